Background: an optimization exercise with open tools, aiming at small area, a short achievable clock period and few clock cycles. Do not read the settings as production practice.
Where RTL was checked, it was by simulation tests only, not by an equivalence proof against the original.
The runs stand in the order in which they began. Some may have run side by side, so a run need not build on the results above it, and the first need not be the original design.
Some runs may be left out. An edit can pass the tests and still lose a function that they never use.
Function not checked in runs 2 to 4: the RTL went through the layout flow alone.

**flow/run.sh**
```bash
#!/bin/bash
# synth_recipe.tcl (not shown) runs the flow's synth.tcl, then flattens the netlist and writes it again
# the make line also repeats each setting of config.mk as NAME=value (left out here)
make -C /OpenROAD-flow-scripts/flow DESIGN_CONFIG=/design/flow/config.mk WORK_HOME=/design/flow/orfs CLKGATE_MAP_FILE= SYNTH_SCRIPT=/design/flow/synth_recipe.tcl finish
```
**flow/config.mk**
```make
export PLATFORM = sky130hd
export DESIGN_NAME = CPU
export DESIGN_NICKNAME = CPU
export VERILOG_FILES = /design/flow/design.v
export SDC_FILE = /design/flow/constraint.sdc
export NUM_CORES = 8
export LEC_CHECK = 0
export CAP_MARGIN = 20
export CORE_MARGIN = 2
export CORE_UTILIZATION = 40
export SETUP_SLACK_MARGIN = 0.4
export SLEW_MARGIN = 20
```
**flow/constraint.sdc**
```tcl
create_clock -name core_clock -period 12.0 [get_ports {clk}]
set_input_delay 2.4000 -clock core_clock [delete_from_list [all_inputs] [get_ports {clk}]]
set_output_delay 2.4000 -clock core_clock [all_outputs]
set_load 0.01 [all_outputs]
```
**flow/design.v**
```verilog
module CPU(clk,
            rst_n,
            wen_D,
            addr_D,
            wdata_D,
            rdata_D,
            addr_I,
            rdata_I);
    input         clk, rst_n ;
    output        wen_D  ;
    output [31:0] addr_D ;
    output [31:0] wdata_D;
    input  [31:0] rdata_D;
    output [31:0] addr_I ;
    input  [31:0] rdata_I;
    reg    [31:0] PC          ;              
    wire   [31:0] PC_nxt      ;              
    wire          regWrite    ;              
    wire   [ 4:0] rs1, rs2, rd;              
    wire   [31:0] rs1_data    ;              
    wire   [31:0] rs2_data    ;              
    wire   [31:0] rd_data     ;              
    wire [31:0] instr = rdata_I;
    wire [6:0]  opcode = instr[6:0];
    wire [4:0]  reg_rd = instr[11:7];
    wire [2:0]  funct3 = instr[14:12];
    wire [4:0]  reg_rs1 = instr[19:15];
    wire [4:0]  reg_rs2 = instr[24:20];
    wire [6:0]  funct7 = instr[31:25];
    wire        Branch, MemRead, MemtoReg, MemWrite, ALUSrc, ALUregWrite, Jump, Jalr;
    wire [3:0]  ALU_control;
    wire        mulDiv_valid, mulDiv_ready;
    wire [1:0]  mulDiv_control;
    assign regWrite = ALUregWrite || mulDiv_ready;
    wire [31:0] imm;
    wire [31:0] ALU_in1;
    wire [31:0] ALU_in2;
    wire [31:0] ALU_result;
    wire        ALU_zero;
    wire [31:0] MulDiv_result;
    wire [31:0] PC_plus4 = PC + 32'd4;
    wire [31:0] branch_jal_target;
    wire [31:0] jalr_target;
    wire [31:0] mem_data_out = rdata_D;
    wire [31:0] wb_data = MemtoReg     ? mem_data_out : 
                          ALUregWrite  ? ALU_result :
                          mulDiv_ready ? MulDiv_result :
                          32'b0;
    assign rd_data = (Jump || Jalr) ? PC_plus4 : wb_data;
    assign rs1 = reg_rs1;
    assign rs2 = reg_rs2;
    assign rd  = reg_rd;
    reg_file reg0(                           
        .clk(clk),                           
        .rst_n(rst_n),                       
        .wen(regWrite),                      
        .a1(rs1),                            
        .a2(rs2),                            
        .aw(rd),                             
        .d(rd_data),                         
        .q1(rs1_data),                       
        .q2(rs2_data));                      
    ImmediateGenerator immGen(
        .instr(instr),
        .imm(imm)
    );
    assign ALU_in1 = ALU_control == 4'b0111 ? PC : rs1_data;
    assign ALU_in2 = ALUSrc ? imm : rs2_data;
    ALU alu0(
        .in1(ALU_in1),
        .in2(ALU_in2),
        .control(ALU_control),
        .result(ALU_result),
        .zero(ALU_zero)
    );
    assign branch_jal_target = PC + imm;             
    assign jalr_target = (rs1_data + imm) & ~32'h1;  
    wire stall = mulDiv_valid;
    wire signed_lt = ($signed(rs1_data) < $signed(rs2_data));
    wire branch_taken = Branch & (
       (funct3 == 3'b000 & ALU_zero)  |  
       (funct3 == 3'b001 & ~ALU_zero) |  
       (funct3 == 3'b100 & signed_lt) |  
       (funct3 == 3'b101 & ~signed_lt)   
    );
    assign PC_nxt = (stall)        ? PC : 
                    (Jump)         ? branch_jal_target :
                    (Jalr)         ? jalr_target :
                    (branch_taken) ? branch_jal_target :
                    PC_plus4;
    assign wen_D = MemWrite;
    assign addr_D  = ALU_result;
    assign wdata_D = rs2_data;
    assign addr_I = PC;
    ControlUnit ctrl(
        .opcode(opcode),
        .funct3(funct3),
        .funct7(funct7),
        .mulDiv_ready(mulDiv_ready),
        .ALUregWrite(ALUregWrite),
        .ALUSrc(ALUSrc),
        .MemRead(MemRead),
        .MemWrite(MemWrite),
        .MemtoReg(MemtoReg),
        .Branch(Branch),
        .Jump(Jump),
        .Jalr(Jalr),
        .ALUOp(ALU_control),
        .mulDiv_valid(mulDiv_valid),
        .mulDivOp(mulDiv_control)
    );
    MulDiv mulDiv0(
        .clk(clk),
        .rst_n(rst_n),
        .valid(mulDiv_valid),
        .ready(mulDiv_ready),
        .control(mulDiv_control),
        .in_A(rs1_data),
        .in_B(rs2_data),
        .out(MulDiv_result)
    );
    always @(posedge clk or negedge rst_n) begin
        if (!rst_n) begin
            PC <= 32'h00010000;  
        end
        else begin
            PC <= PC_nxt;
        end
    end
endmodule
module reg_file(clk, rst_n, wen, a1, a2, aw, d, q1, q2);
    parameter BITS = 32;
    parameter word_depth = 32;
    parameter addr_width = 5;  
    input clk, rst_n, wen;  
    input [BITS-1:0] d;
    input [addr_width-1:0] a1, a2, aw;
    output [BITS-1:0] q1, q2;
    reg [BITS-1:0] mem [0:word_depth-1];
    reg [BITS-1:0] mem_nxt [0:word_depth-1];
    integer i;
    assign q1 = mem[a1];
    assign q2 = mem[a2];
    always @(*) begin
        for (i=0; i<word_depth; i=i+1)
            mem_nxt[i] = (wen && (aw == i)) ? d : mem[i];
    end
    always @(posedge clk or negedge rst_n) begin
        if (!rst_n) begin
            mem[0] <= 0;
            for (i=1; i<word_depth; i=i+1) begin
                case(i)
                    32'd2: mem[i] <= 32'hbffffff0;
                    32'd3: mem[i] <= 32'h10008000;
                    default: mem[i] <= 32'h0;
                endcase
            end
        end
        else begin
            mem[0] <= 0;
            for (i=1; i<word_depth; i=i+1)
                mem[i] <= mem_nxt[i];
        end
    end
endmodule
module ControlUnit(
    input [6:0] opcode,
    input [2:0] funct3,
    input [6:0] funct7,
    input mulDiv_ready,
    output reg ALUregWrite,
    output reg ALUSrc,
    output reg MemRead,
    output reg MemWrite,
    output reg MemtoReg,
    output reg Branch,
    output reg Jump,
    output reg Jalr,
    output reg [3:0] ALUOp,
    output reg mulDiv_valid,
    output reg [1:0] mulDivOp);
    wire isMul  = (opcode == 7'b0110011 && funct7 == 7'b0000001 && funct3 == 3'b000);
    wire isDivu = (opcode == 7'b0110011 && funct7 == 7'b0000001 && funct3 == 3'b101);
    wire isRemu = (opcode == 7'b0110011 && funct7 == 7'b0000001 && funct3 == 3'b111);
    always @(*) begin
        ALUregWrite     = 0;
        ALUSrc          = 0;
        MemRead         = 0;
        MemWrite        = 0;
        MemtoReg        = 0;
        Branch          = 0;
        Jump            = 0;
        Jalr            = 0;
        ALUOp           = 4'b0000;
        mulDiv_valid    = 0;
        mulDivOp     = 2'b00;
        case(opcode)
            7'b0110011: begin  
                if (funct7 == 7'b0000000) begin
                    ALUregWrite = 1;
                    ALUSrc   = 0;
                    case(funct3)
                        3'b000: ALUOp = 4'b0001;  
                        default: ALUOp = 4'b0000;
                    endcase
                end else if (funct7 == 7'b0100000) begin
                    ALUregWrite = 1;
                    ALUSrc   = 0;
                    case(funct3)
                        3'b000: ALUOp = 4'b0010;  
                        default: ALUOp = 4'b0000;
                    endcase
                end else if (funct7 == 7'b0000001) begin
                    ALUregWrite = 0;
                    mulDiv_valid = ~mulDiv_ready;
                    if(isMul)  mulDivOp = 2'b00;  
                    else if(isDivu) mulDivOp = 2'b01;  
                    else if(isRemu) mulDivOp = 2'b10;  
                end
            end
            7'b0010011: begin  
                ALUregWrite = 1;
                ALUSrc   = 1;
                case(funct3)
                    3'b000: ALUOp = 4'b0001;  
                    3'b001: ALUOp = 4'b0011;  
                    3'b101: ALUOp = (funct7[5]) ? 4'b0101 : 4'b0100;  
                    3'b010: ALUOp = 4'b0110;  
                    default: ALUOp = 4'b0000;
                endcase
            end
            7'b0000011: begin  
                ALUregWrite = 1;
                ALUSrc   = 1;
                MemRead  = 1;
                MemtoReg = 1;
                ALUOp    = 4'b0001;  
            end
            7'b0100011: begin  
                ALUSrc   = 1;
                MemWrite = 1;
                ALUOp    = 4'b0001;  
            end
            7'b1100011: begin  
                Branch = 1;
                ALUOp  = 4'b0010;  
            end
            7'b1101111: begin  
                ALUregWrite = 1;
                Jump     = 1;
                ALUOp    = 4'b0001;  
            end
            7'b1100111: begin  
                ALUregWrite = 1;
                Jalr     = 1;
                ALUSrc   = 1;
                ALUOp    = 4'b0001;  
            end
            7'b0110111: begin  
                ALUregWrite = 1;
                ALUSrc   = 1;
                ALUOp    = 4'b1000; 
            end
            7'b0010111: begin  
                ALUregWrite = 1;
                ALUSrc   = 1;
                ALUOp    = 4'b0111;
            end
            default: begin
            end
        endcase
    end
endmodule
module ImmediateGenerator(
    input [31:0] instr,
    output reg [31:0] imm);
    wire [6:0] opcode = instr[6:0];
    wire [2:0] funct3 = instr[14:12];
    always @(*) begin
        case(opcode)
            7'b0000011,  
            7'b0010011,  
            7'b1100111:  
                imm = {{20{instr[31]}}, instr[31:20]};
            7'b0100011:  
                imm = {{20{instr[31]}}, instr[31:25], instr[11:7]};
            7'b1100011:  
                imm = {{19{instr[31]}}, instr[31], instr[7], instr[30:25], instr[11:8], 1'b0};
            7'b0010111,  
            7'b0110111:  
                imm = {instr[31:12], 12'b0};
            7'b1101111:  
                imm = {{11{instr[31]}}, instr[31], instr[19:12], instr[20], instr[30:21], 1'b0};
            default: imm = 32'b0;
        endcase
    end
endmodule
module ALU(
    input  [31:0] in1,
    input  [31:0] in2,
    input  [3:0]  control,
    output reg [31:0] result,
    output zero);
    always @(*) begin
        case(control)
            4'b0001: result = in1 + in2;                                     
            4'b0010: result = in1 - in2;                                     
            4'b0011: result = in1 << in2[4:0];                               
            4'b0100: result = in1 >> in2[4:0];                               
            4'b0101: result = $signed(in1) >>> in2[4:0];                     
            4'b0110: result = $signed(in1) < $signed(in2) ? 32'b1 : 32'b0;   
            4'b0111: result = in1 + in2;                                     
            4'b1000: result = in2;                                           
            default: result = 32'b0;
        endcase
    end
    assign zero = (result == 32'b0);
endmodule
module MulDiv(
    input clk,
    input rst_n,
    input valid,
    output reg ready,
    input  [1:0] control,
    input  [31:0] in_A,
    input  [31:0] in_B,
    output [31:0] out);
    localparam IDLE = 2'b00;
    localparam MUL  = 2'b01;
    localparam DIV  = 2'b10;
    reg [1:0] state, next_state;
    reg [5:0] calc_counter;
    reg [31:0] multiplicand;
    reg [64:0] product;
    reg [63:0] divisor;
    reg [64:0] remainder;
    always @(*) begin
        next_state = state;
        case(state)
            IDLE: begin
                if(valid) begin
                    case(control)
                        2'b00: next_state = MUL;  
                        2'b01,
                        2'b10: next_state = DIV;  
                        default: next_state = IDLE;
                    endcase
                end else begin
                    next_state = IDLE;
                end
            end
            MUL: begin
                if(calc_counter == 6'd31)
                    next_state = IDLE;
                else
                    next_state = MUL;
            end
            DIV: begin
                if(calc_counter == 6'd31)
                    next_state = IDLE;
                else
                    next_state = DIV;
            end
            default: next_state = IDLE;
        endcase
    end
    always @(posedge clk or negedge rst_n) begin
        if(!rst_n)
            state <= IDLE;
        else
            state <= next_state;
    end
    always @(posedge clk or negedge rst_n) begin
        if(!rst_n) begin
            calc_counter <= 6'd0;
        end else begin
            if((state == MUL || state == DIV) && next_state != IDLE)
                calc_counter <= calc_counter + 1;
            else
                calc_counter <= 6'd0;
        end
    end
    always @(*) begin
        ready = 1'b0;
        if((state == MUL || state == DIV) && calc_counter == 6'd31)
            ready = 1'b1;
    end
    assign out = ( (state == MUL) && (calc_counter == 6'd31) ) ? product[31:0] :
             ( (state == DIV) && (calc_counter == 6'd31) && (control == 2'b01) ) ? remainder[31:0] :
             ( (state == DIV) && (calc_counter == 6'd31) && (control == 2'b10) ) ? remainder[64:33] :
             32'b0;
    always @(posedge clk or negedge rst_n) begin
        if(!rst_n) begin
            multiplicand <= 32'b0;
            product <= 65'b0;
            divisor <= 64'b0;
            remainder <= 65'b0;
        end else begin
            case(state)
                IDLE: begin
                    if(valid) begin
                        case(control)
                            2'b00: begin  
                                multiplicand <= in_B;
                                if (in_A[0] == 1) begin
                                    product <= ({33'b0, in_A} + {1'b0, in_B, 32'b0}) >> 1;
                                end else begin
                                    product <= {33'b0, in_A} >> 1;
                                end
                            end
                            2'b01, 2'b10: begin  
                                divisor <= {in_B, 32'b0};
                                if ({32'b0, in_A, 1'b0} >= {1'b0, in_B, 32'b0}) begin
                                    remainder <= ((({33'b0, in_A} << 1) - {in_B, 32'b0}) << 1) + 1;
                                end else begin
                                    remainder <= {33'b0, in_A} << 2;
                                end
                            end
                        endcase
                    end
                end
                MUL: begin
                    if (product[0] == 1)
                        product <= (product + {1'b0, multiplicand, 32'b0}) >> 1;
                    else
                        product <= product >> 1;
                end
                DIV: begin
                    if (remainder >= divisor)
                        remainder <= ((remainder - divisor) << 1) + 1;
                    else
                        remainder <= remainder << 1;
                end
            endcase
        end
    end
endmodule
```
==> report_table.html, run 1 <==
<table>
<tr><th>Metric</th><th>Value</th></tr>
<tr><th colspan="2">Status</th></tr>
<tr><td>Outcome</td><td>no timing/DRC/antenna violations</td></tr>
<tr><th colspan="2">CTS</th></tr>
<tr><td>Maximum number of buffers from clock root to sink</td><td>3</td></tr>
<tr><td>Cell at the root of the clock tree</td><td>sky130_fd_sc_hd__clkbuf_16</td></tr>
<tr><td>H-tree Lvls</td><td>4</td></tr>
<tr><td>Clock buffers created by TritonCTS</td><td>144</td></tr>
<tr><td>Clock sink count</td><td>1225</td></tr>
<tr><td># hold bufs at CTS</td><td>0</td></tr>
<tr><td>Clock slew at reported path FFs</td><td>0.06 ns</td></tr>
<tr><td>Worst-Skew Late Latency</td><td>0.85 ns</td></tr>
<tr><td>Clock tree from TritonCTS</td><td>built</td></tr>
<tr><th colspan="2">Synthesis</th></tr>
<tr><td>Dominant register cell in the synthesized netlist</td><td>sky130_fd_sc_hd__dfrtp_1</td></tr>
<tr><td>Synth Register Bits</td><td>1225</td></tr>
<tr><td>Fraction of the yosys area taken by sequential cells</td><td>39.16%</td></tr>
<tr><td>Most numerous cell in the Yosys netlist</td><td>sky130_fd_sc_hd__dfrtp_1</td></tr>
<tr><td>Biggest area contributors in the synthesized netlist</td><td>sky130_fd_sc_hd__dfrtp_1 38%, sky130_fd_sc_hd__o21ai_0 5.6%, sky130_fd_sc_hd__nand2_1 5.4%</td></tr>
<tr><td>Share of synthesized area spent on multiplexers</td><td>2.733%</td></tr>
<tr><td>Share of flip-flops with an asynchronous set or reset after synthesis</td><td>100.0%</td></tr>
<tr><td>Simple-gate share of the synthesized area</td><td>21.51%</td></tr>
<tr><td>Yosys warnings</td><td>8</td></tr>
<tr><td>Dominant combinational cell family by area after synthesis</td><td>compound AO/OA/AOI/OAI gates</td></tr>
<tr><td>Ranking of synthesized cells by instance count</td><td>1195 x sky130_fd_sc_hd__dfrtp_1, 1128 x sky130_fd_sc_hd__nand2_1, 977 x sky130_fd_sc_hd__nor2_1, 880 x sky130_fd_sc_hd__o21ai_0, 732 x sky130_fd_sc_hd__a21oi_1</td></tr>
<tr><td>Post-synth top area cell</td><td>sky130_fd_sc_hd__dfrtp_1</td></tr>
<tr><td>Synthesized netlist net count</td><td>9781</td></tr>
<tr><td>Area of the mapped netlist</td><td>78370 um^2</td></tr>
<tr><td>Cell count after synthesis</td><td>9477</td></tr>
<tr><td>Post-synthesis adder-cell area fraction</td><td>3.857%</td></tr>
<tr><td>Post-synthesis cell type count</td><td>117</td></tr>
<tr><td>XOR/XNOR Fraction of Synth Area</td><td>1.565%</td></tr>
<tr><td>Number of enable flip-flop cells after synthesis</td><td>0</td></tr>
<tr><td>Fraction of post-synthesis cell area in the top cell type by area</td><td>38.16%</td></tr>
<tr><td>Average cell area after synthesis</td><td>8.270 um^2</td></tr>
<tr><td>Complex-gate fraction of the synthesized area</td><td>25.96%</td></tr>
<tr><th colspan="2">Timing</th></tr>
<tr><td>Highest clock rate</td><td>0.08609 GHz</td></tr>
<tr><td>Actual transition at the worst max-transition pin</td><td>1.238 ns</td></tr>
<tr><td>TNS Setup</td><td>0 ns</td></tr>
<tr><td>Period utilisation layout</td><td>96.80%</td></tr>
<tr><td>Final number of setup-violating endpoints</td><td>0</td></tr>
<tr><td>Hold violation total from the final report</td><td>0</td></tr>
<tr><td>Worst slew margin relative to its limit</td><td>17.21%</td></tr>
<tr><td>Final Slew Violations</td><td>0</td></tr>
<tr><td>Hold slack final</td><td>0.4605 ns</td></tr>
<tr><td>Clock Skews</td><td>0.03739 ns</td></tr>
<tr><td>Clock period minus worst slack</td><td>11.62 ns</td></tr>
<tr><td>Setup repair after global routing missed its margin</td><td>yes</td></tr>
<tr><th colspan="2">Cells and area</th></tr>
<tr><td>Layout Nets</td><td>9901</td></tr>
<tr><td>Fillcell total</td><td>19000</td></tr>
<tr><td>Area growth, synth to finish</td><td>17.02%</td></tr>
<tr><td>Ratio of cells with drive above 1 in the final layout</td><td>12.80%</td></tr>
<tr><td>Area occupied by multi-input gates</td><td>44790 um^2</td></tr>
<tr><td>FF/Latch Area</td><td>30690 um^2</td></tr>
<tr><th colspan="2">Detailed routing</th></tr>
<tr><td>Per-cell routed wire length</td><td>40.19 um</td></tr>
<tr><td>Antenna-violating nets left</td><td>0</td></tr>
<tr><td>Via/cell ratio</td><td>6.927</td></tr>
<tr><td>Routed wire length</td><td>496900 um</td></tr>
<tr><td>Vias</td><td>85640</td></tr>
<tr><td>Detailed Route Iter0 Violations</td><td>12890</td></tr>
<tr><td>DRC errors left</td><td>0</td></tr>
<tr><td>First drt pass iteration count</td><td>12</td></tr>
<tr><th colspan="2">Global route</th></tr>
<tr><td>Global-route wire length before repair</td><td>672500 um</td></tr>
<tr><td>Maximum number of pins on one net before global-route repair</td><td>159</td></tr>
<tr><td>Number of antenna violations at the first check in global routing</td><td>40</td></tr>
<tr><td>Sum of overflow across all layers after global routing</td><td>0</td></tr>
<tr><td>Number of global-route vias before repair</td><td>80040</td></tr>
<tr><td>Total Routing Usage GR</td><td>48.54%</td></tr>
<tr><th colspan="2">Floorplanning</th></tr>
<tr><td>Placeable core area</td><td>194800 um^2</td></tr>
<tr><td>Row Count</td><td>162</td></tr>
<tr><td>Starting density of the core</td><td>40.24%</td></tr>
<tr><td>Number of I/O pins</td><td>163</td></tr>
<tr><td>Chip height</td><td>446.6 um</td></tr>
<tr><td>Die area</td><td>199500 um^2</td></tr>
<tr><td>Die boundary width</td><td>446.6 um</td></tr>
<tr><th colspan="2">Critical path</th></tr>
<tr><td>Crit-path most repeated cell</td><td>sky130_fd_sc_hd__buf_4</td></tr>
<tr><td>Data required time of the critical path</td><td>9.60 ns</td></tr>
<tr><td>Critical path arrival</td><td>9.22 ns</td></tr>
<tr><td>Startpoint Class</td><td>input port</td></tr>
<tr><td>Slowest stage delay, CP</td><td>0.74 ns</td></tr>
<tr><td>Crit-path slowest cell</td><td>sky130_fd_sc_hd__a31oi_1</td></tr>
<tr><td>Crit end category</td><td>primary output</td></tr>
<tr><td>Slack of the worst reg-to-reg path</td><td>3.59 ns</td></tr>
<tr><td>Cell class contributing the biggest share of worst-path delay</td><td>compound AO/OA/AOI/OAI gates</td></tr>
<tr><td>Critical-path maximum fanout</td><td>17</td></tr>
<tr><td>Cell chain of the critical path</td><td>buf_2 &gt; buf_4 &gt; nand3b_1 &gt; nor2_2 &gt; buf_4 &gt; a2111oi_0 &gt; and4_1 &gt; a31oi_1 &gt; ha_1 &gt; nor2b_1 &gt; o21ai_0 &gt; a21oi_1 &gt; o21ai_0 &gt; a21boi_0 &gt; nor4_1 &gt; buf_4 &gt; xnor2_1 &gt; o221ai_2 &gt; buf_4 &gt; a311oi_1 &gt; o21ai_0 &gt; buf_4 &gt; clkdlybuf4s50_1</td></tr>
<tr><td>Classification of the worst setup path</td><td>in -&gt; out</td></tr>
<tr><td>Count of buffering cells on the critical path with inverters included</td><td>7</td></tr>
<tr><th colspan="2">Placed design</th></tr>
<tr><td>DPL Wire Length</td><td>348600 um</td></tr>
<tr><td>RD Place Congestion</td><td>1.072</td></tr>
<tr><td>Buffers on Ports</td><td>162</td></tr>
<tr><th colspan="2">Hold path</th></tr>
<tr><td>Worst min-delay path class</td><td>reg -&gt; reg</td></tr>
<tr><th colspan="2">Flow run</th></tr>
<tr><td># Max-Cap Violations</td><td>0</td></tr>
</table>
==> worst paths after layout <==
kind / startpoint / end / depth (start not counted)
min reg2reg: mulDiv0.calc_counter[0] / mulDiv0.calc_counter[0] / 1
min: mulDiv0.calc_counter[0] / mulDiv0.calc_counter[0] / 1
min in group asynchronous: rst_n / mulDiv0.remainder[52] / 1
max in group asynchronous: rst_n / reg0.mem[13][6] / 3
max reg2reg: reg0.mem[8][0] / PC[21] / 31
max: rdata_I[17] / addr_D[18] / 23
==> through the flow <==
stage	util [%]	worst slack [ns]	instance area (um^2)	cells
detailed placement	44.23	-0.08704	86150	12060
floorplan	-	1.292	78370	9477
global route	47.06	0.2785	91660	12340
CTS	46.83	0.4058	91220	12330
global placement	44.22	-0.1314	86130	12060
finish	47.08	0.3845	91710	12360
==> metal layers <==
metal  up-vias  track usage, %  wire (um)
met5         -         0.04884        217
met4        34           41.10      52780
met3      2144           15.82      56970
met2      6470           71.25     208500
met1     41920           57.34     178400
li1      35070               -          -
==> layout make-up <==
cell class / count / share of cell area (%)
multi-input cells: 7229 / 48.84
flip-flops and latches: 1225 / 33.47
repair buffers: 770 / 7.677
clock buffers: 210 / 4.572
well taps: 2624 / 3.580
inverters: 227 / 0.9291
clock inverters: 56 / 0.8813
diodes: 22 / 0.06003
==> kinds of logic after synthesis <==
kind of cell | Yosys count
multiplexers | 192
AO/OA/AOI/OAI | 3119
flip-flops | 1225
buffers and inverters | 1023
XOR/XNOR | 140
AND/OR/NAND/NOR | 3540
adder cells (fa/ha/maj) | 238
==> timing repair <==
| action | 4_1_cts | 5_1_grt |
|---|---|---|
| resized for setup | 13 | 74 |
| buffers inserted | 2 | 9 |
| gates cloned | 0 | 1 |
| pin swaps | 1 | 10 |
| setup endpoints to repair | 12 | 15 |
==> registers in the layout (all words and copies together) (netlist names) <==
register	cells
mulDiv0.product	64
PC	32
reg0.mem	992
mulDiv0.state	2
mulDiv0.remainder	65
mulDiv0.multiplicand	32
mulDiv0.calc_counter	6
mulDiv0.divisor	32
==> cells in the final DEF, fill, tap and decap left out, types with 37 or more instances in the layout <==
master	Yosys	layout
sky130_fd_sc_hd__dfrtp_1	1195	1195
sky130_fd_sc_hd__nand2_1	1128	1113
sky130_fd_sc_hd__nor2_1	977	909
sky130_fd_sc_hd__o21ai_0	880	850
sky130_fd_sc_hd__a21oi_1	732	726
sky130_fd_sc_hd__buf_4	19	531
sky130_fd_sc_hd__a22oi_1	487	485
sky130_fd_sc_hd__and3_1	436	434
sky130_fd_sc_hd__nand3_1	296	286
sky130_fd_sc_hd__ha_1	232	228
sky130_fd_sc_hd__inv_1	217	217
sky130_fd_sc_hd__clkdlybuf4s50_1	0	154
sky130_fd_sc_hd__clkbuf_16	0	146
sky130_fd_sc_hd__nor3_1	146	138
sky130_fd_sc_hd__mux2i_1	128	123
sky130_fd_sc_hd__a221oi_1	113	113
sky130_fd_sc_hd__nand4_1	101	101
sky130_fd_sc_hd__xnor2_1	88	88
sky130_fd_sc_hd__a2111oi_0	88	81
sky130_fd_sc_hd__a21o_1	67	66
sky130_fd_sc_hd__a22o_1	64	64
sky130_fd_sc_hd__buf_12	0	63
sky130_fd_sc_hd__nand2b_1	64	61
sky130_fd_sc_hd__nor4_1	61	60
sky130_fd_sc_hd__xor2_1	52	52
sky130_fd_sc_hd__nor2_4	0	51
sky130_fd_sc_hd__mux2_2	50	50
sky130_fd_sc_hd__o211ai_1	49	49
sky130_fd_sc_hd__o31ai_1	48	47
sky130_fd_sc_hd__a211oi_1	49	46
sky130_fd_sc_hd__or3_1	47	45
sky130_fd_sc_hd__o22ai_1	45	45
sky130_fd_sc_hd__a31oi_1	48	44
sky130_fd_sc_hd__nor2b_1	41	39
sky130_fd_sc_hd__a222oi_1	37	37
sky130_fd_sc_hd__and4_1	38	37
Testbench counts, summed over its fixed seeds: cycles 166,359.
Power of run 1 is not shown: the default activity estimate is doubtful for this run.
==> run 2, diff against run 1 <==
==> flow/design.v (replaced) <==
module CPU(clk,
            rst_n,
            wen_D,
            addr_D,
            wdata_D,
            rdata_D,
            addr_I,
            rdata_I);
    input         clk, rst_n ;
    output        wen_D  ;
    output [31:0] addr_D ;
    output [31:0] wdata_D;
    input  [31:0] rdata_D;
    output [31:0] addr_I ;
    input  [31:0] rdata_I;
    reg  [31:0] PC;           
    reg  [31:0] IR;           
    reg         ex_v;         
    reg         m_wr;         
    reg         m_ld;         
    reg         m_st;         
    reg  [4:0]  m_rd;
    reg  [31:0] m_val;        
    reg  [31:0] m_sd;         
    wire        rf_we = m_wr;
    wire [31:0] rf_wd = m_ld ? rdata_D : m_val;
    wire [31:0] rf_q [0:31];
    reg  [31:1] rf_vld;
    assign rf_q[0] = 32'b0;
    genvar gi;
    generate
        for (gi = 1; gi < 32; gi = gi + 1) begin : RF
            reg [31:0] r;
            if (gi == 2 || gi == 3) begin : RST
                always @(posedge clk or negedge rst_n) begin
                    if (!rst_n)
                        r <= (gi == 2) ? 32'hbffffff0 : 32'h10008000;
                    else if (rf_we && m_rd == gi)
                        r <= rf_wd;
                end
            end else begin : NRST
                always @(posedge clk) begin
                    if (rf_we && m_rd == gi)
                        r <= rf_wd;
                end
            end
            assign rf_q[gi] = r;
        end
    endgenerate
    always @(posedge clk or negedge rst_n) begin
        if (!rst_n)
            rf_vld <= 31'b110;             
        else if (rf_we)
            rf_vld[m_rd] <= 1'b1;
    end
    wire [31:0] vld = {rf_vld, 1'b0};
    wire [4:0] rs1 = IR[19:15];
    wire [4:0] rs2 = IR[24:20];
    wire [4:0] rd  = IR[11:7];
    wire [2:0] f3  = IR[14:12];
    wire i_br    =  IR[6] & ~IR[2];
    wire i_jalr  =  IR[6] &  IR[2] & ~IR[3];
    wire i_jal   =  IR[6] &  IR[3];
    wire i_U     = ~IR[6] &  IR[2];
    wire i_lui   =  i_U &  IR[5];
    wire i_auipc =  i_U & ~IR[5];
    wire i_ld    = ~IR[6] & ~IR[5] & ~IR[4];
    wire i_st    = ~IR[6] &  IR[5] & ~IR[4];
    wire i_opimm = ~IR[6] & ~IR[5] &  IR[4] & ~IR[2];
    wire i_op    = ~IR[6] &  IR[5] &  IR[4] & ~IR[2];
    wire i_md    =  i_op & IR[25];
    wire use1 = ~i_U & ~i_jal;
    wire use2 =  i_op | i_st | i_br;
    wire wr   = ~i_st & ~i_br & (rd != 5'd0);
    wire [31:0] imm_i = {{20{IR[31]}}, IR[31:20]};
    wire [31:0] imm_s = {{20{IR[31]}}, IR[31:25], IR[11:7]};
    wire [31:0] imm_b = {{19{IR[31]}}, IR[31], IR[7], IR[30:25], IR[11:8], 1'b0};
    wire [31:0] imm_u = {IR[31:12], 12'b0};
    wire [31:0] imm_j = {{11{IR[31]}}, IR[31], IR[19:12], IR[20], IR[30:21], 1'b0};
    wire [31:0] r1 = rf_q[rs1] & {32{vld[rs1]}};
    wire [31:0] r2 = rf_q[rs2] & {32{vld[rs2]}};
    wire fw1 = m_wr & ~m_ld & (m_rd == rs1);
    wire fw2 = m_wr & ~m_ld & (m_rd == rs2);
    wire [31:0] a = fw1 ? m_val : r1;
    wire [31:0] b = fw2 ? m_val : r2;
    wire lu_stall = m_ld & m_wr & ((use1 & (m_rd == rs1)) | (use2 & (m_rd == rs2)));
    wire sel_shift = i_opimm & f3[0];
    wire sel_slt   = i_opimm & f3[1];
    wire sub       = (i_op & IR[30]) | i_br | sel_slt;
    wire [31:0] bi = (i_op | i_br) ? b : (i_st ? imm_s : imm_i);
    wire [31:0] bx = sub ? ~bi : bi;
    wire [31:0] sum = a + bx + {31'b0, sub};
    wire lt = (a[31] ^ bi[31]) ? a[31] : sum[31];
    wire eq = (a == b);
    wire        sh_left = ~f3[2];
    wire [31:0] sh_in;
    wire [31:0] sh_rev;
    genvar gs;
    generate
        for (gs = 0; gs < 32; gs = gs + 1) begin : SHR
            assign sh_in[gs] = sh_left ? a[31-gs] : a[gs];
        end
    endgenerate
    wire [32:0] sh_ext = {IR[30] & a[31] & ~sh_left, sh_in};
    wire [32:0] sh_out = $signed(sh_ext) >>> IR[24:20];
    generate
        for (gs = 0; gs < 32; gs = gs + 1) begin : SHL
            assign sh_rev[gs] = sh_left ? sh_out[31-gs] : sh_out[gs];
        end
    endgenerate
    wire [31:0] imm_pc = i_br ? imm_b : (i_jal ? imm_j : imm_u);
    wire [31:0] tgt    = PC + imm_pc - 32'd4;
    wire taken = f3[2] ? (lt ^ f3[0]) : (eq ^ f3[0]);
    reg         md_busy;
    reg         md_first;
    reg  [4:0]  md_cnt;
    reg  [31:0] md_acc;       
    reg  [31:0] md_bb;        
    reg  [31:0] md_xq;        
    function [5:0] clz32(input [31:0] x);
        reg [4:0] n;
        reg [31:0] v;
        begin
            v = x;
            n[4] = (v[31:16] == 16'b0); if (n[4]) v = {v[15:0], 16'b0};
            n[3] = (v[31:24] ==  8'b0); if (n[3]) v = {v[23:0],  8'b0};
            n[2] = (v[31:28] ==  4'b0); if (n[2]) v = {v[27:0],  4'b0};
            n[1] = (v[31:30] ==  2'b0); if (n[1]) v = {v[29:0],  2'b0};
            n[0] = ~v[31];
            clz32 = (x == 32'b0) ? 6'd32 : {1'b0, n};
        end
    endfunction
    wire        is_mul = ~f3[2];
    wire        is_rem =  f3[1];
    wire [5:0]  clza = clz32(a);
    wire [5:0]  clzb = clz32(b);
    wire [6:0]  sdiff = {1'b0, clzb} - {1'b0, clza};    
    wire        a_short = sdiff[6];                     
    wire        bz = clzb[5];
    wire        zq = bz | a_short;
    wire [31:0] pp0  = md_xq[0] ? md_bb : 32'b0;
    wire [31:0] pp1  = md_xq[1] ? {md_bb[30:0], 1'b0} : 32'b0;
    wire [31:0] prod = md_acc + pp0 + pp1;
    wire [31:0] d_eff = md_first ? (md_bb << md_cnt) : md_bb;
    wire [32:0] diff = {1'b0, md_acc} - {1'b0, d_eff};
    wire        ge = ~diff[32];
    wire [31:0] rem_n = ge ? diff[31:0] : md_acc;
    wire [31:0] quo_n = {md_xq[30:0], ge};
    wire        md_last = is_mul ? (md_xq[31:2] == 30'b0) : (md_cnt == 5'd0);
    wire [31:0] md_res = is_mul ? prod : (is_rem ? rem_n : quo_n);
    wire md_wait  = i_md & ~(md_busy & md_last);
    wire stall    = ex_v & (lu_stall | md_wait);
    wire ex_go    = ex_v & ~stall;
    wire redirect = ex_go & (i_jal | i_jalr | (i_br & taken));
    wire [31:0] rtgt = i_jalr ? {sum[31:1], 1'b0} : tgt;
    always @(posedge clk or negedge rst_n) begin
        if (!rst_n)
            md_busy <= 1'b0;
        else if (ex_v & i_md & ~lu_stall)
            md_busy <= ~(md_busy & md_last);
    end
    always @(posedge clk) begin
        if (~md_busy) begin
            md_first <= 1'b1;
            if (is_mul) begin
                md_acc <= 32'b0;
                md_bb  <= a_short ? b : a;
                md_xq  <= a_short ? a : b;
            end else begin
                md_acc <= a;
                md_bb  <= b;
                md_xq  <= {32{bz}};
                md_cnt <= zq ? 5'd0 : sdiff[4:0];
            end
        end else begin
            md_first <= 1'b0;
            if (is_mul) begin
                md_acc <= prod;
                md_bb  <= {md_bb[29:0], 2'b0};
                md_xq  <= {2'b0, md_xq[31:2]};
            end else begin
                md_acc <= rem_n;
                md_bb  <= {1'b0, d_eff[31:1]};
                md_xq  <= quo_n;
                md_cnt <= md_cnt - 5'd1;
            end
        end
    end
    wire [31:0] ex_res = i_md             ? md_res :
                         (i_jal | i_jalr) ? PC :
                         i_lui            ? imm_u :
                         i_auipc          ? tgt :
                         sel_shift        ? sh_rev[31:0] :
                         sel_slt          ? {31'b0, lt} :
                                            sum;
    always @(posedge clk or negedge rst_n) begin
        if (!rst_n) begin
            m_wr <= 1'b0;
            m_ld <= 1'b0;
            m_st <= 1'b0;
            ex_v <= 1'b0;
            PC   <= 32'h00010000;
        end else begin
            m_wr <= ex_go & wr;
            m_ld <= ex_go & i_ld;
            m_st <= ex_go & i_st;
            if (~stall) begin
                ex_v <= ~redirect;
                PC   <= redirect ? rtgt : PC + 32'd4;
            end
        end
    end
    always @(posedge clk) begin
        m_rd  <= rd;
        m_val <= ex_res;
        m_sd  <= b;
        if (~stall)
            IR <= rdata_I;
    end
    assign addr_I  = PC;
    assign wen_D   = m_st;
    assign addr_D  = m_val;
    assign wdata_D = m_sd;
endmodule
==> run 2 against run 1 <==
Area after synthesis fell by 6.3%. Highest routed layer unchanged. Flip-flop and latch count up 35. Register-to-register slack worse by 1.8 ns. Worst setup slack better by 1.4 ns. Critical path depth grew 6. Count of clock-buffer cells in the layout decreased by 28. Wire length shrank 20%. Largest cell class is now registers. Worst hold slack gained 0.026 ns.
==> report_table.html, run 2 <==
<table>
<tr><th>Metric</th><th>Value</th></tr>
<tr><th colspan="2">Status</th></tr>
<tr><td>Outcome</td><td>no timing/DRC/antenna violations (unchanged)</td></tr>
<tr><th colspan="2">Timing</th></tr>
<tr><td>Period utilisation layout</td><td>85.42% (was 96.80%)</td></tr>
<tr><td>Worst slew margin relative to its limit</td><td>8.917% (was 17.21%)</td></tr>
<tr><td>Final Slew Violations</td><td>0 (unchanged)</td></tr>
<tr><td>Clock period minus worst slack</td><td>10.25 ns (was 11.62 ns)</td></tr>
<tr><td>Highest clock rate</td><td>0.09755 GHz (was 0.08609 GHz)</td></tr>
<tr><td>Hold violation total from the final report</td><td>0 (unchanged)</td></tr>
<tr><td>Setup repair after global routing missed its margin</td><td>no (was yes)</td></tr>
<tr><td>TNS Setup</td><td>0 ns (unchanged)</td></tr>
<tr><td>Clock Skews</td><td>0.09282 ns (was 0.03739 ns)</td></tr>
<tr><td>Final number of setup-violating endpoints</td><td>0 (unchanged)</td></tr>
<tr><td>Actual transition at the worst max-transition pin</td><td>1.356 ns (was 1.238 ns)</td></tr>
<tr><th colspan="2">Cells and area</th></tr>
<tr><td>Final cell utilization of the core</td><td>45.84% (was 47.08%)</td></tr>
<tr><td>Most common cell after layout, fill and taps aside</td><td>sky130_fd_sc_hd__edfxtp_1 (was sky130_fd_sc_hd__dfrtp_1)</td></tr>
<tr><td>Max reg flops</td><td>992 (unchanged)</td></tr>
<tr><td>Ratio of cells with drive above 1 in the final layout</td><td>11.80% (was 12.80%)</td></tr>
<tr><td>Most used cells in the layout excluding fill and tap cells</td><td>963 x sky130_fd_sc_hd__edfxtp_1, 547 x sky130_fd_sc_hd__a22oi_1, 484 x sky130_fd_sc_hd__nand2_1 (was 1195 x sky130_fd_sc_hd__dfrtp_1, 1113 x sky130_fd_sc_hd__nand2_1, 909 x sky130_fd_sc_hd__nor2_1)</td></tr>
<tr><td>Area growth, synth to finish</td><td>14.05% (was 17.02%)</td></tr>
<tr><td>Layout Nets</td><td>7453 (was 9901)</td></tr>
<tr><td>Finished Cell Area</td><td>83740 um^2 (was 91710 um^2)</td></tr>
<tr><td>Register name with the most flops</td><td>RF.r (was reg0.mem)</td></tr>
<tr><th colspan="2">Detailed routing</th></tr>
<tr><td>Antenna-violating nets left</td><td>0 (unchanged)</td></tr>
<tr><td>Routed wire length</td><td>398600 um (was 496900 um)</td></tr>
<tr><td>Per-cell routed wire length</td><td>40.98 um (was 40.19 um)</td></tr>
<tr><td>DRC errors left</td><td>0 (unchanged)</td></tr>
<tr><td>First drt pass iteration count</td><td>12 (unchanged)</td></tr>
<tr><td>Via/cell ratio</td><td>7.445 (was 6.927)</td></tr>
<tr><td>Vias</td><td>72420 (was 85640)</td></tr>
<tr><td>Detailed Route Iter0 Violations</td><td>15500 (was 12890)</td></tr>
<tr><th colspan="2">Synthesis</th></tr>
<tr><td>Post-synth top area cell</td><td>sky130_fd_sc_hd__edfxtp_1 (was sky130_fd_sc_hd__dfrtp_1)</td></tr>
<tr><td>Yosys warnings</td><td>1 (was 8)</td></tr>
<tr><td>Ranking of synthesized cells by instance count</td><td>963 x sky130_fd_sc_hd__edfxtp_1, 547 x sky130_fd_sc_hd__a22oi_1, 485 x sky130_fd_sc_hd__nand2_1, 435 x sky130_fd_sc_hd__clkbuf_1, 421 x sky130_fd_sc_hd__nand3_1 (was 1195 x sky130_fd_sc_hd__dfrtp_1, 1128 x sky130_fd_sc_hd__nand2_1, 977 x sky130_fd_sc_hd__nor2_1, 880 x sky130_fd_sc_hd__o21ai_0, 732 x sky130_fd_sc_hd__a21oi_1)</td></tr>
<tr><td>Cell count after synthesis</td><td>7138 (was 9477)</td></tr>
<tr><td>Dominant register cell in the synthesized netlist</td><td>sky130_fd_sc_hd__edfxtp_1 (was sky130_fd_sc_hd__dfrtp_1)</td></tr>
<tr><td>Area of the mapped netlist</td><td>73430 um^2 (was 78370 um^2)</td></tr>
<tr><td>Synth Register Bits</td><td>1260 (was 1225)</td></tr>
<tr><td>Fraction of the yosys area taken by sequential cells</td><td>48.43% (was 39.16%)</td></tr>
<tr><td>Most numerous cell in the Yosys netlist</td><td>sky130_fd_sc_hd__edfxtp_1 (was sky130_fd_sc_hd__dfrtp_1)</td></tr>
<tr><td>Synthesized netlist net count</td><td>7411 (was 9781)</td></tr>
<tr><td>Biggest area contributors in the synthesized netlist</td><td>sky130_fd_sc_hd__edfxtp_1 39%, sky130_fd_sc_hd__a22oi_1 5.6%, sky130_fd_sc_hd__dfxtp_1 4.5% (was sky130_fd_sc_hd__dfrtp_1 38%, sky130_fd_sc_hd__o21ai_0 5.6%, sky130_fd_sc_hd__nand2_1 5.4%)</td></tr>
<tr><td>Fraction of post-synthesis cell area in the top cell type by area</td><td>39.38% (was 38.16%)</td></tr>
<tr><td>Share of flip-flops with an asynchronous set or reset after synthesis</td><td>10.40% (was 100.0%)</td></tr>
<tr><td>Average cell area after synthesis</td><td>10.29 um^2 (was 8.270 um^2)</td></tr>
<tr><td>Number of enable flip-flop cells after synthesis</td><td>963 (was 0)</td></tr>
<tr><td>Post-synthesis cell type count</td><td>100 (was 117)</td></tr>
<tr><th colspan="2">Floorplanning</th></tr>
<tr><td>Starting density of the core</td><td>40.19% (was 40.24%)</td></tr>
<tr><td>Die boundary width</td><td>432.4 um (was 446.6 um)</td></tr>
<tr><td>Placeable core area</td><td>182700 um^2 (was 194800 um^2)</td></tr>
<tr><td>Chip height</td><td>432.4 um (was 446.6 um)</td></tr>
<tr><td>Die area</td><td>187000 um^2 (was 199500 um^2)</td></tr>
<tr><td>Number of I/O pins</td><td>163 (unchanged)</td></tr>
<tr><td>Row Count</td><td>157 (was 162)</td></tr>
<tr><th colspan="2">Hold path</th></tr>
<tr><td>Launch point of the worst hold path</td><td>rf_vld[8] (was mulDiv0.calc_counter[0])</td></tr>
<tr><td>Hold Crit Endpoint</td><td>rf_vld[8] (was mulDiv0.calc_counter[0])</td></tr>
<tr><td>Worst min-delay path class</td><td>reg -&gt; reg (unchanged)</td></tr>
<tr><td>Number of instances on the worst hold path</td><td>1 (unchanged)</td></tr>
<tr><th colspan="2">Global route</th></tr>
<tr><td>Met3 usage in global routing</td><td>18.81% (was 15.82%)</td></tr>
<tr><td>Maximum number of pins on one net before global-route repair</td><td>188 (was 159)</td></tr>
<tr><td>Met2 Resource Use GR</td><td>57.51% (was 71.25%)</td></tr>
<tr><td>Number of global-route vias before repair</td><td>66030 (was 80040)</td></tr>
<tr><td>Most utilized layer in the global route result</td><td>met2 (unchanged)</td></tr>
<tr><td>Global routing usage on met1</td><td>48.40% (was 57.34%)</td></tr>
<tr><td>Total Routing Usage GR</td><td>41.22% (was 48.54%)</td></tr>
<tr><td>Sum of overflow across all layers after global routing</td><td>0 (unchanged)</td></tr>
<tr><td>Number of antenna violations at the first check in global routing</td><td>35 (was 40)</td></tr>
<tr><td>Global-route wire length before repair</td><td>537300 um (was 672500 um)</td></tr>
<tr><th colspan="2">Critical path</th></tr>
<tr><td>Crit end category</td><td>flip-flop (was primary output)</td></tr>
<tr><td>Data required time of the critical path</td><td>12.68 ns (was 9.60 ns)</td></tr>
<tr><td>Critical path arrival</td><td>10.93 ns (was 9.22 ns)</td></tr>
<tr><td>Crit-path slowest cell</td><td>sky130_fd_sc_hd__edfxtp_1 (was sky130_fd_sc_hd__a31oi_1)</td></tr>
<tr><td>Slack of the worst reg-to-reg path</td><td>1.75 ns (was 3.59 ns)</td></tr>
<tr><td>Classification of the worst setup path</td><td>reg -&gt; reg (was in -&gt; out)</td></tr>
<tr><td>End of the worst register-to-register path</td><td>md_bb[6] (was PC[21])</td></tr>
<tr><td>Count of cells along the worst register-to-register path</td><td>29 (was 31)</td></tr>
<tr><td>R2R Path Start</td><td>IR[15] (was reg0.mem[8][0])</td></tr>
<tr><td>Critical-path maximum fanout</td><td>29 (was 17)</td></tr>
<tr><td>Slowest stage delay, CP</td><td>0.95 ns (was 0.74 ns)</td></tr>
<tr><td>Startpoint Class</td><td>flip-flop (was input port)</td></tr>
<tr><th colspan="2">CTS</th></tr>
<tr><td>H-tree Lvls</td><td>4 (unchanged)</td></tr>
<tr><td># hold bufs at CTS</td><td>0 (unchanged)</td></tr>
<tr><td>Clock buffers created by TritonCTS</td><td>142 (was 144)</td></tr>
<tr><td>Clock tree from TritonCTS</td><td>built (unchanged)</td></tr>
<tr><td>Maximum number of buffers from clock root to sink</td><td>3 (unchanged)</td></tr>
<tr><td>Clock slew at reported path FFs</td><td>0.06 ns (about the same)</td></tr>
<tr><td>Setup Buffers After CTS</td><td>0 (was 2)</td></tr>
<tr><td>Cell at the root of the clock tree</td><td>sky130_fd_sc_hd__clkbuf_16 (unchanged)</td></tr>
<tr><td>Number of resized instances in the post-cts repair step</td><td>0 (was 13)</td></tr>
<tr><td>Worst-Skew Late Latency</td><td>0.89 ns (was 0.85 ns)</td></tr>
<tr><td>Clock sink count</td><td>1260 (was 1225)</td></tr>
<tr><th colspan="2">Placed design</th></tr>
<tr><td>DPL Wire Length</td><td>250700 um (was 348600 um)</td></tr>
<tr><td>Cell area after placement</td><td>78570 um^2 (was 86150 um^2)</td></tr>
<tr><td>RD Place Congestion</td><td>1.032 (was 1.072)</td></tr>
<tr><td>Buffers on Ports</td><td>159 (was 162)</td></tr>
<tr><th colspan="2">Flow run</th></tr>
<tr><td># Max-Cap Violations</td><td>0 (unchanged)</td></tr>
</table>
[run 2: cell types whose count changed after synthesis, sizes merged, moves of 74 or more]
cell	change
a21oi	-325
edfxtp	+963
dfrtp	-1096
o21ai	-569
and2	+92
clkbuf	-223
nand3	+125
a221oi	-76
nor2	-575
dfxtp	+166
nand2	-643
and3	-195
a22o	+74
[run 2: area by class of cell]
class | count | area, um^2
multi-input cells | 5076 | 35230
repair buffers | 464 | 3930
inverters | 236 | 889.6
flip-flops and latches | 1260 | 35560
clock buffers | 182 | 3889
well taps | 2385 | 2984
clock inverters | 80 | 1145
fillers | 16930 | 98940
diodes | 44 | 110.1
[run 2: routing by layer]
| layer | share of wire (%) | routed length, um |
|---|---|---|
| met4 | 11 | 42060 |
| met5 | 0.11 | 434 |
| met1 | 33 | 131400 |
| met3 | 17 | 66170 |
| met2 | 40 | 158500 |
[run 2: metrics by stage]
step,instances,hold slack (ns),setup WS [ns]
2_1_floorplan,7138,0.3835,5.130
3_3_place_gp,9420,0.4703,1.972
3_5_place_dp,9420,0.4727,2.043
4_1_cts,9682,0.4887,2.050
5_1_grt,9686,0.5070,1.438
6_report,9727,0.4869,1.749
[run 2: kinds of logic after synthesis]
logic type | synth area share, %
AO/OA/AOI/OAI | 20.36
multiplexers | 4.882
other | 0.005107
AND/OR/NAND/NOR | 15.71
flip-flops | 48.43
adder cells (fa/ha/maj) | 3.899
buffers and inverters | 4.366
XOR/XNOR | 2.350
[run 2: critical path: cells and delay by family (launching register included)]
| kind | cells | cell delay (ns) |
|---|---|---|
| simple gates | 11 | 3.88 |
| buf+inv | 5 | 1.86 |
| flops | 1 | 0.95 |
| fa+ha+maj | 2 | 0.76 |
| compound gates | 11 | 2.56 |
[run 2: worst max path at each step]
stage	endpoint	slack, ns	from	depth (start not counted)
floorplan	md_xq[29]	5.13	IR[20]	30
global placement	md_bb[19]	1.97	IR[15]	30
detailed placement	md_bb[6]	2.04	IR[15]	28
CTS	md_bb[19]	2.05	IR[15]	30
global route	md_bb[19]	1.44	IR[15]	31
finish	md_bb[6]	1.75	IR[15]	29
Power of run 2 is not shown: the default activity estimate is doubtful for this run.
==> run 3, diff against run 2 <==
--- a/flow/design.v
+++ b/flow/design.v
@@ -15,6 +15,8 @@
     input  [31:0] rdata_I;
     reg  [31:0] PC;           
     reg  [31:0] IR;           
+    reg  [31:0] pc_ex;        
+    reg         ex_pt;        
     reg         ex_v;         
     reg         m_wr;         
     reg         m_ld;         
@@ -54,6 +56,13 @@
             rf_vld[m_rd] <= 1'b1;
     end
     wire [31:0] vld = {rf_vld, 1'b0};
+    wire [31:0] fi     = rdata_I;
+    wire        f_jal  = fi[6] & fi[3];
+    wire        f_br   = fi[6] & ~fi[2];
+    wire        f_pt   = f_jal | (f_br & fi[31]);
+    wire [31:0] f_imm  = fi[3] ? {{11{fi[31]}}, fi[31], fi[19:12], fi[20], fi[30:21], 1'b0}
+                               : {{19{fi[31]}}, fi[31], fi[7], fi[30:25], fi[11:8], 1'b0};
+    wire [31:0] f_tgt  = PC + f_imm;
     wire [4:0] rs1 = IR[19:15];
     wire [4:0] rs2 = IR[24:20];
     wire [4:0] rd  = IR[11:7];
@@ -108,8 +117,8 @@
             assign sh_rev[gs] = sh_left ? sh_out[31-gs] : sh_out[gs];
         end
     endgenerate
-    wire [31:0] imm_pc = i_br ? imm_b : (i_jal ? imm_j : imm_u);
-    wire [31:0] tgt    = PC + imm_pc - 32'd4;
+    wire [31:0] tgt    = pc_ex + (i_br ? imm_b : imm_u);
+    wire [31:0] pc4    = pc_ex + 32'd4;
     wire taken = f3[2] ? (lt ^ f3[0]) : (eq ^ f3[0]);
     reg         md_busy;
     reg         md_first;
@@ -151,8 +160,8 @@
     wire md_wait  = i_md & ~(md_busy & md_last);
     wire stall    = ex_v & (lu_stall | md_wait);
     wire ex_go    = ex_v & ~stall;
-    wire redirect = ex_go & (i_jal | i_jalr | (i_br & taken));
-    wire [31:0] rtgt = i_jalr ? {sum[31:1], 1'b0} : tgt;
+    wire redirect = ex_go & (i_jalr | (i_br & (taken ^ ex_pt)));
+    wire [31:0] rtgt = i_jalr ? {sum[31:1], 1'b0} : (ex_pt ? pc4 : tgt);
     always @(posedge clk or negedge rst_n) begin
         if (!rst_n)
             md_busy <= 1'b0;
@@ -187,7 +196,7 @@
         end
     end
     wire [31:0] ex_res = i_md             ? md_res :
-                         (i_jal | i_jalr) ? PC :
+                         (i_jal | i_jalr) ? pc4 :
                          i_lui            ? imm_u :
                          i_auipc          ? tgt :
                          sel_shift        ? sh_rev[31:0] :
@@ -206,7 +215,7 @@
             m_st <= ex_go & i_st;
             if (~stall) begin
                 ex_v <= ~redirect;
-                PC   <= redirect ? rtgt : PC + 32'd4;
+                PC   <= redirect ? rtgt : (f_pt ? f_tgt : PC + 32'd4);
             end
         end
     end
@@ -214,8 +223,11 @@
         m_rd  <= rd;
         m_val <= ex_res;
         m_sd  <= b;
-        if (~stall)
-            IR <= rdata_I;
+        if (~stall) begin
+            IR    <= rdata_I;
+            pc_ex <= PC;
+            ex_pt <= f_pt;
+        end
     end
     assign addr_I  = PC;
     assign wen_D   = m_st;
--- a/flow/config.mk
+++ b/flow/config.mk
@@ -8,5 +8,5 @@
 export CAP_MARGIN = 20
 export CORE_MARGIN = 2
 export CORE_UTILIZATION = 40
-export SETUP_SLACK_MARGIN = 0.4
+export SETUP_SLACK_MARGIN = 5
 export SLEW_MARGIN = 20
==> run 3 against run 2 <==
Still clean. Worst setup slack better by 2.9 ns. Count of clock-buffer cells in the layout is 7 higher. Worst hold slack worse by 0.0056 ns.
==> report_table.html, run 3 <==
<table>
<tr><th>Metric</th><th>Value</th></tr>
<tr><th colspan="2">Synthesis</th></tr>
<tr><td>Synth Register Bits</td><td>1294 (was 1260)</td></tr>
<tr><td>Area of the mapped netlist</td><td>76320 um^2 (was 73430 um^2)</td></tr>
<tr><td>Average cell area after synthesis</td><td>10.55 um^2 (was 10.29 um^2)</td></tr>
<tr><td>Share of flip-flops with an asynchronous set or reset after synthesis</td><td>10.20% (was 10.40%)</td></tr>
<tr><td>Dominant register cell in the synthesized netlist</td><td>sky130_fd_sc_hd__edfxtp_1 (unchanged)</td></tr>
<tr><td>Post-synthesis cell type count</td><td>126 (was 100)</td></tr>
<tr><td>Post-synth top area cell</td><td>sky130_fd_sc_hd__edfxtp_1 (unchanged)</td></tr>
<tr><td>Ranking of synthesized cells by instance count</td><td>996 x sky130_fd_sc_hd__edfxtp_1, 608 x sky130_fd_sc_hd__a22oi_1, 519 x sky130_fd_sc_hd__nand2_1, 404 x sky130_fd_sc_hd__nand3_1, 376 x sky130_fd_sc_hd__nor2_1 (was 963 x sky130_fd_sc_hd__edfxtp_1, 547 x sky130_fd_sc_hd__a22oi_1, 485 x sky130_fd_sc_hd__nand2_1, 435 x sky130_fd_sc_hd__clkbuf_1, 421 x sky130_fd_sc_hd__nand3_1)</td></tr>
<tr><td>Most numerous cell in the Yosys netlist</td><td>sky130_fd_sc_hd__edfxtp_1 (unchanged)</td></tr>
<tr><td>Synthesized netlist net count</td><td>7513 (was 7411)</td></tr>
<tr><td>Number of enable flip-flop cells after synthesis</td><td>996 (was 963)</td></tr>
<tr><td>Biggest area contributors in the synthesized netlist</td><td>sky130_fd_sc_hd__edfxtp_1 39%, sky130_fd_sc_hd__a22oi_1 6.0%, sky130_fd_sc_hd__dfxtp_1 4.4% (was sky130_fd_sc_hd__edfxtp_1 39%, sky130_fd_sc_hd__a22oi_1 5.6%, sky130_fd_sc_hd__dfxtp_1 4.5%)</td></tr>
<tr><td>Fraction of the yosys area taken by sequential cells</td><td>47.92% (was 48.43%)</td></tr>
<tr><td>Cell count after synthesis</td><td>7236 (was 7138)</td></tr>
<tr><td>Fraction of post-synthesis cell area in the top cell type by area</td><td>39.19% (was 39.38%)</td></tr>
<tr><td>Yosys warnings</td><td>1 (unchanged)</td></tr>
<tr><th colspan="2">Cells and area</th></tr>
<tr><td>Most common cell after layout, fill and taps aside</td><td>sky130_fd_sc_hd__edfxtp_1 (unchanged)</td></tr>
<tr><td>Register name with the most flops</td><td>RF.r (unchanged)</td></tr>
<tr><td>Layout Nets</td><td>8003 (was 7453)</td></tr>
<tr><td>Area growth, synth to finish</td><td>22.93% (was 14.05%)</td></tr>
<tr><td>Ratio of cells with drive above 1 in the final layout</td><td>20.13% (was 11.80%)</td></tr>
<tr><td>Most used cells in the layout excluding fill and tap cells</td><td>996 x sky130_fd_sc_hd__edfxtp_1, 583 x sky130_fd_sc_hd__a22oi_1, 500 x sky130_fd_sc_hd__nand2_1 (was 963 x sky130_fd_sc_hd__edfxtp_1, 547 x sky130_fd_sc_hd__a22oi_1, 484 x sky130_fd_sc_hd__nand2_1)</td></tr>
<tr><td>Fillcell total</td><td>17070 (was 16930)</td></tr>
<tr><td>Number of standard cells in the final layout excluding fillers</td><td>10420 (was 9727)</td></tr>
<tr><td>Max reg flops</td><td>992 (unchanged)</td></tr>
<tr><td>Final cell utilization of the core</td><td>49.44% (was 45.84%)</td></tr>
<tr><th colspan="2">Global route</th></tr>
<tr><td>Number of global-route vias before repair</td><td>70360 (was 66030)</td></tr>
<tr><td>Sum of overflow across all layers after global routing</td><td>0 (unchanged)</td></tr>
<tr><td>Maximum number of pins on one net before global-route repair</td><td>91 (was 188)</td></tr>
<tr><td>Number of antenna violations at the first check in global routing</td><td>54 (was 35)</td></tr>
<tr><td>Global-route wire length before repair</td><td>579900 um (was 537300 um)</td></tr>
<tr><td>Total Routing Usage GR</td><td>43.20% (was 41.22%)</td></tr>
<tr><th colspan="2">Floorplanning</th></tr>
<tr><td>Chip height</td><td>440.8 um (was 432.4 um)</td></tr>
<tr><td>Placeable core area</td><td>189800 um^2 (was 182700 um^2)</td></tr>
<tr><td>Die area</td><td>194300 um^2 (was 187000 um^2)</td></tr>
<tr><td>Row Count</td><td>160 (was 157)</td></tr>
<tr><td>Number of I/O pins</td><td>163 (unchanged)</td></tr>
<tr><td>Die boundary width</td><td>440.8 um (was 432.4 um)</td></tr>
<tr><td>Starting density of the core</td><td>40.21% (was 40.19%)</td></tr>
<tr><th colspan="2">Hold path</th></tr>
<tr><td>Launch point of the worst hold path</td><td>rf_vld[26] (was rf_vld[8])</td></tr>
<tr><td>Hold Crit Endpoint</td><td>rf_vld[26] (was rf_vld[8])</td></tr>
<tr><td>Worst min-delay path class</td><td>reg -&gt; reg (unchanged)</td></tr>
<tr><td>Number of instances on the worst hold path</td><td>1 (unchanged)</td></tr>
<tr><th colspan="2">Critical path</th></tr>
<tr><td>Slowest stage delay, CP</td><td>0.75 ns (was 0.95 ns)</td></tr>
<tr><td>Count of cells along the worst register-to-register path</td><td>31 (was 29)</td></tr>
<tr><td>Critical-path maximum fanout</td><td>26 (was 29)</td></tr>
<tr><td>Critical path arrival</td><td>8.03 ns (was 10.93 ns)</td></tr>
<tr><td>R2R Path Start</td><td>IR[22] (was IR[15])</td></tr>
<tr><td>Crit-path slowest cell</td><td>sky130_fd_sc_hd__a31oi_1 (was sky130_fd_sc_hd__edfxtp_1)</td></tr>
<tr><td>Startpoint Class</td><td>flip-flop (unchanged)</td></tr>
<tr><td>Classification of the worst setup path</td><td>reg -&gt; reg (unchanged)</td></tr>
<tr><td>Slack of the worst reg-to-reg path</td><td>4.65 ns (was 1.75 ns)</td></tr>
<tr><td>Crit end category</td><td>flip-flop (unchanged)</td></tr>
<tr><td>Data required time of the critical path</td><td>12.68 ns (about the same)</td></tr>
<tr><td>End of the worst register-to-register path</td><td>md_xq[1] (was md_bb[6])</td></tr>
<tr><th colspan="2">Timing</th></tr>
<tr><td>Hold violation total from the final report</td><td>0 (unchanged)</td></tr>
<tr><td>Clock Skews</td><td>0.08761 ns (was 0.09282 ns)</td></tr>
<tr><td>Clock period minus worst slack</td><td>7.355 ns (was 10.25 ns)</td></tr>
<tr><td>Final number of setup-violating endpoints</td><td>0 (unchanged)</td></tr>
<tr><td>TNS Setup</td><td>0 ns (unchanged)</td></tr>
<tr><td>Smallest setup slack after layout</td><td>4.645 ns (was 1.749 ns)</td></tr>
<tr><td>Actual transition at the worst max-transition pin</td><td>1.274 ns (was 1.356 ns)</td></tr>
<tr><td>Final Slew Violations</td><td>0 (unchanged)</td></tr>
<tr><td>Highest clock rate</td><td>0.1360 GHz (was 0.09755 GHz)</td></tr>
<tr><td>Period utilisation layout</td><td>61.29% (was 85.42%)</td></tr>
<tr><td>Setup repair after global routing missed its margin</td><td>yes (was no)</td></tr>
<tr><td>Worst slew margin relative to its limit</td><td>12.67% (was 8.917%)</td></tr>
<tr><th colspan="2">CTS</th></tr>
<tr><td>Clock tree from TritonCTS</td><td>built (unchanged)</td></tr>
<tr><td>Maximum number of buffers from clock root to sink</td><td>3 (unchanged)</td></tr>
<tr><td>H-tree Lvls</td><td>4 (unchanged)</td></tr>
<tr><td>Clock buffers created by TritonCTS</td><td>147 (was 142)</td></tr>
<tr><td>Clock sink count</td><td>1294 (was 1260)</td></tr>
<tr><td>Clock slew at reported path FFs</td><td>0.06 ns (about the same)</td></tr>
<tr><td>Worst-Skew Late Latency</td><td>0.86 ns (was 0.89 ns)</td></tr>
<tr><td>Cell at the root of the clock tree</td><td>sky130_fd_sc_hd__clkbuf_16 (unchanged)</td></tr>
<tr><th colspan="2">Detailed routing</th></tr>
<tr><td>Detailed Route Iter0 Violations</td><td>15950 (was 15500)</td></tr>
<tr><td>Antenna-violating nets left</td><td>0 (unchanged)</td></tr>
<tr><td>Vias</td><td>77940 (was 72420)</td></tr>
<tr><td>Per-cell routed wire length</td><td>42.55 um (was 40.98 um)</td></tr>
<tr><td>Routed wire length</td><td>443400 um (was 398600 um)</td></tr>
<tr><td>First drt pass iteration count</td><td>11 (was 12)</td></tr>
<tr><td>DRC errors left</td><td>0 (unchanged)</td></tr>
<tr><td>Via/cell ratio</td><td>7.480 (was 7.445)</td></tr>
<tr><th colspan="2">Placed design</th></tr>
<tr><td>Place WS</td><td>2.581 ns (was 2.043 ns)</td></tr>
<tr><td>DPL Wire Length</td><td>266300 um (was 250700 um)</td></tr>
<tr><td>RD Place Congestion</td><td>1.042 (was 1.032)</td></tr>
<tr><td># placed instances</td><td>9694 (was 9420)</td></tr>
<tr><td>Buffers on Ports</td><td>160 (was 159)</td></tr>
<tr><th colspan="2">Flow run</th></tr>
<tr><td># Max-Cap Violations</td><td>0 (unchanged)</td></tr>
<tr><th colspan="2">Status</th></tr>
<tr><td>Outcome</td><td>no timing/DRC/antenna violations (unchanged)</td></tr>
</table>
==> run 3: cell count changes in the layout (fill, tap and decap cells not counted), sizes merged, moves of 67 or more <==
cell,change
a21oi,-108
buf,+371
a22oi,+74
xor2,+85
a22o,-81
inv,-67
==> run 3: metal layers <==
| metal | vias to the layer above | wire length [um] | track usage (%) |
|---|---|---|---|
| met3 | 2895 | 73500 | 20.84 |
| met2 | 8279 | 174600 | 60.37 |
| met5 | - | 937 | 1.290 |
| met1 | 37420 | 143800 | 50.00 |
| met4 | 38 | 50580 | 34.65 |
| li1 | 29320 | - | - |
==> run 3: area by class of cell <==
type | count | area [um^2] | area share (%)
Antenna cell | 60 | 150.1 | 0.1600
Clock buffer | 189 | 4033 | 4.298
Clock inverter | 83 | 1018 | 1.086
Inverter | 175 | 679.4 | 0.7242
Multi-Input combinational cell | 5248 | 39190 | 41.77
Sequential cell | 1294 | 36580 | 38.99
Tap cell | 2511 | 3142 | 3.349
Timing Repair Buffer | 859 | 9022 | 9.617
Timing Repair inverter | 1 | 5.005 | 0.005334
==> run 3: timing repair <==
item	in CTS	in global routing
buffers inserted	186	167
endpoints found under the setup margin	155	126
pin swaps	77	141
gates resized for setup	399	321
gates cloned	22	17
hold buffers	0	0
==> run 3: worst max-delay path by stage <==
stage | from | depth (start not counted) | slack (ns) | endpoint
2_1_floorplan | IR[20] | 30 | 5.17 | md_bb[28]
3_3_place_gp | IR[17] | 26 | 2.56 | md_bb[10]
6_report | IR[22] | 31 | 4.65 | md_xq[1]
5_1_grt | IR[20] | 33 | 4.69 | md_xq[21]
4_1_cts | IR[15] | 31 | 5.01 | md_xq[1]
3_5_place_dp | IR[17] | 26 | 2.58 | md_bb[10]
==> run 3: worst max-delay path: cells and delay by family, from the launching register on <==
kind / cells / cell delay (ns)
compound gates: 13 / 2.86
simple gates: 7 / 1.47
buf+inv: 8 / 1.45
flops: 1 / 0.52
mux: 1 / 0.46
fa+ha+maj: 2 / 0.42
==> run 3: cells by family (layout without fill, tap and decap cells) <==
logic type,after synthesis,after routing,synth area share (%)
other cells,0,60,0
compound gates,2111,2111,19.56
fa+ha+maj,211,211,3.813
simple gates,2324,2329,15.75
xor+xnor,273,273,3.133
buf+inv,699,1307,4.028
flops,1294,1294,47.92
mux,324,324,5.792
==> run 3: through the flow <==
step | hold slack, ns | cell area (um^2)
5_1_grt | 0.5046 | 93710
6_report | 0.4813 | 93820
4_1_cts | 0.4825 | 90500
2_1_floorplan | 0.3844 | 76320
3_5_place_dp | 0.4672 | 81630
3_3_place_gp | 0.4588 | 81620
Power of run 3 is not shown: the default activity estimate is doubtful for this run.
==> run 4, diff against run 3 <==
==> flow/design.v (replaced) <==
module CPU(clk,
            rst_n,
            wen_D,
            addr_D,
            wdata_D,
            rdata_D,
            addr_I,
            rdata_I);
    input         clk, rst_n ;
    output        wen_D  ;
    output [31:0] addr_D ;
    output [31:0] wdata_D;
    input  [31:0] rdata_D;
    output [31:0] addr_I ;
    input  [31:0] rdata_I;
    integer k;
    reg  [31:0] PC;           
    reg         ex_v;         
    reg  [31:0] IR;           
    reg  [31:0] ex_a;         
    reg  [31:0] ex_b;         
    reg  [31:0] ex_alt;       
    reg         ex_pt;        
    reg         ex_fw1;       
    reg         ex_fw2;       
    reg         ex_lu;        
    reg         m_wr;         
    reg         m_ld;         
    reg         m_st;         
    reg  [4:0]  m_rd;
    reg  [31:0] m_val;        
    reg  [31:0] m_sd;         
    wire [31:0] rf_wd = m_ld ? rdata_D : m_val;
    wire [31:0] rf_q [1:31];
    reg  [31:1] rf_vld;
    genvar gi;
    generate
        for (gi = 1; gi < 32; gi = gi + 1) begin : RF
            reg [31:0] r;
            if (gi == 2 || gi == 3) begin : RST
                always @(posedge clk or negedge rst_n) begin
                    if (!rst_n)
                        r <= (gi == 2) ? 32'hbffffff0 : 32'h10008000;
                    else if (m_wr && m_rd == gi)
                        r <= rf_wd;
                end
            end else begin : NRST
                always @(posedge clk) begin
                    if (m_wr && m_rd == gi)
                        r <= rf_wd;
                end
            end
            assign rf_q[gi] = r;
        end
    endgenerate
    always @(posedge clk or negedge rst_n) begin
        if (!rst_n)
            rf_vld <= 31'b110;             
        else if (m_wr)
            rf_vld[m_rd] <= 1'b1;
    end
    wire [4:0] rd  = IR[11:7];
    wire [2:0] f3  = IR[14:12];
    wire i_br    =  IR[6] & ~IR[2];
    wire i_jalr  =  IR[6] &  IR[2] & ~IR[3];
    wire i_jal   =  IR[6] &  IR[3];
    wire i_U     = ~IR[6] &  IR[2];
    wire i_lui   =  i_U &  IR[5];
    wire i_auipc =  i_U & ~IR[5];
    wire i_ld    = ~IR[6] & ~IR[5] & ~IR[4];
    wire i_st    = ~IR[6] &  IR[5] & ~IR[4];
    wire i_opimm = ~IR[6] & ~IR[5] &  IR[4] & ~IR[2];
    wire i_op    = ~IR[6] &  IR[5] &  IR[4] & ~IR[2];
    wire i_md    =  i_op & IR[25];
    wire wr      = ~i_st & ~i_br & (rd != 5'd0);
    wire [31:0] imm_i = {{20{IR[31]}}, IR[31:20]};
    wire [31:0] imm_s = {{20{IR[31]}}, IR[31:25], IR[11:7]};
    wire [31:0] imm_u = {IR[31:12], 12'b0};
    wire [31:0] a  = ex_fw1 ? m_val : ex_a;
    wire [31:0] b  = ex_fw2 ? m_val : ex_b;
    wire [31:0] bi = (i_op | i_br) ? b : (i_st ? imm_s : imm_i);
    wire        i_sub = i_op & IR[30];
    wire [31:0] sum   = a + (i_sub ? ~bi : bi) + {31'b0, i_sub};
    wire        lt    = $signed(a) < $signed(bi);
    wire        eq    = (a == b);
    wire        sh_left = ~f3[2];
    wire [31:0] sh_in, sh_res;
    genvar gs;
    generate
        for (gs = 0; gs < 32; gs = gs + 1) begin : SHR
            assign sh_in[gs] = sh_left ? a[31-gs] : a[gs];
        end
    endgenerate
    wire [32:0] sh_out = $signed({IR[30] & a[31] & ~sh_left, sh_in}) >>> IR[24:20];
    generate
        for (gs = 0; gs < 32; gs = gs + 1) begin : SHL
            assign sh_res[gs] = sh_left ? sh_out[31-gs] : sh_out[gs];
        end
    endgenerate
    wire taken = f3[2] ? (lt ^ f3[0]) : (eq ^ f3[0]);
    reg         md_busy;
    reg         md_al;        
    reg  [4:0]  md_cnt;       
    reg  [31:0] md_acc;       
    reg  [31:0] md_bb;        
    reg  [31:0] md_xq;        
    function [5:0] clz32(input [31:0] x);
        reg [4:0] n;
        reg [31:0] v;
        begin
            v = x;
            n[4] = (v[31:16] == 16'b0); if (n[4]) v = {v[15:0], 16'b0};
            n[3] = (v[31:24] ==  8'b0); if (n[3]) v = {v[23:0],  8'b0};
            n[2] = (v[31:28] ==  4'b0); if (n[2]) v = {v[27:0],  4'b0};
            n[1] = (v[31:30] ==  2'b0); if (n[1]) v = {v[29:0],  2'b0};
            n[0] = ~v[31];
            clz32 = (x == 32'b0) ? 6'd32 : {1'b0, n};
        end
    endfunction
    function [7:0] nib_therm(input [31:0] x);
        integer j;
        reg any;
        begin
            any = 1'b0;
            for (j = 7; j >= 0; j = j - 1) begin
                any = any | (x[4*j +: 4] != 4'b0);
                nib_therm[j] = any;
            end
        end
    endfunction
    wire        is_mul = ~f3[2];
    wire        is_rem =  f3[1];
    wire        a_fewer = |(nib_therm(b) & ~nib_therm(a));
    wire [5:0]  clza  = clz32(a);
    wire [5:0]  clzb  = clz32(b);
    wire [6:0]  sdiff = {1'b0, clzb} - {1'b0, clza};
    wire        bz    = (b == 32'b0);
    wire        one   = bz | sdiff[6] | (sdiff[4:0] == 5'd0);
    wire [4:0]  sh    = one ? 5'd0 : sdiff[4:0];
    wire [31:0] pp0  = md_xq[0] ? md_bb : 32'b0;
    wire [31:0] pp1  = md_xq[1] ? {md_bb[30:0], 1'b0} : 32'b0;
    wire [31:0] cs_s = md_acc ^ pp0 ^ pp1;
    wire [31:0] cs_c = {(md_acc[30:0] & pp0[30:0]) | (md_acc[30:0] & pp1[30:0]) | (pp0[30:0] & pp1[30:0]), 1'b0};
    wire [32:0] ad_x = is_mul ? {1'b0, cs_s} : {1'b0, md_acc};
    wire [32:0] ad_y = is_mul ? {1'b0, cs_c} : {1'b1, ~md_bb};
    wire [32:0] ad_s = ad_x + ad_y + {32'b0, ~is_mul};
    wire        ge    = ~ad_s[32];
    wire [31:0] rem_n = ge ? ad_s[31:0] : md_acc;
    wire [31:0] quo_n = {md_xq[30:0], ge};
    wire        md_last = is_mul ? (md_xq[31:2] == 30'b0) : (~md_al & (md_cnt == 5'd0));
    wire [31:0] md_res  = is_mul ? ad_s[31:0] : (is_rem ? rem_n : quo_n);
    wire md_wait  = i_md & ~(md_busy & md_last);
    wire stall    = ex_v & (ex_lu | md_wait);
    wire ex_go    = ex_v & ~stall;
    wire redirect = ex_go & (i_jalr | (i_br & (taken ^ ex_pt)));
    wire [31:0] rtgt = i_jalr ? {sum[31:1], 1'b0} : ex_alt;
    always @(posedge clk or negedge rst_n) begin
        if (!rst_n)
            md_busy <= 1'b0;
        else if (ex_v & i_md & ~ex_lu)
            md_busy <= ~(md_busy & md_last);
    end
    always @(posedge clk) begin
        if (~md_busy) begin
            if (is_mul) begin
                md_acc <= 32'b0;
                md_bb  <= a_fewer ? b : a;
                md_xq  <= a_fewer ? a : b;
            end else begin
                md_acc <= a;
                md_bb  <= b;
                md_xq  <= {32{bz}};
                md_cnt <= sh;
                md_al  <= ~one;
            end
        end else begin
            if (is_mul) begin
                md_acc <= ad_s[31:0];
                md_bb  <= {md_bb[29:0], 2'b0};
                md_xq  <= {2'b0, md_xq[31:2]};
            end else if (md_al) begin
                md_bb  <= md_bb << md_cnt;
                md_al  <= 1'b0;
            end else begin
                md_acc <= rem_n;
                md_bb  <= {1'b0, md_bb[31:1]};
                md_xq  <= quo_n;
                md_cnt <= md_cnt - 5'd1;
            end
        end
    end
    wire [31:0] ex_res = i_md              ? md_res :
                         i_jal             ? ex_alt :
                         i_jalr            ? PC :
                         i_lui             ? imm_u :
                         i_auipc           ? ex_alt :
                         (i_opimm & f3[0]) ? sh_res :
                         (i_opimm & f3[1]) ? {31'b0, lt} :
                                             sum;
    wire [31:0] fi     = rdata_I;
    wire [4:0]  f_rs1  = fi[19:15];
    wire [4:0]  f_rs2  = fi[24:20];
    wire        f_jal  =  fi[6] & fi[3];
    wire        f_br   =  fi[6] & ~fi[2];
    wire        f_U    = ~fi[6] & fi[2];
    wire        f_use1 = ~f_U & ~f_jal;
    wire        f_use2 = fi[5] & ~fi[2] & (~fi[4] | ~fi[6]);    
    wire        f_pt   = f_jal | (f_br & fi[31]);
    wire [31:0] f_imm  = f_U   ? {fi[31:12], 12'b0} :
                         fi[3] ? {{11{fi[31]}}, fi[31], fi[19:12], fi[20], fi[30:21], 1'b0} :
                                 {{19{fi[31]}}, fi[31], fi[7], fi[30:25], fi[11:8], 1'b0};
    wire [31:0] f_tgt  = PC + f_imm;
    wire [31:0] f_pc4  = PC + 32'd4;
    reg  [31:0] f_r1, f_r2;
    always @(*) begin
        f_r1 = 32'b0;
        f_r2 = 32'b0;
        for (k = 1; k < 32; k = k + 1) begin
            f_r1 = f_r1 | (rf_q[k] & {32{rf_vld[k] & (f_rs1 == k)}});
            f_r2 = f_r2 | (rf_q[k] & {32{rf_vld[k] & (f_rs2 == k)}});
        end
    end
    wire        f_byp1 = m_wr & (m_rd == f_rs1);
    wire        f_byp2 = m_wr & (m_rd == f_rs2);
    wire        h_byp1 = m_wr & (m_rd == IR[19:15]);
    wire        h_byp2 = m_wr & (m_rd == IR[24:20]);
    wire        n_wr   = ex_go & wr;
    wire        n_fw1  = n_wr & ~i_ld & (rd == f_rs1);
    wire        n_fw2  = n_wr & ~i_ld & (rd == f_rs2);
    wire        n_lu   = n_wr &  i_ld & ((f_use1 & (rd == f_rs1)) | (f_use2 & (rd == f_rs2)));
    always @(posedge clk or negedge rst_n) begin
        if (!rst_n) begin
            m_wr   <= 1'b0;
            m_ld   <= 1'b0;
            m_st   <= 1'b0;
            ex_v   <= 1'b0;
            ex_fw1 <= 1'b0;
            ex_fw2 <= 1'b0;
            ex_lu  <= 1'b0;
            PC     <= 32'h00010000;
        end else begin
            m_wr   <= n_wr;
            m_ld   <= ex_go & i_ld;
            m_st   <= ex_go & i_st;
            ex_fw1 <= n_fw1;
            ex_fw2 <= n_fw2;
            ex_lu  <= n_lu;
            if (~stall) begin
                ex_v <= ~redirect;
                PC   <= redirect ? rtgt : (f_pt ? f_tgt : f_pc4);
            end
        end
    end
    always @(posedge clk) begin
        m_rd  <= rd;
        m_val <= ex_res;
        m_sd  <= b;
        if (~stall) begin
            IR     <= fi;
            ex_alt <= f_pt ? f_pc4 : f_tgt;
            ex_pt  <= f_pt;
            ex_a   <= f_byp1 ? rf_wd : f_r1;
            ex_b   <= f_byp2 ? rf_wd : f_r2;
        end else begin
            if (h_byp1) ex_a <= rf_wd;
            if (h_byp2) ex_b <= rf_wd;
        end
    end
    assign addr_I  = PC;
    assign wen_D   = m_st;
    assign addr_D  = m_val;
    assign wdata_D = m_sd;
endmodule
==> flow/flow/run.sh (new file) <==
#!/bin/bash
set -uo pipefail
bash standard.sh SETUP_SLACK_MARGIN=7 finish > standard_flow.log 2>&1
==> flow/standard.sh (new file) <==
#!/bin/bash
# synth_recipe.tcl (not shown) runs the flow's synth.tcl, then flattens the netlist and writes it again
# the make line also repeats each setting of config.mk as NAME=value (left out here)
make -C /OpenROAD-flow-scripts/flow DESIGN_CONFIG=/design/flow/config.mk WORK_HOME=/design/flow/orfs CLKGATE_MAP_FILE= SYNTH_SCRIPT=/design/flow/synth_recipe.tcl "${@:-finish}"
--- a/flow/config.mk
+++ b/flow/config.mk
@@ -8,5 +8,5 @@
 export CAP_MARGIN = 20
 export CORE_MARGIN = 2
 export CORE_UTILIZATION = 40
-export SETUP_SLACK_MARGIN = 5
+export SETUP_SLACK_MARGIN = 0.4
 export SLEW_MARGIN = 20
removed: flow/run.sh
==> run 4 against run 3 <==
Still clean on timing, DRC and antenna. Core utilization down 2.7 points. Clock skew fell by 0.030 ns. Cell area is 5.6% lower. Register-to-register slack improved by 2.3 ns. Area after synthesis shrank 0.39%. Largest cell class is now registers.
==> report_table.html, run 4 <==
<table>
<tr><th>Metric</th><th>Value</th></tr>
<tr><th colspan="2">Status</th></tr>
<tr><td>Outcome</td><td>no timing/DRC/antenna violations (unchanged)</td></tr>
<tr><th colspan="2">Synthesis</th></tr>
<tr><td>Area of the mapped netlist</td><td>76020 um^2 (was 76320 um^2)</td></tr>
<tr><td>Average cell area after synthesis</td><td>11.13 um^2 (was 10.55 um^2)</td></tr>
<tr><td>Share of flip-flops with an asynchronous set or reset after synthesis</td><td>9.919% (was 10.20%)</td></tr>
<tr><td>Biggest area contributors in the synthesized netlist</td><td>sky130_fd_sc_hd__edfxtp_1 45%, sky130_fd_sc_hd__a22oi_1 3.7%, sky130_fd_sc_hd__a221oi_1 3.7% (was sky130_fd_sc_hd__edfxtp_1 39%, sky130_fd_sc_hd__a22oi_1 6.0%, sky130_fd_sc_hd__dfxtp_1 4.4%)</td></tr>
<tr><td>Post-synth top area cell</td><td>sky130_fd_sc_hd__edfxtp_1 (unchanged)</td></tr>
<tr><td>Fraction of the yosys area taken by sequential cells</td><td>51.62% (was 47.92%)</td></tr>
<tr><td>Most numerous cell in the Yosys netlist</td><td>sky130_fd_sc_hd__edfxtp_1 (unchanged)</td></tr>
<tr><td>Post-synthesis cell type count</td><td>107 (was 126)</td></tr>
<tr><td>Number of enable flip-flop cells after synthesis</td><td>1127 (was 996)</td></tr>
<tr><td>Cell count after synthesis</td><td>6833 (was 7236)</td></tr>
<tr><td>Yosys warnings</td><td>1 (unchanged)</td></tr>
<tr><td>Dominant register cell in the synthesized netlist</td><td>sky130_fd_sc_hd__edfxtp_1 (unchanged)</td></tr>
<tr><td>Synth Register Bits</td><td>1361 (was 1294)</td></tr>
<tr><td>Synthesized netlist net count</td><td>7082 (was 7513)</td></tr>
<tr><td>Fraction of post-synthesis cell area in the top cell type by area</td><td>44.52% (was 39.19%)</td></tr>
<tr><td>Ranking of synthesized cells by instance count</td><td>1127 x sky130_fd_sc_hd__edfxtp_1, 449 x sky130_fd_sc_hd__clkbuf_1, 446 x sky130_fd_sc_hd__nand2_1, 440 x sky130_fd_sc_hd__nor2_1, 392 x sky130_fd_sc_hd__a21oi_1 (was 996 x sky130_fd_sc_hd__edfxtp_1, 608 x sky130_fd_sc_hd__a22oi_1, 519 x sky130_fd_sc_hd__nand2_1, 404 x sky130_fd_sc_hd__nand3_1, 376 x sky130_fd_sc_hd__nor2_1)</td></tr>
<tr><th colspan="2">Critical path</th></tr>
<tr><td>Classification of the worst setup path</td><td>in -&gt; reg (was reg -&gt; reg)</td></tr>
<tr><td>Slowest stage delay, CP</td><td>0.64 ns (was 0.75 ns)</td></tr>
<tr><td>Startpoint Class</td><td>input port (was flip-flop)</td></tr>
<tr><td>Critical-path maximum fanout</td><td>19 (was 26)</td></tr>
<tr><td>Cell chain of the critical path</td><td>clkdlybuf4s15_2 &gt; nor3b_1 &gt; and3_4 &gt; buf_4 &gt; a22o_1 &gt; a221oi_1 &gt; nand4_1 &gt; nor3_1 &gt; a21oi_1</td></tr>
<tr><td>Crit end category</td><td>flip-flop (unchanged)</td></tr>
<tr><td>Critical path arrival</td><td>5.67 ns (was 8.03 ns)</td></tr>
<tr><td>Crit-path slowest cell</td><td>sky130_fd_sc_hd__and3_4 (was sky130_fd_sc_hd__a31oi_1)</td></tr>
<tr><td>Data required time of the critical path</td><td>12.53 ns (was 12.68 ns)</td></tr>
<tr><th colspan="2">Placed design</th></tr>
<tr><td>Buffers on Ports</td><td>160 (unchanged)</td></tr>
<tr><td>RD Place Congestion</td><td>1.044 (was 1.042)</td></tr>
<tr><td>DPL Wire Length</td><td>227400 um (was 266300 um)</td></tr>
<tr><th colspan="2">Floorplanning</th></tr>
<tr><td>Placeable core area</td><td>189600 um^2 (was 189800 um^2)</td></tr>
<tr><td>Die area</td><td>193600 um^2 (was 194300 um^2)</td></tr>
<tr><td>Row Count</td><td>160 (unchanged)</td></tr>
<tr><td>Chip height</td><td>439.9 um (was 440.8 um)</td></tr>
<tr><td>Starting density of the core</td><td>40.10% (was 40.21%)</td></tr>
<tr><td>Number of I/O pins</td><td>163 (unchanged)</td></tr>
<tr><td>Die boundary width</td><td>439.9 um (was 440.8 um)</td></tr>
<tr><th colspan="2">CTS</th></tr>
<tr><td>H-tree Lvls</td><td>4 (unchanged)</td></tr>
<tr><td>Clock buffers created by TritonCTS</td><td>148 (was 147)</td></tr>
<tr><td>Clock slew at reported path FFs</td><td>0.07 ns (was 0.06 ns)</td></tr>
<tr><td># hold bufs at CTS</td><td>0 (unchanged)</td></tr>
<tr><td>Clock tree from TritonCTS</td><td>built (unchanged)</td></tr>
<tr><td>Cell at the root of the clock tree</td><td>sky130_fd_sc_hd__clkbuf_16 (unchanged)</td></tr>
<tr><td>Maximum number of buffers from clock root to sink</td><td>3 (unchanged)</td></tr>
<tr><td>Worst-Skew Late Latency</td><td>0.84 ns (was 0.86 ns)</td></tr>
<tr><td>Clock sink count</td><td>1361 (was 1294)</td></tr>
<tr><th colspan="2">Detailed routing</th></tr>
<tr><td>Per-cell routed wire length</td><td>40.11 um (was 42.55 um)</td></tr>
<tr><td>Via/cell ratio</td><td>7.316 (was 7.480)</td></tr>
<tr><td>Antenna-violating nets left</td><td>0 (unchanged)</td></tr>
<tr><td>First drt pass iteration count</td><td>11 (unchanged)</td></tr>
<tr><td>Routed wire length</td><td>384300 um (was 443400 um)</td></tr>
<tr><td>Vias</td><td>70100 (was 77940)</td></tr>
<tr><td>DRC errors left</td><td>0 (unchanged)</td></tr>
<tr><td>Detailed Route Iter0 Violations</td><td>14190 (was 15950)</td></tr>
<tr><th colspan="2">Global route</th></tr>
<tr><td>Total Routing Usage GR</td><td>38.40% (was 43.20%)</td></tr>
<tr><td>Global-route wire length before repair</td><td>520600 um (was 579900 um)</td></tr>
<tr><td>Sum of overflow across all layers after global routing</td><td>0 (unchanged)</td></tr>
<tr><td>Maximum number of pins on one net before global-route repair</td><td>90 (was 91)</td></tr>
<tr><td>Number of antenna violations at the first check in global routing</td><td>13 (was 54)</td></tr>
<tr><td>Number of global-route vias before repair</td><td>64740 (was 70360)</td></tr>
<tr><th colspan="2">Cells and area</th></tr>
<tr><td>Area occupied by multi-input gates</td><td>35610 um^2 (was 39190 um^2)</td></tr>
<tr><td>Area growth, synth to finish</td><td>16.47% (was 22.93%)</td></tr>
<tr><td>Max reg flops</td><td>992 (unchanged)</td></tr>
<tr><td>Fillcell total</td><td>17130 (was 17070)</td></tr>
<tr><td>Most common cell after layout, fill and taps aside</td><td>sky130_fd_sc_hd__edfxtp_1 (unchanged)</td></tr>
<tr><td>Register name with the most flops</td><td>RF.r (unchanged)</td></tr>
<tr><td>FF/Latch Area</td><td>39260 um^2 (was 36580 um^2)</td></tr>
<tr><td>Most used cells in the layout excluding fill and tap cells</td><td>1127 x sky130_fd_sc_hd__edfxtp_1, 439 x sky130_fd_sc_hd__nand2_1, 407 x sky130_fd_sc_hd__nor2_1 (was 996 x sky130_fd_sc_hd__edfxtp_1, 583 x sky130_fd_sc_hd__a22oi_1, 500 x sky130_fd_sc_hd__nand2_1)</td></tr>
<tr><td>Ratio of cells with drive above 1 in the final layout</td><td>16.59% (was 20.13%)</td></tr>
<tr><td>Layout Nets</td><td>7183 (was 8003)</td></tr>
<tr><th colspan="2">Timing</th></tr>
<tr><td>Worst slew margin relative to its limit</td><td>20.58% (was 12.67%)</td></tr>
<tr><td>Clock period minus worst slack</td><td>5.140 ns (was 7.355 ns)</td></tr>
<tr><td>Clock Skews</td><td>0.05718 ns (was 0.08761 ns)</td></tr>
<tr><td>Final Slew Violations</td><td>0 (unchanged)</td></tr>
<tr><td>Setup repair after global routing missed its margin</td><td>yes (unchanged)</td></tr>
<tr><td>Highest clock rate</td><td>0.1946 GHz (was 0.1360 GHz)</td></tr>
<tr><td>TNS Setup</td><td>0 ns (unchanged)</td></tr>
<tr><td>Period utilisation layout</td><td>42.83% (was 61.29%)</td></tr>
<tr><td>Actual transition at the worst max-transition pin</td><td>1.158 ns (was 1.274 ns)</td></tr>
<tr><td>Hold violation total from the final report</td><td>0 (unchanged)</td></tr>
<tr><td>Final number of setup-violating endpoints</td><td>0 (unchanged)</td></tr>
<tr><th colspan="2">Hold path</th></tr>
<tr><td>Worst min-delay path class</td><td>reg -&gt; reg (unchanged)</td></tr>
<tr><th colspan="2">Flow run</th></tr>
<tr><td># Max-Cap Violations</td><td>0 (unchanged)</td></tr>
</table>
==> run 4: cell types whose count changed after synthesis, moves of 64 or more <==
cell	previous run	this run
sky130_fd_sc_hd__edfxtp_1	996	1127
sky130_fd_sc_hd__dfxtp_1	166	99
sky130_fd_sc_hd__a21oi_1	297	392
sky130_fd_sc_hd__clkbuf_1	335	449
sky130_fd_sc_hd__a221oi_1	27	321
sky130_fd_sc_hd__nand2_1	519	446
sky130_fd_sc_hd__a2111oi_0	93	8
sky130_fd_sc_hd__nand3_1	404	190
sky130_fd_sc_hd__a22o_1	57	280
sky130_fd_sc_hd__and3_1	297	94
sky130_fd_sc_hd__a22oi_1	608	375
sky130_fd_sc_hd__nor2_1	376	440
==> run 4: path summary, 6_finish.rpt <==
path	depth (start not counted)	endpoint	slack, ns	startpoint
max	9	ex_b[1]	6.86	rdata_I[24]
min	1	rf_vld[19]	0.49	rf_vld[19]
max reg2reg	23	md_cnt[3]	6.96	ex_fw1
min reg2reg	1	rf_vld[19]	0.49	rf_vld[19]
max in group asynchronous	3	RF[3].r[7]	8.20	rst_n
min in group asynchronous	1	PC[11]	1.46	rst_n
==> run 4: cells by family (layout without fill, tap and decap cells) <==
family,Yosys count,count (layout),share of synthesized area [%]
buffers and inverters,746,968,3.909
AOI/OAI and AO/OA,2319,2319,21.74
adders and majority gates,183,183,3.358
muxes,340,340,6.287
and+or+nand+nor,1638,1642,10.25
DFF,1361,1361,51.62
xor gates and xnor gates,246,246,2.834
other,0,12,0
==> run 4: worst max-delay path, delay by kind of cell <==
kind | cells | cell delay (ns)
buffers and inverters | 2 | 1.01
AND/OR/NAND/NOR | 4 | 1.48
AO/OA/AOI/OAI | 3 | 0.77
==> run 4: what timing repair did <==
action | CTS | global route
cloned | 8 | 3
pin swaps | 55 | 71
gates resized for setup | 286 | 143
endpoints found under the setup margin | 246 | 125
setup buffers | 74 | 79
==> run 4: through the flow <==
step	setup WS, ns	hold slack, ns	area, um^2	std cells	utilization [%]
after global routing	6.840	0.5068	88510	9571	46.69
after CTS	6.910	0.4895	87310	9488	46.05
final	6.860	0.4907	88540	9582	46.70
after global placement	4.691	0.4697	80410	9131	42.42
after detailed placement	4.631	0.4671	80410	9131	42.42
after floorplan	6.778	0.4332	76150	6833	-
==> run 4: metal layers <==
layer / vias up / wire length, um / global-route usage, %
li1: 27190 / - / -
met1: 33980 / 129000 / 46.28
met2: 6879 / 157900 / 55.23
met3: 2045 / 61010 / 15.75
met4: 8 / 36320 / 27.63
met5: - / 86 / 0.4218
==> run 4: area by class of cell <==
| class | count | area share (%) |
|---|---|---|
| tap | 2511 | 3.548 |
| sequential | 1361 | 44.34 |
| inverter | 180 | 0.8140 |
| multi-input combinational | 4730 | 40.22 |
| clock inverter | 84 | 1.091 |
| antenna | 12 | 0.03392 |
| timing repair buffer | 513 | 5.411 |
| clock buffer | 191 | 4.539 |
Power of run 4 is not shown: the default activity estimate is doubtful for this run.
==> run 5, diff against run 4 <==
--- a/flow/design.v
+++ b/flow/design.v
@@ -21,6 +21,8 @@
     reg  [31:0] ex_b;         
     reg  [31:0] ex_alt;       
     reg         ex_pt;        
+    reg         d_br, d_jalr, d_md, d_ld, d_st, d_wr, d_useb, d_sub, d_lui;
+    reg         d_rs_sum, d_rs_sh, d_rs_slt, d_rs_alt;    
     reg         ex_fw1;       
     reg         ex_fw2;       
     reg         ex_lu;        
@@ -61,29 +63,20 @@
     end
     wire [4:0] rd  = IR[11:7];
     wire [2:0] f3  = IR[14:12];
-    wire i_br    =  IR[6] & ~IR[2];
-    wire i_jalr  =  IR[6] &  IR[2] & ~IR[3];
-    wire i_jal   =  IR[6] &  IR[3];
-    wire i_U     = ~IR[6] &  IR[2];
-    wire i_lui   =  i_U &  IR[5];
-    wire i_auipc =  i_U & ~IR[5];
-    wire i_ld    = ~IR[6] & ~IR[5] & ~IR[4];
-    wire i_st    = ~IR[6] &  IR[5] & ~IR[4];
-    wire i_opimm = ~IR[6] & ~IR[5] &  IR[4] & ~IR[2];
-    wire i_op    = ~IR[6] &  IR[5] &  IR[4] & ~IR[2];
-    wire i_md    =  i_op & IR[25];
-    wire wr      = ~i_st & ~i_br & (rd != 5'd0);
+    wire i_md    = d_md;
+    wire i_ld    = d_ld;
+    wire i_st    = d_st;
     wire [31:0] imm_i = {{20{IR[31]}}, IR[31:20]};
     wire [31:0] imm_s = {{20{IR[31]}}, IR[31:25], IR[11:7]};
     wire [31:0] imm_u = {IR[31:12], 12'b0};
     wire [31:0] a  = ex_fw1 ? m_val : ex_a;
     wire [31:0] b  = ex_fw2 ? m_val : ex_b;
-    wire [31:0] bi = (i_op | i_br) ? b : (i_st ? imm_s : imm_i);
-    wire        i_sub = i_op & IR[30];
-    wire [31:0] sum   = a + (i_sub ? ~bi : bi) + {31'b0, i_sub};
+    wire [31:0] bi = d_useb ? b : (i_st ? imm_s : imm_i);
+    wire [31:0] sum   = a + (d_sub ? ~bi : bi) + {31'b0, d_sub};
     wire        lt    = $signed(a) < $signed(bi);
     wire        eq    = (a == b);
-    wire        sh_left = ~f3[2];
+    wire        sh_left = ~f3[2] | d_md;
+    wire [4:0]  sh_amt  = d_md ? sdiff : IR[24:20];
     wire [31:0] sh_in, sh_res;
     genvar gs;
     generate
@@ -91,7 +84,7 @@
             assign sh_in[gs] = sh_left ? a[31-gs] : a[gs];
         end
     endgenerate
-    wire [32:0] sh_out = $signed({IR[30] & a[31] & ~sh_left, sh_in}) >>> IR[24:20];
+    wire [32:0] sh_out = $signed({IR[30] & a[31] & ~sh_left, sh_in}) >>> sh_amt;
     generate
         for (gs = 0; gs < 32; gs = gs + 1) begin : SHL
             assign sh_res[gs] = sh_left ? sh_out[31-gs] : sh_out[gs];
@@ -99,10 +92,10 @@
     endgenerate
     wire taken = f3[2] ? (lt ^ f3[0]) : (eq ^ f3[0]);
     reg         md_busy;
-    reg         md_al;        
+    reg         md_ph;        
+    reg  [5:0]  md_ca;        
+    reg  [5:0]  md_cb;        
     reg  [4:0]  md_cnt;       
-    reg  [31:0] md_acc;       
-    reg  [31:0] md_bb;        
     reg  [31:0] md_xq;        
     function [5:0] clz32(input [31:0] x);
         reg [4:0] n;
@@ -130,30 +123,36 @@
     endfunction
     wire        is_mul = ~f3[2];
     wire        is_rem =  f3[1];
+    wire        md_start = ex_v & i_md & ~md_busy & ~ex_lu;
     wire        a_fewer = |(nib_therm(b) & ~nib_therm(a));
-    wire [5:0]  clza  = clz32(a);
-    wire [5:0]  clzb  = clz32(b);
-    wire [6:0]  sdiff = {1'b0, clzb} - {1'b0, clza};
     wire        bz    = (b == 32'b0);
-    wire        one   = bz | sdiff[6] | (sdiff[4:0] == 5'd0);
-    wire [4:0]  sh    = one ? 5'd0 : sdiff[4:0];
-    wire [31:0] pp0  = md_xq[0] ? md_bb : 32'b0;
-    wire [31:0] pp1  = md_xq[1] ? {md_bb[30:0], 1'b0} : 32'b0;
-    wire [31:0] cs_s = md_acc ^ pp0 ^ pp1;
-    wire [31:0] cs_c = {(md_acc[30:0] & pp0[30:0]) | (md_acc[30:0] & pp1[30:0]) | (pp0[30:0] & pp1[30:0]), 1'b0};
-    wire [32:0] ad_x = is_mul ? {1'b0, cs_s} : {1'b0, md_acc};
-    wire [32:0] ad_y = is_mul ? {1'b0, cs_c} : {1'b1, ~md_bb};
+    wire [4:0]  sdiff = md_cb[4:0] - md_ca[4:0];
+    wire        one   = md_cb[5] | (md_ca >= md_cb);
+    wire        md_al = md_ph & ~one;                
+    wire [31:0] pp0  = md_xq[0] ? ex_a : 32'b0;
+    wire [31:0] pp1  = md_xq[1] ? {ex_a[30:0], 1'b0} : 32'b0;
+    wire [31:0] cs_s = ex_b ^ pp0 ^ pp1;
+    wire [31:0] cs_c = {(ex_b[30:0] & pp0[30:0]) | (ex_b[30:0] & pp1[30:0]) | (pp0[30:0] & pp1[30:0]), 1'b0};
+    wire [32:0] ad_x = is_mul ? {1'b0, cs_s} : {1'b0, ex_b};
+    wire [32:0] ad_y = is_mul ? {1'b0, cs_c} : {1'b1, ~ex_a};
     wire [32:0] ad_s = ad_x + ad_y + {32'b0, ~is_mul};
     wire        ge    = ~ad_s[32];
-    wire [31:0] rem_n = ge ? ad_s[31:0] : md_acc;
+    wire [31:0] rem_n = ge ? ad_s[31:0] : ex_b;
     wire [31:0] quo_n = {md_xq[30:0], ge};
-    wire        md_last = is_mul ? (md_xq[31:2] == 30'b0) : (~md_al & (md_cnt == 5'd0));
+    wire        md_last = is_mul ? (md_xq[31:2] == 30'b0) : (md_ph ? one : (md_cnt == 5'd0));
     wire [31:0] md_res  = is_mul ? ad_s[31:0] : (is_rem ? rem_n : quo_n);
+    wire [31:0] md_a = md_start ? (is_mul ? (a_fewer ? b : a) : b) :
+                       is_mul   ? {ex_a[29:0], 2'b0} :
+                       md_al    ? sh_res :
+                                  {1'b0, ex_a[31:1]};
+    wire [31:0] md_b = md_start ? (is_mul ? 32'b0 : a) :
+                       (is_mul | ~md_al) ? (is_mul ? ad_s[31:0] : rem_n) :
+                                  ex_b;
     wire md_wait  = i_md & ~(md_busy & md_last);
     wire stall    = ex_v & (ex_lu | md_wait);
     wire ex_go    = ex_v & ~stall;
-    wire redirect = ex_go & (i_jalr | (i_br & (taken ^ ex_pt)));
-    wire [31:0] rtgt = i_jalr ? {sum[31:1], 1'b0} : ex_alt;
+    wire redirect = ex_go & (d_jalr | (d_br & (taken ^ ex_pt)));
+    wire [31:0] rtgt = d_jalr ? {sum[31:1], 1'b0} : ex_alt;
     always @(posedge clk or negedge rst_n) begin
         if (!rst_n)
             md_busy <= 1'b0;
@@ -161,48 +160,44 @@
             md_busy <= ~(md_busy & md_last);
     end
     always @(posedge clk) begin
-        if (~md_busy) begin
+        if (md_start) begin
             if (is_mul) begin
-                md_acc <= 32'b0;
-                md_bb  <= a_fewer ? b : a;
                 md_xq  <= a_fewer ? a : b;
             end else begin
-                md_acc <= a;
-                md_bb  <= b;
                 md_xq  <= {32{bz}};
-                md_cnt <= sh;
-                md_al  <= ~one;
-            end
-        end else begin
+                md_ca  <= clz32(a);
+                md_cb  <= clz32(b);
+                md_ph  <= 1'b1;
+            end
+        end else if (md_busy) begin
+            md_ph <= 1'b0;
             if (is_mul) begin
-                md_acc <= ad_s[31:0];
-                md_bb  <= {md_bb[29:0], 2'b0};
                 md_xq  <= {2'b0, md_xq[31:2]};
             end else if (md_al) begin
-                md_bb  <= md_bb << md_cnt;
-                md_al  <= 1'b0;
+                md_cnt <= sdiff;
             end else begin
-                md_acc <= rem_n;
-                md_bb  <= {1'b0, md_bb[31:1]};
                 md_xq  <= quo_n;
                 md_cnt <= md_cnt - 5'd1;
             end
         end
     end
-    wire [31:0] ex_res = i_md              ? md_res :
-                         i_jal             ? ex_alt :
-                         i_jalr            ? PC :
-                         i_lui             ? imm_u :
-                         i_auipc           ? ex_alt :
-                         (i_opimm & f3[0]) ? sh_res :
-                         (i_opimm & f3[1]) ? {31'b0, lt} :
-                                             sum;
+    wire [31:0] ex_alt_res = d_lui ? imm_u : ex_alt;
+    wire [31:0] ex_res = ({32{d_md}}     & md_res) |
+                         ({32{d_rs_sum}} & sum) |
+                         ({32{d_rs_sh}}  & sh_res) |
+                         ({32{d_rs_slt}} & {31'b0, lt}) |
+                         ({32{d_rs_alt}} & ex_alt_res);
     wire [31:0] fi     = rdata_I;
     wire [4:0]  f_rs1  = fi[19:15];
     wire [4:0]  f_rs2  = fi[24:20];
     wire        f_jal  =  fi[6] & fi[3];
     wire        f_br   =  fi[6] & ~fi[2];
     wire        f_U    = ~fi[6] & fi[2];
+    wire        f_jalr =  fi[6] & fi[2] & ~fi[3];
+    wire        f_ld   = ~fi[6] & ~fi[5] & ~fi[4];
+    wire        f_st   = ~fi[6] &  fi[5] & ~fi[4];
+    wire        f_opimm= ~fi[6] & ~fi[5] &  fi[4] & ~fi[2];
+    wire        f_op   = ~fi[6] &  fi[5] &  fi[4] & ~fi[2];
     wire        f_use1 = ~f_U & ~f_jal;
     wire        f_use2 = fi[5] & ~fi[2] & (~fi[4] | ~fi[6]);    
     wire        f_pt   = f_jal | (f_br & fi[31]);
@@ -224,7 +219,7 @@
     wire        f_byp2 = m_wr & (m_rd == f_rs2);
     wire        h_byp1 = m_wr & (m_rd == IR[19:15]);
     wire        h_byp2 = m_wr & (m_rd == IR[24:20]);
-    wire        n_wr   = ex_go & wr;
+    wire        n_wr   = ex_go & d_wr;
     wire        n_fw1  = n_wr & ~i_ld & (rd == f_rs1);
     wire        n_fw2  = n_wr & ~i_ld & (rd == f_rs2);
     wire        n_lu   = n_wr &  i_ld & ((f_use1 & (rd == f_rs1)) | (f_use2 & (rd == f_rs2)));
@@ -257,10 +252,26 @@
         m_sd  <= b;
         if (~stall) begin
             IR     <= fi;
-            ex_alt <= f_pt ? f_pc4 : f_tgt;
+            ex_alt <= (f_pt | f_jalr) ? f_pc4 : f_tgt;
+            d_br     <= f_br;
+            d_jalr   <= f_jalr;
+            d_md     <= f_op & fi[25];
+            d_ld     <= f_ld;
+            d_st     <= f_st;
+            d_wr     <= ~f_st & ~f_br & (fi[11:7] != 5'd0);
+            d_useb   <= f_op | f_br;
+            d_sub    <= f_op & fi[30] & ~fi[25];
+            d_lui    <= f_U & fi[5];
+            d_rs_sum <= (f_op & ~fi[25]) | f_ld | f_st | (f_opimm & (fi[14:12] == 3'b000));
+            d_rs_sh  <= f_opimm & fi[12];
+            d_rs_slt <= f_opimm & fi[13];
+            d_rs_alt <= f_jal | f_jalr | f_U;
             ex_pt  <= f_pt;
             ex_a   <= f_byp1 ? rf_wd : f_r1;
             ex_b   <= f_byp2 ? rf_wd : f_r2;
+        end else if (md_start | md_busy) begin
+            ex_a   <= md_a;
+            ex_b   <= md_b;
         end else begin
             if (h_byp1) ex_a <= rf_wd;
             if (h_byp2) ex_b <= rf_wd;
==> flow/flow/run.sh (replaced) <==
#!/bin/bash
set -uo pipefail
bash standard.sh SETUP_SLACK_MARGIN=7.5 TNS_END_PERCENT=5 \
  "BUFFER_PORTS_ARGS=-buffer_cell sky130_fd_sc_hd__buf_4" finish > standard_flow.log 2>&1
==> run 5 against run 4 <==
Still clean. Worst hold slack gained 0.0022 ns. Wire length grew 5.4%. Flip-flop and latch count shrank 44. Worst setup slack gained 0.097 ns. Die area shrank 2.5%. Register-to-register slack is essentially flat. Critical path depth grew 2. Largest cell class unchanged.
==> report_table.html, run 5 <==
<table>
<tr><th>Metric</th><th>Value</th></tr>
<tr><th colspan="2">Timing</th></tr>
<tr><td>Highest clock rate</td><td>0.1983 GHz (was 0.1946 GHz)</td></tr>
<tr><td>Setup repair after global routing missed its margin</td><td>yes (unchanged)</td></tr>
<tr><td>Clock Skews</td><td>0.05189 ns (was 0.05718 ns)</td></tr>
<tr><td>Final number of setup-violating endpoints</td><td>0 (unchanged)</td></tr>
<tr><td>TNS Setup</td><td>0 ns (unchanged)</td></tr>
<tr><td>Period utilisation layout</td><td>42.02% (was 42.83%)</td></tr>
<tr><td>Clock period minus worst slack</td><td>5.043 ns (was 5.140 ns)</td></tr>
<tr><td>Worst slew margin relative to its limit</td><td>11.69% (was 20.58%)</td></tr>
<tr><td>Actual transition at the worst max-transition pin</td><td>1.311 ns (was 1.158 ns)</td></tr>
<tr><td>Final Slew Violations</td><td>0 (unchanged)</td></tr>
<tr><td>Smallest setup slack after layout</td><td>6.957 ns (was 6.860 ns)</td></tr>
<tr><td>Hold violation total from the final report</td><td>0 (unchanged)</td></tr>
<tr><th colspan="2">Detailed routing</th></tr>
<tr><td>Via/cell ratio</td><td>7.464 (was 7.316)</td></tr>
<tr><td>Detailed Route Iter0 Violations</td><td>13870 (was 14190)</td></tr>
<tr><td>First drt pass iteration count</td><td>12 (was 11)</td></tr>
<tr><td>Vias</td><td>70250 (was 70100)</td></tr>
<tr><td>Routed wire length</td><td>405000 um (was 384300 um)</td></tr>
<tr><td>Per-cell routed wire length</td><td>43.03 um (was 40.11 um)</td></tr>
<tr><td>Antenna-violating nets left</td><td>0 (unchanged)</td></tr>
<tr><td>DRC errors left</td><td>0 (unchanged)</td></tr>
<tr><th colspan="2">Global route</th></tr>
<tr><td>Met3 usage in global routing</td><td>18.44% (was 15.75%)</td></tr>
<tr><td>Most utilized layer in the global route result</td><td>met2 (unchanged)</td></tr>
<tr><td>Global-route wire length before repair</td><td>543100 um (was 520600 um)</td></tr>
<tr><td>Maximum number of pins on one net before global-route repair</td><td>90 (unchanged)</td></tr>
<tr><td>Global routing usage on met1</td><td>48.90% (was 46.28%)</td></tr>
<tr><td>Total Routing Usage GR</td><td>41.77% (was 38.40%)</td></tr>
<tr><td>Number of global-route vias before repair</td><td>65250 (was 64740)</td></tr>
<tr><td>Number of antenna violations at the first check in global routing</td><td>37 (was 13)</td></tr>
<tr><td>Met2 Resource Use GR</td><td>58.79% (was 55.23%)</td></tr>
<tr><td>Sum of overflow across all layers after global routing</td><td>0 (unchanged)</td></tr>
<tr><th colspan="2">Synthesis</th></tr>
<tr><td>Fraction of the yosys area taken by sequential cells</td><td>51.59% (was 51.62%)</td></tr>
<tr><td>Most numerous cell in the Yosys netlist</td><td>sky130_fd_sc_hd__edfxtp_1 (unchanged)</td></tr>
<tr><td>Post-synthesis cell type count</td><td>103 (was 107)</td></tr>
<tr><td>Synthesized netlist net count</td><td>6897 (was 7082)</td></tr>
<tr><td>Area of the mapped netlist</td><td>74090 um^2 (was 76020 um^2)</td></tr>
<tr><td>Ranking of synthesized cells by instance count</td><td>1113 x sky130_fd_sc_hd__edfxtp_1, 506 x sky130_fd_sc_hd__nor2_1, 452 x sky130_fd_sc_hd__clkbuf_1, 370 x sky130_fd_sc_hd__a21oi_1, 323 x sky130_fd_sc_hd__a22oi_1 (was 1127 x sky130_fd_sc_hd__edfxtp_1, 449 x sky130_fd_sc_hd__clkbuf_1, 446 x sky130_fd_sc_hd__nand2_1, 440 x sky130_fd_sc_hd__nor2_1, 392 x sky130_fd_sc_hd__a21oi_1)</td></tr>
<tr><td>Cell count after synthesis</td><td>6647 (was 6833)</td></tr>
<tr><td>Synth Register Bits</td><td>1317 (was 1361)</td></tr>
<tr><td>Number of enable flip-flop cells after synthesis</td><td>1113 (was 1127)</td></tr>
<tr><td>Share of flip-flops with an asynchronous set or reset after synthesis</td><td>10.25% (was 9.919%)</td></tr>
<tr><td>Fraction of post-synthesis cell area in the top cell type by area</td><td>45.11% (was 44.52%)</td></tr>
<tr><td>Average cell area after synthesis</td><td>11.15 um^2 (was 11.13 um^2)</td></tr>
<tr><td>Biggest area contributors in the synthesized netlist</td><td>sky130_fd_sc_hd__edfxtp_1 45%, sky130_fd_sc_hd__a221oi_1 3.6%, sky130_fd_sc_hd__a22o_1 3.5% (was sky130_fd_sc_hd__edfxtp_1 45%, sky130_fd_sc_hd__a22oi_1 3.7%, sky130_fd_sc_hd__a221oi_1 3.7%)</td></tr>
<tr><td>Yosys warnings</td><td>1 (unchanged)</td></tr>
<tr><td>Post-synth top area cell</td><td>sky130_fd_sc_hd__edfxtp_1 (unchanged)</td></tr>
<tr><td>Dominant register cell in the synthesized netlist</td><td>sky130_fd_sc_hd__edfxtp_1 (unchanged)</td></tr>
<tr><th colspan="2">Status</th></tr>
<tr><td>Outcome</td><td>no timing/DRC/antenna violations (unchanged)</td></tr>
<tr><th colspan="2">Critical path</th></tr>
<tr><td>Startpoint Class</td><td>input port (unchanged)</td></tr>
<tr><td>Timing startpoint of the critical path</td><td>rdata_I[22] (was rdata_I[24])</td></tr>
<tr><td>Crit-path slowest cell</td><td>sky130_fd_sc_hd__buf_4 (was sky130_fd_sc_hd__and3_4)</td></tr>
<tr><td>Slack of the worst reg-to-reg path</td><td>6.96 ns (about the same)</td></tr>
<tr><td>Critical path arrival</td><td>5.71 ns (was 5.67 ns)</td></tr>
<tr><td>Count of cells along the worst register-to-register path</td><td>11 (was 23)</td></tr>
<tr><td>Data required time of the critical path</td><td>12.67 ns (was 12.53 ns)</td></tr>
<tr><td>Cell chain of the critical path</td><td>buf_4 &gt; nor2b_2 &gt; and3_2 &gt; buf_4 &gt; buf_4 &gt; a22oi_1 &gt; nand3_1 &gt; nor4_1 &gt; a21oi_1 &gt; o21ai_0 &gt; o21ai_0 (was clkdlybuf4s15_2 &gt; nor3b_1 &gt; and3_4 &gt; buf_4 &gt; a22o_1 &gt; a221oi_1 &gt; nand4_1 &gt; nor3_1 &gt; a21oi_1)</td></tr>
<tr><td>End of the worst register-to-register path</td><td>ex_a[24] (was md_cnt[3])</td></tr>
<tr><td>Crit. path cell count</td><td>11 (was 9)</td></tr>
<tr><td>Critical-path maximum fanout</td><td>17 (was 19)</td></tr>
<tr><td>Endpoint of the worst setup timing path</td><td>ex_b[30] (was ex_b[1])</td></tr>
<tr><td>Crit end category</td><td>flip-flop (unchanged)</td></tr>
<tr><td>Slowest stage delay, CP</td><td>0.62 ns (was 0.64 ns)</td></tr>
<tr><td>Cell class contributing the biggest share of worst-path delay</td><td>buffers and inverters (was simple AND/OR/NAND/NOR gates)</td></tr>
<tr><td>Classification of the worst setup path</td><td>in -&gt; reg (unchanged)</td></tr>
<tr><td>R2R Path Start</td><td>d_md (was ex_fw1)</td></tr>
<tr><td>Count of buffering cells on the critical path with inverters included</td><td>3 (was 2)</td></tr>
<tr><td>Crit-path most repeated cell</td><td>sky130_fd_sc_hd__buf_4</td></tr>
<tr><th colspan="2">CTS</th></tr>
<tr><td>Maximum number of buffers from clock root to sink</td><td>3 (unchanged)</td></tr>
<tr><td>Worst-Skew Late Latency</td><td>0.85 ns (was 0.84 ns)</td></tr>
<tr><td>Clock buffers created by TritonCTS</td><td>148 (unchanged)</td></tr>
<tr><td>Clock slew at reported path FFs</td><td>0.06 ns (was 0.07 ns)</td></tr>
<tr><td>H-tree Lvls</td><td>4 (unchanged)</td></tr>
<tr><td>Clock sink count</td><td>1317 (was 1361)</td></tr>
<tr><td>Cell at the root of the clock tree</td><td>sky130_fd_sc_hd__clkbuf_16 (unchanged)</td></tr>
<tr><td># hold bufs at CTS</td><td>0 (unchanged)</td></tr>
<tr><td>Clock tree from TritonCTS</td><td>built (unchanged)</td></tr>
<tr><th colspan="2">Hold path</th></tr>
<tr><td>Number of instances on the worst hold path</td><td>1 (unchanged)</td></tr>
<tr><td>Worst min-delay path class</td><td>reg -&gt; reg (unchanged)</td></tr>
<tr><th colspan="2">Cells and area</th></tr>
<tr><td>Area growth, synth to finish</td><td>18.07% (was 16.47%)</td></tr>
<tr><td>Fillcell total</td><td>16620 (was 17130)</td></tr>
<tr><td>Most used cells in the layout excluding fill and tap cells</td><td>1113 x sky130_fd_sc_hd__edfxtp_1, 463 x sky130_fd_sc_hd__nor2_1, 453 x sky130_fd_sc_hd__buf_4 (was 1127 x sky130_fd_sc_hd__edfxtp_1, 439 x sky130_fd_sc_hd__nand2_1, 407 x sky130_fd_sc_hd__nor2_1)</td></tr>
<tr><td>Max reg flops</td><td>992 (unchanged)</td></tr>
<tr><td>Most common cell after layout, fill and taps aside</td><td>sky130_fd_sc_hd__edfxtp_1 (unchanged)</td></tr>
<tr><td>Layout Nets</td><td>7055 (was 7183)</td></tr>
<tr><td>Ratio of cells with drive above 1 in the final layout</td><td>19.59% (was 16.59%)</td></tr>
<tr><td>Register name with the most flops</td><td>RF.r (unchanged)</td></tr>
<tr><th colspan="2">Placed design</th></tr>
<tr><td>DPL Wire Length</td><td>247900 um (was 227400 um)</td></tr>
<tr><td>RD Place Congestion</td><td>1.037 (was 1.044)</td></tr>
<tr><td>Place WS</td><td>5.585 ns (was 4.631 ns)</td></tr>
<tr><td>Buffers on Ports</td><td>160 (unchanged)</td></tr>
<tr><th colspan="2">Floorplanning</th></tr>
<tr><td>Die boundary width</td><td>434.4 um (was 439.9 um)</td></tr>
<tr><td>Chip height</td><td>434.4 um (was 439.9 um)</td></tr>
<tr><td>Number of I/O pins</td><td>163 (unchanged)</td></tr>
<tr><td>Die area</td><td>188700 um^2 (was 193600 um^2)</td></tr>
<tr><td>Placeable core area</td><td>183500 um^2 (was 189600 um^2)</td></tr>
<tr><td>Row Count</td><td>157 (was 160)</td></tr>
<tr><td>Starting density of the core</td><td>40.38% (was 40.10%)</td></tr>
<tr><th colspan="2">Flow run</th></tr>
<tr><td># Max-Cap Violations</td><td>0 (unchanged)</td></tr>
</table>
## run 5: cells by family after synthesis
group	Yosys count	share of synthesized area (%)
compound gates	2206	22.03
xor+xnor	250	2.955
fa+ha+maj	184	3.462
buf+inv	708	3.766
flops	1317	51.59
mux	389	5.688
simple gates	1593	10.51
## run 5: what timing repair did
item,in CTS,in global routing
pin swaps,48,23
resized for setup,296,137
setup endpoints to repair,224,149
buffers inserted,88,30
gates cloned,15,1
## run 5: layout make-up
type	count	area, um^2	area share, %
multi-input cells	4623	34970	39.97
inverters	148	594.3	0.6794
clock buffers	189	4094	4.680
diodes	15	37.54	0.04291
well taps	2464	3083	3.524
repair buffers	567	5236	5.986
flip-flops and latches	1317	38240	43.71
clock inverters	89	1231	1.407
## run 5: layer usage
metal	part of all wire, %	routed length, um	up-vias
met2	40	161700	7257
li1	-	-	26710
met3	16	66130	2462
met1	33	132500	33800
met4	11	44310	28
met5	0.11	448	-
## run 5: worst min path at each step
stage                           from          to  slack, ns
final                     rf_vld[10]  rf_vld[10]       0.49
after global routing       rf_vld[6]   rf_vld[6]       0.51
after CTS                 rf_vld[10]  rf_vld[10]       0.50
after detailed placement   rf_vld[6]   rf_vld[6]       0.47
after global placement    rf_vld[10]  rf_vld[10]       0.48
after floorplan               IR[11]     m_rd[4]       0.43
## run 5: metrics by stage
step / util, % / hold slack, ns / cell area (um^2) / instances
after CTS: 47.19 / 0.4964 / 86580 / 9363
after detailed placement: 42.92 / 0.4717 / 78740 / 8982
after global placement: 42.91 / 0.4769 / 78720 / 8979
after global routing: 47.66 / 0.5143 / 87450 / 9401
after floorplan: - / 0.4270 / 74240 / 6647
final: 47.68 / 0.4929 / 87480 / 9412
Testbench counts for the RTL of run 5, summed over its fixed seeds: cycles 70,407.
Power of run 5 is not shown: the default activity estimate is doubtful for this run.
==> run 6, diff against run 5 <==
--- a/flow/design.v
+++ b/flow/design.v
@@ -96,7 +96,7 @@
     reg  [5:0]  md_ca;        
     reg  [5:0]  md_cb;        
     reg  [4:0]  md_cnt;       
-    reg  [31:0] md_xq;        
+    wire [31:0] md_xq = m_sd;   
     function [5:0] clz32(input [31:0] x);
         reg [4:0] n;
         reg [31:0] v;
@@ -159,26 +159,21 @@
         else if (ex_v & i_md & ~ex_lu)
             md_busy <= ~(md_busy & md_last);
     end
+    wire [31:0] md_xq_n = md_start ? (is_mul ? (a_fewer ? a : b) : {32{bz}}) :
+                          is_mul   ? {2'b0, md_xq[31:2]} :
+                          md_al    ? md_xq :
+                                     quo_n;
     always @(posedge clk) begin
         if (md_start) begin
-            if (is_mul) begin
-                md_xq  <= a_fewer ? a : b;
-            end else begin
-                md_xq  <= {32{bz}};
-                md_ca  <= clz32(a);
-                md_cb  <= clz32(b);
-                md_ph  <= 1'b1;
-            end
+            md_ph  <= ~is_mul;
+            md_ca  <= clz32(a);
+            md_cb  <= clz32(b);
         end else if (md_busy) begin
             md_ph <= 1'b0;
-            if (is_mul) begin
-                md_xq  <= {2'b0, md_xq[31:2]};
-            end else if (md_al) begin
+            if (md_al)
                 md_cnt <= sdiff;
-            end else begin
-                md_xq  <= quo_n;
+            else
                 md_cnt <= md_cnt - 5'd1;
-            end
         end
     end
     wire [31:0] ex_alt_res = d_lui ? imm_u : ex_alt;
@@ -206,19 +201,28 @@
                                  {{19{fi[31]}}, fi[31], fi[7], fi[30:25], fi[11:8], 1'b0};
     wire [31:0] f_tgt  = PC + f_imm;
     wire [31:0] f_pc4  = PC + 32'd4;
+    wire        f_byp1 = m_wr & (m_rd == f_rs1);
+    wire        f_byp2 = m_wr & (m_rd == f_rs2);
+    wire        h_byp1 = m_wr & (m_rd == IR[19:15]);
+    wire        h_byp2 = m_wr & (m_rd == IR[24:20]);
     reg  [31:0] f_r1, f_r2;
     always @(*) begin
         f_r1 = 32'b0;
         f_r2 = 32'b0;
         for (k = 1; k < 32; k = k + 1) begin
-            f_r1 = f_r1 | (rf_q[k] & {32{rf_vld[k] & (f_rs1 == k)}});
-            f_r2 = f_r2 | (rf_q[k] & {32{rf_vld[k] & (f_rs2 == k)}});
-        end
-    end
-    wire        f_byp1 = m_wr & (m_rd == f_rs1);
-    wire        f_byp2 = m_wr & (m_rd == f_rs2);
-    wire        h_byp1 = m_wr & (m_rd == IR[19:15]);
-    wire        h_byp2 = m_wr & (m_rd == IR[24:20]);
+            f_r1 = f_r1 | (rf_q[k] & {32{rf_vld[k] & (f_rs1 == k) & ~f_byp1 & ~stall}});
+            f_r2 = f_r2 | (rf_q[k] & {32{rf_vld[k] & (f_rs2 == k) & ~f_byp2 & ~stall}});
+        end
+    end
+    wire        md_on  = md_start | md_busy;
+    wire [31:0] o_a = ({32{~stall & f_byp1}} & rf_wd) |
+                      ({32{stall & md_on}} & md_a) |
+                      ({32{stall & ~md_on & h_byp1}} & rf_wd) |
+                      ({32{stall & ~md_on & ~h_byp1}} & ex_a);
+    wire [31:0] o_b = ({32{~stall & f_byp2}} & rf_wd) |
+                      ({32{stall & md_on}} & md_b) |
+                      ({32{stall & ~md_on & h_byp2}} & rf_wd) |
+                      ({32{stall & ~md_on & ~h_byp2}} & ex_b);
     wire        n_wr   = ex_go & d_wr;
     wire        n_fw1  = n_wr & ~i_ld & (rd == f_rs1);
     wire        n_fw2  = n_wr & ~i_ld & (rd == f_rs2);
@@ -249,7 +253,7 @@
     always @(posedge clk) begin
         m_rd  <= rd;
         m_val <= ex_res;
-        m_sd  <= b;
+        m_sd  <= (md_start | md_busy) ? md_xq_n : b;
         if (~stall) begin
             IR     <= fi;
             ex_alt <= (f_pt | f_jalr) ? f_pc4 : f_tgt;
@@ -267,15 +271,9 @@
             d_rs_slt <= f_opimm & fi[13];
             d_rs_alt <= f_jal | f_jalr | f_U;
             ex_pt  <= f_pt;
-            ex_a   <= f_byp1 ? rf_wd : f_r1;
-            ex_b   <= f_byp2 ? rf_wd : f_r2;
-        end else if (md_start | md_busy) begin
-            ex_a   <= md_a;
-            ex_b   <= md_b;
-        end else begin
-            if (h_byp1) ex_a <= rf_wd;
-            if (h_byp2) ex_b <= rf_wd;
-        end
+        end
+        ex_a <= f_r1 | o_a;
+        ex_b <= f_r2 | o_b;
     end
     assign addr_I  = PC;
     assign wen_D   = m_st;
==> flow/flow/run.sh (replaced) <==
#!/bin/bash
# Standard ORFS layout with these changes to how it is made:
#  - ports are buffered with buf_4 instead of the default delay-cell buffer;
#  - clock tree: larger sink clusters driven by clkbuf_8.
set -uo pipefail
bash standard.sh SETUP_SLACK_MARGIN=7.5 TNS_END_PERCENT=5 \
  "BUFFER_PORTS_ARGS=-buffer_cell sky130_fd_sc_hd__buf_4" \
  CTS_CLUSTER_SIZE=14 CTS_CLUSTER_DIAMETER=50 CTS_BUF_LIST=sky130_fd_sc_hd__clkbuf_8 \
  finish > standard_flow.log 2>&1
==> run 6 against run 5 <==
Worst setup slack lost 0.13 ns. Core utilization grew 0.43 points. Flip-flop and latch count shrank 32. Critical path type unchanged. Highest routed layer unchanged.
==> report_table.html, run 6 <==
<table>
<tr><th>Metric</th><th>Value</th></tr>
<tr><th colspan="2">Synthesis</th></tr>
<tr><td>Dominant register cell in the synthesized netlist</td><td>sky130_fd_sc_hd__edfxtp_1 (unchanged)</td></tr>
<tr><td>Post-synthesis cell type count</td><td>102 (was 103)</td></tr>
<tr><td>Number of enable flip-flop cells after synthesis</td><td>1049 (was 1113)</td></tr>
<tr><td>Fraction of the yosys area taken by sequential cells</td><td>50.40% (was 51.59%)</td></tr>
<tr><td>Synth Register Bits</td><td>1285 (was 1317)</td></tr>
<tr><td>Biggest area contributors in the synthesized netlist</td><td>sky130_fd_sc_hd__edfxtp_1 43%, sky130_fd_sc_hd__a22oi_1 5.5%, sky130_fd_sc_hd__dfrtp_1 3.5% (was sky130_fd_sc_hd__edfxtp_1 45%, sky130_fd_sc_hd__a221oi_1 3.6%, sky130_fd_sc_hd__a22o_1 3.5%)</td></tr>
<tr><td>Yosys warnings</td><td>1 (unchanged)</td></tr>
<tr><td>Most numerous cell in the Yosys netlist</td><td>sky130_fd_sc_hd__edfxtp_1 (unchanged)</td></tr>
<tr><td>Ranking of synthesized cells by instance count</td><td>1049 x sky130_fd_sc_hd__edfxtp_1, 538 x sky130_fd_sc_hd__a22oi_1, 442 x sky130_fd_sc_hd__nor2_1, 410 x sky130_fd_sc_hd__a21oi_1, 410 x sky130_fd_sc_hd__nand2_1 (was 1113 x sky130_fd_sc_hd__edfxtp_1, 506 x sky130_fd_sc_hd__nor2_1, 452 x sky130_fd_sc_hd__clkbuf_1, 370 x sky130_fd_sc_hd__a21oi_1, 323 x sky130_fd_sc_hd__a22oi_1)</td></tr>
<tr><td>Fraction of post-synthesis cell area in the top cell type by area</td><td>42.98% (was 45.11%)</td></tr>
<tr><td>Average cell area after synthesis</td><td>10.90 um^2 (was 11.15 um^2)</td></tr>
<tr><td>Synthesized netlist net count</td><td>6976 (was 6897)</td></tr>
<tr><td>Area of the mapped netlist</td><td>73290 um^2 (was 74090 um^2)</td></tr>
<tr><td>Share of flip-flops with an asynchronous set or reset after synthesis</td><td>10.51% (was 10.25%)</td></tr>
<tr><td>Cell count after synthesis</td><td>6726 (was 6647)</td></tr>
<tr><td>Post-synth top area cell</td><td>sky130_fd_sc_hd__edfxtp_1 (unchanged)</td></tr>
<tr><th colspan="2">Critical path</th></tr>
<tr><td>Crit. path cell count</td><td>9 (was 11)</td></tr>
<tr><td>Classification of the worst setup path</td><td>in -&gt; reg (unchanged)</td></tr>
<tr><td>R2R Path Start</td><td>ex_fw1 (was d_md)</td></tr>
<tr><td>Slowest stage delay, CP</td><td>0.81 ns (was 0.62 ns)</td></tr>
<tr><td>Count of cells along the worst register-to-register path</td><td>13 (was 11)</td></tr>
<tr><td>Critical path arrival</td><td>6.09 ns (was 5.71 ns)</td></tr>
<tr><td>Timing startpoint of the critical path</td><td>rdata_I[22] (unchanged)</td></tr>
<tr><td>Critical-path maximum fanout</td><td>18 (was 17)</td></tr>
<tr><td>Cell class contributing the biggest share of worst-path delay</td><td>simple AND/OR/NAND/NOR gates (was buffers and inverters)</td></tr>
<tr><td>Startpoint Class</td><td>input port (unchanged)</td></tr>
<tr><td>Crit-path slowest cell</td><td>sky130_fd_sc_hd__and3_1 (was sky130_fd_sc_hd__buf_4)</td></tr>
<tr><td>Count of buffering cells on the critical path with inverters included</td><td>2 (was 3)</td></tr>
<tr><td>Cell chain of the critical path</td><td>buf_4 &gt; nor2_2 &gt; and3_1 &gt; nor2b_4 &gt; buf_12 &gt; a22o_1 &gt; nor3_2 &gt; nand4_1 &gt; a221o_1 (was buf_4 &gt; nor2b_2 &gt; and3_2 &gt; buf_4 &gt; buf_4 &gt; a22oi_1 &gt; nand3_1 &gt; nor4_1 &gt; a21oi_1 &gt; o21ai_0 &gt; o21ai_0)</td></tr>
<tr><td>Data required time of the critical path</td><td>12.91 ns (was 12.67 ns)</td></tr>
<tr><td>Crit end category</td><td>flip-flop (unchanged)</td></tr>
<tr><th colspan="2">Floorplanning</th></tr>
<tr><td>Die area</td><td>186700 um^2 (was 188700 um^2)</td></tr>
<tr><td>Die boundary width</td><td>432.0 um (was 434.4 um)</td></tr>
<tr><td>Number of I/O pins</td><td>163 (unchanged)</td></tr>
<tr><td>Row Count</td><td>157 (unchanged)</td></tr>
<tr><td>Starting density of the core</td><td>40.16% (was 40.38%)</td></tr>
<tr><td>Placeable core area</td><td>182500 um^2 (was 183500 um^2)</td></tr>
<tr><td>Chip height</td><td>432.0 um (was 434.4 um)</td></tr>
<tr><th colspan="2">Cells and area</th></tr>
<tr><td>FF/Latch Area</td><td>36980 um^2 (was 38240 um^2)</td></tr>
<tr><td>Ratio of cells with drive above 1 in the final layout</td><td>22.11% (was 19.59%)</td></tr>
<tr><td>Most used cells in the layout excluding fill and tap cells</td><td>1049 x sky130_fd_sc_hd__edfxtp_1, 628 x sky130_fd_sc_hd__buf_4, 522 x sky130_fd_sc_hd__a22oi_1 (was 1113 x sky130_fd_sc_hd__edfxtp_1, 463 x sky130_fd_sc_hd__nor2_1, 453 x sky130_fd_sc_hd__buf_4)</td></tr>
<tr><td>Layout Nets</td><td>7403 (was 7055)</td></tr>
<tr><td>Area growth, synth to finish</td><td>19.80% (was 18.07%)</td></tr>
<tr><td>Most common cell after layout, fill and taps aside</td><td>sky130_fd_sc_hd__edfxtp_1 (unchanged)</td></tr>
<tr><td>Final cell utilization of the core</td><td>48.11% (was 47.68%)</td></tr>
<tr><td>Max reg flops</td><td>992 (unchanged)</td></tr>
<tr><td>Fillcell total</td><td>16710 (was 16620)</td></tr>
<tr><td>Area occupied by multi-input gates</td><td>36350 um^2 (was 34970 um^2)</td></tr>
<tr><td>Register name with the most flops</td><td>RF.r (unchanged)</td></tr>
<tr><th colspan="2">Global route</th></tr>
<tr><td>Global-route wire length before repair</td><td>641000 um (was 543100 um)</td></tr>
<tr><td>Number of antenna violations at the first check in global routing</td><td>72 (was 37)</td></tr>
<tr><td>Total Routing Usage GR</td><td>51.50% (was 41.77%)</td></tr>
<tr><td>Number of global-route vias before repair</td><td>68190 (was 65250)</td></tr>
<tr><td>Sum of overflow across all layers after global routing</td><td>0 (unchanged)</td></tr>
<tr><td>Maximum number of pins on one net before global-route repair</td><td>69 (was 90)</td></tr>
<tr><th colspan="2">Detailed routing</th></tr>
<tr><td>DRC errors left</td><td>0 (unchanged)</td></tr>
<tr><td>Routed wire length</td><td>496200 um (was 405000 um)</td></tr>
<tr><td>Antenna-violating nets left</td><td>0 (unchanged)</td></tr>
<tr><td>Vias</td><td>78090 (was 70250)</td></tr>
<tr><td>Via/cell ratio</td><td>8.020 (was 7.464)</td></tr>
<tr><td>First drt pass iteration count</td><td>17 (was 12)</td></tr>
<tr><td>Per-cell routed wire length</td><td>50.96 um (was 43.03 um)</td></tr>
<tr><td>Detailed Route Iter0 Violations</td><td>18960 (was 13870)</td></tr>
<tr><th colspan="2">Timing</th></tr>
<tr><td>Hold violation total from the final report</td><td>0 (unchanged)</td></tr>
<tr><td>Clock Skews</td><td>0.08232 ns (was 0.05189 ns)</td></tr>
<tr><td>Clock period minus worst slack</td><td>5.171 ns (was 5.043 ns)</td></tr>
<tr><td>Final number of setup-violating endpoints</td><td>0 (unchanged)</td></tr>
<tr><td>TNS Setup</td><td>0 ns (unchanged)</td></tr>
<tr><td>Highest clock rate</td><td>0.1934 GHz (was 0.1983 GHz)</td></tr>
<tr><td>Worst slew margin relative to its limit</td><td>5.374% (was 11.69%)</td></tr>
<tr><td>Period utilisation layout</td><td>43.09% (was 42.02%)</td></tr>
<tr><td>Final Slew Violations</td><td>0 (unchanged)</td></tr>
<tr><td>Setup repair after global routing missed its margin</td><td>yes (unchanged)</td></tr>
<tr><td>Actual transition at the worst max-transition pin</td><td>1.411 ns (was 1.311 ns)</td></tr>
<tr><th colspan="2">Placed design</th></tr>
<tr><td>RD Place Congestion</td><td>1.088 (was 1.037)</td></tr>
<tr><td>DPL Wire Length</td><td>312600 um (was 247900 um)</td></tr>
<tr><td>Buffers on Ports</td><td>160 (unchanged)</td></tr>
<tr><th colspan="2">Flow run</th></tr>
<tr><td># Max-Cap Violations</td><td>0 (unchanged)</td></tr>
<tr><th colspan="2">CTS</th></tr>
<tr><td>Clock tree from TritonCTS</td><td>built (unchanged)</td></tr>
<tr><td>H-tree Lvls</td><td>4 (unchanged)</td></tr>
<tr><td>Clock slew at reported path FFs</td><td>0.08 ns (was 0.06 ns)</td></tr>
<tr><td>Maximum number of buffers from clock root to sink</td><td>3 (unchanged)</td></tr>
<tr><td>Cell at the root of the clock tree</td><td>sky130_fd_sc_hd__clkbuf_8 (was sky130_fd_sc_hd__clkbuf_16)</td></tr>
<tr><td>Clock buffers created by TritonCTS</td><td>149 (was 148)</td></tr>
<tr><td>Clock sink count</td><td>1285 (was 1317)</td></tr>
<tr><td>Worst-Skew Late Latency</td><td>1.03 ns (was 0.85 ns)</td></tr>
<tr><th colspan="2">Hold path</th></tr>
<tr><td>Worst min-delay path class</td><td>reg -&gt; reg (unchanged)</td></tr>
<tr><td>Launch point of the worst hold path</td><td>PC[0] (was rf_vld[10])</td></tr>
<tr><td>Number of instances on the worst hold path</td><td>0 (was 1)</td></tr>
<tr><th colspan="2">Status</th></tr>
<tr><td>Outcome</td><td>no timing/DRC/antenna violations (unchanged)</td></tr>
</table>
run 6: what timing repair did:
action	4_1_cts	5_1_grt
hold buffers	0	0
resized for setup	396	169
gates cloned	24	3
pin swaps	66	69
setup endpoints to repair	226	179
buffers inserted	144	51
run 6: layout make-up:
class                      instances  share of cell area [%]
tap                             2385                   3.399
clock buffer                     158                   2.477
inverter                         161                  0.7339
clock inverter                   118                   1.391
multi-input combinational       4786                   41.41
timing repair inverter             1                0.005700
sequential                      1285                   42.12
antenna                           74                  0.2109
timing repair buffer             769                   8.259
run 6: routing by layer:
| metal | track usage [%] | part of all wire, % | vias up |
|---|---|---|---|
| met5 | 11.71 | 0.45 | - |
| met4 | 45.60 | 12 | 60 |
| met3 | 31.28 | 18 | 3373 |
| met2 | 66.63 | 37 | 9250 |
| met1 | 57.45 | 32 | 37730 |
| li1 | - | - | 27670 |
run 6: path summary, 6_finish.rpt:
kind                            slack, ns          end
min in group asynchronous            1.37       PC[31]
worst max register to register       6.85     ex_a[12]
worst max-delay path                 6.83     ex_b[29]
worst min register to register       0.49    ex_alt[0]
max in group asynchronous            9.20  RF[3].r[10]
worst min-delay path                 0.49    ex_alt[0]
run 6: cell families (layout without fill, tap and decap cells):
family | count (synthesis) | in the layout | share of synthesized area, %
AOI/OAI and AO/OA | 2288 | 2289 | 22.59
muxes | 344 | 344 | 5.414
adders and majority gates | 184 | 184 | 3.500
buffers and inverters | 656 | 1207 | 3.529
other | 0 | 74 | 0
xor gates and xnor gates | 234 | 234 | 2.796
DFF | 1285 | 1285 | 50.40
and+or+nand+nor | 1735 | 1735 | 11.77
run 6: worst register-to-register path, delay by kind of cell, from the launching register on:
family,cells,cell delay (ns)
AND/OR/NAND/NOR,2,0.29
buffers and inverters,4,0.99
flip-flops,1,0.54
multiplexers,3,0.98
AO/OA/AOI/OAI,4,2.33
run 6: metrics by stage:
step                cells  hold WS [ns]  setup WS, ns  cell area (um^2)
global placement     9158        0.4734         4.600             79210
global route         9685        0.5178         7.141             87670
CTS                  9604        0.4951         7.240             86240
detailed placement   9160        0.4790         4.593             79220
finish               9737        0.4899         6.829             87800
floorplan            6726        0.4234         6.646             73540
Testbench counts for the RTL of run 6, summed over its fixed seeds: cycles 70,407.
Power of run 6 is not shown: the default activity estimate is doubtful for this run.
==> run 7, diff against run 6 <==
--- a/flow/design.v
+++ b/flow/design.v
@@ -26,6 +26,7 @@
     reg         ex_fw1;       
     reg         ex_fw2;       
     reg         ex_lu;        
+    reg         ex_fwl2;      
     reg         m_wr;         
     reg         m_ld;         
     reg         m_st;         
@@ -131,11 +132,12 @@
     wire        md_al = md_ph & ~one;                
     wire [31:0] pp0  = md_xq[0] ? ex_a : 32'b0;
     wire [31:0] pp1  = md_xq[1] ? {ex_a[30:0], 1'b0} : 32'b0;
-    wire [31:0] cs_s = ex_b ^ pp0 ^ pp1;
-    wire [31:0] cs_c = {(ex_b[30:0] & pp0[30:0]) | (ex_b[30:0] & pp1[30:0]) | (pp0[30:0] & pp1[30:0]), 1'b0};
-    wire [32:0] ad_x = is_mul ? {1'b0, cs_s} : {1'b0, ex_b};
-    wire [32:0] ad_y = is_mul ? {1'b0, cs_c} : {1'b1, ~ex_a};
-    wire [32:0] ad_s = ad_x + ad_y + {32'b0, ~is_mul};
+    wire [32:0] cs_x = {1'b0, ex_b};
+    wire [32:0] cs_y = is_mul ? {1'b0, pp0} : {1'b1, ~ex_a};
+    wire [32:0] cs_z = is_mul ? {1'b0, pp1} : 33'b0;
+    wire [32:0] cs_s = cs_x ^ cs_y ^ cs_z;
+    wire [32:0] cs_c = (cs_x & cs_y) | (cs_x & cs_z) | (cs_y & cs_z);
+    wire [32:0] ad_s = cs_s + {cs_c[31:0], 1'b0} + {32'b0, ~is_mul};
     wire        ge    = ~ad_s[32];
     wire [31:0] rem_n = ge ? ad_s[31:0] : ex_b;
     wire [31:0] quo_n = {md_xq[30:0], ge};
@@ -205,13 +207,20 @@
     wire        f_byp2 = m_wr & (m_rd == f_rs2);
     wire        h_byp1 = m_wr & (m_rd == IR[19:15]);
     wire        h_byp2 = m_wr & (m_rd == IR[24:20]);
+    wire [31:1] rf_rd_ok;
+    genvar gk;
+    generate
+        for (gk = 1; gk < 32; gk = gk + 1) begin : RDOK
+            assign rf_rd_ok[gk] = rf_vld[gk] & ~(m_wr & (m_rd == gk)) & ~stall;
+        end
+    endgenerate
     reg  [31:0] f_r1, f_r2;
     always @(*) begin
         f_r1 = 32'b0;
         f_r2 = 32'b0;
         for (k = 1; k < 32; k = k + 1) begin
-            f_r1 = f_r1 | (rf_q[k] & {32{rf_vld[k] & (f_rs1 == k) & ~f_byp1 & ~stall}});
-            f_r2 = f_r2 | (rf_q[k] & {32{rf_vld[k] & (f_rs2 == k) & ~f_byp2 & ~stall}});
+            f_r1 = f_r1 | (rf_q[k] & {32{rf_rd_ok[k] & (f_rs1 == k)}});
+            f_r2 = f_r2 | (rf_q[k] & {32{rf_rd_ok[k] & (f_rs2 == k)}});
         end
     end
     wire        md_on  = md_start | md_busy;
@@ -226,7 +235,8 @@
     wire        n_wr   = ex_go & d_wr;
     wire        n_fw1  = n_wr & ~i_ld & (rd == f_rs1);
     wire        n_fw2  = n_wr & ~i_ld & (rd == f_rs2);
-    wire        n_lu   = n_wr &  i_ld & ((f_use1 & (rd == f_rs1)) | (f_use2 & (rd == f_rs2)));
+    wire        n_lu   = n_wr &  i_ld & ((f_use1 & (rd == f_rs1)) | (f_use2 & ~f_st & (rd == f_rs2)));
+    wire        n_fwl2 = n_wr &  i_ld & f_st & (rd == f_rs2);    
     always @(posedge clk or negedge rst_n) begin
         if (!rst_n) begin
             m_wr   <= 1'b0;
@@ -236,6 +246,7 @@
             ex_fw1 <= 1'b0;
             ex_fw2 <= 1'b0;
             ex_lu  <= 1'b0;
+            ex_fwl2 <= 1'b0;
             PC     <= 32'h00010000;
         end else begin
             m_wr   <= n_wr;
@@ -244,6 +255,7 @@
             ex_fw1 <= n_fw1;
             ex_fw2 <= n_fw2;
             ex_lu  <= n_lu;
+            ex_fwl2 <= n_fwl2;
             if (~stall) begin
                 ex_v <= ~redirect;
                 PC   <= redirect ? rtgt : (f_pt ? f_tgt : f_pc4);
@@ -253,10 +265,9 @@
     always @(posedge clk) begin
         m_rd  <= rd;
         m_val <= ex_res;
-        m_sd  <= (md_start | md_busy) ? md_xq_n : b;
+        m_sd  <= (md_start | md_busy) ? md_xq_n : (ex_fwl2 ? rdata_D : b);
         if (~stall) begin
             IR     <= fi;
-            ex_alt <= (f_pt | f_jalr) ? f_pc4 : f_tgt;
             d_br     <= f_br;
             d_jalr   <= f_jalr;
             d_md     <= f_op & fi[25];
@@ -273,6 +284,7 @@
             ex_pt  <= f_pt;
         end
         ex_a <= f_r1 | o_a;
+        ex_alt <= ({32{~stall}} & ((f_pt | f_jalr) ? f_pc4 : f_tgt)) | ({32{stall}} & ex_alt);
         ex_b <= f_r2 | o_b;
     end
     assign addr_I  = PC;
==> flow/flow/run.sh (replaced) <==
#!/bin/bash
set -uo pipefail
bash standard.sh SETUP_SLACK_MARGIN=7.2 \
  "BUFFER_PORTS_ARGS=-buffer_cell sky130_fd_sc_hd__buf_4" \
  finish > standard_flow.log 2>&1
--- a/flow/config.mk
+++ b/flow/config.mk
@@ -8,5 +8,8 @@
 export CAP_MARGIN = 20
 export CORE_MARGIN = 2
 export CORE_UTILIZATION = 40
-export SETUP_SLACK_MARGIN = 0.4
+export CTS_CLUSTER_DIAMETER = 60
+export CTS_CLUSTER_SIZE = 20
+export PLACE_DENSITY = 0.6
 export SLEW_MARGIN = 20
+export TNS_END_PERCENT = 100
==> run 7 against run 6 <==
Worst hold slack worse by 0.016 ns. Wire length is 9.0% lower. First-iteration DRC count is 7.6% lower. Maximum frequency is 1.4% higher. Clock skew is 0.012 ns higher. Critical endpoint is now m_val[30]. Register-to-register slack better by 0.05 ns. Non-clock buffer count is 32 lower. Flip-flop and latch count is 1 higher. Highest routed layer unchanged. Global-route usage is 4.7 points lower. Die area is 1.7% lower. Via count is 5.2% lower. Cell area is 0.77% lower.
==> report_table.html, run 7 <==
<table>
<tr><th>Metric</th><th>Value</th></tr>
<tr><th colspan="2">Status</th></tr>
<tr><td>Outcome</td><td>no timing/DRC/antenna violations (unchanged)</td></tr>
<tr><th colspan="2">Synthesis</th></tr>
<tr><td>Yosys warnings</td><td>1 (unchanged)</td></tr>
<tr><td>Dominant register cell in the synthesized netlist</td><td>sky130_fd_sc_hd__edfxtp_1 (unchanged)</td></tr>
<tr><td>Ranking of synthesized cells by instance count</td><td>1049 x sky130_fd_sc_hd__edfxtp_1, 468 x sky130_fd_sc_hd__a22oi_1, 466 x sky130_fd_sc_hd__nor2_1, 395 x sky130_fd_sc_hd__clkbuf_1, 353 x sky130_fd_sc_hd__a21oi_1 (was 1049 x sky130_fd_sc_hd__edfxtp_1, 538 x sky130_fd_sc_hd__a22oi_1, 442 x sky130_fd_sc_hd__nor2_1, 410 x sky130_fd_sc_hd__a21oi_1, 410 x sky130_fd_sc_hd__nand2_1)</td></tr>
<tr><td>Synth Register Bits</td><td>1286 (was 1285)</td></tr>
<tr><td>Post-synth top area cell</td><td>sky130_fd_sc_hd__edfxtp_1 (unchanged)</td></tr>
<tr><td>Cell count after synthesis</td><td>6531 (was 6726)</td></tr>
<tr><td>Average cell area after synthesis</td><td>11.03 um^2 (was 10.90 um^2)</td></tr>
<tr><td>Fraction of post-synthesis cell area in the top cell type by area</td><td>43.74% (was 42.98%)</td></tr>
<tr><td>Fraction of the yosys area taken by sequential cells</td><td>51.33% (was 50.40%)</td></tr>
<tr><td>Biggest area contributors in the synthesized netlist</td><td>sky130_fd_sc_hd__edfxtp_1 44%, sky130_fd_sc_hd__a22oi_1 4.9%, sky130_fd_sc_hd__dfrtp_1 3.6% (was sky130_fd_sc_hd__edfxtp_1 43%, sky130_fd_sc_hd__a22oi_1 5.5%, sky130_fd_sc_hd__dfrtp_1 3.5%)</td></tr>
<tr><td>Post-synthesis cell type count</td><td>98 (was 102)</td></tr>
<tr><td>Share of flip-flops with an asynchronous set or reset after synthesis</td><td>10.58% (was 10.51%)</td></tr>
<tr><td>Area of the mapped netlist</td><td>72010 um^2 (was 73290 um^2)</td></tr>
<tr><td>Number of enable flip-flop cells after synthesis</td><td>1049 (unchanged)</td></tr>
<tr><td>Most numerous cell in the Yosys netlist</td><td>sky130_fd_sc_hd__edfxtp_1 (unchanged)</td></tr>
<tr><td>Synthesized netlist net count</td><td>6782 (was 6976)</td></tr>
<tr><th colspan="2">Critical path</th></tr>
<tr><td>Slack of the worst reg-to-reg path</td><td>6.90 ns (was 6.85 ns)</td></tr>
<tr><td>End of the worst register-to-register path</td><td>m_val[30] (was ex_a[12])</td></tr>
<tr><td>Count of cells along the worst register-to-register path</td><td>18 (was 13)</td></tr>
<tr><td>Startpoint Class</td><td>flip-flop (was input port)</td></tr>
<tr><td>Timing startpoint of the critical path</td><td>ex_fw2 (was rdata_I[22])</td></tr>
<tr><td>Count of buffering cells on the critical path with inverters included</td><td>3 (was 2)</td></tr>
<tr><td>Crit end category</td><td>flip-flop (unchanged)</td></tr>
<tr><td>Crit-path slowest cell</td><td>sky130_fd_sc_hd__a22oi_2 (was sky130_fd_sc_hd__and3_1)</td></tr>
<tr><td>Data required time of the critical path</td><td>12.58 ns (was 12.91 ns)</td></tr>
<tr><td>Crit. path cell count</td><td>18 (was 9)</td></tr>
<tr><td>Critical path arrival</td><td>5.68 ns (was 6.09 ns)</td></tr>
<tr><td>R2R Path Start</td><td>ex_fw2 (was ex_fw1)</td></tr>
<tr><td>Cell class contributing the biggest share of worst-path delay</td><td>compound AO/OA/AOI/OAI gates (was simple AND/OR/NAND/NOR gates)</td></tr>
<tr><td>Crit-path most repeated cell</td><td>sky130_fd_sc_hd__mux2i_4</td></tr>
<tr><td>Cell chain of the critical path</td><td>buf_12 &gt; clkbuf_16 &gt; mux2i_4 &gt; buf_6 &gt; mux2i_4 &gt; mux2_4 &gt; fa_2 &gt; a21oi_2 &gt; nor2_2 &gt; o31a_1 &gt; o31ai_4 &gt; o311ai_2 &gt; o2111ai_2 &gt; nand2b_1 &gt; a311oi_2 &gt; xnor2_2 &gt; a22oi_2 &gt; o211ai_1 (was buf_4 &gt; nor2_2 &gt; and3_1 &gt; nor2b_4 &gt; buf_12 &gt; a22o_1 &gt; nor3_2 &gt; nand4_1 &gt; a221o_1)</td></tr>
<tr><td>Slowest stage delay, CP</td><td>0.57 ns (was 0.81 ns)</td></tr>
<tr><td>Classification of the worst setup path</td><td>reg -&gt; reg (was in -&gt; reg)</td></tr>
<tr><td>Critical-path maximum fanout</td><td>5 (was 18)</td></tr>
<tr><th colspan="2">Placed design</th></tr>
<tr><td>Cell area after placement</td><td>77850 um^2 (was 79220 um^2)</td></tr>
<tr><td>Buffers on Ports</td><td>160 (unchanged)</td></tr>
<tr><td># placed instances</td><td>8907 (was 9160)</td></tr>
<tr><td>DPL Wire Length</td><td>281200 um (was 312600 um)</td></tr>
<tr><td>RD Place Congestion</td><td>1.110 (was 1.088)</td></tr>
<tr><th colspan="2">Hold path</th></tr>
<tr><td>Hold Crit Endpoint</td><td>rf_vld[1] (was ex_alt[0])</td></tr>
<tr><td>Worst min-delay path class</td><td>reg -&gt; reg (unchanged)</td></tr>
<tr><td>Launch point of the worst hold path</td><td>rf_vld[1] (was PC[0])</td></tr>
<tr><td>Number of instances on the worst hold path</td><td>1 (was 0)</td></tr>
<tr><th colspan="2">Floorplanning</th></tr>
<tr><td>Placeable core area</td><td>178600 um^2 (was 182500 um^2)</td></tr>
<tr><td>Die boundary width</td><td>428.3 um (was 432.0 um)</td></tr>
<tr><td>Row Count</td><td>155 (was 157)</td></tr>
<tr><td>Starting density of the core</td><td>40.32% (was 40.16%)</td></tr>
<tr><td>Number of I/O pins</td><td>163 (unchanged)</td></tr>
<tr><td>Chip height</td><td>428.3 um (was 432.0 um)</td></tr>
<tr><td>Die area</td><td>183400 um^2 (was 186700 um^2)</td></tr>
<tr><th colspan="2">Cells and area</th></tr>
<tr><td>Number of standard cells in the final layout excluding fillers</td><td>9398 (was 9737)</td></tr>
<tr><td>Layout Nets</td><td>7139 (was 7403)</td></tr>
<tr><td>Max reg flops</td><td>992 (unchanged)</td></tr>
<tr><td>Finished Cell Area</td><td>87130 um^2 (was 87800 um^2)</td></tr>
<tr><td>Most common cell after layout, fill and taps aside</td><td>sky130_fd_sc_hd__edfxtp_1 (unchanged)</td></tr>
<tr><td>Most used cells in the layout excluding fill and tap cells</td><td>1049 x sky130_fd_sc_hd__edfxtp_1, 630 x sky130_fd_sc_hd__buf_4, 465 x sky130_fd_sc_hd__a22oi_1 (was 1049 x sky130_fd_sc_hd__edfxtp_1, 628 x sky130_fd_sc_hd__buf_4, 522 x sky130_fd_sc_hd__a22oi_1)</td></tr>
<tr><td>Ratio of cells with drive above 1 in the final layout</td><td>22.87% (was 22.11%)</td></tr>
<tr><td>Register name with the most flops</td><td>RF.r (unchanged)</td></tr>
<tr><td>Fillcell total</td><td>15890 (was 16710)</td></tr>
<tr><td>Area growth, synth to finish</td><td>20.99% (was 19.80%)</td></tr>
<tr><th colspan="2">Global route</th></tr>
<tr><td>Number of antenna violations at the first check in global routing</td><td>57 (was 72)</td></tr>
<tr><td>Global-route wire length before repair</td><td>584400 um (was 641000 um)</td></tr>
<tr><td>Total Routing Usage GR</td><td>46.78% (was 51.50%)</td></tr>
<tr><td>Maximum number of pins on one net before global-route repair</td><td>65 (was 69)</td></tr>
<tr><td>Sum of overflow across all layers after global routing</td><td>0 (unchanged)</td></tr>
<tr><td>Number of global-route vias before repair</td><td>65180 (was 68190)</td></tr>
<tr><th colspan="2">Timing</th></tr>
<tr><td>Highest clock rate</td><td>0.1961 GHz (was 0.1934 GHz)</td></tr>
<tr><td>Setup repair after global routing missed its margin</td><td>yes (unchanged)</td></tr>
<tr><td>Final Slew Violations</td><td>0 (unchanged)</td></tr>
<tr><td>Clock period minus worst slack</td><td>5.099 ns (was 5.171 ns)</td></tr>
<tr><td>Hold slack final</td><td>0.4738 ns (was 0.4899 ns)</td></tr>
<tr><td>Worst slew margin relative to its limit</td><td>9.235% (was 5.374%)</td></tr>
<tr><td>TNS Setup</td><td>0 ns (unchanged)</td></tr>
<tr><td>Hold violation total from the final report</td><td>0 (unchanged)</td></tr>
<tr><td>Clock Skews</td><td>0.09409 ns (was 0.08232 ns)</td></tr>
<tr><td>Period utilisation layout</td><td>42.49% (was 43.09%)</td></tr>
<tr><td>Final number of setup-violating endpoints</td><td>0 (unchanged)</td></tr>
<tr><td>Actual transition at the worst max-transition pin</td><td>1.352 ns (was 1.411 ns)</td></tr>
<tr><th colspan="2">CTS</th></tr>
<tr><td>H-tree Lvls</td><td>3 (was 4)</td></tr>
<tr><td>Clock tree from TritonCTS</td><td>built (unchanged)</td></tr>
<tr><td>Maximum number of buffers from clock root to sink</td><td>3 (unchanged)</td></tr>
<tr><td>Clock slew at reported path FFs</td><td>0.08 ns (about the same)</td></tr>
<tr><td>Clock buffers created by TritonCTS</td><td>108 (was 149)</td></tr>
<tr><td>Clock sink count</td><td>1286 (was 1285)</td></tr>
<tr><td>Cell at the root of the clock tree</td><td>sky130_fd_sc_hd__clkbuf_16 (was sky130_fd_sc_hd__clkbuf_8)</td></tr>
<tr><td>Worst-Skew Late Latency</td><td>0.85 ns (was 1.03 ns)</td></tr>
<tr><th colspan="2">Detailed routing</th></tr>
<tr><td>First drt pass iteration count</td><td>12 (was 17)</td></tr>
<tr><td>Via/cell ratio</td><td>7.876 (was 8.020)</td></tr>
<tr><td>DRC errors left</td><td>0 (unchanged)</td></tr>
<tr><td>Per-cell routed wire length</td><td>48.06 um (was 50.96 um)</td></tr>
<tr><td>Vias</td><td>74020 (was 78090)</td></tr>
<tr><td>Detailed Route Iter0 Violations</td><td>17510 (was 18960)</td></tr>
<tr><td>Routed wire length</td><td>451600 um (was 496200 um)</td></tr>
<tr><td>Antenna-violating nets left</td><td>0 (unchanged)</td></tr>
<tr><th colspan="2">Flow run</th></tr>
<tr><td># Max-Cap Violations</td><td>0 (unchanged)</td></tr>
</table>
## run 7: worst max-delay path by stage
stage | slack (ns) | endpoint
global route | 6.92 | m_val[30]
finish | 6.90 | m_val[30]
global placement | 5.38 | m_val[30]
CTS | 6.99 | m_val[30]
floorplan | 6.74 | flip-flop
detailed placement | 5.43 | m_val[30]
## run 7: cells by family (layout without fill, tap and decap cells)
family | after synthesis | in the layout | share of synthesized area (%)
mux | 362 | 362 | 5.308
fa+ha+maj | 185 | 185 | 3.579
buf+inv | 621 | 1073 | 3.404
compound gates | 2254 | 2254 | 22.90
simple gates | 1586 | 1586 | 10.60
other cells | 0 | 60 | 0
flops | 1286 | 1286 | 51.33
xor+xnor | 237 | 237 | 2.883
## run 7: area by class of cell
cell class              count  area [um^2]  share of cell area [%]
flip-flops and latches   1286        36990                   42.46
multi-input cells        4624        35850                   41.15
repair buffers            737         6683                   7.670
well taps                2355         2947                   3.382
clock buffers             131         2903                   3.332
clock inverters            74         1055                   1.211
inverters                 131        549.3                  0.6304
diodes                     60        150.1                  0.1723
## run 7: layer usage
layer / routed length, um / up-vias / share of wire, % / track usage, %
met5: 1122 / - / 0.25 / 5.074
met4: 50680 / 35 / 11 / 39.00
li1: - / 26860 / - / -
met3: 83020 / 2955 / 18 / 28.39
met2: 171600 / 8500 / 38 / 62.11
met1: 145200 / 35670 / 32 / 52.34
## run 7: worst register-to-register path, delay by kind of cell, from the launching register on
kind	cells	cell delay, ns
mux	3	0.77
buf+inv	3	0.50
compound gates	8	2.47
xor+xnor	1	0.14
fa+ha+maj	1	0.38
simple gates	2	0.19
flops	1	0.45
## run 7: stage by stage
| step | setup slack (ns) | util (%) |
|---|---|---|
| final | 6.901 | 48.78 |
| after global routing | 6.920 | 48.72 |
| after CTS | 6.991 | 47.26 |
| after detailed placement | 5.430 | 43.58 |
| after global placement | 5.380 | 43.57 |
| after floorplan | 6.740 | - |
## run 7: what timing repair did
action	in CTS	in global routing
pin swaps	61	148
hold buffers	0	0
resized for setup	308	334
setup buffers	87	115
setup endpoints to repair	186	138
cloned	14	6
Testbench counts for the RTL of run 7, summed over its fixed seeds: cycles 70,086.
Power of run 7 is not shown: the default activity estimate is doubtful for this run.
==> run 8, diff against run 7 <==
==> flow/flow/run.sh (replaced) <==
#!/bin/bash
set -uo pipefail
bash standard.sh SETUP_SLACK_MARGIN=7.5 \
  "BUFFER_PORTS_ARGS=-buffer_cell sky130_fd_sc_hd__buf_4" \
  finish > standard_flow.log 2>&1
--- a/flow/config.mk
+++ b/flow/config.mk
@@ -10,6 +10,5 @@
 export CORE_UTILIZATION = 40
 export CTS_CLUSTER_DIAMETER = 60
 export CTS_CLUSTER_SIZE = 20
-export PLACE_DENSITY = 0.6
 export SLEW_MARGIN = 20
-export TNS_END_PERCENT = 100
+export TNS_END_PERCENT = 5
==> run 8 against run 7 <==
Critical endpoint is now ex_b[10]. Clock skew increased by 0.025 ns. Global-route usage increased by 0.18 points. Non-clock buffer count decreased by 27. Wire length decreased by 0.28%. Cell area decreased by 0.80%.
==> report_table.html, run 8 <==
<table>
<tr><th>Metric</th><th>Value</th></tr>
<tr><th colspan="2">Status</th></tr>
<tr><td>Outcome</td><td>no timing/DRC/antenna violations (unchanged)</td></tr>
<tr><th colspan="2">Global route</th></tr>
<tr><td>Sum of overflow across all layers after global routing</td><td>0 (unchanged)</td></tr>
<tr><td>Global-route wire length before repair</td><td>588000 um (was 584400 um)</td></tr>
<tr><td>Number of global-route vias before repair</td><td>66160 (was 65180)</td></tr>
<tr><td>Maximum number of pins on one net before global-route repair</td><td>65 (unchanged)</td></tr>
<tr><td>Number of antenna violations at the first check in global routing</td><td>51 (was 57)</td></tr>
<tr><td>Total Routing Usage GR</td><td>46.97% (was 46.78%)</td></tr>
<tr><th colspan="2">Timing</th></tr>
<tr><td>Hold violation total from the final report</td><td>0 (unchanged)</td></tr>
<tr><td>TNS Setup</td><td>0 ns (unchanged)</td></tr>
<tr><td>Final number of setup-violating endpoints</td><td>0 (unchanged)</td></tr>
<tr><td>Setup repair after global routing missed its margin</td><td>yes (unchanged)</td></tr>
<tr><td>Actual transition at the worst max-transition pin</td><td>1.354 ns (was 1.352 ns)</td></tr>
<tr><td>Clock period minus worst slack</td><td>5.275 ns (was 5.099 ns)</td></tr>
<tr><td>Period utilisation layout</td><td>43.96% (was 42.49%)</td></tr>
<tr><td>Final Slew Violations</td><td>0 (unchanged)</td></tr>
<tr><td>Clock Skews</td><td>0.1191 ns (was 0.09409 ns)</td></tr>
<tr><td>Highest clock rate</td><td>0.1896 GHz (was 0.1961 GHz)</td></tr>
<tr><td>Worst slew margin relative to its limit</td><td>9.744% (was 9.235%)</td></tr>
<tr><th colspan="2">Critical path</th></tr>
<tr><td>Crit end category</td><td>flip-flop (unchanged)</td></tr>
<tr><td>Crit-path slowest cell</td><td>sky130_fd_sc_hd__mux2i_2 (was sky130_fd_sc_hd__a22oi_2)</td></tr>
<tr><td>Critical-path maximum fanout</td><td>31 (was 5)</td></tr>
<tr><td>Data required time of the critical path</td><td>12.64 ns (was 12.58 ns)</td></tr>
<tr><td>Startpoint Class</td><td>input port (was flip-flop)</td></tr>
<tr><td>Classification of the worst setup path</td><td>in -&gt; reg (was reg -&gt; reg)</td></tr>
<tr><td>Cell class contributing the biggest share of worst-path delay</td><td>simple AND/OR/NAND/NOR gates (was compound AO/OA/AOI/OAI gates)</td></tr>
<tr><td>Critical path arrival</td><td>5.91 ns (was 5.68 ns)</td></tr>
<tr><td>Count of buffering cells on the critical path with inverters included</td><td>2 (was 3)</td></tr>
<tr><td>Count of cells along the worst register-to-register path</td><td>11 (was 18)</td></tr>
<tr><td>Slack of the worst reg-to-reg path</td><td>6.73 ns (was 6.90 ns)</td></tr>
<tr><td>End of the worst register-to-register path</td><td>ex_b[10] (was m_val[30])</td></tr>
<tr><td>R2R Path Start</td><td>md_busy (was ex_fw2)</td></tr>
<tr><td>Slowest stage delay, CP</td><td>0.97 ns (was 0.57 ns)</td></tr>
<tr><td>Cell chain of the critical path</td><td>buf_4 &gt; mux2i_2 &gt; inv_1 &gt; a22oi_1 &gt; nand4_1 &gt; nor4_4 &gt; o21ai_0 (was buf_12 &gt; clkbuf_16 &gt; mux2i_4 &gt; buf_6 &gt; mux2i_4 &gt; mux2_4 &gt; fa_2 &gt; a21oi_2 &gt; nor2_2 &gt; o31a_1 &gt; o31ai_4 &gt; o311ai_2 &gt; o2111ai_2 &gt; nand2b_1 &gt; a311oi_2 &gt; xnor2_2 &gt; a22oi_2 &gt; o211ai_1)</td></tr>
<tr><th colspan="2">Detailed routing</th></tr>
<tr><td>Routed wire length</td><td>450400 um (was 451600 um)</td></tr>
<tr><td>Detailed Route Iter0 Violations</td><td>16050 (was 17510)</td></tr>
<tr><td>Per-cell routed wire length</td><td>48.14 um (was 48.06 um)</td></tr>
<tr><td>First drt pass iteration count</td><td>13 (was 12)</td></tr>
<tr><td>Vias</td><td>73000 (was 74020)</td></tr>
<tr><td>Antenna-violating nets left</td><td>0 (unchanged)</td></tr>
<tr><td>Via/cell ratio</td><td>7.802 (was 7.876)</td></tr>
<tr><td>DRC errors left</td><td>0 (unchanged)</td></tr>
<tr><th colspan="2">Cells and area</th></tr>
<tr><td>Area growth, synth to finish</td><td>20.03% (was 20.99%)</td></tr>
<tr><td>Most common cell after layout, fill and taps aside</td><td>sky130_fd_sc_hd__edfxtp_1 (unchanged)</td></tr>
<tr><td>Register name with the most flops</td><td>RF.r (unchanged)</td></tr>
<tr><td>Most used cells in the layout excluding fill and tap cells</td><td>1049 x sky130_fd_sc_hd__edfxtp_1, 592 x sky130_fd_sc_hd__buf_4, 462 x sky130_fd_sc_hd__a22oi_1 (was 1049 x sky130_fd_sc_hd__edfxtp_1, 630 x sky130_fd_sc_hd__buf_4, 465 x sky130_fd_sc_hd__a22oi_1)</td></tr>
<tr><td>Layout Nets</td><td>7111 (was 7139)</td></tr>
<tr><td>Max reg flops</td><td>992 (unchanged)</td></tr>
<tr><td>Ratio of cells with drive above 1 in the final layout</td><td>21.53% (was 22.87%)</td></tr>
<tr><th colspan="2">Synthesis</th></tr>
<tr><td>Post-synth top area cell</td><td>sky130_fd_sc_hd__edfxtp_1 (unchanged)</td></tr>
<tr><td>Fraction of the yosys area taken by sequential cells</td><td>51.33% (unchanged)</td></tr>
<tr><td>Synth Register Bits</td><td>1286 (unchanged)</td></tr>
<tr><td>Biggest area contributors in the synthesized netlist</td><td>sky130_fd_sc_hd__edfxtp_1 44%, sky130_fd_sc_hd__a22oi_1 4.9%, sky130_fd_sc_hd__dfrtp_1 3.6% (unchanged)</td></tr>
<tr><td>Cell count after synthesis</td><td>6531 (unchanged)</td></tr>
<tr><td>Dominant register cell in the synthesized netlist</td><td>sky130_fd_sc_hd__edfxtp_1 (unchanged)</td></tr>
<tr><td>Area of the mapped netlist</td><td>72010 um^2 (unchanged)</td></tr>
<tr><td>Ranking of synthesized cells by instance count</td><td>1049 x sky130_fd_sc_hd__edfxtp_1, 468 x sky130_fd_sc_hd__a22oi_1, 466 x sky130_fd_sc_hd__nor2_1, 395 x sky130_fd_sc_hd__clkbuf_1, 353 x sky130_fd_sc_hd__a21oi_1 (unchanged)</td></tr>
<tr><td>Fraction of post-synthesis cell area in the top cell type by area</td><td>43.74% (unchanged)</td></tr>
<tr><td>Share of flip-flops with an asynchronous set or reset after synthesis</td><td>10.58% (unchanged)</td></tr>
<tr><td>Yosys warnings</td><td>1 (unchanged)</td></tr>
<tr><td>Most numerous cell in the Yosys netlist</td><td>sky130_fd_sc_hd__edfxtp_1 (unchanged)</td></tr>
<tr><td>Post-synthesis cell type count</td><td>98 (unchanged)</td></tr>
<tr><td>Number of enable flip-flop cells after synthesis</td><td>1049 (unchanged)</td></tr>
<tr><td>Synthesized netlist net count</td><td>6782 (unchanged)</td></tr>
<tr><td>Average cell area after synthesis</td><td>11.03 um^2 (unchanged)</td></tr>
<tr><th colspan="2">Hold path</th></tr>
<tr><td>Hold Crit Endpoint</td><td>rf_vld[1] (unchanged)</td></tr>
<tr><td>Worst min-delay path class</td><td>reg -&gt; reg (unchanged)</td></tr>
<tr><td>Launch point of the worst hold path</td><td>rf_vld[1] (unchanged)</td></tr>
<tr><td>Number of instances on the worst hold path</td><td>1 (unchanged)</td></tr>
<tr><th colspan="2">CTS</th></tr>
<tr><td>Cell at the root of the clock tree</td><td>sky130_fd_sc_hd__clkbuf_16 (unchanged)</td></tr>
<tr><td>Worst-Skew Late Latency</td><td>0.89 ns (was 0.85 ns)</td></tr>
<tr><td>Maximum number of buffers from clock root to sink</td><td>3 (unchanged)</td></tr>
<tr><td>Clock sink count</td><td>1286 (unchanged)</td></tr>
<tr><td>Clock tree from TritonCTS</td><td>built (unchanged)</td></tr>
<tr><td>Clock buffers created by TritonCTS</td><td>104 (was 108)</td></tr>
<tr><td>Clock slew at reported path FFs</td><td>0.08 ns (about the same)</td></tr>
<tr><td>H-tree Lvls</td><td>3 (unchanged)</td></tr>
<tr><th colspan="2">Placed design</th></tr>
<tr><td>Buffers on Ports</td><td>160 (unchanged)</td></tr>
<tr><td>DPL Wire Length</td><td>284800 um (was 281200 um)</td></tr>
<tr><td>RD Place Congestion</td><td>1.081 (was 1.110)</td></tr>
<tr><th colspan="2">Floorplanning</th></tr>
<tr><td>Number of I/O pins</td><td>163 (unchanged)</td></tr>
<tr><td>Chip height</td><td>428.3 um (unchanged)</td></tr>
<tr><td>Placeable core area</td><td>178600 um^2 (unchanged)</td></tr>
<tr><td>Row Count</td><td>155 (unchanged)</td></tr>
<tr><td>Die area</td><td>183400 um^2 (unchanged)</td></tr>
<tr><td>Starting density of the core</td><td>40.32% (unchanged)</td></tr>
<tr><td>Die boundary width</td><td>428.3 um (unchanged)</td></tr>
<tr><th colspan="2">Flow run</th></tr>
<tr><td># Max-Cap Violations</td><td>0 (unchanged)</td></tr>
</table>
run 8: what timing repair did:
action	CTS	global route
setup buffers	87	97
hold buffers	0	0
gates resized for setup	349	203
pin swaps	73	65
hold endpoints to repair	0	0
gates cloned	17	5
endpoints found under the setup margin	188	154
run 8: layer usage:
metal | track usage [%] | up-vias | routed length, um
li1 | - | 26770 | -
met4 | 40.78 | 50 | 51510
met1 | 52.33 | 35290 | 145000
met3 | 27.37 | 2855 | 80580
met2 | 63.05 | 8038 | 172500
met5 | 1.717 | - | 796
run 8: worst max-delay path by stage:
stage,start,to,slack (ns),cells past startpoint
2_1_floorplan,rdata_I[2],flip-flop,6.74,19
3_3_place_gp,ex_fw2,PC[13],5.30,13
3_5_place_dp,ex_fw2,PC[13],5.38,13
4_1_cts,IR[14],m_val[10],7.16,19
5_1_grt,ex_fw1,m_val[16],6.88,13
6_report,rdata_D[10],ex_b[10],6.73,7
run 8: cells by family (layout without fill, tap and decap cells):
group / count (synthesis) / in the layout / share of synthesized area [%]
xor+xnor: 237 / 238 / 2.883
flops: 1286 / 1286 / 51.33
fa+ha+maj: 185 / 185 / 3.579
simple gates: 1586 / 1587 / 10.60
mux: 362 / 362 / 5.308
buf+inv: 621 / 1040 / 3.404
compound gates: 2254 / 2254 / 22.90
other cells: 0 / 49 / 0
run 8: through the flow:
| stage | cell area (um^2) | setup WS, ns | hold slack, ns | util [%] | cells |
|---|---|---|---|---|---|
| finish | 86440 | 6.725 | 0.4712 | 48.39 | 9356 |
| CTS | 84380 | 7.156 | 0.4762 | 47.24 | 9202 |
| detailed placement | 77770 | 5.385 | 0.4552 | 43.54 | 8900 |
| global placement | 77740 | 5.297 | 0.4558 | 43.52 | 8897 |
| floorplan | 72230 | 6.740 | 0.4216 | - | 6531 |
| global route | 86340 | 6.877 | 0.4877 | 48.34 | 9318 |
run 8: layout make-up:
class	instances	area, um^2
Timing Repair Buffer	710	6638
Multi-Input combinational cell	4626	35490
Inverter	131	550.5
Sequential cell	1286	36990
Clock inverter	69	918.4
Clock buffer	129	2769
Antenna cell	49	122.6
Tap cell	2355	2947
Fill cell	16080	92180
Timing Repair inverter	1	11.26
Power of run 8 is not shown: the default activity estimate is doubtful for this run.
==> run 9, diff against run 8 <==
--- a/flow/design.v
+++ b/flow/design.v
@@ -25,7 +25,6 @@
     reg         d_rs_sum, d_rs_sh, d_rs_slt, d_rs_alt;    
     reg         ex_fw1;       
     reg         ex_fw2;       
-    reg         ex_lu;        
     reg         ex_fwl2;      
     reg         m_wr;         
     reg         m_ld;         
@@ -33,6 +32,11 @@
     reg  [4:0]  m_rd;
     reg  [31:0] m_val;        
     reg  [31:0] m_sd;         
+    reg         md_busy;
+    reg         md_ph;        
+    reg         md_one;       
+    reg  [4:0]  md_sd;        
+    reg  [4:0]  md_cnt;       
     wire [31:0] rf_wd = m_ld ? rdata_D : m_val;
     wire [31:0] rf_q [1:31];
     reg  [31:1] rf_vld;
@@ -73,11 +77,14 @@
     wire [31:0] a  = ex_fw1 ? m_val : ex_a;
     wire [31:0] b  = ex_fw2 ? m_val : ex_b;
     wire [31:0] bi = d_useb ? b : (i_st ? imm_s : imm_i);
-    wire [31:0] sum   = a + (d_sub ? ~bi : bi) + {31'b0, d_sub};
+    wire [31:0] bx_fw  = m_val ^ {32{d_sub}};
+    wire [31:0] bx_rf  = ex_b  ^ {32{d_sub}};
+    wire [31:0] bx     = d_useb ? (ex_fw2 ? bx_fw : bx_rf) : (i_st ? imm_s : imm_i);
+    wire [31:0] sum    = a + bx + {31'b0, d_sub};
     wire        lt    = $signed(a) < $signed(bi);
     wire        eq    = (a == b);
     wire        sh_left = ~f3[2] | d_md;
-    wire [4:0]  sh_amt  = d_md ? sdiff : IR[24:20];
+    wire [4:0]  sh_amt  = d_md ? md_sd : IR[24:20];
     wire [31:0] sh_in, sh_res;
     genvar gs;
     generate
@@ -92,11 +99,6 @@
         end
     endgenerate
     wire taken = f3[2] ? (lt ^ f3[0]) : (eq ^ f3[0]);
-    reg         md_busy;
-    reg         md_ph;        
-    reg  [5:0]  md_ca;        
-    reg  [5:0]  md_cb;        
-    reg  [4:0]  md_cnt;       
     wire [31:0] md_xq = m_sd;   
     function [5:0] clz32(input [31:0] x);
         reg [4:0] n;
@@ -124,12 +126,12 @@
     endfunction
     wire        is_mul = ~f3[2];
     wire        is_rem =  f3[1];
-    wire        md_start = ex_v & i_md & ~md_busy & ~ex_lu;
+    wire        md_start = ex_v & i_md & ~md_busy;
     wire        a_fewer = |(nib_therm(b) & ~nib_therm(a));
     wire        bz    = (b == 32'b0);
-    wire [4:0]  sdiff = md_cb[4:0] - md_ca[4:0];
-    wire        one   = md_cb[5] | (md_ca >= md_cb);
-    wire        md_al = md_ph & ~one;                
+    wire [5:0]  clza  = clz32(a);
+    wire [5:0]  clzb  = clz32(b);
+    wire        md_al = md_ph & ~md_one;             
     wire [31:0] pp0  = md_xq[0] ? ex_a : 32'b0;
     wire [31:0] pp1  = md_xq[1] ? {ex_a[30:0], 1'b0} : 32'b0;
     wire [32:0] cs_x = {1'b0, ex_b};
@@ -141,7 +143,7 @@
     wire        ge    = ~ad_s[32];
     wire [31:0] rem_n = ge ? ad_s[31:0] : ex_b;
     wire [31:0] quo_n = {md_xq[30:0], ge};
-    wire        md_last = is_mul ? (md_xq[31:2] == 30'b0) : (md_ph ? one : (md_cnt == 5'd0));
+    wire        md_last = is_mul ? (md_xq[31:2] == 30'b0) : (md_ph ? md_one : (md_cnt == 5'd0));
     wire [31:0] md_res  = is_mul ? ad_s[31:0] : (is_rem ? rem_n : quo_n);
     wire [31:0] md_a = md_start ? (is_mul ? (a_fewer ? b : a) : b) :
                        is_mul   ? {ex_a[29:0], 2'b0} :
@@ -151,14 +153,14 @@
                        (is_mul | ~md_al) ? (is_mul ? ad_s[31:0] : rem_n) :
                                   ex_b;
     wire md_wait  = i_md & ~(md_busy & md_last);
-    wire stall    = ex_v & (ex_lu | md_wait);
+    wire stall    = ex_v & md_wait;              
     wire ex_go    = ex_v & ~stall;
     wire redirect = ex_go & (d_jalr | (d_br & (taken ^ ex_pt)));
     wire [31:0] rtgt = d_jalr ? {sum[31:1], 1'b0} : ex_alt;
     always @(posedge clk or negedge rst_n) begin
         if (!rst_n)
             md_busy <= 1'b0;
-        else if (ex_v & i_md & ~ex_lu)
+        else if (ex_v & i_md)
             md_busy <= ~(md_busy & md_last);
     end
     wire [31:0] md_xq_n = md_start ? (is_mul ? (a_fewer ? a : b) : {32{bz}}) :
@@ -168,22 +170,22 @@
     always @(posedge clk) begin
         if (md_start) begin
             md_ph  <= ~is_mul;
-            md_ca  <= clz32(a);
-            md_cb  <= clz32(b);
+            md_one <= clzb[5] | (clza >= clzb);
+            md_sd  <= clzb[4:0] - clza[4:0];
         end else if (md_busy) begin
             md_ph <= 1'b0;
             if (md_al)
-                md_cnt <= sdiff;
+                md_cnt <= md_sd;
             else
                 md_cnt <= md_cnt - 5'd1;
         end
     end
     wire [31:0] ex_alt_res = d_lui ? imm_u : ex_alt;
-    wire [31:0] ex_res = ({32{d_md}}     & md_res) |
-                         ({32{d_rs_sum}} & sum) |
+    wire [31:0] ex_oth = ({32{d_md}}     & md_res) |
                          ({32{d_rs_sh}}  & sh_res) |
                          ({32{d_rs_slt}} & {31'b0, lt}) |
                          ({32{d_rs_alt}} & ex_alt_res);
+    wire [31:0] ex_res = d_rs_sum ? sum : ex_oth;
     wire [31:0] fi     = rdata_I;
     wire [4:0]  f_rs1  = fi[19:15];
     wire [4:0]  f_rs2  = fi[24:20];
@@ -205,8 +207,6 @@
     wire [31:0] f_pc4  = PC + 32'd4;
     wire        f_byp1 = m_wr & (m_rd == f_rs1);
     wire        f_byp2 = m_wr & (m_rd == f_rs2);
-    wire        h_byp1 = m_wr & (m_rd == IR[19:15]);
-    wire        h_byp2 = m_wr & (m_rd == IR[24:20]);
     wire [31:1] rf_rd_ok;
     genvar gk;
     generate
@@ -223,19 +223,12 @@
             f_r2 = f_r2 | (rf_q[k] & {32{rf_rd_ok[k] & (f_rs2 == k)}});
         end
     end
-    wire        md_on  = md_start | md_busy;
-    wire [31:0] o_a = ({32{~stall & f_byp1}} & rf_wd) |
-                      ({32{stall & md_on}} & md_a) |
-                      ({32{stall & ~md_on & h_byp1}} & rf_wd) |
-                      ({32{stall & ~md_on & ~h_byp1}} & ex_a);
-    wire [31:0] o_b = ({32{~stall & f_byp2}} & rf_wd) |
-                      ({32{stall & md_on}} & md_b) |
-                      ({32{stall & ~md_on & h_byp2}} & rf_wd) |
-                      ({32{stall & ~md_on & ~h_byp2}} & ex_b);
+    wire [31:0] o_a = ({32{~stall & f_byp1}} & rf_wd) | ({32{stall}} & md_a);
+    wire [31:0] o_b = ({32{~stall & f_byp2}} & rf_wd) | ({32{stall}} & md_b);
     wire        n_wr   = ex_go & d_wr;
     wire        n_fw1  = n_wr & ~i_ld & (rd == f_rs1);
     wire        n_fw2  = n_wr & ~i_ld & (rd == f_rs2);
-    wire        n_lu   = n_wr &  i_ld & ((f_use1 & (rd == f_rs1)) | (f_use2 & ~f_st & (rd == f_rs2)));
+    wire        f_lu   = n_wr &  i_ld & ((f_use1 & (rd == f_rs1)) | (f_use2 & ~f_st & (rd == f_rs2)));
     wire        n_fwl2 = n_wr &  i_ld & f_st & (rd == f_rs2);    
     always @(posedge clk or negedge rst_n) begin
         if (!rst_n) begin
@@ -245,7 +238,6 @@
             ex_v   <= 1'b0;
             ex_fw1 <= 1'b0;
             ex_fw2 <= 1'b0;
-            ex_lu  <= 1'b0;
             ex_fwl2 <= 1'b0;
             PC     <= 32'h00010000;
         end else begin
@@ -254,11 +246,10 @@
             m_st   <= ex_go & i_st;
             ex_fw1 <= n_fw1;
             ex_fw2 <= n_fw2;
-            ex_lu  <= n_lu;
             ex_fwl2 <= n_fwl2;
             if (~stall) begin
-                ex_v <= ~redirect;
-                PC   <= redirect ? rtgt : (f_pt ? f_tgt : f_pc4);
+                ex_v <= ~redirect & ~f_lu;
+                PC   <= redirect ? rtgt : (f_lu ? PC : (f_pt ? f_tgt : f_pc4));
             end
         end
     end
@@ -282,9 +273,9 @@
             d_rs_slt <= f_opimm & fi[13];
             d_rs_alt <= f_jal | f_jalr | f_U;
             ex_pt  <= f_pt;
+            ex_alt <= (f_pt | f_jalr) ? f_pc4 : f_tgt;
         end
         ex_a <= f_r1 | o_a;
-        ex_alt <= ({32{~stall}} & ((f_pt | f_jalr) ? f_pc4 : f_tgt)) | ({32{stall}} & ex_alt);
         ex_b <= f_r2 | o_b;
     end
     assign addr_I  = PC;
==> flow/flow/run.sh (replaced) <==
#!/bin/bash
set -uo pipefail
bash standard.sh SETUP_SLACK_MARGIN=7.2 \
  "BUFFER_PORTS_ARGS=-buffer_cell sky130_fd_sc_hd__buf_4" \
  finish > standard_flow.log 2>&1
--- a/flow/config.mk
+++ b/flow/config.mk
@@ -10,5 +10,6 @@
 export CORE_UTILIZATION = 40
 export CTS_CLUSTER_DIAMETER = 60
 export CTS_CLUSTER_SIZE = 20
+export PLACE_DENSITY = 0.6
 export SLEW_MARGIN = 20
-export TNS_END_PERCENT = 5
+export TNS_END_PERCENT = 100
==> run 9 against run 8 <==
Synthesized cell count fell by 0.18%. Cell count rose by 0.11%. Worst setup slack improved by 0.15 ns. Area after synthesis fell by 0.35%. Clock skew fell by 0.0051 ns. Die area fell by 0.35%. Critical path depth rose by 3. Maximum frequency rose by 2.9%. Non-clock buffer count rose by 16. Largest cell class unchanged.
==> report_table.html, run 9 <==
<table>
<tr><th>Metric</th><th>Value</th></tr>
<tr><th colspan="2">CTS</th></tr>
<tr><td>Worst-Skew Late Latency</td><td>0.87 ns (was 0.89 ns)</td></tr>
<tr><td>Clock buffers created by TritonCTS</td><td>111 (was 104)</td></tr>
<tr><td>Clock slew at reported path FFs</td><td>0.08 ns (about the same)</td></tr>
<tr><td>Clock sink count</td><td>1279 (was 1286)</td></tr>
<tr><td>Maximum number of buffers from clock root to sink</td><td>3 (unchanged)</td></tr>
<tr><td># hold bufs at CTS</td><td>0 (unchanged)</td></tr>
<tr><td>Clock tree from TritonCTS</td><td>built (unchanged)</td></tr>
<tr><td>H-tree Lvls</td><td>3 (unchanged)</td></tr>
<tr><td>Cell at the root of the clock tree</td><td>sky130_fd_sc_hd__clkbuf_16 (unchanged)</td></tr>
<tr><th colspan="2">Critical path</th></tr>
<tr><td>Timing startpoint of the critical path</td><td>rdata_I[20] (was rdata_D[10])</td></tr>
<tr><td>Crit end category</td><td>flip-flop (unchanged)</td></tr>
<tr><td>Startpoint Class</td><td>input port (unchanged)</td></tr>
<tr><td>Critical path arrival</td><td>5.74 ns (was 5.91 ns)</td></tr>
<tr><td>Data required time of the critical path</td><td>12.61 ns (was 12.64 ns)</td></tr>
<tr><td>Slack of the worst reg-to-reg path</td><td>6.99 ns (was 6.73 ns)</td></tr>
<tr><td>Classification of the worst setup path</td><td>in -&gt; reg (unchanged)</td></tr>
<tr><td>Endpoint of the worst setup timing path</td><td>ex_b[20] (was ex_b[10])</td></tr>
<tr><td>End of the worst register-to-register path</td><td>ex_b[4] (was ex_b[10])</td></tr>
<tr><td>Count of cells along the worst register-to-register path</td><td>22 (was 11)</td></tr>
<tr><td>R2R Path Start</td><td>m_sd[0] (was md_busy)</td></tr>
<tr><td>Critical-path maximum fanout</td><td>20 (was 31)</td></tr>
<tr><th colspan="2">Detailed routing</th></tr>
<tr><td>Antenna-violating nets left</td><td>0 (unchanged)</td></tr>
<tr><td>Vias</td><td>71990 (was 73000)</td></tr>
<tr><td>Detailed Route Iter0 Violations</td><td>14390 (was 16050)</td></tr>
<tr><td>DRC errors left</td><td>0 (unchanged)</td></tr>
<tr><td>Routed wire length</td><td>433100 um (was 450400 um)</td></tr>
<tr><td>Via/cell ratio</td><td>7.686 (was 7.802)</td></tr>
<tr><td>Per-cell routed wire length</td><td>46.24 um (was 48.14 um)</td></tr>
<tr><td>First drt pass iteration count</td><td>12 (was 13)</td></tr>
<tr><th colspan="2">Cells and area</th></tr>
<tr><td>Ratio of cells with drive above 1 in the final layout</td><td>22.81% (was 21.53%)</td></tr>
<tr><td>Most used cells in the layout excluding fill and tap cells</td><td>1043 x sky130_fd_sc_hd__edfxtp_1, 630 x sky130_fd_sc_hd__buf_4, 432 x sky130_fd_sc_hd__nand2_1 (was 1049 x sky130_fd_sc_hd__edfxtp_1, 592 x sky130_fd_sc_hd__buf_4, 462 x sky130_fd_sc_hd__a22oi_1)</td></tr>
<tr><td>FF/Latch Area</td><td>36780 um^2 (was 36990 um^2)</td></tr>
<tr><td>Max reg flops</td><td>992 (unchanged)</td></tr>
<tr><td>Layout Nets</td><td>7132 (was 7111)</td></tr>
<tr><td>Area occupied by multi-input gates</td><td>35550 um^2 (was 35490 um^2)</td></tr>
<tr><td>Area growth, synth to finish</td><td>20.36% (was 20.03%)</td></tr>
<tr><td>Most common cell after layout, fill and taps aside</td><td>sky130_fd_sc_hd__edfxtp_1 (unchanged)</td></tr>
<tr><td>Fillcell total</td><td>16010 (was 16080)</td></tr>
<tr><td>Register name with the most flops</td><td>RF.r (unchanged)</td></tr>
<tr><th colspan="2">Floorplanning</th></tr>
<tr><td>Row Count</td><td>155 (unchanged)</td></tr>
<tr><td>Chip height</td><td>427.5 um (was 428.3 um)</td></tr>
<tr><td>Number of I/O pins</td><td>163 (unchanged)</td></tr>
<tr><td>Die area</td><td>182800 um^2 (was 183400 um^2)</td></tr>
<tr><td>Starting density of the core</td><td>40.22% (was 40.32%)</td></tr>
<tr><td>Placeable core area</td><td>178400 um^2 (was 178600 um^2)</td></tr>
<tr><td>Die boundary width</td><td>427.5 um (was 428.3 um)</td></tr>
<tr><th colspan="2">Placed design</th></tr>
<tr><td>Buffers on Ports</td><td>160 (unchanged)</td></tr>
<tr><td>RD Place Congestion</td><td>1.072 (was 1.081)</td></tr>
<tr><td>DPL Wire Length</td><td>270000 um (was 284800 um)</td></tr>
<tr><th colspan="2">Timing</th></tr>
<tr><td>Highest clock rate</td><td>0.1951 GHz (was 0.1896 GHz)</td></tr>
<tr><td>Setup repair after global routing missed its margin</td><td>yes (unchanged)</td></tr>
<tr><td>Final Slew Violations</td><td>0 (unchanged)</td></tr>
<tr><td>Worst slew margin relative to its limit</td><td>7.460% (was 9.744%)</td></tr>
<tr><td>Period utilisation layout</td><td>42.71% (was 43.96%)</td></tr>
<tr><td>Actual transition at the worst max-transition pin</td><td>1.378 ns (was 1.354 ns)</td></tr>
<tr><td>Final number of setup-violating endpoints</td><td>0 (unchanged)</td></tr>
<tr><td>TNS Setup</td><td>0 ns (unchanged)</td></tr>
<tr><td>Clock period minus worst slack</td><td>5.125 ns (was 5.275 ns)</td></tr>
<tr><td>Clock Skews</td><td>0.1141 ns (was 0.1191 ns)</td></tr>
<tr><td>Hold violation total from the final report</td><td>0 (unchanged)</td></tr>
<tr><th colspan="2">Global route</th></tr>
<tr><td>Global routing usage on met1</td><td>52.24% (was 52.33%)</td></tr>
<tr><td>Number of antenna violations at the first check in global routing</td><td>36 (was 51)</td></tr>
<tr><td>Sum of overflow across all layers after global routing</td><td>0 (unchanged)</td></tr>
<tr><td>Maximum number of pins on one net before global-route repair</td><td>78 (was 65)</td></tr>
<tr><td>Global-route wire length before repair</td><td>566400 um (was 588000 um)</td></tr>
<tr><td>Total Routing Usage GR</td><td>45.52% (was 46.97%)</td></tr>
<tr><td>Met2 Resource Use GR</td><td>61.87% (was 63.05%)</td></tr>
<tr><td>Met3 usage in global routing</td><td>25.79% (was 27.37%)</td></tr>
<tr><td>Number of global-route vias before repair</td><td>64650 (was 66160)</td></tr>
<tr><td>Most utilized layer in the global route result</td><td>met2 (unchanged)</td></tr>
<tr><th colspan="2">Synthesis</th></tr>
<tr><td>Biggest area contributors in the synthesized netlist</td><td>sky130_fd_sc_hd__edfxtp_1 44%, sky130_fd_sc_hd__a22oi_1 3.9%, sky130_fd_sc_hd__a221oi_1 3.7% (was sky130_fd_sc_hd__edfxtp_1 44%, sky130_fd_sc_hd__a22oi_1 4.9%, sky130_fd_sc_hd__dfrtp_1 3.6%)</td></tr>
<tr><td>Cell count after synthesis</td><td>6519 (was 6531)</td></tr>
<tr><td>Share of flip-flops with an asynchronous set or reset after synthesis</td><td>10.56% (was 10.58%)</td></tr>
<tr><td>Fraction of post-synthesis cell area in the top cell type by area</td><td>43.65% (was 43.74%)</td></tr>
<tr><td>Number of enable flip-flop cells after synthesis</td><td>1043 (was 1049)</td></tr>
<tr><td>Post-synthesis cell type count</td><td>106 (was 98)</td></tr>
<tr><td>Most numerous cell in the Yosys netlist</td><td>sky130_fd_sc_hd__edfxtp_1 (unchanged)</td></tr>
<tr><td>Yosys warnings</td><td>1 (unchanged)</td></tr>
<tr><td>Synthesized netlist net count</td><td>6771 (was 6782)</td></tr>
<tr><td>Fraction of the yosys area taken by sequential cells</td><td>51.23% (was 51.33%)</td></tr>
<tr><td>Average cell area after synthesis</td><td>11.01 um^2 (was 11.03 um^2)</td></tr>
<tr><td>Ranking of synthesized cells by instance count</td><td>1043 x sky130_fd_sc_hd__edfxtp_1, 453 x sky130_fd_sc_hd__nand2_1, 422 x sky130_fd_sc_hd__nor2_1, 372 x sky130_fd_sc_hd__a22oi_1, 360 x sky130_fd_sc_hd__clkbuf_1 (was 1049 x sky130_fd_sc_hd__edfxtp_1, 468 x sky130_fd_sc_hd__a22oi_1, 466 x sky130_fd_sc_hd__nor2_1, 395 x sky130_fd_sc_hd__clkbuf_1, 353 x sky130_fd_sc_hd__a21oi_1)</td></tr>
<tr><td>Post-synth top area cell</td><td>sky130_fd_sc_hd__edfxtp_1 (unchanged)</td></tr>
<tr><td>Area of the mapped netlist</td><td>71760 um^2 (was 72010 um^2)</td></tr>
<tr><td>Synth Register Bits</td><td>1279 (was 1286)</td></tr>
<tr><td>Dominant register cell in the synthesized netlist</td><td>sky130_fd_sc_hd__edfxtp_1 (unchanged)</td></tr>
<tr><th colspan="2">Hold path</th></tr>
<tr><td>Worst min-delay path class</td><td>reg -&gt; reg (unchanged)</td></tr>
<tr><th colspan="2">Status</th></tr>
<tr><td>Outcome</td><td>no timing/DRC/antenna violations (unchanged)</td></tr>
<tr><th colspan="2">Flow run</th></tr>
<tr><td># Max-Cap Violations</td><td>0 (unchanged)</td></tr>
</table>
==> run 9: metrics by stage <==
stage / std cells / utilization, % / setup WS [ns] / area, um^2 / hold slack (ns)
finish: 9366 / 48.41 / 6.875 / 86370 / 0.4763
global route: 9336 / 48.36 / 7.006 / 86290 / 0.4923
detailed placement: 8862 / 43.16 / 5.014 / 77010 / 0.4588
global placement: 8857 / 43.13 / 5.009 / 76950 / 0.4602
floorplan: 6519 / - / 6.563 / 71850 / 0.4280
CTS: 9223 / 47.03 / 6.942 / 83910 / 0.4791
==> run 9: layer usage <==
layer  vias to the layer above  wire, um
li1                      26620         -
met1                     34900    141700
met2                      7818    168000
met3                      2597     76700
met4                        56     45160
met5                         -      1495
==> run 9: how the worst min path moves through the flow <==
stage | start | endpoint | slack (ns) | depth (start not counted)
2_1_floorplan | IR[9] | m_rd[2] | 0.43 | 0
3_3_place_gp | rf_vld[6] | rf_vld[6] | 0.46 | 1
3_5_place_dp | rf_vld[6] | rf_vld[6] | 0.46 | 1
4_1_cts | rf_vld[6] | rf_vld[6] | 0.48 | 1
5_1_grt | rf_vld[19] | rf_vld[19] | 0.49 | 1
6_report | rf_vld[26] | rf_vld[26] | 0.48 | 1
==> run 9: timing repair <==
| action | 4_1_cts | 5_1_grt |
|---|---|---|
| setup endpoints to repair | 182 | 133 |
| gates cloned | 14 | 7 |
| gates resized for setup | 327 | 316 |
| buffers inserted | 136 | 102 |
| pin swaps | 83 | 160 |
==> run 9: area by class of cell <==
cell class	instances	area share, %
diodes	33	0.09561
flip-flops and latches	1279	42.59
clock inverters	73	1.072
clock buffers	138	3.416
repair inverters	5	0.02897
repair buffers	726	7.342
multi-input cells	4584	41.16
well taps	2355	3.412
inverters	173	0.8895
==> run 9: logic make-up (layout without fill, tap and decap cells) <==
logic type	count (synthesis)	count (layout)	synth area share, %
and+or+nand+nor	1597	1598	10.63
xor gates and xnor gates	237	237	2.893
other	0	33	0
DFF	1279	1279	51.23
adders and majority gates	186	186	3.620
AOI/OAI and AO/OA	2278	2280	23.14
muxes	283	283	4.752
buffers and inverters	659	1115	3.733
==> run 9: worst max-delay path: stages <==
cell and delay, ns:
sky130_fd_sc_hd__buf_4 0.21, sky130_fd_sc_hd__nor3b_1 0.53, sky130_fd_sc_hd__nand3_1 0.21, sky130_fd_sc_hd__nor2_4 0.71, sky130_fd_sc_hd__buf_4 0.64, sky130_fd_sc_hd__a22o_1 0.23, sky130_fd_sc_hd__a221oi_1 0.05, sky130_fd_sc_hd__nand4_1 0.17
sky130_fd_sc_hd__a2111oi_0 0.09, sky130_fd_sc_hd__o211ai_1 0.44
Testbench counts for the RTL of run 9, summed over its fixed seeds: cycles 70,086.
Power of run 9 is not shown: the default activity estimate is doubtful for this run.
==> run 10, diff against run 9 <==
==> flow/flow/run.sh (replaced) <==
#!/bin/bash
set -uo pipefail
bash standard.sh SETUP_SLACK_MARGIN=7.0 \
  "BUFFER_PORTS_ARGS=-buffer_cell sky130_fd_sc_hd__buf_4" \
  finish > standard_flow.log 2>&1
==> run 10 against run 9 <==
Global-route usage down 0.59 points. Area after synthesis unchanged. Cell count fell by 0.95%. Wire length shrank 2.2%. Largest cell class unchanged. Count of clock-buffer cells in the layout shrank 7. Non-clock buffer count is 86 lower. Worst setup slack worse by 0.12 ns. First-iteration DRC count is 8.0% higher. Flip-flop and latch count did not move. Cell area is 2.2% lower. Via count fell by 1.3%.
==> report_table.html, run 10 <==
<table>
<tr><th>Metric</th><th>Value</th></tr>
<tr><th colspan="2">Placed design</th></tr>
<tr><td>DPL Wire Length</td><td>265900 um (was 270000 um)</td></tr>
<tr><td>Place WS</td><td>5.035 ns (was 5.014 ns)</td></tr>
<tr><td>RD Place Congestion</td><td>1.075 (was 1.072)</td></tr>
<tr><td># placed instances</td><td>8860 (was 8862)</td></tr>
<tr><td>Buffers on Ports</td><td>160 (unchanged)</td></tr>
<tr><th colspan="2">Timing</th></tr>
<tr><td>Setup repair after global routing missed its margin</td><td>yes (unchanged)</td></tr>
<tr><td>Smallest setup slack after layout</td><td>6.755 ns (was 6.875 ns)</td></tr>
<tr><td>Clock Skews</td><td>0.1365 ns (was 0.1141 ns)</td></tr>
<tr><td>Highest clock rate</td><td>0.1907 GHz (was 0.1951 GHz)</td></tr>
<tr><td>Actual transition at the worst max-transition pin</td><td>1.363 ns (was 1.378 ns)</td></tr>
<tr><td>Period utilisation layout</td><td>43.71% (was 42.71%)</td></tr>
<tr><td>Worst slew margin relative to its limit</td><td>9.165% (was 7.460%)</td></tr>
<tr><td>Hold violation total from the final report</td><td>0 (unchanged)</td></tr>
<tr><td>Final Slew Violations</td><td>0 (unchanged)</td></tr>
<tr><td>Clock period minus worst slack</td><td>5.245 ns (was 5.125 ns)</td></tr>
<tr><td>TNS Setup</td><td>0 ns (unchanged)</td></tr>
<tr><td>Final number of setup-violating endpoints</td><td>0 (unchanged)</td></tr>
<tr><th colspan="2">Detailed routing</th></tr>
<tr><td>Routed wire length</td><td>423500 um (was 433100 um)</td></tr>
<tr><td>First drt pass iteration count</td><td>15 (was 12)</td></tr>
<tr><td>Via/cell ratio</td><td>7.657 (was 7.686)</td></tr>
<tr><td>Per-cell routed wire length</td><td>45.65 um (was 46.24 um)</td></tr>
<tr><td>Vias</td><td>71040 (was 71990)</td></tr>
<tr><td>DRC errors left</td><td>0 (unchanged)</td></tr>
<tr><td>Antenna-violating nets left</td><td>0 (unchanged)</td></tr>
<tr><td>Detailed Route Iter0 Violations</td><td>15540 (was 14390)</td></tr>
<tr><th colspan="2">Cells and area</th></tr>
<tr><td>Register name with the most flops</td><td>RF.r (unchanged)</td></tr>
<tr><td>Ratio of cells with drive above 1 in the final layout</td><td>19.79% (was 22.81%)</td></tr>
<tr><td>Fillcell total</td><td>16160 (was 16010)</td></tr>
<tr><td>Layout Nets</td><td>7039 (was 7132)</td></tr>
<tr><td>Final cell utilization of the core</td><td>47.35% (was 48.41%)</td></tr>
<tr><td>Most common cell after layout, fill and taps aside</td><td>sky130_fd_sc_hd__edfxtp_1 (unchanged)</td></tr>
<tr><td>Most used cells in the layout excluding fill and tap cells</td><td>1043 x sky130_fd_sc_hd__edfxtp_1, 574 x sky130_fd_sc_hd__buf_4, 443 x sky130_fd_sc_hd__nand2_1 (was 1043 x sky130_fd_sc_hd__edfxtp_1, 630 x sky130_fd_sc_hd__buf_4, 432 x sky130_fd_sc_hd__nand2_1)</td></tr>
<tr><td>Area growth, synth to finish</td><td>17.73% (was 20.36%)</td></tr>
<tr><td>Number of standard cells in the final layout excluding fillers</td><td>9277 (was 9366)</td></tr>
<tr><td>Max reg flops</td><td>992 (unchanged)</td></tr>
<tr><th colspan="2">CTS</th></tr>
<tr><td>Clock tree from TritonCTS</td><td>built (unchanged)</td></tr>
<tr><td>Worst-Skew Late Latency</td><td>0.90 ns (was 0.87 ns)</td></tr>
<tr><td>Clock slew at reported path FFs</td><td>0.08 ns (about the same)</td></tr>
<tr><td>H-tree Lvls</td><td>3 (unchanged)</td></tr>
<tr><td>Cell at the root of the clock tree</td><td>sky130_fd_sc_hd__clkbuf_16 (unchanged)</td></tr>
<tr><td>Maximum number of buffers from clock root to sink</td><td>3 (unchanged)</td></tr>
<tr><td>Clock sink count</td><td>1279 (unchanged)</td></tr>
<tr><td>Clock buffers created by TritonCTS</td><td>108 (was 111)</td></tr>
<tr><td># hold bufs at CTS</td><td>0 (unchanged)</td></tr>
<tr><th colspan="2">Critical path</th></tr>
<tr><td>Critical-path maximum fanout</td><td>9 (was 20)</td></tr>
<tr><td>Cell class contributing the biggest share of worst-path delay</td><td>compound AO/OA/AOI/OAI gates (was simple AND/OR/NAND/NOR gates)</td></tr>
<tr><td>Crit-path most repeated cell</td><td>sky130_fd_sc_hd__buf_4 (unchanged)</td></tr>
<tr><td>Timing startpoint of the critical path</td><td>ex_a[20] (was rdata_I[20])</td></tr>
<tr><td>Critical path arrival</td><td>6.00 ns (was 5.74 ns)</td></tr>
<tr><td>Slowest stage delay, CP</td><td>0.94 ns (was 0.71 ns)</td></tr>
<tr><td>Crit end category</td><td>flip-flop (unchanged)</td></tr>
<tr><td>Cell chain of the critical path</td><td>mux2i_1 &gt; buf_4 &gt; inv_1 &gt; buf_4 &gt; ha_1 &gt; a21o_1 &gt; o21bai_1 &gt; a32o_1 &gt; or4_1 &gt; o221ai_1 &gt; o21ai_0 &gt; nor2_1 &gt; a211oi_1 &gt; a21oi_1 (was buf_4 &gt; nor3b_1 &gt; nand3_1 &gt; nor2_4 &gt; buf_4 &gt; a22o_1 &gt; a221oi_1 &gt; nand4_1 &gt; a2111oi_0 &gt; o211ai_1)</td></tr>
<tr><td>Startpoint Class</td><td>flip-flop (was input port)</td></tr>
<tr><td>Crit-path slowest cell</td><td>sky130_fd_sc_hd__dfxtp_1 (was sky130_fd_sc_hd__nor2_4)</td></tr>
<tr><td>Count of buffering cells on the critical path with inverters included</td><td>3 (was 2)</td></tr>
<tr><td>R2R Path Start</td><td>ex_a[20] (was m_sd[0])</td></tr>
<tr><td>Data required time of the critical path</td><td>12.75 ns (was 12.61 ns)</td></tr>
<tr><td>Classification of the worst setup path</td><td>reg -&gt; reg (was in -&gt; reg)</td></tr>
<tr><th colspan="2">Floorplanning</th></tr>
<tr><td>Placeable core area</td><td>178400 um^2 (unchanged)</td></tr>
<tr><td>Die boundary width</td><td>427.5 um (unchanged)</td></tr>
<tr><td>Number of I/O pins</td><td>163 (unchanged)</td></tr>
<tr><td>Die area</td><td>182800 um^2 (unchanged)</td></tr>
<tr><td>Starting density of the core</td><td>40.22% (unchanged)</td></tr>
<tr><td>Chip height</td><td>427.5 um (unchanged)</td></tr>
<tr><td>Row Count</td><td>155 (unchanged)</td></tr>
<tr><th colspan="2">Flow run</th></tr>
<tr><td># Max-Cap Violations</td><td>0 (unchanged)</td></tr>
<tr><th colspan="2">Synthesis</th></tr>
<tr><td>Fraction of post-synthesis cell area in the top cell type by area</td><td>43.65% (unchanged)</td></tr>
<tr><td>Fraction of the yosys area taken by sequential cells</td><td>51.23% (unchanged)</td></tr>
<tr><td>Synthesized netlist net count</td><td>6771 (unchanged)</td></tr>
<tr><td>Post-synth top area cell</td><td>sky130_fd_sc_hd__edfxtp_1 (unchanged)</td></tr>
<tr><td>Post-synthesis cell type count</td><td>106 (unchanged)</td></tr>
<tr><td>Dominant register cell in the synthesized netlist</td><td>sky130_fd_sc_hd__edfxtp_1 (unchanged)</td></tr>
<tr><td>Most numerous cell in the Yosys netlist</td><td>sky130_fd_sc_hd__edfxtp_1 (unchanged)</td></tr>
<tr><td>Average cell area after synthesis</td><td>11.01 um^2 (unchanged)</td></tr>
<tr><td>Ranking of synthesized cells by instance count</td><td>1043 x sky130_fd_sc_hd__edfxtp_1, 453 x sky130_fd_sc_hd__nand2_1, 422 x sky130_fd_sc_hd__nor2_1, 372 x sky130_fd_sc_hd__a22oi_1, 360 x sky130_fd_sc_hd__clkbuf_1 (unchanged)</td></tr>
<tr><td>Area of the mapped netlist</td><td>71760 um^2 (unchanged)</td></tr>
<tr><td>Cell count after synthesis</td><td>6519 (unchanged)</td></tr>
<tr><td>Yosys warnings</td><td>1 (unchanged)</td></tr>
<tr><td>Biggest area contributors in the synthesized netlist</td><td>sky130_fd_sc_hd__edfxtp_1 44%, sky130_fd_sc_hd__a22oi_1 3.9%, sky130_fd_sc_hd__a221oi_1 3.7% (unchanged)</td></tr>
<tr><td>Synth Register Bits</td><td>1279 (unchanged)</td></tr>
<tr><td>Share of flip-flops with an asynchronous set or reset after synthesis</td><td>10.56% (unchanged)</td></tr>
<tr><td>Number of enable flip-flop cells after synthesis</td><td>1043 (unchanged)</td></tr>
<tr><th colspan="2">Global route</th></tr>
<tr><td>Total Routing Usage GR</td><td>44.93% (was 45.52%)</td></tr>
<tr><td>Sum of overflow across all layers after global routing</td><td>0 (unchanged)</td></tr>
<tr><td>Number of antenna violations at the first check in global routing</td><td>50 (was 36)</td></tr>
<tr><td>Maximum number of pins on one net before global-route repair</td><td>78 (unchanged)</td></tr>
<tr><td>Global-route wire length before repair</td><td>559600 um (was 566400 um)</td></tr>
<tr><td>Number of global-route vias before repair</td><td>64220 (was 64650)</td></tr>
<tr><th colspan="2">Hold path</th></tr>
<tr><td>Launch point of the worst hold path</td><td>rf_vld[10] (was rf_vld[26])</td></tr>
<tr><td>Worst min-delay path class</td><td>reg -&gt; reg (unchanged)</td></tr>
<tr><th colspan="2">Status</th></tr>
<tr><td>Outcome</td><td>no timing/DRC/antenna violations (unchanged)</td></tr>
</table>
==> run 10: changes by cell type in the layout (fill, tap and decap cells not counted), sizes merged <==
cell,before,now
nor2b,70,71
inv,170,172
nand3,177,178
bufinv,3,12
diode,33,39
clkinvlp,33,19
o221a,11,10
bufbuf,4,5
buf,717,631
clkbuf,143,135
==> run 10: cell type report <==
class                           count  area, um^2  share of cell area [%]
Timing Repair Buffer              640        5418                   6.413
Clock inverter                     75        1114                   1.318
Multi-Input combinational cell   4585       34520                   40.86
Tap cell                         2355        2947                   3.488
Antenna cell                       39       97.59                  0.1155
Clock buffer                      131        2892                   3.423
Sequential cell                  1279       36770                   43.53
Inverter                          173       715.7                  0.8472
==> run 10: worst paths after layout <==
kind	end	slack, ns	cells after the start
worst max-delay path	PC[29]	6.76	14
worst min register to register	rf_vld[10]	0.47	1
worst max register to register	PC[29]	6.76	14
min in group asynchronous	RF[3].r[18]	1.57	1
worst min-delay path	rf_vld[10]	0.47	1
max in group asynchronous	ex_fwl2	8.81	2
==> run 10: timing repair <==
action / CTS / global route
pin swaps: 22 / 58
setup buffers: 64 / 92
resized for setup: 166 / 189
endpoints found under the setup margin: 176 / 107
gates cloned: 9 / 2
==> run 10: layer usage <==
metal / GRT usage [%] / vias to the layer above / share of wire (%)
li1: - / 26460 / -
met1: 51.28 / 34170 / 32
met2: 60.39 / 7720 / 38
met3: 25.83 / 2613 / 18
met4: 35.35 / 76 / 11
met5: 6.719 / - / 0.48
==> run 10: per-stage QoR <==
step / hold slack, ns / area, um^2
2_1_floorplan: 0.4280 / 71840
3_3_place_gp: 0.4648 / 76920
3_5_place_dp: 0.4623 / 77020
4_1_cts: 0.4799 / 82580
5_1_grt: 0.4965 / 84440
6_report: 0.4719 / 84480
==> run 10: kinds of logic after synthesis <==
| group | synth area share [%] |
|---|---|
| and+or+nand+nor | 10.63 |
| DFF | 51.23 |
| buffers and inverters | 3.733 |
| muxes | 4.752 |
| adders and majority gates | 3.620 |
| xor gates and xnor gates | 2.893 |
| AOI/OAI and AO/OA | 23.14 |
Power of run 10 is not shown: the default activity estimate is doubtful for this run.
==> run 11, diff against run 10 <==
==> flow/flow/run.sh (replaced) <==
#!/bin/bash
set -uo pipefail
bash standard.sh SETUP_SLACK_MARGIN=7.4 \
  "BUFFER_PORTS_ARGS=-buffer_cell sky130_fd_sc_hd__buf_4" \
  finish > standard_flow.log 2>&1
==> run 11 against run 10 <==
Cell area increased by 5.0%. Core utilization increased by 2.4 points. Largest cell class unchanged. Clock skew decreased by 0.027 ns. Sequential share of layout area decreased by 2.1 points. Non-clock buffer count increased by 179. Critical path depth unchanged.
==> report_table.html, run 11 <==
<table>
<tr><th>Metric</th><th>Value</th></tr>
<tr><th colspan="2">Status</th></tr>
<tr><td>Outcome</td><td>no timing/DRC/antenna violations (unchanged)</td></tr>
<tr><th colspan="2">Synthesis</th></tr>
<tr><td>Share of flip-flops with an asynchronous set or reset after synthesis</td><td>10.56% (unchanged)</td></tr>
<tr><td>Post-synthesis adder-cell area fraction</td><td>3.620% (unchanged)</td></tr>
<tr><td>Dominant register cell in the synthesized netlist</td><td>sky130_fd_sc_hd__edfxtp_1 (unchanged)</td></tr>
<tr><td>Dominant combinational cell family by area after synthesis</td><td>compound AO/OA/AOI/OAI gates (unchanged)</td></tr>
<tr><td>Number of enable flip-flop cells after synthesis</td><td>1043 (unchanged)</td></tr>
<tr><td>Share of synthesized area spent on multiplexers</td><td>4.752% (unchanged)</td></tr>
<tr><td>Yosys warnings</td><td>1 (unchanged)</td></tr>
<tr><td>Fraction of post-synthesis cell area in the top cell type by area</td><td>43.65% (unchanged)</td></tr>
<tr><td>Average cell area after synthesis</td><td>11.01 um^2 (unchanged)</td></tr>
<tr><td>Synth Register Bits</td><td>1279 (unchanged)</td></tr>
<tr><td>Most numerous cell in the Yosys netlist</td><td>sky130_fd_sc_hd__edfxtp_1 (unchanged)</td></tr>
<tr><td>Post-synth top area cell</td><td>sky130_fd_sc_hd__edfxtp_1 (unchanged)</td></tr>
<tr><td>Synthesized netlist net count</td><td>6771 (unchanged)</td></tr>
<tr><td>Area of the mapped netlist</td><td>71760 um^2 (unchanged)</td></tr>
<tr><td>Simple-gate share of the synthesized area</td><td>10.63% (unchanged)</td></tr>
<tr><td>Ranking of synthesized cells by instance count</td><td>1043 x sky130_fd_sc_hd__edfxtp_1, 453 x sky130_fd_sc_hd__nand2_1, 422 x sky130_fd_sc_hd__nor2_1, 372 x sky130_fd_sc_hd__a22oi_1, 360 x sky130_fd_sc_hd__clkbuf_1 (unchanged)</td></tr>
<tr><td>Cell count after synthesis</td><td>6519 (unchanged)</td></tr>
<tr><td>Post-synthesis cell type count</td><td>106 (unchanged)</td></tr>
<tr><td>Fraction of the yosys area taken by sequential cells</td><td>51.23% (unchanged)</td></tr>
<tr><td>Biggest area contributors in the synthesized netlist</td><td>sky130_fd_sc_hd__edfxtp_1 44%, sky130_fd_sc_hd__a22oi_1 3.9%, sky130_fd_sc_hd__a221oi_1 3.7% (unchanged)</td></tr>
<tr><td>XOR/XNOR Fraction of Synth Area</td><td>2.893% (unchanged)</td></tr>
<tr><td>Complex-gate fraction of the synthesized area</td><td>23.14% (unchanged)</td></tr>
<tr><th colspan="2">Timing</th></tr>
<tr><td>Hold violation total from the final report</td><td>0 (unchanged)</td></tr>
<tr><td>Highest clock rate</td><td>0.2028 GHz (was 0.1907 GHz)</td></tr>
<tr><td>Period utilisation layout</td><td>41.08% (was 43.71%)</td></tr>
<tr><td>Final Slew Violations</td><td>0 (unchanged)</td></tr>
<tr><td>Final number of setup-violating endpoints</td><td>0 (unchanged)</td></tr>
<tr><td>TNS Setup</td><td>0 ns (unchanged)</td></tr>
<tr><td>Clock period minus worst slack</td><td>4.930 ns (was 5.245 ns)</td></tr>
<tr><td>Clock Skews</td><td>0.1097 ns (was 0.1365 ns)</td></tr>
<tr><td>Worst slew margin relative to its limit</td><td>18.97% (was 9.165%)</td></tr>
<tr><td>Actual transition at the worst max-transition pin</td><td>1.215 ns (was 1.363 ns)</td></tr>
<tr><td>Setup repair after global routing missed its margin</td><td>yes (unchanged)</td></tr>
<tr><th colspan="2">Global route</th></tr>
<tr><td>Total Routing Usage GR</td><td>46.42% (was 44.93%)</td></tr>
<tr><td>Number of global-route vias before repair</td><td>64410 (was 64220)</td></tr>
<tr><td>Sum of overflow across all layers after global routing</td><td>0 (unchanged)</td></tr>
<tr><td>Global-route wire length before repair</td><td>572800 um (was 559600 um)</td></tr>
<tr><td>Maximum number of pins on one net before global-route repair</td><td>78 (unchanged)</td></tr>
<tr><td>Met2 Resource Use GR</td><td>64.08% (was 60.39%)</td></tr>
<tr><td>Number of antenna violations at the first check in global routing</td><td>40 (was 50)</td></tr>
<tr><td>Most utilized layer in the global route result</td><td>met2 (unchanged)</td></tr>
<tr><td>Global routing usage on met1</td><td>53.87% (was 51.28%)</td></tr>
<tr><td>Met3 usage in global routing</td><td>22.98% (was 25.83%)</td></tr>
<tr><th colspan="2">Floorplanning</th></tr>
<tr><td>Row Count</td><td>155 (unchanged)</td></tr>
<tr><td>Die area</td><td>182800 um^2 (unchanged)</td></tr>
<tr><td>Chip height</td><td>427.5 um (unchanged)</td></tr>
<tr><td>Placeable core area</td><td>178400 um^2 (unchanged)</td></tr>
<tr><td>Starting density of the core</td><td>40.22% (unchanged)</td></tr>
<tr><td>Die boundary width</td><td>427.5 um (unchanged)</td></tr>
<tr><td>Number of I/O pins</td><td>163 (unchanged)</td></tr>
<tr><th colspan="2">CTS</th></tr>
<tr><td>H-tree Lvls</td><td>3 (unchanged)</td></tr>
<tr><td>Clock slew at reported path FFs</td><td>0.07 ns (was 0.08 ns)</td></tr>
<tr><td>Cell at the root of the clock tree</td><td>sky130_fd_sc_hd__clkbuf_16 (unchanged)</td></tr>
<tr><td># hold bufs at CTS</td><td>0 (unchanged)</td></tr>
<tr><td>Clock buffers created by TritonCTS</td><td>107 (was 108)</td></tr>
<tr><td>Maximum number of buffers from clock root to sink</td><td>3 (unchanged)</td></tr>
<tr><td>Worst-Skew Late Latency</td><td>0.85 ns (was 0.90 ns)</td></tr>
<tr><td>Clock sink count</td><td>1279 (unchanged)</td></tr>
<tr><td>Clock tree from TritonCTS</td><td>built (unchanged)</td></tr>
<tr><th colspan="2">Detailed routing</th></tr>
<tr><td>Antenna-violating nets left</td><td>0 (unchanged)</td></tr>
<tr><td>Detailed Route Iter0 Violations</td><td>14470 (was 15540)</td></tr>
<tr><td>Vias</td><td>71810 (was 71040)</td></tr>
<tr><td>Routed wire length</td><td>441400 um (was 423500 um)</td></tr>
<tr><td>Via/cell ratio</td><td>7.592 (was 7.657)</td></tr>
<tr><td>Per-cell routed wire length</td><td>46.67 um (was 45.65 um)</td></tr>
<tr><td>First drt pass iteration count</td><td>11 (was 15)</td></tr>
<tr><td>DRC errors left</td><td>0 (unchanged)</td></tr>
<tr><th colspan="2">Critical path</th></tr>
<tr><td>Count of cells along the worst register-to-register path</td><td>14 (unchanged)</td></tr>
<tr><td>Data required time of the critical path</td><td>12.68 ns (was 12.75 ns)</td></tr>
<tr><td>End of the worst register-to-register path</td><td>PC[23] (was PC[29])</td></tr>
<tr><td>Classification of the worst setup path</td><td>reg -&gt; reg (unchanged)</td></tr>
<tr><td>Critical path arrival</td><td>5.61 ns (was 6.00 ns)</td></tr>
<tr><td>Startpoint Class</td><td>flip-flop (unchanged)</td></tr>
<tr><td>R2R Path Start</td><td>m_val[4] (was ex_a[20])</td></tr>
<tr><td>Critical-path maximum fanout</td><td>7 (was 9)</td></tr>
<tr><td>Crit end category</td><td>flip-flop (unchanged)</td></tr>
<tr><td>Slack of the worst reg-to-reg path</td><td>7.07 ns (was 6.76 ns)</td></tr>
<tr><th colspan="2">Hold path</th></tr>
<tr><td>Number of instances on the worst hold path</td><td>1 (unchanged)</td></tr>
<tr><td>Hold Crit Endpoint</td><td>rf_vld[18] (was rf_vld[10])</td></tr>
<tr><td>Launch point of the worst hold path</td><td>rf_vld[18] (was rf_vld[10])</td></tr>
<tr><td>Worst min-delay path class</td><td>reg -&gt; reg (unchanged)</td></tr>
<tr><th colspan="2">Placed design</th></tr>
<tr><td>RD Place Congestion</td><td>1.041 (was 1.075)</td></tr>
<tr><td>DPL Wire Length</td><td>275900 um (was 265900 um)</td></tr>
<tr><td>Buffers on Ports</td><td>160 (unchanged)</td></tr>
<tr><td># placed instances</td><td>8867 (was 8860)</td></tr>
<tr><th colspan="2">Cells and area</th></tr>
<tr><td>Max reg flops</td><td>992 (unchanged)</td></tr>
<tr><td>Register name with the most flops</td><td>RF.r (unchanged)</td></tr>
<tr><td>Number of standard cells in the final layout excluding fillers</td><td>9458 (was 9277)</td></tr>
<tr><td>Ratio of cells with drive above 1 in the final layout</td><td>25.66% (was 19.79%)</td></tr>
<tr><td>Fillcell total</td><td>15770 (was 16160)</td></tr>
<tr><td>Layout Nets</td><td>7230 (was 7039)</td></tr>
<tr><td>Most used cells in the layout excluding fill and tap cells</td><td>1043 x sky130_fd_sc_hd__edfxtp_1, 635 x sky130_fd_sc_hd__buf_4, 427 x sky130_fd_sc_hd__nand2_1 (was 1043 x sky130_fd_sc_hd__edfxtp_1, 574 x sky130_fd_sc_hd__buf_4, 443 x sky130_fd_sc_hd__nand2_1)</td></tr>
<tr><td>Most common cell after layout, fill and taps aside</td><td>sky130_fd_sc_hd__edfxtp_1 (unchanged)</td></tr>
<tr><td>Area growth, synth to finish</td><td>23.63% (was 17.73%)</td></tr>
<tr><td>Final cell utilization of the core</td><td>49.72% (was 47.35%)</td></tr>
<tr><th colspan="2">Flow run</th></tr>
<tr><td># Max-Cap Violations</td><td>0 (unchanged)</td></tr>
</table>
run 11: cell counts after synthesis:
Identical to the previous run, type by type.
run 11: final cells by class:
type                            count  area, um^2  share of cell area, %
Timing Repair inverter             15       75.07                0.08463
Inverter                          173       779.5                 0.8787
Clock inverter                     72       904.6                  1.020
Multi-Input combinational cell   4583       36680                  41.35
Clock buffer                      132        2823                  3.182
Antenna cell                       30       75.07                0.08463
Tap cell                         2355        2947                  3.322
Sequential cell                  1279       36780                  41.46
Timing Repair Buffer              819        7642                  8.615
run 11: repair_timing:
item                       4_1_cts  5_1_grt
pin swaps                      148      213
gates resized for setup        569      378
setup buffers                  199      121
gates cloned                    20       16
setup endpoints to repair      185      143
run 11: worst max-delay path: stages, from the launching register on:
cell	delay [ns]
sky130_fd_sc_hd__dfxtp_1	0.98
sky130_fd_sc_hd__mux2i_2	0.16
sky130_fd_sc_hd__inv_1	0.56
sky130_fd_sc_hd__ha_1	0.40
sky130_fd_sc_hd__o2111a_1	0.24
sky130_fd_sc_hd__o41ai_2	0.37
sky130_fd_sc_hd__a31oi_1	0.17
sky130_fd_sc_hd__or3_1	0.41
sky130_fd_sc_hd__a41oi_1	0.33
sky130_fd_sc_hd__o21bai_1	0.10
sky130_fd_sc_hd__a21oi_1	0.26
sky130_fd_sc_hd__xor2_2	0.15
sky130_fd_sc_hd__buf_4	0.21
sky130_fd_sc_hd__mux2i_1	0.11
sky130_fd_sc_hd__a221o_1	0.37
run 11: worst max-delay path by stage:
stage	from	to	slack, ns	depth (start not counted)
floorplan	rdata_I[2]	PC[23]	6.56	18
global placement	ex_fw2	PC[6]	5.41	16
detailed placement	rdata_I[2]	PC[23]	5.49	18
CTS	rdata_I[2]	PC[23]	7.12	19
global route	rdata_I[2]	ex_alt[30]	6.93	20
finish	m_val[4]	PC[23]	7.07	14
run 11: cells by family after synthesis:
group,count (synthesis)
XOR/XNOR,237
AO/OA/AOI/OAI,2278
multiplexers,283
adder cells (fa/ha/maj),186
AND/OR/NAND/NOR,1597
flip-flops,1279
buffers and inverters,659
run 11: metal layers:
layer	share of wire, %	up-vias	wire length [um]
li1	-	26810	-
met1	33	34860	144600
met2	39	7500	172900
met3	17	2596	74800
met4	11	38	48550
met5	0.11	-	501
run 11: metrics by stage:
step / cell area, um^2 / hold slack, ns / setup WS, ns
4_1_cts: 85730 / 0.4756 / 7.122
5_1_grt: 88640 / 0.4937 / 6.927
3_5_place_dp: 77130 / 0.4609 / 5.489
2_1_floorplan: 71900 / 0.4280 / 6.563
6_report: 88710 / 0.4712 / 7.070
3_3_place_gp: 77060 / 0.4599 / 5.408
Power of run 11 is not shown: the default activity estimate is doubtful for this run.
==> run 12, diff against run 11 <==
==> flow/flow/run.sh (replaced) <==
#!/bin/bash
set -uo pipefail
bash standard.sh SETUP_SLACK_MARGIN=7.8 \
  "BUFFER_PORTS_ARGS=-buffer_cell sky130_fd_sc_hd__buf_4" \
  finish > standard_flow.log 2>&1
==> run 12 against run 11 <==
Highest routed layer unchanged. Register-to-register slack got worse by 0.30 ns. Worst hold slack better by 0.017 ns. First-iteration DRC count grew 18%. Still clean. Area after synthesis is the same. Flip-flop and latch count did not move. Critical path depth did not move. Global-route usage is 1.8 points higher. Critical path type unchanged.
==> report_table.html, run 12 <==
<table>
<tr><th>Metric</th><th>Value</th></tr>
<tr><th colspan="2">Timing</th></tr>
<tr><td>Worst slew margin relative to its limit</td><td>9.678% (was 18.97%)</td></tr>
<tr><td>Clock Skews</td><td>0.1001 ns (was 0.1097 ns)</td></tr>
<tr><td>Hold violation total from the final report</td><td>0 (unchanged)</td></tr>
<tr><td>Actual transition at the worst max-transition pin</td><td>1.317 ns (was 1.215 ns)</td></tr>
<tr><td>Setup repair after global routing missed its margin</td><td>yes (unchanged)</td></tr>
<tr><td>Clock period minus worst slack</td><td>5.233 ns (was 4.930 ns)</td></tr>
<tr><td>Highest clock rate</td><td>0.1911 GHz (was 0.2028 GHz)</td></tr>
<tr><td>Final Slew Violations</td><td>0 (unchanged)</td></tr>
<tr><td>Final number of setup-violating endpoints</td><td>0 (unchanged)</td></tr>
<tr><td>Period utilisation layout</td><td>43.61% (was 41.08%)</td></tr>
<tr><td>TNS Setup</td><td>0 ns (unchanged)</td></tr>
<tr><th colspan="2">Detailed routing</th></tr>
<tr><td>Via/cell ratio</td><td>7.834 (was 7.592)</td></tr>
<tr><td>DRC errors left</td><td>0 (unchanged)</td></tr>
<tr><td>Per-cell routed wire length</td><td>47.65 um (was 46.67 um)</td></tr>
<tr><td>Vias</td><td>76160 (was 71810)</td></tr>
<tr><td>Detailed Route Iter0 Violations</td><td>17090 (was 14470)</td></tr>
<tr><td>Antenna-violating nets left</td><td>0 (unchanged)</td></tr>
<tr><td>Routed wire length</td><td>463300 um (was 441400 um)</td></tr>
<tr><td>First drt pass iteration count</td><td>13 (was 11)</td></tr>
<tr><th colspan="2">CTS</th></tr>
<tr><td>Clock buffers created by TritonCTS</td><td>110 (was 107)</td></tr>
<tr><td>Clock sink count</td><td>1279 (unchanged)</td></tr>
<tr><td>Maximum number of buffers from clock root to sink</td><td>3 (unchanged)</td></tr>
<tr><td>H-tree Lvls</td><td>3 (unchanged)</td></tr>
<tr><td>Cell at the root of the clock tree</td><td>sky130_fd_sc_hd__clkbuf_16 (unchanged)</td></tr>
<tr><td># hold bufs at CTS</td><td>0 (unchanged)</td></tr>
<tr><td>Clock tree from TritonCTS</td><td>built (unchanged)</td></tr>
<tr><td>Clock slew at reported path FFs</td><td>0.08 ns (was 0.07 ns)</td></tr>
<tr><td>Worst-Skew Late Latency</td><td>0.85 ns (about the same)</td></tr>
<tr><th colspan="2">Cells and area</th></tr>
<tr><td>Area occupied by multi-input gates</td><td>37500 um^2 (was 36680 um^2)</td></tr>
<tr><td>FF/Latch Area</td><td>36790 um^2 (was 36780 um^2)</td></tr>
<tr><td>Max reg flops</td><td>992 (unchanged)</td></tr>
<tr><td>Finished Cell Area</td><td>92830 um^2 (was 88710 um^2)</td></tr>
<tr><td>Fillcell total</td><td>15460 (was 15770)</td></tr>
<tr><td>Register name with the most flops</td><td>RF.r (unchanged)</td></tr>
<tr><td>Most used cells in the layout excluding fill and tap cells</td><td>1043 x sky130_fd_sc_hd__edfxtp_1, 691 x sky130_fd_sc_hd__buf_4, 430 x sky130_fd_sc_hd__nand2_1 (was 1043 x sky130_fd_sc_hd__edfxtp_1, 635 x sky130_fd_sc_hd__buf_4, 427 x sky130_fd_sc_hd__nand2_1)</td></tr>
<tr><td>Layout Nets</td><td>7457 (was 7230)</td></tr>
<tr><td>Area growth, synth to finish</td><td>29.37% (was 23.63%)</td></tr>
<tr><td>Ratio of cells with drive above 1 in the final layout</td><td>29.49% (was 25.66%)</td></tr>
<tr><td>Most common cell after layout, fill and taps aside</td><td>sky130_fd_sc_hd__edfxtp_1 (unchanged)</td></tr>
<tr><th colspan="2">Critical path</th></tr>
<tr><td>Crit. path cell count</td><td>14 (unchanged)</td></tr>
<tr><td>Crit end category</td><td>flip-flop (unchanged)</td></tr>
<tr><td>Critical-path maximum fanout</td><td>32 (was 7)</td></tr>
<tr><td>Startpoint Class</td><td>flip-flop (unchanged)</td></tr>
<tr><td>End of the worst register-to-register path</td><td>ex_b[2] (was PC[23])</td></tr>
<tr><td>Slack of the worst reg-to-reg path</td><td>6.77 ns (was 7.07 ns)</td></tr>
<tr><td>Data required time of the critical path</td><td>12.49 ns (was 12.68 ns)</td></tr>
<tr><td>Classification of the worst setup path</td><td>reg -&gt; reg (unchanged)</td></tr>
<tr><td>Count of buffering cells on the critical path with inverters included</td><td>6 (was 2)</td></tr>
<tr><td>Crit-path most repeated cell</td><td>sky130_fd_sc_hd__buf_4</td></tr>
<tr><td>Cell chain of the critical path</td><td>clkinvlp_4 &gt; buf_4 &gt; nand2_1 &gt; buf_4 &gt; clkinv_1 &gt; buf_4 &gt; nand2_1 &gt; buf_6 &gt; nor2_1 &gt; a221o_1 &gt; a221oi_1 &gt; nand4_1 &gt; nor3_1 &gt; o211ai_1 (was mux2i_2 &gt; inv_1 &gt; ha_1 &gt; o2111a_1 &gt; o41ai_2 &gt; a31oi_1 &gt; or3_1 &gt; a41oi_1 &gt; o21bai_1 &gt; a21oi_1 &gt; xor2_2 &gt; buf_4 &gt; mux2i_1 &gt; a221o_1)</td></tr>
<tr><td>Slowest stage delay, CP</td><td>0.59 ns (was 0.98 ns)</td></tr>
<tr><td>Count of cells along the worst register-to-register path</td><td>14 (unchanged)</td></tr>
<tr><td>Critical path arrival</td><td>5.72 ns (was 5.61 ns)</td></tr>
<tr><td>R2R Path Start</td><td>md_busy (was m_val[4])</td></tr>
<tr><td>Crit-path slowest cell</td><td>sky130_fd_sc_hd__dfrtp_2 (was sky130_fd_sc_hd__dfxtp_1)</td></tr>
<tr><td>Cell class contributing the biggest share of worst-path delay</td><td>buffers and inverters (was compound AO/OA/AOI/OAI gates)</td></tr>
<tr><td>Timing startpoint of the critical path</td><td>md_busy (was m_val[4])</td></tr>
<tr><th colspan="2">Floorplanning</th></tr>
<tr><td>Number of I/O pins</td><td>163 (unchanged)</td></tr>
<tr><td>Chip height</td><td>427.5 um (unchanged)</td></tr>
<tr><td>Die boundary width</td><td>427.5 um (unchanged)</td></tr>
<tr><td>Starting density of the core</td><td>40.22% (unchanged)</td></tr>
<tr><td>Row Count</td><td>155 (unchanged)</td></tr>
<tr><td>Placeable core area</td><td>178400 um^2 (unchanged)</td></tr>
<tr><td>Die area</td><td>182800 um^2 (unchanged)</td></tr>
<tr><th colspan="2">Synthesis</th></tr>
<tr><td>Fraction of post-synthesis cell area in the top cell type by area</td><td>43.65% (unchanged)</td></tr>
<tr><td>Most numerous cell in the Yosys netlist</td><td>sky130_fd_sc_hd__edfxtp_1 (unchanged)</td></tr>
<tr><td>Biggest area contributors in the synthesized netlist</td><td>sky130_fd_sc_hd__edfxtp_1 44%, sky130_fd_sc_hd__a22oi_1 3.9%, sky130_fd_sc_hd__a221oi_1 3.7% (unchanged)</td></tr>
<tr><td>Average cell area after synthesis</td><td>11.01 um^2 (unchanged)</td></tr>
<tr><td>Share of flip-flops with an asynchronous set or reset after synthesis</td><td>10.56% (unchanged)</td></tr>
<tr><td>Synthesized netlist net count</td><td>6771 (unchanged)</td></tr>
<tr><td>Yosys warnings</td><td>1 (unchanged)</td></tr>
<tr><td>Fraction of the yosys area taken by sequential cells</td><td>51.23% (unchanged)</td></tr>
<tr><td>Synth Register Bits</td><td>1279 (unchanged)</td></tr>
<tr><td>Ranking of synthesized cells by instance count</td><td>1043 x sky130_fd_sc_hd__edfxtp_1, 453 x sky130_fd_sc_hd__nand2_1, 422 x sky130_fd_sc_hd__nor2_1, 372 x sky130_fd_sc_hd__a22oi_1, 360 x sky130_fd_sc_hd__clkbuf_1 (unchanged)</td></tr>
<tr><td>Dominant register cell in the synthesized netlist</td><td>sky130_fd_sc_hd__edfxtp_1 (unchanged)</td></tr>
<tr><td>Number of enable flip-flop cells after synthesis</td><td>1043 (unchanged)</td></tr>
<tr><td>Post-synth top area cell</td><td>sky130_fd_sc_hd__edfxtp_1 (unchanged)</td></tr>
<tr><td>Post-synthesis cell type count</td><td>106 (unchanged)</td></tr>
<tr><td>Area of the mapped netlist</td><td>71760 um^2 (unchanged)</td></tr>
<tr><td>Cell count after synthesis</td><td>6519 (unchanged)</td></tr>
<tr><th colspan="2">Placed design</th></tr>
<tr><td>Cell area after placement</td><td>77250 um^2 (was 77130 um^2)</td></tr>
<tr><td>Buffers on Ports</td><td>160 (unchanged)</td></tr>
<tr><td>DPL Wire Length</td><td>271200 um (was 275900 um)</td></tr>
<tr><td>RD Place Congestion</td><td>1.048 (was 1.041)</td></tr>
<tr><th colspan="2">Hold path</th></tr>
<tr><td>Number of instances on the worst hold path</td><td>1 (unchanged)</td></tr>
<tr><td>Launch point of the worst hold path</td><td>rf_vld[10] (was rf_vld[18])</td></tr>
<tr><td>Worst min-delay path class</td><td>reg -&gt; reg (unchanged)</td></tr>
<tr><td>Hold Crit Endpoint</td><td>rf_vld[10] (was rf_vld[18])</td></tr>
<tr><th colspan="2">Flow run</th></tr>
<tr><td># Max-Cap Violations</td><td>0 (unchanged)</td></tr>
<tr><th colspan="2">Global route</th></tr>
<tr><td>Number of global-route vias before repair</td><td>67100 (was 64410)</td></tr>
<tr><td>Maximum number of pins on one net before global-route repair</td><td>78 (unchanged)</td></tr>
<tr><td>Sum of overflow across all layers after global routing</td><td>0 (unchanged)</td></tr>
<tr><td>Global-route wire length before repair</td><td>595200 um (was 572800 um)</td></tr>
<tr><td>Number of antenna violations at the first check in global routing</td><td>51 (was 40)</td></tr>
<tr><td>Total Routing Usage GR</td><td>48.18% (was 46.42%)</td></tr>
<tr><th colspan="2">Status</th></tr>
<tr><td>Outcome</td><td>no timing/DRC/antenna violations (unchanged)</td></tr>
</table>
-- run 12: cell counts after synthesis --
Identical to the previous run, type by type.
-- run 12: worst max path at each step --
stage,to,slack [ns]
3_5_place_dp,PC[20],5.16
4_1_cts,PC[31],7.04
6_report,ex_b[2],6.77
5_1_grt,PC[30],6.85
2_1_floorplan,PC[23],6.56
3_3_place_gp,md_one,5.14
-- run 12: layout make-up --
class                           count  area share [%]
Inverter                          173          0.8721
Clock inverter                     74          0.9583
Antenna cell                       65          0.1752
Multi-Input combinational cell   4585           40.40
Tap cell                         2355           3.174
Clock buffer                      135           3.146
Sequential cell                  1279           39.63
Timing Repair Buffer             1033           11.51
Timing Repair inverter             23          0.1361
-- run 12: cells by family after synthesis --
family,share of synthesized area [%]
AND/OR/NAND/NOR,10.63
flip-flops,51.23
adder cells (fa/ha/maj),3.620
buffers and inverters,3.733
AO/OA/AOI/OAI,23.14
XOR/XNOR,2.893
multiplexers,4.752
-- run 12: what timing repair did --
action / in CTS / in global routing
resized for setup: 875 / 381
setup buffers: 359 / 177
endpoints found under the setup margin: 199 / 190
gates cloned: 42 / 22
pin swaps: 255 / 220
-- run 12: per-stage QoR --
stage | instances | hold slack, ns | utilization, % | worst slack [ns]
floorplan | 6519 | 0.4280 | - | 6.563
global placement | 8844 | 0.4655 | 43.28 | 5.143
detailed placement | 8845 | 0.4722 | 43.30 | 5.165
CTS | 9455 | 0.4942 | 49.88 | 7.040
global route | 9674 | 0.5073 | 51.96 | 6.855
finish | 9722 | 0.4878 | 52.03 | 6.767
-- run 12: metal layers --
| metal | vias up | share of wire (%) | GRT usage [%] |
|---|---|---|---|
| li1 | 27330 | - | - |
| met1 | 36580 | 32 | 53.95 |
| met2 | 8931 | 38 | 64.35 |
| met3 | 3258 | 18 | 28.82 |
| met4 | 62 | 12 | 39.87 |
| met5 | - | 0.51 | 5.833 |
Power of run 12 is not shown: the default activity estimate is doubtful for this run.
==> run 13, diff against run 12 <==
==> flow/flow/run.sh (replaced) <==
#!/bin/bash
set -uo pipefail
bash standard.sh SETUP_SLACK_MARGIN=7.6 \
  "BUFFER_PORTS_ARGS=-buffer_cell sky130_fd_sc_hd__buf_4" \
  finish > standard_flow.log 2>&1
--- a/flow/config.mk
+++ b/flow/config.mk
@@ -5,11 +5,11 @@
 export SDC_FILE = /design/flow/constraint.sdc
 export NUM_CORES = 8
 export LEC_CHECK = 0
-export CAP_MARGIN = 20
+export CAP_MARGIN = 30
 export CORE_MARGIN = 2
 export CORE_UTILIZATION = 40
 export CTS_CLUSTER_DIAMETER = 60
 export CTS_CLUSTER_SIZE = 20
 export PLACE_DENSITY = 0.6
-export SLEW_MARGIN = 20
+export SLEW_MARGIN = 30
 export TNS_END_PERCENT = 100
==> run 13 against run 12 <==
Global-route usage down 1.5 points. Critical path depth grew 6. Non-clock buffer count shrank 159. Worst setup slack better by 0.26 ns. Highest routed layer unchanged.
==> report_table.html, run 13 <==
<table>
<tr><th>Metric</th><th>Value</th></tr>
<tr><th colspan="2">Cells and area</th></tr>
<tr><td>Area growth, synth to finish</td><td>25.90% (was 29.37%)</td></tr>
<tr><td>Fillcell total</td><td>15590 (was 15460)</td></tr>
<tr><td>Most common cell after layout, fill and taps aside</td><td>sky130_fd_sc_hd__edfxtp_1 (unchanged)</td></tr>
<tr><td>Ratio of cells with drive above 1 in the final layout</td><td>27.39% (was 29.49%)</td></tr>
<tr><td>Max reg flops</td><td>992 (unchanged)</td></tr>
<tr><td>Layout Nets</td><td>7290 (was 7457)</td></tr>
<tr><td>Register name with the most flops</td><td>RF.r (unchanged)</td></tr>
<tr><td>Most used cells in the layout excluding fill and tap cells</td><td>1043 x sky130_fd_sc_hd__edfxtp_1, 622 x sky130_fd_sc_hd__buf_4, 429 x sky130_fd_sc_hd__nand2_1 (was 1043 x sky130_fd_sc_hd__edfxtp_1, 691 x sky130_fd_sc_hd__buf_4, 430 x sky130_fd_sc_hd__nand2_1)</td></tr>
<tr><th colspan="2">Synthesis</th></tr>
<tr><td>Dominant register cell in the synthesized netlist</td><td>sky130_fd_sc_hd__edfxtp_1 (unchanged)</td></tr>
<tr><td>Fraction of post-synthesis cell area in the top cell type by area</td><td>43.65% (unchanged)</td></tr>
<tr><td>Synth Register Bits</td><td>1279 (unchanged)</td></tr>
<tr><td>Complex-gate fraction of the synthesized area</td><td>23.14% (unchanged)</td></tr>
<tr><td>Dominant combinational cell family by area after synthesis</td><td>compound AO/OA/AOI/OAI gates (unchanged)</td></tr>
<tr><td>Synthesized netlist net count</td><td>6771 (unchanged)</td></tr>
<tr><td>Post-synthesis adder-cell area fraction</td><td>3.620% (unchanged)</td></tr>
<tr><td>Share of synthesized area spent on multiplexers</td><td>4.752% (unchanged)</td></tr>
<tr><td>Cell count after synthesis</td><td>6519 (unchanged)</td></tr>
<tr><td>XOR/XNOR Fraction of Synth Area</td><td>2.893% (unchanged)</td></tr>
<tr><td>Share of flip-flops with an asynchronous set or reset after synthesis</td><td>10.56% (unchanged)</td></tr>
<tr><td>Post-synthesis cell type count</td><td>106 (unchanged)</td></tr>
<tr><td>Ranking of synthesized cells by instance count</td><td>1043 x sky130_fd_sc_hd__edfxtp_1, 453 x sky130_fd_sc_hd__nand2_1, 422 x sky130_fd_sc_hd__nor2_1, 372 x sky130_fd_sc_hd__a22oi_1, 360 x sky130_fd_sc_hd__clkbuf_1 (unchanged)</td></tr>
<tr><td>Simple-gate share of the synthesized area</td><td>10.63% (unchanged)</td></tr>
<tr><td>Post-synth top area cell</td><td>sky130_fd_sc_hd__edfxtp_1 (unchanged)</td></tr>
<tr><td>Area of the mapped netlist</td><td>71760 um^2 (unchanged)</td></tr>
<tr><td>Yosys warnings</td><td>1 (unchanged)</td></tr>
<tr><td>Biggest area contributors in the synthesized netlist</td><td>sky130_fd_sc_hd__edfxtp_1 44%, sky130_fd_sc_hd__a22oi_1 3.9%, sky130_fd_sc_hd__a221oi_1 3.7% (unchanged)</td></tr>
<tr><td>Most numerous cell in the Yosys netlist</td><td>sky130_fd_sc_hd__edfxtp_1 (unchanged)</td></tr>
<tr><td>Average cell area after synthesis</td><td>11.01 um^2 (unchanged)</td></tr>
<tr><td>Fraction of the yosys area taken by sequential cells</td><td>51.23% (unchanged)</td></tr>
<tr><td>Number of enable flip-flop cells after synthesis</td><td>1043 (unchanged)</td></tr>
<tr><th colspan="2">Global route</th></tr>
<tr><td>Number of global-route vias before repair</td><td>66340 (was 67100)</td></tr>
<tr><td>Global-route wire length before repair</td><td>579700 um (was 595200 um)</td></tr>
<tr><td>Sum of overflow across all layers after global routing</td><td>0 (unchanged)</td></tr>
<tr><td>Total Routing Usage GR</td><td>46.70% (was 48.18%)</td></tr>
<tr><td>Maximum number of pins on one net before global-route repair</td><td>78 (unchanged)</td></tr>
<tr><td>Number of antenna violations at the first check in global routing</td><td>49 (was 51)</td></tr>
<tr><th colspan="2">Floorplanning</th></tr>
<tr><td>Starting density of the core</td><td>40.22% (unchanged)</td></tr>
<tr><td>Chip height</td><td>427.5 um (unchanged)</td></tr>
<tr><td>Number of I/O pins</td><td>163 (unchanged)</td></tr>
<tr><td>Placeable core area</td><td>178400 um^2 (unchanged)</td></tr>
<tr><td>Die area</td><td>182800 um^2 (unchanged)</td></tr>
<tr><td>Die boundary width</td><td>427.5 um (unchanged)</td></tr>
<tr><td>Row Count</td><td>155 (unchanged)</td></tr>
<tr><th colspan="2">Timing</th></tr>
<tr><td>Hold violation total from the final report</td><td>0 (unchanged)</td></tr>
<tr><td>Final Slew Violations</td><td>0 (unchanged)</td></tr>
<tr><td>Period utilisation layout</td><td>41.43% (was 43.61%)</td></tr>
<tr><td>Setup repair after global routing missed its margin</td><td>yes (unchanged)</td></tr>
<tr><td>Clock Skews</td><td>0.08302 ns (was 0.1001 ns)</td></tr>
<tr><td>Final number of setup-violating endpoints</td><td>0 (unchanged)</td></tr>
<tr><td>Actual transition at the worst max-transition pin</td><td>1.239 ns (was 1.317 ns)</td></tr>
<tr><td>Worst slew margin relative to its limit</td><td>16.83% (was 9.678%)</td></tr>
<tr><td>TNS Setup</td><td>0 ns (unchanged)</td></tr>
<tr><td>Highest clock rate</td><td>0.2011 GHz (was 0.1911 GHz)</td></tr>
<tr><td>Clock period minus worst slack</td><td>4.972 ns (was 5.233 ns)</td></tr>
<tr><th colspan="2">Critical path</th></tr>
<tr><td>Data required time of the critical path</td><td>12.71 ns (was 12.49 ns)</td></tr>
<tr><td>R2R Path Start</td><td>m_sd[1] (was md_busy)</td></tr>
<tr><td>Critical path arrival</td><td>5.69 ns (was 5.72 ns)</td></tr>
<tr><td>Critical-path maximum fanout</td><td>16 (was 32)</td></tr>
<tr><td>Count of cells along the worst register-to-register path</td><td>20 (was 14)</td></tr>
<tr><td>End of the worst register-to-register path</td><td>ex_b[0] (was ex_b[2])</td></tr>
<tr><td>Crit end category</td><td>flip-flop (unchanged)</td></tr>
<tr><td>Classification of the worst setup path</td><td>reg -&gt; reg (unchanged)</td></tr>
<tr><td>Slack of the worst reg-to-reg path</td><td>7.03 ns (was 6.77 ns)</td></tr>
<tr><td>Startpoint Class</td><td>flip-flop (unchanged)</td></tr>
<tr><th colspan="2">Detailed routing</th></tr>
<tr><td>Via/cell ratio</td><td>7.795 (was 7.834)</td></tr>
<tr><td>DRC errors left</td><td>0 (unchanged)</td></tr>
<tr><td>Routed wire length</td><td>444400 um (was 463300 um)</td></tr>
<tr><td>Detailed Route Iter0 Violations</td><td>15680 (was 17090)</td></tr>
<tr><td>Antenna-violating nets left</td><td>0 (unchanged)</td></tr>
<tr><td>Vias</td><td>74340 (was 76160)</td></tr>
<tr><td>Per-cell routed wire length</td><td>46.59 um (was 47.65 um)</td></tr>
<tr><td>First drt pass iteration count</td><td>36 (was 13)</td></tr>
<tr><th colspan="2">Hold path</th></tr>
<tr><td>Worst min-delay path class</td><td>reg -&gt; reg (unchanged)</td></tr>
<tr><td>Launch point of the worst hold path</td><td>rf_vld[27] (was rf_vld[10])</td></tr>
<tr><td>Number of instances on the worst hold path</td><td>1 (unchanged)</td></tr>
<tr><td>Hold Crit Endpoint</td><td>rf_vld[27] (was rf_vld[10])</td></tr>
<tr><th colspan="2">CTS</th></tr>
<tr><td>Clock sink count</td><td>1279 (unchanged)</td></tr>
<tr><td>Clock buffers created by TritonCTS</td><td>109 (was 110)</td></tr>
<tr><td>Cell at the root of the clock tree</td><td>sky130_fd_sc_hd__clkbuf_16 (unchanged)</td></tr>
<tr><td>Maximum number of buffers from clock root to sink</td><td>3 (unchanged)</td></tr>
<tr><td>Clock slew at reported path FFs</td><td>0.08 ns (about the same)</td></tr>
<tr><td>H-tree Lvls</td><td>3 (unchanged)</td></tr>
<tr><td>Worst-Skew Late Latency</td><td>0.83 ns (was 0.85 ns)</td></tr>
<tr><td>Clock tree from TritonCTS</td><td>built (unchanged)</td></tr>
<tr><th colspan="2">Placed design</th></tr>
<tr><td>DPL Wire Length</td><td>266300 um (was 271200 um)</td></tr>
<tr><td>Buffers on Ports</td><td>160 (unchanged)</td></tr>
<tr><td>RD Place Congestion</td><td>1.068 (was 1.048)</td></tr>
<tr><th colspan="2">Flow run</th></tr>
<tr><td># Max-Cap Violations</td><td>0 (unchanged)</td></tr>
<tr><th colspan="2">Status</th></tr>
<tr><td>Outcome</td><td>no timing/DRC/antenna violations (unchanged)</td></tr>
</table>
-- run 13: cell type report --
cell class	count	area (um^2)	share of cell area [%]
Sequential cell	1279	36790	40.73
Timing Repair inverter	16	80.08	0.08864
Timing Repair Buffer	874	8464	9.370
Clock buffer	128	2870	3.177
Antenna cell	47	117.6	0.1302
Clock inverter	80	1144	1.266
Inverter	173	820.8	0.9086
Multi-Input combinational cell	4585	37100	41.07
Tap cell	2355	2947	3.262
-- run 13: worst max-delay path, cell delays in order (launching register included) --
cell and delay (ns):
sky130_fd_sc_hd__edfxtp_1 0.53, sky130_fd_sc_hd__nor2b_4 0.19, sky130_fd_sc_hd__buf_12 0.15, sky130_fd_sc_hd__and2_4 0.16, sky130_fd_sc_hd__fa_1 0.56, sky130_fd_sc_hd__inv_2 0.06, sky130_fd_sc_hd__fa_2 0.40, sky130_fd_sc_hd__nor2b_4 0.12
sky130_fd_sc_hd__o31a_1 0.22, sky130_fd_sc_hd__a31oi_4 0.12, sky130_fd_sc_hd__nand2_4 0.11, sky130_fd_sc_hd__a31oi_4 0.14, sky130_fd_sc_hd__o21a_1 0.22, sky130_fd_sc_hd__o211ai_1 0.20, sky130_fd_sc_hd__buf_6 0.16, sky130_fd_sc_hd__buf_8 0.15
sky130_fd_sc_hd__buf_4 0.13, sky130_fd_sc_hd__nor2_4 0.04, sky130_fd_sc_hd__mux2i_4 0.22, sky130_fd_sc_hd__a211oi_4 0.75, sky130_fd_sc_hd__or4_1 0.21
-- run 13: layer usage --
layer | up-vias | share of wire (%) | GRT usage [%]
met3 | 2898 | 18 | 28.28
met2 | 8414 | 38 | 62.63
met1 | 35980 | 32 | 51.89
met4 | 44 | 11 | 38.50
li1 | 27000 | - | -
met5 | - | 0.33 | 5.938
-- run 13: worst max-delay path by stage --
stage	startpoint	endpoint	slack [ns]	cells after the start
floorplan	rdata_I[2]	PC[23]	6.56	18
global placement	rdata_I[22]	ex_b[4]	5.13	10
detailed placement	rdata_I[2]	PC[23]	5.50	18
CTS	rdata_I[6]	PC[23]	7.16	18
global route	IR[14]	m_val[16]	6.97	21
finish	m_sd[1]	ex_b[0]	7.03	20
-- run 13: cells by family after synthesis --
kind of cell	count (synthesis)
adders and majority gates	186
xor gates and xnor gates	237
AOI/OAI and AO/OA	2278
and+or+nand+nor	1597
muxes	283
buffers and inverters	659
DFF	1279
-- run 13: stage by stage --
stage          area (um^2)  cells  worst slack, ns  hold WS (ns)  utilization [%]
5_1_grt              90270   9508            6.969        0.4907            50.59
2_1_floorplan        71990   6519            6.563        0.4280                -
6_report             90340   9537            7.028        0.4812            50.63
3_3_place_gp         76810   8828            5.132        0.4641            43.05
4_1_cts              87230   9346            7.157        0.4822            48.89
3_5_place_dp         76960   8834            5.500        0.4603            43.13
-- run 13: what timing repair did --
| item | in CTS | in global routing |
|---|---|---|
| gates resized for setup | 722 | 377 |
| buffers inserted | 272 | 126 |
| hold buffers | 0 | 0 |
| pin swaps | 182 | 198 |
| setup endpoints to repair | 190 | 160 |
| cloned | 32 | 14 |
Power of run 13 is not shown: the default activity estimate is doubtful for this run.
==> run 14, diff against run 13 <==
--- a/flow/design.v
+++ b/flow/design.v
@@ -21,6 +21,7 @@
     reg  [31:0] ex_b;         
     reg  [31:0] ex_alt;       
     reg         ex_pt;        
+    reg  [15:2] ras;          
     reg         d_br, d_jalr, d_md, d_ld, d_st, d_wr, d_useb, d_sub, d_lui;
     reg         d_rs_sum, d_rs_sh, d_rs_slt, d_rs_alt;    
     reg         ex_fw1;       
@@ -155,7 +156,8 @@
     wire md_wait  = i_md & ~(md_busy & md_last);
     wire stall    = ex_v & md_wait;              
     wire ex_go    = ex_v & ~stall;
-    wire redirect = ex_go & (d_jalr | (d_br & (taken ^ ex_pt)));
+    wire ret_ok   = (a[31:1] == PC[31:1]);
+    wire redirect = ex_go & ((d_jalr & ~(ex_pt & ret_ok)) | (d_br & (taken ^ ex_pt)));
     wire [31:0] rtgt = d_jalr ? {sum[31:1], 1'b0} : ex_alt;
     always @(posedge clk or negedge rst_n) begin
         if (!rst_n)
@@ -200,6 +202,8 @@
     wire        f_use1 = ~f_U & ~f_jal;
     wire        f_use2 = fi[5] & ~fi[2] & (~fi[4] | ~fi[6]);    
     wire        f_pt   = f_jal | (f_br & fi[31]);
+    wire        f_ret  = (fi == 32'h00008067);           
+    wire [31:0] f_ret_tgt = {PC[31:16], ras, 2'b00};
     wire [31:0] f_imm  = f_U   ? {fi[31:12], 12'b0} :
                          fi[3] ? {{11{fi[31]}}, fi[31], fi[19:12], fi[20], fi[30:21], 1'b0} :
                                  {{19{fi[31]}}, fi[31], fi[7], fi[30:25], fi[11:8], 1'b0};
@@ -249,7 +253,7 @@
             ex_fwl2 <= n_fwl2;
             if (~stall) begin
                 ex_v <= ~redirect & ~f_lu;
-                PC   <= redirect ? rtgt : (f_lu ? PC : (f_pt ? f_tgt : f_pc4));
+                PC   <= redirect ? rtgt : (f_lu ? PC : (f_pt ? f_tgt : (f_ret ? f_ret_tgt : f_pc4)));
             end
         end
     end
@@ -272,7 +276,9 @@
             d_rs_sh  <= f_opimm & fi[12];
             d_rs_slt <= f_opimm & fi[13];
             d_rs_alt <= f_jal | f_jalr | f_U;
-            ex_pt  <= f_pt;
+            ex_pt  <= f_pt | f_ret;
+            if (f_jal & (fi[11:7] == 5'd1))
+                ras <= f_pc4[15:2];
             ex_alt <= (f_pt | f_jalr) ? f_pc4 : f_tgt;
         end
         ex_a <= f_r1 | o_a;
==> flow/flow/run.sh (replaced) <==
#!/bin/bash
set -uo pipefail
bash standard.sh SETUP_SLACK_MARGIN=7.4 \
  "BUFFER_PORTS_ARGS=-buffer_cell sky130_fd_sc_hd__buf_4" \
  finish > standard_flow.log 2>&1
--- a/flow/config.mk
+++ b/flow/config.mk
@@ -5,11 +5,11 @@
 export SDC_FILE = /design/flow/constraint.sdc
 export NUM_CORES = 8
 export LEC_CHECK = 0
-export CAP_MARGIN = 30
+export CAP_MARGIN = 20
 export CORE_MARGIN = 2
 export CORE_UTILIZATION = 40
 export CTS_CLUSTER_DIAMETER = 60
 export CTS_CLUSTER_SIZE = 20
 export PLACE_DENSITY = 0.6
-export SLEW_MARGIN = 30
+export SLEW_MARGIN = 20
 export TNS_END_PERCENT = 100
==> run 14 against run 13 <==
Worst hold slack about the same. Die area up 1.2%. Worst setup slack worse by 0.22 ns. First-iteration DRC count down 11%. Cell area down 3.5%. Critical endpoint is now ex_b[23]. Flip-flop and latch count up 14. Register-to-register slack worse by 0.22 ns. Area after synthesis up 1.2%. Still clean. Count of clock-buffer cells in the layout down 1. Critical path depth down 6. Largest cell class is now registers.
==> report_table.html, run 14 <==
<table>
<tr><th>Metric</th><th>Value</th></tr>
<tr><th colspan="2">Timing</th></tr>
<tr><td>Clock Skews</td><td>0.05691 ns (was 0.08302 ns)</td></tr>
<tr><td>TNS Setup</td><td>0 ns (unchanged)</td></tr>
<tr><td>Hold violation total from the final report</td><td>0 (unchanged)</td></tr>
<tr><td>Final number of setup-violating endpoints</td><td>0 (unchanged)</td></tr>
<tr><td>Highest clock rate</td><td>0.1927 GHz (was 0.2011 GHz)</td></tr>
<tr><td>Clock period minus worst slack</td><td>5.189 ns (was 4.972 ns)</td></tr>
<tr><td>Final Slew Violations</td><td>0 (unchanged)</td></tr>
<tr><td>Worst slew margin relative to its limit</td><td>11.97% (was 16.83%)</td></tr>
<tr><td>Actual transition at the worst max-transition pin</td><td>1.311 ns (was 1.239 ns)</td></tr>
<tr><td>Hold slack final</td><td>0.4809 ns (was 0.4812 ns)</td></tr>
<tr><td>Setup repair after global routing missed its margin</td><td>yes (unchanged)</td></tr>
<tr><td>Period utilisation layout</td><td>43.24% (was 41.43%)</td></tr>
<tr><th colspan="2">Floorplanning</th></tr>
<tr><td>Die area</td><td>185000 um^2 (was 182800 um^2)</td></tr>
<tr><td>Placeable core area</td><td>180500 um^2 (was 178400 um^2)</td></tr>
<tr><td>Die boundary width</td><td>430.1 um (was 427.5 um)</td></tr>
<tr><td>Row Count</td><td>156 (was 155)</td></tr>
<tr><td>Chip height</td><td>430.1 um (was 427.5 um)</td></tr>
<tr><td>Number of I/O pins</td><td>163 (unchanged)</td></tr>
<tr><td>Starting density of the core</td><td>40.23% (was 40.22%)</td></tr>
<tr><th colspan="2">Critical path</th></tr>
<tr><td>Slowest stage delay, CP</td><td>0.71 ns (was 0.75 ns)</td></tr>
<tr><td>Classification of the worst setup path</td><td>reg -&gt; reg (unchanged)</td></tr>
<tr><td>Crit end category</td><td>flip-flop (unchanged)</td></tr>
<tr><td>Critical path arrival</td><td>5.99 ns (was 5.69 ns)</td></tr>
<tr><td>Critical-path maximum fanout</td><td>31 (was 16)</td></tr>
<tr><td>Data required time of the critical path</td><td>12.80 ns (was 12.71 ns)</td></tr>
<tr><td>Crit-path most repeated cell</td><td>sky130_fd_sc_hd__nand4_1</td></tr>
<tr><td>Cell chain of the critical path</td><td>nor4_1 &gt; nand4_1 &gt; o21ai_1 &gt; buf_4 &gt; a31oi_2 &gt; buf_12 &gt; or3b_2 &gt; nor3_2 &gt; buf_8 &gt; a22o_1 &gt; a221oi_1 &gt; nand4_1 &gt; or3_1 &gt; a221o_1 (was nor2b_4 &gt; buf_12 &gt; and2_4 &gt; fa_1 &gt; inv_2 &gt; fa_2 &gt; nor2b_4 &gt; o31a_1 &gt; a31oi_4 &gt; nand2_4 &gt; a31oi_4 &gt; o21a_1 &gt; o211ai_1 &gt; buf_6 &gt; buf_8 &gt; buf_4 &gt; nor2_4 &gt; mux2i_4 &gt; a211oi_4 &gt; or4_1)</td></tr>
<tr><td>Startpoint Class</td><td>flip-flop (unchanged)</td></tr>
<tr><td>Cell class contributing the biggest share of worst-path delay</td><td>simple AND/OR/NAND/NOR gates (was compound AO/OA/AOI/OAI gates)</td></tr>
<tr><td>Crit-path slowest cell</td><td>sky130_fd_sc_hd__or3b_2 (was sky130_fd_sc_hd__a211oi_4)</td></tr>
<tr><td>Count of buffering cells on the critical path with inverters included</td><td>3 (was 5)</td></tr>
<tr><th colspan="2">Synthesis</th></tr>
<tr><td>Synth Register Bits</td><td>1293 (was 1279)</td></tr>
<tr><td>Average cell area after synthesis</td><td>11.09 um^2 (was 11.01 um^2)</td></tr>
<tr><td>Yosys warnings</td><td>1 (unchanged)</td></tr>
<tr><td>Fraction of the yosys area taken by sequential cells</td><td>51.19% (was 51.23%)</td></tr>
<tr><td>Synthesized netlist net count</td><td>6803 (was 6771)</td></tr>
<tr><td>Biggest area contributors in the synthesized netlist</td><td>sky130_fd_sc_hd__edfxtp_1 44%, sky130_fd_sc_hd__a22oi_1 4.5%, sky130_fd_sc_hd__dfrtp_1 3.5% (was sky130_fd_sc_hd__edfxtp_1 44%, sky130_fd_sc_hd__a22oi_1 3.9%, sky130_fd_sc_hd__a221oi_1 3.7%)</td></tr>
<tr><td>Post-synthesis cell type count</td><td>100 (was 106)</td></tr>
<tr><td>Number of enable flip-flop cells after synthesis</td><td>1057 (was 1043)</td></tr>
<tr><td>Post-synth top area cell</td><td>sky130_fd_sc_hd__edfxtp_1 (unchanged)</td></tr>
<tr><td>Cell count after synthesis</td><td>6551 (was 6519)</td></tr>
<tr><td>Most numerous cell in the Yosys netlist</td><td>sky130_fd_sc_hd__edfxtp_1 (unchanged)</td></tr>
<tr><td>Share of flip-flops with an asynchronous set or reset after synthesis</td><td>10.44% (was 10.56%)</td></tr>
<tr><td>Dominant register cell in the synthesized netlist</td><td>sky130_fd_sc_hd__edfxtp_1 (unchanged)</td></tr>
<tr><td>Area of the mapped netlist</td><td>72630 um^2 (was 71760 um^2)</td></tr>
<tr><td>Ranking of synthesized cells by instance count</td><td>1057 x sky130_fd_sc_hd__edfxtp_1, 527 x sky130_fd_sc_hd__nand2_1, 433 x sky130_fd_sc_hd__a22oi_1, 404 x sky130_fd_sc_hd__o21ai_0, 372 x sky130_fd_sc_hd__clkbuf_1 (was 1043 x sky130_fd_sc_hd__edfxtp_1, 453 x sky130_fd_sc_hd__nand2_1, 422 x sky130_fd_sc_hd__nor2_1, 372 x sky130_fd_sc_hd__a22oi_1, 360 x sky130_fd_sc_hd__clkbuf_1)</td></tr>
<tr><td>Fraction of post-synthesis cell area in the top cell type by area</td><td>43.70% (was 43.65%)</td></tr>
<tr><th colspan="2">Detailed routing</th></tr>
<tr><td>Vias</td><td>71110 (was 74340)</td></tr>
<tr><td>Via/cell ratio</td><td>7.624 (was 7.795)</td></tr>
<tr><td>First drt pass iteration count</td><td>17 (was 36)</td></tr>
<tr><td>Per-cell routed wire length</td><td>46.17 um (was 46.59 um)</td></tr>
<tr><td>DRC errors left</td><td>0 (unchanged)</td></tr>
<tr><td>Detailed Route Iter0 Violations</td><td>14020 (was 15680)</td></tr>
<tr><td>Antenna-violating nets left</td><td>0 (unchanged)</td></tr>
<tr><td>Routed wire length</td><td>430600 um (was 444400 um)</td></tr>
<tr><th colspan="2">CTS</th></tr>
<tr><td>Clock buffers created by TritonCTS</td><td>110 (was 109)</td></tr>
<tr><td># hold bufs at CTS</td><td>0 (unchanged)</td></tr>
<tr><td>H-tree Lvls</td><td>3 (unchanged)</td></tr>
<tr><td>Clock slew at reported path FFs</td><td>0.08 ns (about the same)</td></tr>
<tr><td>Clock sink count</td><td>1293 (was 1279)</td></tr>
<tr><td>Clock tree from TritonCTS</td><td>built (unchanged)</td></tr>
<tr><td>Maximum number of buffers from clock root to sink</td><td>3 (unchanged)</td></tr>
<tr><td>Worst-Skew Late Latency</td><td>0.89 ns (was 0.83 ns)</td></tr>
<tr><td>Cell at the root of the clock tree</td><td>sky130_fd_sc_hd__clkbuf_16 (unchanged)</td></tr>
<tr><th colspan="2">Global route</th></tr>
<tr><td>Number of global-route vias before repair</td><td>64800 (was 66340)</td></tr>
<tr><td>Most utilized layer in the global route result</td><td>met2 (unchanged)</td></tr>
<tr><td>Total Routing Usage GR</td><td>44.63% (was 46.70%)</td></tr>
<tr><td>Global routing usage on met1</td><td>50.72% (was 51.89%)</td></tr>
<tr><td>Maximum number of pins on one net before global-route repair</td><td>83 (was 78)</td></tr>
<tr><td>Global-route wire length before repair</td><td>566000 um (was 579700 um)</td></tr>
<tr><td>Met3 usage in global routing</td><td>21.55% (was 28.28%)</td></tr>
<tr><td>Met2 Resource Use GR</td><td>62.65% (was 62.63%)</td></tr>
<tr><td>Sum of overflow across all layers after global routing</td><td>0 (unchanged)</td></tr>
<tr><td>Number of antenna violations at the first check in global routing</td><td>54 (was 49)</td></tr>
<tr><th colspan="2">Placed design</th></tr>
<tr><td>Cell area after placement</td><td>77500 um^2 (was 76960 um^2)</td></tr>
<tr><td>DPL Wire Length</td><td>271200 um (was 266300 um)</td></tr>
<tr><td>RD Place Congestion</td><td>1.092 (was 1.068)</td></tr>
<tr><td>Buffers on Ports</td><td>162 (was 160)</td></tr>
<tr><td># placed instances</td><td>8824 (was 8834)</td></tr>
<tr><th colspan="2">Cells and area</th></tr>
<tr><td>Most common cell after layout, fill and taps aside</td><td>sky130_fd_sc_hd__edfxtp_1 (unchanged)</td></tr>
<tr><td>Area growth, synth to finish</td><td>20.09% (was 25.90%)</td></tr>
<tr><td>Number of standard cells in the final layout excluding fillers</td><td>9326 (was 9537)</td></tr>
<tr><td>Ratio of cells with drive above 1 in the final layout</td><td>23.09% (was 27.39%)</td></tr>
<tr><td>Max reg flops</td><td>992 (unchanged)</td></tr>
<tr><td>Finished Cell Area</td><td>87220 um^2 (was 90340 um^2)</td></tr>
<tr><td>Most used cells in the layout excluding fill and tap cells</td><td>1057 x sky130_fd_sc_hd__edfxtp_1, 505 x sky130_fd_sc_hd__nand2_1, 505 x sky130_fd_sc_hd__buf_4 (was 1043 x sky130_fd_sc_hd__edfxtp_1, 622 x sky130_fd_sc_hd__buf_4, 429 x sky130_fd_sc_hd__nand2_1)</td></tr>
<tr><td>Layout Nets</td><td>7066 (was 7290)</td></tr>
<tr><td>Register name with the most flops</td><td>RF.r (unchanged)</td></tr>
<tr><td>Fillcell total</td><td>16170 (was 15590)</td></tr>
<tr><th colspan="2">Flow run</th></tr>
<tr><td># Max-Cap Violations</td><td>0 (unchanged)</td></tr>
<tr><th colspan="2">Status</th></tr>
<tr><td>Outcome</td><td>no timing/DRC/antenna violations (unchanged)</td></tr>
<tr><th colspan="2">Hold path</th></tr>
<tr><td>Worst min-delay path class</td><td>reg -&gt; reg (unchanged)</td></tr>
</table>
-- run 14: cell types whose count changed after synthesis, moves of 35 or more --
cell,before,now
sky130_fd_sc_hd__a21oi_1,333,232
sky130_fd_sc_hd__a221oi_1,304,248
sky130_fd_sc_hd__a222oi_1,80,144
sky130_fd_sc_hd__a22o_1,268,210
sky130_fd_sc_hd__a22oi_1,372,433
sky130_fd_sc_hd__mux2i_1,189,151
sky130_fd_sc_hd__nand2_1,453,527
sky130_fd_sc_hd__nand3_1,175,136
sky130_fd_sc_hd__nand4_1,161,210
sky130_fd_sc_hd__nor2_1,422,300
sky130_fd_sc_hd__nor3_1,66,101
sky130_fd_sc_hd__o21ai_0,328,404
-- run 14: logic make-up (layout without fill, tap and decap cells) --
group | Yosys count | in the layout | share of synthesized area (%)
DFF | 1293 | 1293 | 51.19
buffers and inverters | 679 | 1035 | 3.864
AOI/OAI and AO/OA | 2208 | 2209 | 22.26
muxes | 279 | 279 | 4.801
other | 0 | 44 | 0
xor gates and xnor gates | 256 | 257 | 3.113
adders and majority gates | 186 | 186 | 3.576
and+or+nand+nor | 1650 | 1653 | 11.19
-- run 14: per-layer routing --
layer | wire length [um] | part of all wire (%)
met1 | 140100 | 33
met2 | 173100 | 40
met3 | 69630 | 16
met4 | 47220 | 11
met5 | 537 | 0.12
-- run 14: per-stage QoR --
| step | worst slack (ns) | utilization, % |
|---|---|---|
| after global routing | 6.846 | 48.25 |
| final | 6.811 | 48.31 |
| after detailed placement | 5.837 | 42.93 |
| after CTS | 7.042 | 47.07 |
| after global placement | 5.747 | 42.87 |
| after floorplan | 6.553 | - |
-- run 14: worst register-to-register path, cell delays in order (launching register included) --
cell and delay, ns:
sky130_fd_sc_hd__edfxtp_1 0.56, sky130_fd_sc_hd__nor4_1 0.45, sky130_fd_sc_hd__nand4_1 0.40, sky130_fd_sc_hd__o21ai_1 0.40, sky130_fd_sc_hd__buf_4 0.19, sky130_fd_sc_hd__a31oi_2 0.11
sky130_fd_sc_hd__buf_12 0.18, sky130_fd_sc_hd__or3b_2 0.75, sky130_fd_sc_hd__nor3_2 0.32, sky130_fd_sc_hd__buf_8 0.45, sky130_fd_sc_hd__a22o_1 0.26, sky130_fd_sc_hd__a221oi_1 0.05
sky130_fd_sc_hd__nand4_1 0.14, sky130_fd_sc_hd__or3_1 0.62, sky130_fd_sc_hd__a221o_1 0.22
-- run 14: final cells by class --
type                    instances  area, um^2  area share [%]
flip-flops and latches       1293       37240           42.70
multi-input cells            4584       36180           41.49
repair buffers                640        5942           6.813
well taps                    2370        2965           3.400
clock buffers                 127        2836           3.252
clock inverters                83        1126           1.291
inverters                     177       768.2          0.8808
diodes                         44       110.1          0.1262
repair inverters                8       40.04         0.04591
-- run 14: path summary, 6_finish.rpt --
check / from / end / slack, ns / depth (start not counted)
setup / recovery: m_sd[18] / ex_b[23] / 6.81 / 14
hold / removal: rf_vld[27] / rf_vld[27] / 0.48 / 1
hold reg to reg: rf_vld[27] / rf_vld[27] / 0.48 / 1
setup reg to reg: m_sd[18] / ex_b[23] / 6.81 / 14
min in group asynchronous: rst_n / m_st / 1.48 / 1
max in group asynchronous: rst_n / RF[3].r[25] / 9.16 / 2
-- run 14: what timing repair did --
action                                  in CTS  in global routing
resized for setup                          424                283
endpoints found under the hold margin        0                  0
endpoints found under the setup margin     181                151
cloned                                      17                 10
buffers inserted                           137                 83
pin swaps                                  105                140
Testbench counts for the RTL of run 14, summed over its fixed seeds: cycles 68,973.
Power of run 14 is not shown: the default activity estimate is doubtful for this run.
==> run 15, diff against run 14 <==
--- a/flow/design.v
+++ b/flow/design.v
@@ -35,6 +35,7 @@
     reg  [31:0] m_sd;         
     reg         md_busy;
     reg         md_ph;        
+    reg         md_mlast;     
     reg         md_one;       
     reg  [4:0]  md_sd;        
     reg  [4:0]  md_cnt;       
@@ -130,6 +131,12 @@
     wire        md_start = ex_v & i_md & ~md_busy;
     wire        a_fewer = |(nib_therm(b) & ~nib_therm(a));
     wire        bz    = (b == 32'b0);
+    reg  [31:0] b_therm;
+    always @(*) begin
+        b_therm[31] = b[31];
+        for (k = 30; k >= 0; k = k - 1)
+            b_therm[k] = b_therm[k+1] | b[k];
+    end
     wire [5:0]  clza  = clz32(a);
     wire [5:0]  clzb  = clz32(b);
     wire        md_al = md_ph & ~md_one;             
@@ -144,7 +151,7 @@
     wire        ge    = ~ad_s[32];
     wire [31:0] rem_n = ge ? ad_s[31:0] : ex_b;
     wire [31:0] quo_n = {md_xq[30:0], ge};
-    wire        md_last = is_mul ? (md_xq[31:2] == 30'b0) : (md_ph ? md_one : (md_cnt == 5'd0));
+    wire        md_last = is_mul ? md_mlast : (md_ph ? md_one : (md_cnt == 5'd0));
     wire [31:0] md_res  = is_mul ? ad_s[31:0] : (is_rem ? rem_n : quo_n);
     wire [31:0] md_a = md_start ? (is_mul ? (a_fewer ? b : a) : b) :
                        is_mul   ? {ex_a[29:0], 2'b0} :
@@ -172,10 +179,12 @@
     always @(posedge clk) begin
         if (md_start) begin
             md_ph  <= ~is_mul;
-            md_one <= clzb[5] | (clza >= clzb);
+            md_mlast <= ((a_fewer ? a[31:2] : b[31:2]) == 30'b0);
+            md_one <= bz | ~|(a & ~b_therm);
             md_sd  <= clzb[4:0] - clza[4:0];
         end else if (md_busy) begin
             md_ph <= 1'b0;
+            md_mlast <= (md_xq[31:4] == 28'b0);
             if (md_al)
                 md_cnt <= md_sd;
             else
@@ -204,10 +213,10 @@
     wire        f_pt   = f_jal | (f_br & fi[31]);
     wire        f_ret  = (fi == 32'h00008067);           
     wire [31:0] f_ret_tgt = {PC[31:16], ras, 2'b00};
-    wire [31:0] f_imm  = f_U   ? {fi[31:12], 12'b0} :
-                         fi[3] ? {{11{fi[31]}}, fi[31], fi[19:12], fi[20], fi[30:21], 1'b0} :
+    wire [31:0] f_imm  = fi[3] ? {{11{fi[31]}}, fi[31], fi[19:12], fi[20], fi[30:21], 1'b0} :
                                  {{19{fi[31]}}, fi[31], fi[7], fi[30:25], fi[11:8], 1'b0};
     wire [31:0] f_tgt  = PC + f_imm;
+    wire [31:0] f_tgtu = {PC[31:12] + fi[31:12], PC[11:0]};
     wire [31:0] f_pc4  = PC + 32'd4;
     wire        f_byp1 = m_wr & (m_rd == f_rs1);
     wire        f_byp2 = m_wr & (m_rd == f_rs2);
@@ -279,7 +288,7 @@
             ex_pt  <= f_pt | f_ret;
             if (f_jal & (fi[11:7] == 5'd1))
                 ras <= f_pc4[15:2];
-            ex_alt <= (f_pt | f_jalr) ? f_pc4 : f_tgt;
+            ex_alt <= (f_pt | f_jalr) ? f_pc4 : (f_U ? f_tgtu : f_tgt);
         end
         ex_a <= f_r1 | o_a;
         ex_b <= f_r2 | o_b;
==> run 15 against run 14 <==
Area after synthesis grew 1.6%. Via count grew 4.9%. Critical path depth grew 7.
==> report_table.html, run 15 <==
<table>
<tr><th>Metric</th><th>Value</th></tr>
<tr><th colspan="2">Timing</th></tr>
<tr><td>Clock Skews</td><td>0.08953 ns (was 0.05691 ns)</td></tr>
<tr><td>Worst slew margin relative to its limit</td><td>17.51% (was 11.97%)</td></tr>
<tr><td>Final Slew Violations</td><td>0 (unchanged)</td></tr>
<tr><td>Hold violation total from the final report</td><td>0 (unchanged)</td></tr>
<tr><td>Setup repair after global routing missed its margin</td><td>yes (unchanged)</td></tr>
<tr><td>Final number of setup-violating endpoints</td><td>0 (unchanged)</td></tr>
<tr><td>TNS Setup</td><td>0 ns (unchanged)</td></tr>
<tr><td>Hold slack final</td><td>0.4637 ns (was 0.4809 ns)</td></tr>
<tr><td>Actual transition at the worst max-transition pin</td><td>1.237 ns (was 1.311 ns)</td></tr>
<tr><td>Period utilisation layout</td><td>42.95% (was 43.24%)</td></tr>
<tr><td>Clock period minus worst slack</td><td>5.154 ns (was 5.189 ns)</td></tr>
<tr><td>Highest clock rate</td><td>0.1940 GHz (was 0.1927 GHz)</td></tr>
<tr><th colspan="2">Placed design</th></tr>
<tr><td>DPL Wire Length</td><td>280600 um (was 271200 um)</td></tr>
<tr><td>Buffers on Ports</td><td>162 (unchanged)</td></tr>
<tr><td>RD Place Congestion</td><td>1.086 (was 1.092)</td></tr>
<tr><th colspan="2">Synthesis</th></tr>
<tr><td>Fraction of post-synthesis cell area in the top cell type by area</td><td>43.07% (was 43.70%)</td></tr>
<tr><td>Ranking of synthesized cells by instance count</td><td>1058 x sky130_fd_sc_hd__edfxtp_1, 432 x sky130_fd_sc_hd__nor2_1, 415 x sky130_fd_sc_hd__a22oi_1, 412 x sky130_fd_sc_hd__nand2_1, 350 x sky130_fd_sc_hd__clkbuf_1 (was 1057 x sky130_fd_sc_hd__edfxtp_1, 527 x sky130_fd_sc_hd__nand2_1, 433 x sky130_fd_sc_hd__a22oi_1, 404 x sky130_fd_sc_hd__o21ai_0, 372 x sky130_fd_sc_hd__clkbuf_1)</td></tr>
<tr><td>Area of the mapped netlist</td><td>73770 um^2 (was 72630 um^2)</td></tr>
<tr><td>Cell count after synthesis</td><td>6726 (was 6551)</td></tr>
<tr><td>Biggest area contributors in the synthesized netlist</td><td>sky130_fd_sc_hd__edfxtp_1 43%, sky130_fd_sc_hd__a22oi_1 4.2%, sky130_fd_sc_hd__dfrtp_1 3.5% (was sky130_fd_sc_hd__edfxtp_1 44%, sky130_fd_sc_hd__a22oi_1 4.5%, sky130_fd_sc_hd__dfrtp_1 3.5%)</td></tr>
<tr><td>Synthesized netlist net count</td><td>6993 (was 6803)</td></tr>
<tr><td>Number of enable flip-flop cells after synthesis</td><td>1058 (was 1057)</td></tr>
<tr><td>Synth Register Bits</td><td>1294 (was 1293)</td></tr>
<tr><td>Post-synth top area cell</td><td>sky130_fd_sc_hd__edfxtp_1 (unchanged)</td></tr>
<tr><td>Share of flip-flops with an asynchronous set or reset after synthesis</td><td>10.43% (was 10.44%)</td></tr>
<tr><td>Fraction of the yosys area taken by sequential cells</td><td>50.44% (was 51.19%)</td></tr>
<tr><td>Most numerous cell in the Yosys netlist</td><td>sky130_fd_sc_hd__edfxtp_1 (unchanged)</td></tr>
<tr><td>Yosys warnings</td><td>1 (unchanged)</td></tr>
<tr><td>Post-synthesis cell type count</td><td>104 (was 100)</td></tr>
<tr><td>Dominant register cell in the synthesized netlist</td><td>sky130_fd_sc_hd__edfxtp_1 (unchanged)</td></tr>
<tr><td>Average cell area after synthesis</td><td>10.97 um^2 (was 11.09 um^2)</td></tr>
<tr><th colspan="2">Cells and area</th></tr>
<tr><td>Area occupied by multi-input gates</td><td>37100 um^2 (was 36180 um^2)</td></tr>
<tr><td>Layout Nets</td><td>7321 (was 7066)</td></tr>
<tr><td>Most common cell after layout, fill and taps aside</td><td>sky130_fd_sc_hd__edfxtp_1 (unchanged)</td></tr>
<tr><td>Max reg flops</td><td>992 (unchanged)</td></tr>
<tr><td>Area growth, synth to finish</td><td>20.93% (was 20.09%)</td></tr>
<tr><td>Ratio of cells with drive above 1 in the final layout</td><td>22.56% (was 23.09%)</td></tr>
<tr><td>Register name with the most flops</td><td>RF.r (unchanged)</td></tr>
<tr><td>Fillcell total</td><td>16470 (was 16170)</td></tr>
<tr><td>Most used cells in the layout excluding fill and tap cells</td><td>1058 x sky130_fd_sc_hd__edfxtp_1, 544 x sky130_fd_sc_hd__buf_4, 410 x sky130_fd_sc_hd__a22oi_1 (was 1057 x sky130_fd_sc_hd__edfxtp_1, 505 x sky130_fd_sc_hd__nand2_1, 505 x sky130_fd_sc_hd__buf_4)</td></tr>
<tr><td>FF/Latch Area</td><td>37240 um^2 (about the same)</td></tr>
<tr><td>Final cell utilization of the core</td><td>48.73% (was 48.31%)</td></tr>
<tr><th colspan="2">Detailed routing</th></tr>
<tr><td>Per-cell routed wire length</td><td>47.55 um (was 46.17 um)</td></tr>
<tr><td>Antenna-violating nets left</td><td>0 (unchanged)</td></tr>
<tr><td>Routed wire length</td><td>459500 um (was 430600 um)</td></tr>
<tr><td>Detailed Route Iter0 Violations</td><td>14680 (was 14020)</td></tr>
<tr><td>DRC errors left</td><td>0 (unchanged)</td></tr>
<tr><td>Via/cell ratio</td><td>7.719 (was 7.624)</td></tr>
<tr><td>Vias</td><td>74600 (was 71110)</td></tr>
<tr><td>First drt pass iteration count</td><td>10 (was 17)</td></tr>
<tr><th colspan="2">CTS</th></tr>
<tr><td>H-tree Lvls</td><td>3 (unchanged)</td></tr>
<tr><td>Worst-Skew Late Latency</td><td>0.85 ns (was 0.89 ns)</td></tr>
<tr><td>Clock sink count</td><td>1294 (was 1293)</td></tr>
<tr><td># hold bufs at CTS</td><td>0 (unchanged)</td></tr>
<tr><td>Cell at the root of the clock tree</td><td>sky130_fd_sc_hd__clkbuf_16 (unchanged)</td></tr>
<tr><td>Clock tree from TritonCTS</td><td>built (unchanged)</td></tr>
<tr><td>Clock buffers created by TritonCTS</td><td>111 (was 110)</td></tr>
<tr><td>Maximum number of buffers from clock root to sink</td><td>3 (unchanged)</td></tr>
<tr><td>Clock slew at reported path FFs</td><td>0.08 ns (about the same)</td></tr>
<tr><th colspan="2">Critical path</th></tr>
<tr><td>Data required time of the critical path</td><td>12.65 ns (was 12.80 ns)</td></tr>
<tr><td>Crit-path slowest cell</td><td>sky130_fd_sc_hd__dfxtp_1 (was sky130_fd_sc_hd__or3b_2)</td></tr>
<tr><td>Slowest stage delay, CP</td><td>0.85 ns (was 0.71 ns)</td></tr>
<tr><td>Classification of the worst setup path</td><td>reg -&gt; reg (unchanged)</td></tr>
<tr><td>R2R Path Start</td><td>ex_a[19] (was m_sd[18])</td></tr>
<tr><td>Timing startpoint of the critical path</td><td>ex_a[19] (was m_sd[18])</td></tr>
<tr><td>Startpoint Class</td><td>flip-flop (unchanged)</td></tr>
<tr><td>Critical-path maximum fanout</td><td>8 (was 31)</td></tr>
<tr><td>Crit end category</td><td>flip-flop (unchanged)</td></tr>
<tr><td>Critical path arrival</td><td>5.80 ns (was 5.99 ns)</td></tr>
<tr><td>Cell chain of the critical path</td><td>buf_4 &gt; nand3_1 &gt; o21ai_0 &gt; fa_1 &gt; ha_1 &gt; and3_1 &gt; a31oi_1 &gt; nand2_1 &gt; a31oi_4 &gt; o21ai_4 &gt; a211oi_4 &gt; buf_12 &gt; buf_6 &gt; o211ai_4 &gt; buf_4 &gt; buf_6 &gt; buf_6 &gt; nand4_1 &gt; buf_4 &gt; a21boi_4 &gt; o21ai_1 (was nor4_1 &gt; nand4_1 &gt; o21ai_1 &gt; buf_4 &gt; a31oi_2 &gt; buf_12 &gt; or3b_2 &gt; nor3_2 &gt; buf_8 &gt; a22o_1 &gt; a221oi_1 &gt; nand4_1 &gt; or3_1 &gt; a221o_1)</td></tr>
<tr><th colspan="2">Floorplanning</th></tr>
<tr><td>Number of I/O pins</td><td>163 (unchanged)</td></tr>
<tr><td>Row Count</td><td>157 (was 156)</td></tr>
<tr><td>Starting density of the core</td><td>40.29% (was 40.23%)</td></tr>
<tr><td>Die area</td><td>187900 um^2 (was 185000 um^2)</td></tr>
<tr><td>Placeable core area</td><td>183100 um^2 (was 180500 um^2)</td></tr>
<tr><td>Chip height</td><td>433.4 um (was 430.1 um)</td></tr>
<tr><td>Die boundary width</td><td>433.4 um (was 430.1 um)</td></tr>
<tr><th colspan="2">Global route</th></tr>
<tr><td>Sum of overflow across all layers after global routing</td><td>0 (unchanged)</td></tr>
<tr><td>Number of global-route vias before repair</td><td>67970 (was 64800)</td></tr>
<tr><td>Total Routing Usage GR</td><td>47.09% (was 44.63%)</td></tr>
<tr><td>Global-route wire length before repair</td><td>600800 um (was 566000 um)</td></tr>
<tr><td>Number of antenna violations at the first check in global routing</td><td>64 (was 54)</td></tr>
<tr><td>Maximum number of pins on one net before global-route repair</td><td>77 (was 83)</td></tr>
<tr><th colspan="2">Flow run</th></tr>
<tr><td># Max-Cap Violations</td><td>0 (unchanged)</td></tr>
<tr><th colspan="2">Hold path</th></tr>
<tr><td>Worst min-delay path class</td><td>reg -&gt; reg (unchanged)</td></tr>
<tr><td>Launch point of the worst hold path</td><td>rf_vld[21] (was rf_vld[27])</td></tr>
<tr><th colspan="2">Status</th></tr>
<tr><td>Outcome</td><td>no timing/DRC/antenna violations (unchanged)</td></tr>
</table>
## run 15: metal layers
layer | GRT usage (%) | part of all wire [%]
met1 | 53.01 | 32
met2 | 65.69 | 40
met3 | 24.57 | 17
met4 | 38.94 | 11
met5 | 0.7546 | 0.23
## run 15: final cells by class
cell class,count,share of cell area [%]
Multi-Input combinational cell,4761,41.59
Clock inverter,76,1.264
Antenna cell,49,0.1374
Timing Repair inverter,13,0.07573
Tap cell,2464,3.456
Inverter,161,0.8415
Sequential cell,1294,41.74
Timing Repair Buffer,712,7.573
Clock buffer,134,3.327
## run 15: metrics by stage
step / area, um^2 / instances / worst slack [ns]
6_report: 89210 / 9664 / 6.846
5_1_grt: 89110 / 9621 / 6.911
4_1_cts: 87320 / 9520 / 7.062
3_5_place_dp: 79000 / 9119 / 5.580
3_3_place_gp: 78890 / 9115 / 4.464
2_1_floorplan: 74000 / 6726 / 6.434
## run 15: cells by family after synthesis
group / synth area share, %
buffers and inverters: 3.804
and+or+nand+nor: 10.99
DFF: 50.44
muxes: 4.922
adders and majority gates: 3.786
AOI/OAI and AO/OA: 22.90
xor gates and xnor gates: 3.158
## run 15: worst max-delay path: cells and delay by family, from the launching register on
family                   cells  cell delay, ns
adder cells (fa/ha/maj)      2            0.86
AO/OA/AOI/OAI                8            1.47
AND/OR/NAND/NOR              4            0.64
buffers and inverters        7            1.18
flip-flops                   1            0.85
## run 15: worst paths after layout
kind	to	slack, ns	cells past startpoint
min in group asynchronous	rf_vld[1]	1.66	1
max in group asynchronous	PC[16]	8.87	3
max	m_val[30]	6.85	21
min reg2reg	rf_vld[21]	0.46	1
min	rf_vld[21]	0.46	1
max reg2reg	m_val[30]	6.85	21
## run 15: what timing repair did
action | in CTS | in global routing
gates resized for setup | 456 | 235
hold endpoints to repair | 0 | 0
endpoints found under the setup margin | 185 | 148
pin swaps | 132 | 101
cloned | 25 | 15
setup buffers | 166 | 79
Testbench counts for the RTL of run 15, summed over its fixed seeds: cycles 68,973.
Power of run 15 is not shown: the default activity estimate is doubtful for this run.

==> re-timing with driven ports <==
Ports are ideal in the flow. The routed layouts listed here were re-timed in OpenROAD.
Step 1 sets driving cells, clkbuf_16 on the clock port and buf_2 on the other inputs (assumed; they add their load-dependent delay and slew).
Step 2 moves the port delays by t, midway between the first and last clock arrival at a register: inputs arrive t later, outputs are due t later. That takes back most of the time a late clock gives input paths.
Slacks: ideal ports / drivers / drivers and shift; pairs: ideal ports / drivers.
| run | t (ns) | slack for setup (ns) | hold WS [ns] | clock arrival spread, ns | cell pins on the clock port's net |
|---|---|---|---|---|---|
| run 1 | 0.922 | 0.385 / 0.361 / 0.361 | 0.461 / 0.461 / 0.461 | 0.038 / 0.037 | 1 |
| run 2 | 0.927 | 1.749 / 1.749 / 1.749 | 0.487 / 0.487 / 0.487 | 0.093 / 0.093 | 1 |
| run 3 | 0.900 | 4.645 / 4.645 / 4.547 | 0.481 / 0.481 / 0.481 | 0.088 / 0.087 | 1 |
| run 4 | 0.901 | 6.860 / 6.908 / 6.007 | 0.491 / 0.491 / 0.491 | 0.057 / 0.057 | 1 |
| run 5 | 0.917 | 6.957 / 6.964 / 6.090 | 0.493 / 0.493 / 0.493 | 0.058 / 0.058 | 1 |
| run 6 | 1.073 | 6.829 / 6.845 / 5.817 | 0.490 / 0.490 / 0.490 | 0.090 / 0.090 | 1 |
| run 7 | 0.901 | 6.901 / 6.901 / 6.288 | 0.474 / 0.474 / 0.474 | 0.095 / 0.095 | 1 |
| run 8 | 0.916 | 6.725 / 6.733 / 5.867 | 0.471 / 0.471 / 0.471 | 0.124 / 0.123 | 1 |
| run 9 | 0.899 | 6.875 / 6.941 / 6.042 | 0.476 / 0.476 / 0.476 | 0.114 / 0.115 | 1 |
| run 10 | 0.916 | 6.755 / 6.755 / 6.011 | 0.472 / 0.472 / 0.472 | 0.139 / 0.139 | 1 |
| run 11 | 0.893 | 7.070 / 7.070 / 6.244 | 0.471 / 0.471 / 0.471 | 0.111 / 0.111 | 1 |
| run 12 | 0.885 | 6.767 / 6.767 / 6.118 | 0.488 / 0.488 / 0.488 | 0.100 / 0.101 | 1 |
| run 13 | 0.881 | 7.028 / 7.028 / 6.231 | 0.481 / 0.481 / 0.481 | 0.087 / 0.087 | 1 |
| run 14 | 0.939 | 6.811 / 6.811 / 5.965 | 0.481 / 0.481 / 0.481 | 0.063 / 0.063 | 1 |
| run 15 | 0.892 | 6.846 / 6.846 / 6.153 | 0.464 / 0.464 / 0.464 | 0.095 / 0.095 | 1 |
After both steps setup and hold are still met in every run listed. For run 6, which loses most, drivers alone change the setup slack by +0.016 ns; drivers and shift together by -1.012 ns.
